Source: an optimization exercise on an open RTL-to-GDS flow (aim: small area). Production flows keep margins and buffers that such runs may drop. At most, simulation tests tie the RTL to the original design; equivalence was not proved. Runs are listed by start time; runs that overlapped did not see each other's results, and the first one shown may already differ from the original design. The series may have gaps, and a smaller design here may also do less where the tests do not look. Function not checked in runs 3 and 4: the RTL went through the layout flow alone. No activity file was given, so power comes from the tool's default toggle rates.

[run.sh]
#!/bin/bash
# synth_recipe.tcl (not shown) runs the flow's synth.tcl, then flattens the netlist and writes it again
# the make line also repeats each setting of config.mk as NAME=value (left out here)
make -C /OpenROAD-flow-scripts/flow DESIGN_CONFIG=/design/flow/config.mk WORK_HOME=/design/flow/orfs CLKGATE_MAP_FILE= SYNTH_SCRIPT=/design/flow/synth_recipe.tcl finish
[config.mk]
export PLATFORM = sky130hd
export DESIGN_NAME = testpattern
export DESIGN_NICKNAME = testpattern
export VERILOG_FILES = /design/flow/design.v
export SDC_FILE = /design/flow/constraint.sdc
export NUM_CORES = 8
export LEC_CHECK = 0
export CAP_MARGIN = 20
export CORE_MARGIN = 2
export CORE_UTILIZATION = 40
export SLEW_MARGIN = 20
[constraint.sdc]
create_clock -name core_clock -period 6.7 [get_ports {I_pxl_clk}]
set_input_delay 1.3400 -clock core_clock [delete_from_list [all_inputs] [get_ports {I_pxl_clk}]]
set_output_delay 1.3400 -clock core_clock [all_outputs]
set_load 0.01 [all_outputs]
[design.v]
module testpattern
(
	input              I_pxl_clk   , 
    input              I_rst_n     , 
    input      [2:0]   I_mode      , 
    input      [7:0]   I_single_r  ,
    input      [7:0]   I_single_g  ,
    input      [7:0]   I_single_b  ,
    input      [11:0]  I_h_total   , 
    input      [11:0]  I_h_sync    , 
    input      [11:0]  I_h_bporch  , 
    input      [11:0]  I_h_res     , 
    input      [11:0]  I_v_total   , 
    input      [11:0]  I_v_sync    , 
    input      [11:0]  I_v_bporch  , 
    input      [11:0]  I_v_res     , 
    input              I_hs_pol    , 
    input              I_vs_pol    , 
    output             O_de        ,   
    output reg         O_hs        , 
    output reg         O_vs        , 
    output     [7:0]   O_data_r    ,    
    output     [7:0]   O_data_g    ,
    output     [7:0]   O_data_b    
); 
localparam N = 5;  
localparam	WHITE	= {8'd255 , 8'd255 , 8'd255 }; 
localparam	YELLOW	= {8'd0   , 8'd255 , 8'd255 };
localparam	CYAN	= {8'd255 , 8'd255 , 8'd0   };
localparam	GREEN	= {8'd0   , 8'd255 , 8'd0   };
localparam	MAGENTA	= {8'd255 , 8'd0   , 8'd255 };
localparam	RED		= {8'd0   , 8'd0   , 8'd255 };
localparam	BLUE	= {8'd255 , 8'd0   , 8'd0   };
localparam	BLACK	= {8'd0   , 8'd0   , 8'd0   };
reg  [11:0]   V_cnt     ;
reg  [11:0]   H_cnt     ;
wire          Pout_de_w    ;                          
wire          Pout_hs_w    ;
wire          Pout_vs_w    ;
reg  [N-1:0]  Pout_de_dn   ;                          
reg  [N-1:0]  Pout_hs_dn   ;
reg  [N-1:0]  Pout_vs_dn   ;
wire 		  De_pos;
wire 		  De_neg;
wire 		  Vs_pos;
reg  [11:0]   De_vcnt     ;
reg  [11:0]   De_hcnt     ;
reg  [11:0]   De_hcnt_d1  ;
reg  [11:0]   De_hcnt_d2  ;
reg  [11:0]   Color_trig_num; 
reg           Color_trig    ;
reg  [3:0]    Color_cnt     ;
reg  [23:0]   Color_bar     ;
reg           Net_h_trig;
reg           Net_v_trig;
wire [1:0]    Net_pos   ;
reg  [23:0]   Net_grid  ;
reg  [23:0]   Gray;
reg  [23:0]   Gray_d1;
wire [23:0]   Single_color;
wire [23:0]   Data_sel;
reg  [23:0]   Data_tmp ;
always@(posedge I_pxl_clk or negedge I_rst_n)
begin
	if(!I_rst_n)
		V_cnt <= 12'd0;
	else     
		begin
			if((V_cnt >= (I_v_total-1'b1)) && (H_cnt >= (I_h_total-1'b1)))
				V_cnt <= 12'd0;
			else if(H_cnt >= (I_h_total-1'b1))
				V_cnt <=  V_cnt + 1'b1;
			else
				V_cnt <= V_cnt;
		end
end
always @(posedge I_pxl_clk or negedge I_rst_n)
begin
	if(!I_rst_n)
		H_cnt <=  12'd0; 
	else if(H_cnt >= (I_h_total-1'b1))
		H_cnt <=  12'd0 ; 
	else 
		H_cnt <=  H_cnt + 1'b1 ;           
end
assign  Pout_de_w = ((H_cnt>=(I_h_sync+I_h_bporch))&(H_cnt<=(I_h_sync+I_h_bporch+I_h_res-1'b1)))&
                    ((V_cnt>=(I_v_sync+I_v_bporch))&(V_cnt<=(I_v_sync+I_v_bporch+I_v_res-1'b1))) ;
assign  Pout_hs_w =  ~((H_cnt>=12'd0) & (H_cnt<=(I_h_sync-1'b1))) ;
assign  Pout_vs_w =  ~((V_cnt>=12'd0) & (V_cnt<=(I_v_sync-1'b1))) ;  
always@(posedge I_pxl_clk or negedge I_rst_n)
begin
	if(!I_rst_n)
		begin
			Pout_de_dn  <= {N{1'b0}};                          
			Pout_hs_dn  <= {N{1'b1}};
			Pout_vs_dn  <= {N{1'b1}}; 
		end
	else 
		begin
			Pout_de_dn  <= {Pout_de_dn[N-2:0],Pout_de_w};                          
			Pout_hs_dn  <= {Pout_hs_dn[N-2:0],Pout_hs_w};
			Pout_vs_dn  <= {Pout_vs_dn[N-2:0],Pout_vs_w}; 
		end
end
assign O_de = Pout_de_dn[4]; 
always@(posedge I_pxl_clk or negedge I_rst_n)
begin
	if(!I_rst_n)
		begin                        
			O_hs  <= 1'b1;
			O_vs  <= 1'b1; 
		end
	else 
		begin                         
			O_hs  <= I_hs_pol ? ~Pout_hs_dn[3] : Pout_hs_dn[3] ;
			O_vs  <= I_vs_pol ? ~Pout_vs_dn[3] : Pout_vs_dn[3] ;
		end
end
assign De_pos	= !Pout_de_dn[1] & Pout_de_dn[0];  
assign De_neg	= Pout_de_dn[1] && !Pout_de_dn[0]; 
assign Vs_pos	= !Pout_vs_dn[1] && Pout_vs_dn[0]; 
always @(posedge I_pxl_clk or negedge I_rst_n)
begin
	if(!I_rst_n)
		De_hcnt <= 12'd0;
	else if (De_pos == 1'b1)
		De_hcnt <= 12'd0;
	else if (Pout_de_dn[1] == 1'b1)
		De_hcnt <= De_hcnt + 1'b1;
	else
		De_hcnt <= De_hcnt;
end
always @(posedge I_pxl_clk or negedge I_rst_n)
begin
	if(!I_rst_n) 
		De_vcnt <= 12'd0;
	else if (Vs_pos == 1'b1)
		De_vcnt <= 12'd0;
	else if (De_neg == 1'b1)
		De_vcnt <= De_vcnt + 1'b1;
	else
		De_vcnt <= De_vcnt;
end
always @(posedge I_pxl_clk or negedge I_rst_n)
begin
	if(!I_rst_n)
		Color_trig_num <= 12'd0;
	else if (Pout_de_dn[1] == 1'b0)
		Color_trig_num <= I_h_res[11:3];  
	else if ((Color_trig == 1'b1) && (Pout_de_dn[1] == 1'b1))
		Color_trig_num <= Color_trig_num + I_h_res[11:3];
	else
		Color_trig_num <= Color_trig_num;
end
always @(posedge I_pxl_clk or negedge I_rst_n)
begin
	if(!I_rst_n)
		Color_trig <= 1'b0;
	else if (De_hcnt == (Color_trig_num-1'b1)) 
		Color_trig <= 1'b1;
	else
		Color_trig <= 1'b0;
end
always @(posedge I_pxl_clk or negedge I_rst_n)
begin
	if(!I_rst_n)
		Color_cnt <= 3'd0;
	else if (Pout_de_dn[1] == 1'b0)
		Color_cnt <= 3'd0;
	else if ((Color_trig == 1'b1) && (Pout_de_dn[1] == 1'b1))
		Color_cnt <= Color_cnt + 1'b1;
	else
		Color_cnt <= Color_cnt;
end
always @(posedge I_pxl_clk or negedge I_rst_n)
begin
	if(!I_rst_n)
		Color_bar <= 24'd0;
	else if(Pout_de_dn[2] == 1'b1)
		case(Color_cnt)
			3'd0	:	Color_bar	<=	WHITE  ;
			3'd1	:	Color_bar	<=	YELLOW ;
			3'd2	:	Color_bar	<=	CYAN   ;
			3'd3	:	Color_bar	<=	GREEN  ;
			3'd4	:	Color_bar	<=	MAGENTA;
			3'd5	:	Color_bar	<=	RED    ;
			3'd6	:	Color_bar	<=	BLUE   ;
			3'd7	:	Color_bar	<=	BLACK  ;
			default	:	Color_bar	<=	BLACK  ;
		endcase
	else
		Color_bar	<=	BLACK  ;
end
always @(posedge I_pxl_clk or negedge I_rst_n)
begin
	if(!I_rst_n)
		Net_h_trig <= 1'b0;
	else if (((De_hcnt[4:0] == 5'd0) || (De_hcnt == (I_h_res-1'b1))) && (Pout_de_dn[1] == 1'b1))
		Net_h_trig <= 1'b1;
	else
		Net_h_trig <= 1'b0;
end
always @(posedge I_pxl_clk or negedge I_rst_n)
begin
	if(!I_rst_n)
		Net_v_trig <= 1'b0;
	else if (((De_vcnt[4:0] == 5'd0) || (De_vcnt == (I_v_res-1'b1))) && (Pout_de_dn[1] == 1'b1))
		Net_v_trig <= 1'b1;
	else
		Net_v_trig <= 1'b0;
end
assign Net_pos = {Net_v_trig,Net_h_trig};
always @(posedge I_pxl_clk or negedge I_rst_n)
begin
	if(!I_rst_n)
		Net_grid <= 24'd0;
	else if(Pout_de_dn[2] == 1'b1)
		case(Net_pos)
			2'b00	:	Net_grid	<=	BLACK  ;
			2'b01	:	Net_grid	<=	RED    ;
			2'b10	:	Net_grid	<=	RED    ;
			2'b11	:	Net_grid	<=	RED    ;
			default	:	Net_grid	<=	BLACK  ;
		endcase
	else
		Net_grid	<=	BLACK  ;
end
always @(posedge I_pxl_clk or negedge I_rst_n)
begin
	if(!I_rst_n)
		Gray <= 24'd0;
	else
		Gray <= {De_hcnt[7:0],De_hcnt[7:0],De_hcnt[7:0]};
end
always @(posedge I_pxl_clk or negedge I_rst_n)
begin
	if(!I_rst_n)
		Gray_d1 <= 24'd0;
	else
		Gray_d1 <= Gray;
end
assign Single_color = {I_single_b,I_single_g,I_single_r};
assign Data_sel = (I_mode[2:0] == 3'b000) ? Color_bar		: 
                  (I_mode[2:0] == 3'b001) ? Net_grid 		: 
                  (I_mode[2:0] == 3'b010) ? Gray_d1    		: 
				  (I_mode[2:0] == 3'b011) ? Single_color	: BLUE;
always @(posedge I_pxl_clk or negedge I_rst_n)
begin
	if(!I_rst_n) 
		Data_tmp <= 24'd0;
	else
		Data_tmp <= Data_sel;
end
assign O_data_r = Data_tmp[ 7: 0];
assign O_data_g = Data_tmp[15: 8];
assign O_data_b = Data_tmp[23:16];
endmodule       
==> results of run 1 <==
-- worst paths after layout --
kind,start,end,cells past startpoint
max,I_v_sync[0],Pout_de_dn[0]$_DFF_PN0_,23
max reg2reg,V_cnt[0]$_DFFE_PN0P_,V_cnt[3]$_DFFE_PN0P_,11
min,Gray[20]$_DFF_PN0_,Gray_d1[20]$_DFF_PN0_,0
min reg2reg,Gray[20]$_DFF_PN0_,Gray_d1[20]$_DFF_PN0_,0
min in group asynchronous,I_rst_n,Color_trig_num[2]$_DFFE_PN0P_,1
max in group asynchronous,I_rst_n,Data_tmp[5]$_DFF_PN0_,2
-- cell families (layout without fill, tap and decap cells) --
kind of cell / after synthesis / in the layout / synth area share [%]
muxes: 23 / 23 / 2.057
and+or+nand+nor: 411 / 411 / 18.46
xor gates and xnor gates: 160 / 160 / 12.32
adders and majority gates: 175 / 175 / 19.43
DFF: 126 / 126 / 27.83
buffers and inverters: 132 / 281 / 4.422
AOI/OAI and AO/OA: 292 / 292 / 15.48
-- metal layers --
layer | global-route usage, % | part of all wire, % | vias up | wire (um)
met5 | 0 | 0 | - | 0
met4 | 4.701 | 1.1 | 0 | 317
met3 | 2.682 | 4.0 | 20 | 1115
met2 | 30.81 | 45 | 220 | 12530
met1 | 25.46 | 50 | 4440 | 13760
li1 | - | - | 4933 | -
-- sequential cells by signal (all words and copies together), names as in the netlist, 5 cells and up --
register	count
De_vcnt	12
V_cnt	12
Gray_d1	8
Pout_de_dn	5
De_hcnt	12
Data_tmp	24
Color_trig_num	12
H_cnt	12
Gray	8
-- layout by cell type, fill, tap and decap left out, types with 4 or more instances in the layout --
master	count
nor4_1	12
nand3_1	29
or3_1	12
dfstp_2	10
ha_1	163
inv_1	92
dfrtp_1	116
o31ai_1	5
a21o_1	31
nor2_1	112
o21a_1	5
xnor2_1	89
and3_1	22
nand2_1	68
clkbuf_16	17
a211oi_1	6
or4_1	7
and2_1	13
nand2b_1	22
a21oi_1	104
nor3_1	33
clkdlybuf4s50_1	152
mux2i_1	20
fa_1	5
a31oi_1	12
maj3_1	7
a22o_1	11
o21ai_0	80
nor2b_1	31
nand4_1	24
inv_6	5
o211ai_1	6
or2_2	10
xor2_1	71
buf_4	4
a2111oi_0	7
-- cell type report --
cell class,count,area share [%]
Clock buffer,18,3.171
Clock inverter,14,1.138
Inverter,92,2.494
Multi-Input combinational cell,1061,55.64
Sequential cell,126,22.86
Tap cell,378,3.415
Timing Repair Buffer,157,11.28
-- where the power goes --
group	internal, W	switching (W)	total (W)
sequential	0.000803	0.0000845	0.000888
combinational	0.000556	0.000612	0.00117
clock	0.000564	0.000368	0.000932
-- critical path, delay by kind of cell --
family | cells | cell delay (ns)
compound gates | 9 | 1.53
xor+xnor | 2 | 0.36
fa+ha+maj | 5 | 1.53
buf+inv | 2 | 0.53
simple gates | 5 | 1.17
-- through the flow --
stage                     setup WS (ns)  cells  utilization, %  hold WS (ns)
after CTS                        0.5795   1846           49.71        0.3473
final                            0.5470   1846           49.71        0.3446
after floorplan                   1.146   1319               -        0.3312
after global routing            0.04466   1846           49.71        0.3565
after detailed placement         0.1396   1814           47.57        0.3347
after global placement           0.3145   1814           47.57        0.3320
==> out/metrics.cfg, run 1 <==
[synth]
synth_edf_count = 0
yosys-top-cells-count = 163 x ha_1, 116 x dfrtp_1, 112 x nor2_1
syn_area_um2 = 11370
syn_inst = 1319
yosysMostFrequentCell = ha_1
yosysTopAreaCell = dfrtp_1
synth_cell_types = 60
ys_ff_latch = 126
syn_nets = 1614
yosysSeqAreaShare_pct = 27.83
yosys.area.top_type_share_pct = 25.52
syn_avg_cell_area_um2 = 8.623
ys_top_cells_by_area = dfrtp_1 26%, ha_1 18%, xnor2_1 6.9%
yosysWarnings = 1
async_flop_share_pct = 100.0
synth_flop_cell = dfrtp_1

[power_and_ir_drop]
max-vdd-ir-drop_mv = 0.1677
power.leakage_nw = 6.382
powerDensity_nw_per_um2 = 215.7
power_w = 0.002988

[min_path]
hold_class = reg -> reg

[clock_network]
postCtsSetupBuffers = 0
cts-buffers-inserted = 17
insertion_delay_ns = 0.42
hold_buffers = 0
cts-htree-levels = 4
cts_tree = yes
clockBufferDepth = 2
clk_pin_slew_worst_paths_ns = 0.06
clock-root-buffer = clkbuf_16
clock-sinks = 126
cts_resized = 0

[run]
maxCapViolations = 0

[setup_path]
worstPathCellList = clkdlybuf4s50_1 > ha_1 > fa_1 > a21oi_1 > o211ai_1 > or4_1 > a31o_2 > a21oi_1 > xor2_1 > ha_1 > inv_1 > ha_1 > and2_1 > o21ai_0 > o31ai_1 > nor2_1 > xor2_1 > ha_1 > nand4_1 > or2_2 > o21ai_0 > o21ai_0 > a311oi_1
r2r_setup_slack_ns = 3.49
path_common_cell = ha_1
crit_arrival_ns = 6.47
crit_path_end_kind = register
critPathMaxStageDelay_ns = 0.47
slowest_stage = clkdlybuf4s50_1
worstPathRequired_ns = 7.02
worstSetupStartpointType = input pin
critPathMaxFanout = 4
worstSetupPathType = in -> reg

[sta]
slew_headroom_pct = 35.18
setup_viol = 0
slew_violations = 0
min_period_over_period_pct = 91.84
final-hold-violation-count = 0
fin_worst_skew_ns = 0.01003
fmax_ghz = 0.1625
tightest_slew_ns = 0.9678
min_period_ns = 6.153
rsz0062_at_grt = false
setup_tns_ns = 0

[global_route]
grt_pass1_wl_um = 45870
grt_usage_pct = 18.59
grt_pass1_vias = 9154
overflow = 0
antenna_found_initial = 0
grt_max_degree = 73

[floorplan]
die_w_um = 172.6
die_h_um = 172.6
ios = 154
num_rows = 61
initial_core_util_pct = 40.83
dieArea_um2 = 29800
core-area_um2 = 27860

[place]
globalplace.congestion = 0.8270
dpl_cell_area_um2 = 13250
hpwl_um = 21570
portBuffers = 153

[layout]
multi_input_area_um2 = 7705
fillCellCount = 2645
final_layout_size_suffix_gt1_share_pct = 4.564
n_antenna_cell = 0
syn_to_final_growth_pct = 21.76
design_area_um2 = 13850
final_nets = 1750
seq_area_um2 = 3166

[routing]
first_pass_iters = 5
viasPerCell = 5.207
ant_nets = 0
drc = 0
avgRoutedWirePerCell_um = 15.02
drt-total-wl_um = 27720
drt_iter0_drc = 543
vias = 9613

[outcome]
status = complete, no violations

==> inputs of run 2 (changes only) <==
==> design.v (replaced) <==
module testpattern
(
    input              I_pxl_clk   ,
    input              I_rst_n     ,
    input      [2:0]   I_mode      ,
    input      [7:0]   I_single_r  ,
    input      [7:0]   I_single_g  ,
    input      [7:0]   I_single_b  ,
    input      [11:0]  I_h_total   ,
    input      [11:0]  I_h_sync    ,
    input      [11:0]  I_h_bporch  ,
    input      [11:0]  I_h_res     ,
    input      [11:0]  I_v_total   ,
    input      [11:0]  I_v_sync    ,
    input      [11:0]  I_v_bporch  ,
    input      [11:0]  I_v_res     ,
    input              I_hs_pol    ,
    input              I_vs_pol    ,
    output reg         O_de        ,
    output reg         O_hs        ,
    output reg         O_vs        ,
    output     [7:0]   O_data_r    ,
    output     [7:0]   O_data_g    ,
    output     [7:0]   O_data_b
);
localparam SYNC = 2'd0, BP = 2'd1, ACT = 2'd2, FP = 2'd3;
reg  [11:0] L, S;
reg  [1:0]  hph;
wire        lend  = (L == 12'd1);
wire [11:0] S_inc = S + 1'b1;
wire [11:0] hlen  = hph[1] ? I_h_res : (hph[0] ? I_h_bporch : I_h_sync);
wire        send  = (S_inc == hlen);
wire        hbp0  = (I_h_bporch == 12'd0);
always @(posedge I_pxl_clk) begin
    if (!I_rst_n) begin
        L   <= 12'd4;        
        S   <= 12'd0;
        hph <= FP;
    end else if (lend) begin
        L   <= I_h_total;
        S   <= 12'd0;
        hph <= SYNC;
    end else begin
        L   <= L - 1'b1;
        S   <= send ? 12'd0 : S_inc;
        if (send)
            case (hph)
                SYNC:    hph <= hbp0 ? ACT : BP;
                BP:      hph <= ACT;
                default: hph <= FP;
            endcase
    end
end
reg  [11:0] VL, VS;
reg  [1:0]  vph;
wire        fend   = (VL == 12'd1);
wire [11:0] VS_inc = VS + 1'b1;
wire [11:0] vlen   = vph[1] ? I_v_res : (vph[0] ? I_v_bporch : I_v_sync);
wire        vsend  = (VS_inc == vlen);
wire        vbp0   = (I_v_bporch == 12'd0);
always @(posedge I_pxl_clk) begin
    if (!I_rst_n) begin
        VL  <= 12'd1;
        VS  <= 12'd0;
        vph <= FP;
    end else if (lend) begin
        if (fend) begin
            VL  <= I_v_total;
            VS  <= 12'd0;
            vph <= SYNC;
        end else begin
            VL  <= VL - 1'b1;
            VS  <= vsend ? 12'd0 : VS_inc;
            if (vsend)
                case (vph)
                    SYNC:    vph <= vbp0 ? ACT : BP;
                    BP:      vph <= ACT;
                    default: vph <= FP;
                endcase
        end
    end
end
wire de  = (hph == ACT) & (vph == ACT);
wire hsn = (hph != SYNC);
wire vsn = (vph != SYNC);
reg        seen;             
reg  [8:0] u;                
reg  [3:0] bar;              
reg        k;                
reg        sk;               
wire [8:0] W    = I_h_res[11:3];
wire       W1   = (W == 9'd1);
wire [8:0] u_inc = u + 1'b1;
wire       eqW  = (u_inc == W);
wire       c_in = eqW & ~sk & ~(W1 & ~k & (bar != 4'd0));
wire       c0   = O_de ? (W1 ? k : eqW) : (~seen & W1);
always @(posedge I_pxl_clk) begin
    if (!I_rst_n) begin
        seen <= 1'b0;
        u    <= 9'd0;
        bar  <= 4'd0;
        k    <= 1'b0;
        sk   <= 1'b0;
    end else if (de) begin
        seen <= 1'b1;
        u    <= eqW ? 9'd0 : u_inc;
        bar  <= bar + c_in;
        sk   <= sk & ~eqW;
    end else begin
        u    <= 9'd0;
        bar  <= {3'd0, c0};
        k    <= c0;
        sk   <= c0 & ~W1;
    end
end
wire        blk     = ~de | bar[3];
wire [23:0] color   = blk ? 24'd0 : {{8{~bar[0]}}, {8{~bar[2]}}, {8{~bar[1]}}};
wire        grid    = de & ((S[4:0] == 5'd0) | send | (VS[4:0] == 5'd0) | ((vph == ACT) & vsend));
wire [7:0]  gray    = de ? S[7:0] : (seen ? I_h_res[7:0] : 8'd0);
wire [23:0] data_sel = (I_mode == 3'd0) ? color :
                       (I_mode == 3'd1) ? {16'd0, {8{grid}}} :
                       (I_mode == 3'd2) ? {gray, gray, gray} :
                       (I_mode == 3'd3) ? {I_single_b, I_single_g, I_single_r} :
                                          {8'hff, 16'd0};
reg [23:0] data;
always @(posedge I_pxl_clk or negedge I_rst_n) begin
    if (!I_rst_n) begin
        O_de <= 1'b0;
        O_hs <= 1'b1;
        O_vs <= 1'b1;
        data <= 24'd0;
    end else begin
        O_de <= de;
        O_hs <= I_hs_pol ? ~hsn : hsn;
        O_vs <= I_vs_pol ? ~vsn : vsn;
        data <= data_sel;
    end
end
assign O_data_r = data[ 7: 0];
assign O_data_g = data[15: 8];
assign O_data_b = data[23:16];
endmodule
==> run 2 against run 1 <==
  * Clock-buffer cell count decreased by 6
  * Sequential cell count decreased by 31
  * Synthesized cell count decreased by 42%
  * Area after synthesis fell by 46%
  * Critical path type is now reg -> reg
  * Largest power group unchanged
==> out/metrics.cfg, run 2 <==
[floorplan]
initial_core_util_pct = 40.52  ; was 40.83%
ios = 154  ; unchanged
num_rows = 45  ; was 61
core-area_um2 = 15090  ; was 27,860 um2
dieArea_um2 = 16290  ; was 29,800 um2
die_h_um = 127.6  ; was 172.6 um
die_w_um = 127.6  ; was 172.6 um

[clock_network]
clk_pin_slew_worst_paths_ns = 0.07  ; was 0.06 ns
cts-htree-levels = 3  ; was 4
clock-sinks = 95  ; was 126
hold_buffers = 0  ; unchanged
cts_resized = 0  ; unchanged
postCtsSetupBuffers = 0  ; unchanged
insertion_delay_ns = 0.35  ; was 0.42 ns
cts_tree = yes  ; unchanged
cts-buffers-inserted = 9  ; was 17
clock-root-buffer = clkbuf_16  ; unchanged
clockBufferDepth = 2  ; unchanged

[power_and_ir_drop]
max-vdd-ir-drop_mv = 0.2085  ; was 0.1677 mV
comb_power_share_pct = 38.2  ; was 39.1%
p_switching_w = 0.0007395  ; was 0.001065 W
p_int_w = 0.001255  ; was 0.001923 W
seq_power_share_pct = 35.3  ; was 29.7%
p_clk_share_pct = 26.5  ; was 31.2%
powerDensity_nw_per_um2 = 250.1  ; was 215.7 nW/um2
sw_frac_of_total_pct = 37.08  ; was 35.63%
power.leakage_nw = 3.150  ; was 6.382 nW

[layout]
layout_common_cells = 152 x clkdlybuf4s50_1, 76 x nor2_1, 74 x nand2_1  ; was 163 x ha_1, 152 x clkdlybuf4s50_1, 116 x dfrtp_1
mostFrequentLayoutCell = clkdlybuf4s50_1  ; was ha_1
n_antenna_cell = 0  ; unchanged
largest-register = data  ; was Data_tmp
largest_register_ffs = 24  ; unchanged
final_nets = 1016  ; was 1,750
final_layout_size_suffix_gt1_share_pct = 4.643  ; was 4.564%
design_area_um2 = 7975  ; was 13,850 um2
syn_to_final_growth_pct = 30.43  ; was 21.76%

[synth]
synth_flop_cell = dfxtp_1  ; was dfrtp_1
yosys.area.top_type_share_pct = 22.26  ; was 25.52%
yosysSeqAreaShare_pct = 33.35  ; was 27.83%
synth_cell_types = 71  ; was 60
async_flop_share_pct = 28.42  ; was 100.0%
yosysWarnings = 1  ; unchanged
synth_edf_count = 0  ; unchanged
syn_area_um2 = 6115  ; was 11,370 um2
syn_nets = 898  ; was 1,614
syn_inst = 760  ; was 1,319
syn_avg_cell_area_um2 = 8.046  ; was 8.623 um2
yosys-top-cells-count = 76 x nor2_1, 74 x nand2_1, 68 x a21oi_1, 68 x dfxtp_1, 50 x o21ai_0  ; was 163 x ha_1, 116 x dfrtp_1, 112 x nor2_1
yosysTopAreaCell = dfxtp_1  ; was dfrtp_1
yosysMostFrequentCell = nor2_1  ; was ha_1
ys_ff_latch = 95  ; was 126
ys_top_cells_by_area = dfxtp_1 22%, dfrtp_1 10%, a21oi_1 5.6%  ; was dfrtp_1 26%, ha_1 18%, xnor2_1 6.9%

[global_route]
grt_max_degree = 59  ; was 73
antenna_found_initial = 0  ; unchanged
grt_pass1_wl_um = 29610  ; was 45,870 um
grt_pass1_vias = 5914  ; was 9,154
overflow = 0  ; unchanged
grt_usage_pct = 22.33  ; was 18.59%

[place]
hpwl_um = 13450  ; was 21,570 um
dpl_cell_area_um2 = 7675  ; was 13,250 um2
globalplace.congestion = 0.8189  ; was 0.8270
portBuffers = 153  ; unchanged

[sta]
rsz0062_at_grt = false  ; unchanged
fmax_ghz = 0.2749  ; was 0.1625 GHz
tightest_slew_ns = 0.9837  ; was 0.9678 ns
setup_tns_ns = 0  ; unchanged
slew_headroom_pct = 34.02  ; was 35.18%
slew_violations = 0  ; unchanged
setup_viol = 0  ; unchanged
final-hold-violation-count = 0  ; unchanged
fin_worst_skew_ns = 0.007238  ; was 0.01003 ns
min_period_over_period_pct = 54.29  ; was 91.84%
min_period_ns = 3.638  ; was 6.153 ns

[setup_path]
slowest_stage = dfxtp_1  ; was clkdlybuf4s50_1
worstSetupPathType = reg -> reg  ; was in -> reg
path_common_cell = a21oi_1  ; was ha_1
crit_path_end_kind = register  ; unchanged
worstSetupStartpointType = register  ; was input pin
worstPathRequired_ns = 6.97  ; was 7.02 ns
worstPathCellList = nand4bb_1 > inv_1 > nand2_1 > a21oi_1 > a21oi_1 > nor2_1 > a21oi_1 > a31oi_1  ; was clkdlybuf4s50_1 > ha_1 > fa_1 > a21oi_1 > o211ai_1 > or4_1 > a31o_2 > a21oi_1 > xor2_1 > ha_1 > inv_1 > ha_1 > and2_1 > o21ai_0 > o31ai_1 > nor2_1 > xor2_1 > ha_1 > nand4_1 > or2_2 > o21ai_0 > o21ai_0 > a311oi_1
crit_arrival_ns = 3.91  ; was 6.47 ns
cp_num_buf_inv = 1  ; was 2
critPathMaxStageDelay_ns = 0.94  ; was 0.47 ns
path_delay_family = simple AND/OR/NAND/NOR gates  ; was adder cells
critPathMaxFanout = 27  ; was 4

[routing]
drc = 0  ; unchanged
drt_iter0_drc = 337  ; was 543
drt-total-wl_um = 18230  ; was 27,720 um
first_pass_iters = 5  ; unchanged
vias = 6032  ; was 9,613
viasPerCell = 5.632  ; was 5.207
avgRoutedWirePerCell_um = 17.02  ; was 15.02 um
ant_nets = 0  ; unchanged

[outcome]
status = complete, no violations  ; unchanged

[min_path]
hold_class = reg -> reg  ; unchanged

[run]
maxCapViolations = 0  ; unchanged

[run 2: cell types whose count changed after synthesis, moves of 36 or more]
cell	previous run	this run
nor2_1	112	76
xnor2_1	89	34
inv_1	92	24
ha_1	163	11
xor2_1	71	18
dfrtp_1	116	25
a21oi_1	104	68
dfxtp_1	0	68
[run 2: final timing paths]
kind | start | slack [ns] | end | cells past startpoint
setup reg to reg | vph[1]$_SDFFE_PN1P_ | 3.06 | data[1]$_DFF_PN0_ | 8
hold reg to reg | VL[1]$_SDFFE_PN0P_ | 0.48 | VL[1]$_SDFFE_PN0P_ | 2
setup / recovery | vph[1]$_SDFFE_PN1P_ | 3.06 | data[1]$_DFF_PN0_ | 8
min in group asynchronous | I_rst_n | 1.11 | data[17]$_DFF_PN0_ | 2
hold / removal | VL[1]$_SDFFE_PN0P_ | 0.48 | VL[1]$_SDFFE_PN0P_ | 2
max in group asynchronous | I_rst_n | 5.15 | data[0]$_DFF_PN0_ | 2
[run 2: cells by family (layout without fill, tap and decap cells)]
| group | after synthesis | count (layout) | synth area share [%] |
|---|---|---|---|
| compound gates | 210 | 210 | 21.87 |
| xor+xnor | 56 | 56 | 8.963 |
| fa+ha+maj | 11 | 11 | 2.251 |
| buf+inv | 72 | 195 | 5.095 |
| flops | 95 | 95 | 33.35 |
| mux | 28 | 28 | 4.747 |
| simple gates | 288 | 288 | 23.72 |
[run 2: worst min-delay path, cell delays in order (launching register included)]
cell	delay, ns
dfxtp_1	0.32
nand2_1	0.06
a21oi_1	0.05
[run 2: cell type report]
| class | instances | area, um2 |
|---|---|---|
| Tap cell | 188 | 235.2 |
| Clock buffer | 12 | 246.5 |
| Clock inverter | 4 | 53.80 |
| Timing Repair Buffer | 155 | 1541 |
| Inverter | 24 | 90.09 |
| Fill cell | 1453 | 7114 |
| Multi-Input combinational cell | 593 | 3769 |
| Sequential cell | 95 | 2039 |
[run 2: routing by layer]
layer	share of wire (%)	routed length (um)	track usage [%]	vias up
met5	0	0	0	-
met3	4.2	764	3.141	23
met1	44	7942	27.37	2874
met2	51	9233	40.92	151
li1	-	-	-	2984
met4	1.6	289	5.947	0
[run 2: metrics by stage]
| stage | util (%) | power [W] | setup slack [ns] | hold slack, ns | cells |
|---|---|---|---|---|---|
| after floorplan | - | 0.001257 | 3.501 | 0.4298 | 760 |
| after global placement | 50.86 | 0.001462 | 2.753 | 0.4478 | 1055 |
| after detailed placement | 50.86 | 0.001475 | 2.723 | 0.4661 | 1055 |
| after CTS | 52.85 | 0.002008 | 3.095 | 0.4775 | 1071 |
| after global routing | 52.85 | 0.002117 | 2.749 | 0.5122 | 1071 |
| final | 52.85 | 0.001995 | 3.062 | 0.4793 | 1071 |
[run 2: power groups by stage]
stage	clock network (W)	logic, W	registers, W
4_1_cts	0.000541	0.000762	0.000705
5_1_grt	0.000564	0.000837	0.000717
3_5_place_dp	0	0.000759	0.000716
6_report	0.000529	0.000761	0.000704
3_3_place_gp	0	0.000749	0.000713
2_1_floorplan	0	0.000581	0.000676
==> inputs of run 3 (changes only) <==
--- a/design.v
+++ b/design.v
@@ -54,9 +54,7 @@
 reg  [11:0] VL, VS;
 reg  [1:0]  vph;
 wire        fend   = (VL == 12'd1);
-wire [11:0] VS_inc = VS + 1'b1;
-wire [11:0] vlen   = vph[1] ? I_v_res : (vph[0] ? I_v_bporch : I_v_sync);
-wire        vsend  = (VS_inc == vlen);
+wire        vsend  = (VS == 12'd1);
 wire        vbp0   = (I_v_bporch == 12'd0);
 always @(posedge I_pxl_clk) begin
     if (!I_rst_n) begin
@@ -66,15 +64,15 @@
     end else if (lend) begin
         if (fend) begin
             VL  <= I_v_total;
-            VS  <= 12'd0;
+            VS  <= I_v_sync;
             vph <= SYNC;
         end else begin
             VL  <= VL - 1'b1;
-            VS  <= vsend ? 12'd0 : VS_inc;
+            VS  <= VS - 1'b1;
             if (vsend)
                 case (vph)
-                    SYNC:    vph <= vbp0 ? ACT : BP;
-                    BP:      vph <= ACT;
+                    SYNC:    begin vph <= vbp0 ? ACT : BP; VS <= vbp0 ? I_v_res : I_v_bporch; end
+                    BP:      begin vph <= ACT; VS <= I_v_res; end
                     default: vph <= FP;
                 endcase
         end
@@ -83,31 +81,26 @@
 wire de  = (hph == ACT) & (vph == ACT);
 wire hsn = (hph != SYNC);
 wire vsn = (vph != SYNC);
-reg        seen;             
-reg  [8:0] u;                
-reg  [3:0] bar;              
-reg        k;                
-reg        sk;               
+reg        seen;
+reg  [8:0] d;
+reg  [3:0] bar;
+reg        k;
+reg        sk;
 wire [8:0] W    = I_h_res[11:3];
 wire       W1   = (W == 9'd1);
-wire [8:0] u_inc = u + 1'b1;
-wire       eqW  = (u_inc == W);
+wire       eqW  = (d == 9'd1);
 wire       c_in = eqW & ~sk & ~(W1 & ~k & (bar != 4'd0));
 wire       c0   = O_de ? (W1 ? k : eqW) : (~seen & W1);
 always @(posedge I_pxl_clk) begin
     if (!I_rst_n) begin
-        seen <= 1'b0;
-        u    <= 9'd0;
-        bar  <= 4'd0;
-        k    <= 1'b0;
-        sk   <= 1'b0;
+        seen <= 1'b0; d <= 9'd0; bar <= 4'd0; k <= 1'b0; sk <= 1'b0;
     end else if (de) begin
         seen <= 1'b1;
-        u    <= eqW ? 9'd0 : u_inc;
+        d    <= eqW ? W : d - 1'b1;
         bar  <= bar + c_in;
         sk   <= sk & ~eqW;
     end else begin
-        u    <= 9'd0;
+        d    <= W;
         bar  <= {3'd0, c0};
         k    <= c0;
         sk   <= c0 & ~W1;
@@ -115,7 +108,7 @@
 end
 wire        blk     = ~de | bar[3];
 wire [23:0] color   = blk ? 24'd0 : {{8{~bar[0]}}, {8{~bar[2]}}, {8{~bar[1]}}};
-wire        grid    = de & ((S[4:0] == 5'd0) | send | (VS[4:0] == 5'd0) | ((vph == ACT) & vsend));
+wire        grid    = de & ((S[4:0] == 5'd0) | send | (VS[4:0] == I_v_res[4:0]) | ((vph == ACT) & vsend));
 wire [7:0]  gray    = de ? S[7:0] : (seen ? I_h_res[7:0] : 8'd0);
 wire [23:0] data_sel = (I_mode == 3'd0) ? color :
                        (I_mode == 3'd1) ? {16'd0, {8{grid}}} :
==> flow/run.sh (new file) <==
#!/bin/bash
# Own layout flow: the standard ORFS flow, with two changes:
#  - ABC maps the logic with an area-oriented script (flow/area.script)
#    instead of the delay-oriented one; everything else in synthesis
#    (synth_recipe.tcl, registers, flattening, renaming) is unchanged.
#  - the input/output port buffers are sky130_fd_sc_hd__buf_1.
#  - clock tree synthesis uses clkbuf_8 cells and no dummy loads.
set -euo pipefail
HERE=$(pwd)
cat > "$HERE/own_synth.tcl" <<EOT
proc abc {args} {
  set i [lsearch \$args -script]
  if {\$i >= 0} { lset args [expr {\$i + 1}] $HERE/flow/area.script }
  yosys abc {*}\$args
}
source $HERE/synth_recipe.tcl
EOT
bash standard.sh SYNTH_SCRIPT="$HERE/own_synth.tcl" \
  BUFFER_PORTS_ARGS="-buffer_cell sky130_fd_sc_hd__buf_1" \
  CTS_ARGS="-sink_clustering_enable -repair_clock_nets -buf_list sky130_fd_sc_hd__clkbuf_8 -dont_use_dummy_load" finish > "$HERE/standard.log" 2>&1
==> flow/area.script (new file) <==
&get -n
&st
&dch
&nf -a
&put
topo
dnsize
==> standard.sh (new file) <==
#!/bin/bash
# synth_recipe.tcl (not shown) runs the flow's synth.tcl, then flattens the netlist and writes it again
# the make line also repeats each setting of config.mk as NAME=value (left out here)
make -C /OpenROAD-flow-scripts/flow DESIGN_CONFIG=/design/flow/config.mk WORK_HOME=/design/flow/orfs CLKGATE_MAP_FILE= SYNTH_SCRIPT=/design/flow/synth_recipe.tcl "${@:-finish}"
removed: run.sh
==> run 3 against run 2 <==
  * Combinational power is 11% lower
  * Critical path type unchanged
  * Still clean on timing, DRC and antenna
  * Highest routed layer unchanged
  * Final cell count is 13% lower
  * First-iteration DRC count is 2.1% higher
==> out/metrics.cfg, run 3 <==
[outcome]
status = complete, no violations  ; unchanged

[floorplan]
num_rows = 41  ; was 45
dieArea_um2 = 13750  ; was 16,290 um2
core-area_um2 = 12570  ; was 15,090 um2
ios = 154  ; unchanged
die_w_um = 117.2  ; was 127.6 um
initial_core_util_pct = 40.82  ; was 40.52%
die_h_um = 117.2  ; was 127.6 um

[global_route]
met3_usage_pct = 3.605  ; was 3.141%
antenna_found_initial = 1  ; was 0
grt_pass1_vias = 5027  ; was 5,914
grt_max_degree = 50  ; was 59
grt_use_met1_pct = 30.02  ; was 27.37%
gr-max-usage-layer = met2  ; unchanged
met2_usage_pct = 38.39  ; was 40.92%
overflow = 0  ; unchanged
grt_usage_pct = 23.25  ; was 22.33%
grt_pass1_wl_um = 24800  ; was 29,610 um

[setup_path]
worstPathRequired_ns = 7.02  ; was 6.97 ns
path_delay_family = simple AND/OR/NAND/NOR gates  ; unchanged
path_common_cell = a21oi_1  ; unchanged
crit_arrival_ns = 3.41  ; was 3.91 ns
r2r_cells = 8  ; unchanged
worstSetupStartpointType = register  ; unchanged
critPathLaunch = hph[1]$_SDFFE_PN1P_  ; was vph[1]$_SDFFE_PN1P_
crit_path_end_kind = register  ; unchanged
crit_end = data[1]$_DFF_PN0_  ; unchanged
reg2reg_to = data[1]$_DFF_PN0_  ; unchanged
cp_num_buf_inv = 0  ; was 1
worstPathCellList = nor2_1 > a22o_1 > a21oi_1 > xor2_1 > nor3_1 > nand4_1 > a21oi_1 > a2111o_1  ; was nand4bb_1 > inv_1 > nand2_1 > a21oi_1 > a21oi_1 > nor2_1 > a21oi_1 > a31oi_1
slowest_stage = nor2_1  ; was dfxtp_1
r2r_setup_slack_ns = 3.62  ; was 3.06 ns
critPathMaxFanout = 17  ; was 27
r2r-start = hph[1]$_SDFFE_PN1P_  ; was vph[1]$_SDFFE_PN1P_
worstSetupPathType = reg -> reg  ; unchanged
crit_cells = 8  ; unchanged
critPathMaxStageDelay_ns = 0.82  ; was 0.94 ns

[layout]
fillCellCount = 1306  ; was 1,453
seq_area_um2 = 2039  ; unchanged
final_nets = 902  ; was 1,016
largest_register_ffs = 24  ; unchanged
post-route-util_pct = 48.35  ; was 52.85%
final_layout_size_suffix_gt1_share_pct = 2.234  ; was 4.643%
mostFrequentLayoutCell = buf_1  ; was clkdlybuf4s50_1
syn_to_final_growth_pct = 18.46  ; was 30.43%
multi_input_area_um2 = 3049  ; was 3769 um2
layout_common_cells = 152 x buf_1, 68 x dfxtp_1, 60 x nand2_1  ; was 152 x clkdlybuf4s50_1, 76 x nor2_1, 74 x nand2_1
design_area_um2 = 6077  ; was 7975 um2
largest-register = data  ; unchanged

[clock_network]
clockBufferDepth = 2  ; unchanged
cts-buffers-inserted = 9  ; unchanged
insertion_delay_ns = 0.39  ; was 0.35 ns
clock-root-buffer = clkbuf_8  ; was clkbuf_16
clk_pin_slew_worst_paths_ns = 0.09  ; was 0.07 ns
hold_buffers = 0  ; unchanged
cts_tree = yes  ; unchanged
cts_resized = 0  ; unchanged
cts-htree-levels = 3  ; unchanged
clock-sinks = 95  ; unchanged
postCtsSetupBuffers = 0  ; unchanged

[synth]
yosys.area.top_type_share_pct = 26.54  ; was 22.26%
synth_top_family_by_area = compound AO/OA/AOI/OAI gates  ; was simple AND/OR/NAND/NOR gates
ys_top_cells_by_area = dfxtp_1 27%, dfrtp_1 12%, a21oi_1 5.6%  ; was dfxtp_1 22%, dfrtp_1 10%, a21oi_1 5.6%
yosys.area_share.simple_pct = 21.10  ; was 23.72%
yosysTopAreaCell = dfxtp_1  ; unchanged
syn_nets = 735  ; was 898
synth_flop_cell = dfxtp_1  ; unchanged
yosysWarnings = 1  ; unchanged
syn_avg_cell_area_um2 = 8.607  ; was 8.046 um2
async_flop_share_pct = 28.42  ; unchanged
synthAdderAreaFrac_pct = 2.927  ; was 2.251%
synth_compound_gate_area_share_pct = 25.88  ; was 21.87%
yosysMostFrequentCell = dfxtp_1  ; was nor2_1
ys_ff_latch = 95  ; unchanged
syn_area_um2 = 5130  ; was 6115 um2
synth_cell_types = 46  ; was 71
yosys-top-cells-count = 68 x dfxtp_1, 60 x nand2_1, 57 x a21oi_1  ; was 76 x nor2_1, 74 x nand2_1, 68 x a21oi_1, 68 x dfxtp_1, 50 x o21ai_0
synthXorXnorAreaFrac_pct = 9.390  ; was 8.963%
synth_edf_count = 0  ; unchanged
syn_inst = 596  ; was 760
synth_mux_area_share_pct = 0  ; was 4.747%
yosysSeqAreaShare_pct = 39.76  ; was 33.35%

[sta]
rsz0062_at_grt = false  ; unchanged
fin_worst_skew_ns = 0.02754  ; was 0.007238 ns
min_period_ns = 3.082  ; was 3.638 ns
setup_viol = 0  ; unchanged
slew_violations = 0  ; unchanged
setup_tns_ns = 0  ; unchanged
final-hold-violation-count = 0  ; unchanged
setup_ws_ns = 3.618  ; was 3.062 ns
tightest_slew_ns = 0.9692  ; was 0.9837 ns
slew_headroom_pct = 35.15  ; was 34.02%
fmax_ghz = 0.3245  ; was 0.2749 GHz
min_period_over_period_pct = 46.00  ; was 54.29%

[routing]
drc = 0  ; unchanged
avgRoutedWirePerCell_um = 16.86  ; was 17.02 um
first_pass_iters = 6  ; was 5
vias = 5313  ; was 6,032
viasPerCell = 5.688  ; was 5.632
drt_iter0_drc = 344  ; was 337
ant_nets = 0  ; unchanged
drt-total-wl_um = 15750  ; was 18,230 um

[place]
pre_cts_ws_ns = 3.417  ; was 2.723 ns
hpwl_um = 12010  ; was 13,450 um
portBuffers = 153  ; unchanged
dpl_cell_area_um2 = 5948  ; was 7675 um2
globalplace.congestion = 0.9167  ; was 0.8189

[min_path]
hold_class = reg -> reg  ; unchanged

[power_and_ir_drop]
power_w = 0.001711  ; was 0.001995 W
power.leakage_nw = 2.199  ; was 3.150 nW
max-vdd-ir-drop_mv = 0.09883  ; was 0.2085 mV
powerDensity_nw_per_um2 = 281.6  ; was 250.1 nW/um2

[run]
maxCapViolations = 0  ; unchanged

-- run 3: cell count changes after synthesis, sizes merged, moves of 13 or more --
cell    before  now
a22oi        0   15
buf         23    0
clkbuf      25    0
clkinv       0   13
inv         24    0
mux2i       23    0
nand2       75   60
nand3       35   20
nor2        76   48
o22ai       13    0
-- run 3: worst min-delay path, stage by stage (launching register included) --
cell     delay (ns)
dfxtp_1        0.32
nand3_1        0.07
nand2_1        0.05
-- run 3: stage by stage --
step	hold slack (ns)	instances
finish	0.4716	934
global route	0.4985	933
CTS	0.4723	933
detailed placement	0.4594	924
global placement	0.4472	924
floorplan	0.4309	596
-- run 3: cell families (layout without fill, tap and decap cells) --
family          count (synthesis)  after routing
flops                          95             95
xor+xnor                       55             55
buf+inv                        13            178
other cells                     0              1
simple gates                  218            218
compound gates                203            203
fa+ha+maj                      12             12
-- run 3: area by class of cell --
| cell class | instances | area share (%) |
|---|---|---|
| Antenna cell | 1 | 0.04118 |
| Multi-Input combinational cell | 488 | 50.17 |
| Clock buffer | 9 | 2.038 |
| Timing Repair Buffer | 156 | 9.841 |
| Inverter | 13 | 0.8030 |
| Tap cell | 172 | 3.541 |
| Sequential cell | 95 | 33.56 |
-- run 3: report_power, final --
part	switching [W]	internal (W)	total [W]
logic	0.000416	0.000263	0.000679
registers	0.0000819	0.000640	0.000722
clock network	0.000189	0.000121	0.000310
-- run 3: worst min path at each step --
stage / slack [ns] / start / cells past startpoint / endpoint
after floorplan: 0.43 / seen$_SDFFE_PN0P_ / 2 / seen$_SDFFE_PN0P_
final: 0.47 / k$_SDFFE_PN0N_ / 2 / k$_SDFFE_PN0N_
after detailed placement: 0.46 / k$_SDFFE_PN0N_ / 2 / k$_SDFFE_PN0N_
after global placement: 0.45 / k$_SDFFE_PN0N_ / 2 / k$_SDFFE_PN0N_
after CTS: 0.47 / k$_SDFFE_PN0N_ / 2 / k$_SDFFE_PN0N_
after global routing: 0.50 / sk$_SDFF_PN0_ / 2 / sk$_SDFF_PN0_
-- run 3: per-layer routing --
layer	wire length, um	part of all wire (%)
met2	7381	47
met5	0	0
met3	865	5.5
met1	6965	44
met4	538	3.4
==> inputs of run 4 (changes only) <==
--- a/flow/run.sh
+++ b/flow/run.sh
@@ -17,4 +17,4 @@
 EOT
 bash standard.sh SYNTH_SCRIPT="$HERE/own_synth.tcl" \
   BUFFER_PORTS_ARGS="-buffer_cell sky130_fd_sc_hd__buf_1" \
-  CTS_ARGS="-sink_clustering_enable -repair_clock_nets -buf_list sky130_fd_sc_hd__clkbuf_8 -dont_use_dummy_load" finish > "$HERE/standard.log" 2>&1
+  CTS_ARGS="-sink_clustering_enable -repair_clock_nets -buf_list sky130_fd_sc_hd__clkbuf_8 -sink_clustering_size 30 -dont_use_dummy_load" finish > "$HERE/standard.log" 2>&1
==> run 4 against run 3 <==
  * Maximum frequency stayed put
  * Clock-buffer cell count is the same
  * Worst setup slack did not move
  * Global-route usage did not move
  * Largest cell class unchanged
  * Clock skew is the same
==> out/metrics.cfg, run 4 <==
[outcome]
status = complete, no violations  ; unchanged

[global_route]
gr-max-usage-layer = met2  ; unchanged
antenna_found_initial = 1  ; unchanged
met2_usage_pct = 38.39  ; unchanged
grt_pass1_wl_um = 24800  ; unchanged
grt_use_met1_pct = 30.02  ; unchanged
overflow = 0  ; unchanged
grt_pass1_vias = 5027  ; unchanged
grt_max_degree = 50  ; unchanged
met3_usage_pct = 3.605  ; unchanged
grt_usage_pct = 23.25  ; unchanged

[floorplan]
ios = 154  ; unchanged
die_w_um = 117.2  ; unchanged
initial_core_util_pct = 40.82  ; unchanged
die_h_um = 117.2  ; unchanged
dieArea_um2 = 13750  ; unchanged
num_rows = 41  ; unchanged
core-area_um2 = 12570  ; unchanged

[clock_network]
cts-htree-levels = 3  ; unchanged
hold_buffers = 0  ; unchanged
cts_resized = 0  ; unchanged
cts_tree = yes  ; unchanged
postCtsSetupBuffers = 0  ; unchanged
clk_pin_slew_worst_paths_ns = 0.09  ; about the same
clockBufferDepth = 2  ; unchanged
clock-root-buffer = clkbuf_8  ; unchanged
insertion_delay_ns = 0.39  ; about the same
clock-sinks = 95  ; unchanged
cts-buffers-inserted = 9  ; unchanged

[synth]
yosys-top-cells-count = 68 x dfxtp_1, 60 x nand2_1, 57 x a21oi_1  ; unchanged
synth_flop_cell = dfxtp_1  ; unchanged
yosys.area.top_type_share_pct = 26.54  ; unchanged
synth_edf_count = 0  ; unchanged
syn_avg_cell_area_um2 = 8.607  ; unchanged
syn_inst = 596  ; unchanged
syn_nets = 735  ; unchanged
yosysSeqAreaShare_pct = 39.76  ; unchanged
synth_cell_types = 46  ; unchanged
async_flop_share_pct = 28.42  ; unchanged
yosysTopAreaCell = dfxtp_1  ; unchanged
ys_ff_latch = 95  ; unchanged
yosysWarnings = 1  ; unchanged
yosysMostFrequentCell = dfxtp_1  ; unchanged
ys_top_cells_by_area = dfxtp_1 27%, dfrtp_1 12%, a21oi_1 5.6%  ; unchanged
syn_area_um2 = 5130  ; unchanged

[power_and_ir_drop]
power.leakage_nw = 2.199  ; unchanged
powerDensity_nw_per_um2 = 281.6  ; unchanged
max-vdd-ir-drop_mv = 0.09883  ; unchanged

[setup_path]
critPathMaxFanout = 17  ; unchanged
worstSetupStartpointType = register  ; unchanged
crit_arrival_ns = 3.41  ; about the same
crit_path_end_kind = register  ; unchanged
worstSetupPathType = reg -> reg  ; unchanged
worstPathRequired_ns = 7.02  ; about the same
r2r_setup_slack_ns = 3.62  ; about the same

[sta]
fin_worst_skew_ns = 0.02754  ; unchanged
min_period_over_period_pct = 46.00  ; unchanged
tightest_slew_ns = 0.9692  ; unchanged
whs_ns = 0.4716  ; unchanged
slew_violations = 0  ; unchanged
setup_viol = 0  ; unchanged
rsz0062_at_grt = false  ; unchanged
min_period_ns = 3.082  ; unchanged
setup_tns_ns = 0  ; unchanged
fmax_ghz = 0.3245  ; unchanged
setup_ws_ns = 3.618  ; unchanged
slew_headroom_pct = 35.15  ; unchanged
final-hold-violation-count = 0  ; unchanged

[routing]
drc = 0  ; unchanged
first_pass_iters = 6  ; unchanged
drt_iter0_drc = 344  ; unchanged
ant_nets = 0  ; unchanged
vias = 5313  ; unchanged
avgRoutedWirePerCell_um = 16.86  ; unchanged
viasPerCell = 5.688  ; unchanged
drt-total-wl_um = 15750  ; unchanged

[layout]
final_nets = 902  ; unchanged
largest_register_ffs = 24  ; unchanged
syn_to_final_growth_pct = 18.46  ; unchanged
layout_common_cells = 152 x buf_1, 68 x dfxtp_1, 60 x nand2_1  ; unchanged
mostFrequentLayoutCell = buf_1  ; unchanged
final_layout_size_suffix_gt1_share_pct = 2.234  ; unchanged
largest-register = data  ; unchanged

[run]
maxCapViolations = 0  ; unchanged

[place]
hpwl_um = 12010  ; unchanged
globalplace.congestion = 0.9167  ; unchanged
portBuffers = 153  ; unchanged
pre_cts_ws_ns = 3.417  ; unchanged

[min_path]
hold_class = reg -> reg  ; unchanged

-- run 4: path summary, 6_finish.rpt --
check | cells after the start | end | startpoint
setup / recovery | 8 | data[1]$_DFF_PN0_ | hph[1]$_SDFFE_PN1P_
hold / removal | 2 | k$_SDFFE_PN0N_ | k$_SDFFE_PN0N_
setup reg to reg | 8 | data[1]$_DFF_PN0_ | hph[1]$_SDFFE_PN1P_
hold reg to reg | 2 | k$_SDFFE_PN0N_ | k$_SDFFE_PN0N_
max in group asynchronous | 2 | O_vs$_DFF_PN1_ | I_rst_n
min in group asynchronous | 1 | data[4]$_DFF_PN0_ | I_rst_n
-- run 4: cell families after synthesis --
kind of cell / synth area share [%]
xor gates and xnor gates: 9.390
AOI/OAI and AO/OA: 25.88
DFF: 39.76
and+or+nand+nor: 21.10
adders and majority gates: 2.927
buffers and inverters: 0.9513
-- run 4: cell type report --
type / count / area, um2
Fill cell: 1306 / 6491
Multi-Input combinational cell: 488 / 3049
Sequential cell: 95 / 2039
Timing Repair Buffer: 156 / 598.1
Tap cell: 172 / 215.2
Clock buffer: 9 / 123.9
Inverter: 13 / 48.80
Antenna cell: 1 / 2.502
-- run 4: critical path, cell delays in order (launching register included) --
cell      delay [ns]
dfxtp_1         0.50
nor2_1          0.82
a22o_1          0.29
a21oi_1         0.07
xor2_1          0.22
nor3_1          0.22
nand4_1         0.18
a21oi_1         0.56
a2111o_1        0.18
-- run 4: metrics by stage --
| step | instances | power [W] | util [%] | instance area, um2 |
|---|---|---|---|---|
| after CTS | 933 | 0.001710 | 48.31 | 6072 |
| after detailed placement | 924 | 0.001402 | 47.33 | 5948 |
| final | 934 | 0.001711 | 48.35 | 6077 |
| after global placement | 924 | 0.001389 | 47.33 | 5948 |
| after floorplan | 596 | 0.001199 | - | 5130 |
| after global routing | 933 | 0.001832 | 48.33 | 6075 |
-- run 4: metal layers --
metal,vias to the layer above,part of all wire [%]
met5,-,0
met4,0,3.4
met3,39,5.5
met2,172,47
met1,2526,44
li1,2576,-
-- run 4: power breakdown --
group | total (W) | switching [W] | internal [W]
clock | 0.000310 | 0.000189 | 0.000121
combinational | 0.000679 | 0.000416 | 0.000263
sequential | 0.000722 | 0.0000819 | 0.000640
total | 0.00171 | 0.000687 | 0.00102
==> inputs of run 5 (changes only) <==
--- a/design.v
+++ b/design.v
@@ -56,26 +56,26 @@
 wire        fend   = (VL == 12'd1);
 wire        vsend  = (VS == 12'd1);
 wire        vbp0   = (I_v_bporch == 12'd0);
+wire        vnew   = lend & fend;
+wire        vseg   = lend & vsend;
 always @(posedge I_pxl_clk) begin
     if (!I_rst_n) begin
         VL  <= 12'd1;
         VS  <= 12'd0;
         vph <= FP;
-    end else if (lend) begin
-        if (fend) begin
-            VL  <= I_v_total;
+    end else begin
+        VL <= vnew ? I_v_total : VL - lend;
+        if (vnew) begin
             VS  <= I_v_sync;
             vph <= SYNC;
-        end else begin
-            VL  <= VL - 1'b1;
-            VS  <= VS - 1'b1;
-            if (vsend)
-                case (vph)
-                    SYNC:    begin vph <= vbp0 ? ACT : BP; VS <= vbp0 ? I_v_res : I_v_bporch; end
-                    BP:      begin vph <= ACT; VS <= I_v_res; end
-                    default: vph <= FP;
-                endcase
-        end
+        end else if (vseg) begin
+            case (vph)
+                SYNC:    begin vph <= vbp0 ? ACT : BP; VS <= vbp0 ? I_v_res : I_v_bporch; end
+                BP:      begin vph <= ACT; VS <= I_v_res; end
+                default: begin vph <= FP; VS <= 12'd0; end
+            endcase
+        end else
+            VS <= VS - lend;
     end
 end
 wire de  = (hph == ACT) & (vph == ACT);
--- a/flow/run.sh
+++ b/flow/run.sh
@@ -17,4 +17,4 @@
 EOT
 bash standard.sh SYNTH_SCRIPT="$HERE/own_synth.tcl" \
   BUFFER_PORTS_ARGS="-buffer_cell sky130_fd_sc_hd__buf_1" \
-  CTS_ARGS="-sink_clustering_enable -repair_clock_nets -buf_list sky130_fd_sc_hd__clkbuf_8 -sink_clustering_size 30 -dont_use_dummy_load" finish > "$HERE/standard.log" 2>&1
+  CTS_ARGS="-sink_clustering_enable -repair_clock_nets -buf_list sky130_fd_sc_hd__clkbuf_8 -dont_use_dummy_load" finish > "$HERE/standard.log" 2>&1
==> flow/area.script (replaced) <==
&get -n
&st
&syn2
&dch -f
&nf -a
&put
topo
dnsize
==> run 5 against run 4 <==
  * Still clean on timing, DRC and antenna
  * Final cell count is 0.21% lower
  * Non-clock buffer count is 1 lower
  * Sequential power is 6.8% higher
  * Critical path depth is 1 higher
  * Clock power is 2% lower
  * Synthesized cell count is 0.67% higher
  * Worst setup slack worse by 0.42 ns
  * Die area is 2.1% lower
  * First-iteration DRC count is 21% lower
  * Via count is 6.7% lower
==> out/metrics.cfg, run 5 <==
[setup_path]
worstPathRequired_ns = 6.98  ; was 7.02 ns
worstPathCellList = buf_1 > mux2_1 > mux2i_1 > nand3_1 > a2111oi_0 > nand4_1 > nor4_1 > o2111ai_1 > o221ai_1  ; was nor2_1 > a22o_1 > a21oi_1 > xor2_1 > nor3_1 > nand4_1 > a21oi_1 > a2111o_1
crit_path_end_kind = register  ; unchanged
crit_arrival_ns = 3.79  ; was 3.41 ns
r2r_cells = 8  ; unchanged
critPathMaxFanout = 8  ; was 17
critPathLaunch = I_h_bporch[8]  ; was hph[1]$_SDFFE_PN1P_
r2r-start = hph[0]$_SDFFE_PN1P_  ; was hph[1]$_SDFFE_PN1P_
reg2reg_to = data[3]$_DFF_PN0_  ; was data[1]$_DFF_PN0_
worstSetupPathType = in -> reg  ; was reg -> reg
critPathMaxStageDelay_ns = 0.53  ; was 0.82 ns
r2r_setup_slack_ns = 3.28  ; was 3.62 ns
slowest_stage = nor4_1  ; was nor2_1
worstSetupStartpointType = input pin  ; was register

[synth]
yosysWarnings = 1  ; unchanged
synth_cell_types = 42  ; was 46
syn_nets = 739  ; was 735
yosysTopAreaCell = dfxtp_1  ; unchanged
synth_edf_count = 0  ; unchanged
yosys-top-cells-count = 91 x nor2_1, 72 x o21ai_0, 68 x dfxtp_1  ; was 68 x dfxtp_1, 60 x nand2_1, 57 x a21oi_1
synth_flop_cell = dfxtp_1  ; unchanged
yosysMostFrequentCell = nor2_1  ; was dfxtp_1
syn_avg_cell_area_um2 = 8.362  ; was 8.607 um2
syn_inst = 600  ; was 596
async_flop_share_pct = 28.42  ; unchanged
syn_area_um2 = 5017  ; was 5130 um2
ys_ff_latch = 95  ; unchanged
yosys.area.top_type_share_pct = 27.13  ; was 26.54%
yosysSeqAreaShare_pct = 40.65  ; was 39.76%
ys_top_cells_by_area = dfxtp_1 27%, dfrtp_1 12%, o21ai_0 7.2%  ; was dfxtp_1 27%, dfrtp_1 12%, a21oi_1 5.6%

[floorplan]
num_rows = 40  ; was 41
die_w_um = 116.0  ; was 117.2 um
core-area_um2 = 12110  ; was 12,570 um2
dieArea_um2 = 13450  ; was 13,750 um2
ios = 154  ; unchanged
initial_core_util_pct = 41.43  ; was 40.82%
die_h_um = 116.0  ; was 117.2 um

[routing]
viasPerCell = 5.318  ; was 5.688
avgRoutedWirePerCell_um = 14.75  ; was 16.86 um
drt-total-wl_um = 13750  ; was 15,750 um
vias = 4956  ; was 5,313
first_pass_iters = 5  ; was 6
drt_iter0_drc = 271  ; was 344
drc = 0  ; unchanged
ant_nets = 0  ; unchanged

[layout]
design_area_um2 = 5943  ; was 6077 um2
fillCellCount = 1267  ; was 1,306
final_nets = 905  ; was 902
layout_common_cells = 152 x buf_1, 91 x nor2_1, 72 x o21ai_0  ; was 152 x buf_1, 68 x dfxtp_1, 60 x nand2_1
n_antenna_cell = 0  ; was 1
seq_area_um2 = 2039  ; unchanged
largest_register_ffs = 24  ; unchanged
largest-register = data  ; unchanged
final_layout_size_suffix_gt1_share_pct = 1.963  ; was 2.234%
syn_to_final_growth_pct = 18.45  ; was 18.46%
multi_input_area_um2 = 2915  ; was 3049 um2
mostFrequentLayoutCell = buf_1  ; unchanged

[power_and_ir_drop]
max-vdd-ir-drop_mv = 0.1017  ; was 0.09883 mV
powerDensity_nw_per_um2 = 267.3  ; was 281.6 nW/um2
power.leakage_nw = 2.313  ; was 2.199 nW

[sta]
final-hold-violation-count = 0  ; unchanged
setup_viol = 0  ; unchanged
slew_headroom_pct = 30.61  ; was 35.15%
tightest_slew_ns = 1.033  ; was 0.9692 ns
fmax_ghz = 0.2852  ; was 0.3245 GHz
rsz0062_at_grt = false  ; unchanged
setup_tns_ns = 0  ; unchanged
slew_violations = 0  ; unchanged
min_period_ns = 3.507  ; was 3.082 ns
fin_worst_skew_ns = 0.02116  ; was 0.02754 ns
setup_ws_ns = 3.193  ; was 3.618 ns
min_period_over_period_pct = 52.34  ; was 46.00%

[global_route]
grt_max_degree = 83  ; was 50
grt_usage_pct = 20.71  ; was 23.25%
antenna_found_initial = 0  ; was 1
overflow = 0  ; unchanged
grt_pass1_vias = 4697  ; was 5,027
grt_pass1_wl_um = 22030  ; was 24,800 um

[clock_network]
cts_tree = yes  ; unchanged
cts-htree-levels = 3  ; unchanged
cts-buffers-inserted = 9  ; unchanged
hold_buffers = 0  ; unchanged
clk_pin_slew_worst_paths_ns = 0.09  ; about the same
clockBufferDepth = 2  ; unchanged
clock-sinks = 95  ; unchanged
insertion_delay_ns = 0.37  ; was 0.39 ns
postCtsSetupBuffers = 0  ; unchanged
cts_resized = 0  ; unchanged
clock-root-buffer = clkbuf_8  ; unchanged

[min_path]
hold_class = reg -> reg  ; unchanged
hold_depth = 2  ; unchanged
worst_hold_path.endpoint = sk$_SDFF_PN0_  ; was k$_SDFFE_PN0N_
hold_start = sk$_SDFF_PN0_  ; was k$_SDFFE_PN0N_

[place]
portBuffers = 153  ; unchanged
pre_cts_ws_ns = 2.884  ; was 3.417 ns
hpwl_um = 10380  ; was 12,010 um
dpl_cell_area_um2 = 5818  ; was 5948 um2
globalplace.congestion = 0.8548  ; was 0.9167

[outcome]
status = complete, no violations  ; unchanged

[run]
maxCapViolations = 0  ; unchanged

## run 5: cells by family (layout without fill, tap and decap cells)
group                      after synthesis  count (layout)  share of synthesized area (%)
adders and majority gates               12              12                          2.992
DFF                                     95              95                          40.65
AOI/OAI and AO/OA                      174             174                          20.32
muxes                                   16              16                          3.217
and+or+nand+nor                        229             229                          21.32
buffers and inverters                   17             181                          1.272
xor gates and xnor gates                57              57                          10.22
## run 5: final cells by class
cell class / instances / share of cell area (%)
multi-input combinational: 488 / 49.05
sequential: 95 / 34.32
timing repair buffer: 155 / 9.937
tap: 168 / 3.537
clock buffer: 9 / 2.084
inverter: 17 / 1.074
## run 5: worst max-delay path by stage
stage,to,slack (ns),depth (start not counted)
finish,data[3]$_DFF_PN0_,3.19,9
global route,data[3]$_DFF_PN0_,3.06,9
CTS,data[6]$_DFF_PN0_,3.27,9
detailed placement,data[6]$_DFF_PN0_,2.88,9
global placement,data[0]$_DFF_PN0_,2.95,9
floorplan,S[8]$_SDFF_PP0_,3.49,8
## run 5: metrics by stage
stage	util, %	power, W	hold WS [ns]	cells
2_1_floorplan	-	0.001142	0.4446	600
3_3_place_gp	48.04	0.001286	0.4677	923
3_5_place_dp	48.04	0.001296	0.4753	923
4_1_cts	49.06	0.001602	0.4852	932
5_1_grt	49.07	0.001710	0.5382	932
6_report	49.07	0.001589	0.4772	932
## run 5: routing by layer
| layer | track usage (%) | wire length (um) |
|---|---|---|
| met1 | 27.08 | 6348 |
| met5 | 0 | 0 |
| met2 | 34.70 | 6517 |
| met4 | 7.540 | 251 |
| met3 | 3.295 | 633 |
## run 5: power by group
group | total, W | switching (W) | internal (W)
Combinational | 0.000515 | 0.000284 | 0.000231
Clock | 0.000303 | 0.000182 | 0.000121
Sequential | 0.000771 | 0.000108 | 0.000664
Total | 0.00159 | 0.000573 | 0.00102
## run 5: critical path: cells and delay by family
kind	cells	cell delay, ns
mux	2	0.51
simple gates	3	0.78
buf+inv	1	0.08
compound gates	3	1.07
==> inputs of run 6 (changes only) <==
==> design.v (replaced) <==
module testpattern
(
    input              I_pxl_clk   ,
    input              I_rst_n     ,
    input      [2:0]   I_mode      ,
    input      [7:0]   I_single_r  ,
    input      [7:0]   I_single_g  ,
    input      [7:0]   I_single_b  ,
    input      [11:0]  I_h_total   ,
    input      [11:0]  I_h_sync    ,
    input      [11:0]  I_h_bporch  ,
    input      [11:0]  I_h_res     ,
    input      [11:0]  I_v_total   ,
    input      [11:0]  I_v_sync    ,
    input      [11:0]  I_v_bporch  ,
    input      [11:0]  I_v_res     ,
    input              I_hs_pol    ,
    input              I_vs_pol    ,
    output reg         O_de        ,
    output reg         O_hs        ,
    output reg         O_vs        ,
    output     [7:0]   O_data_r    ,
    output     [7:0]   O_data_g    ,
    output     [7:0]   O_data_b
);
localparam SYNC = 2'd0, BP = 2'd1, ACT = 2'd2, FP = 2'd3;
reg  [11:0] L, S;
reg  [1:0]  hph;
wire        lend  = (L == 12'd1);
wire [11:0] S_inc = S + 1'b1;
wire [11:0] hlen  = hph[1] ? I_h_res : (hph[0] ? I_h_bporch : I_h_sync);
wire        send  = (S_inc == hlen);
wire        hbp0  = (I_h_bporch == 12'd0);
always @(posedge I_pxl_clk)
    if (!I_rst_n)  L <= 12'd4;
    else if (lend) L <= I_h_total;
    else           L <= L - 1'b1;
always @(posedge I_pxl_clk)
    S <= (lend | send) ? 12'd0 : S_inc;
always @(posedge I_pxl_clk)
    if (!I_rst_n)  hph <= FP;
    else if (lend) hph <= SYNC;
    else if (send)
        case (hph)
            SYNC:    hph <= hbp0 ? ACT : BP;
            BP:      hph <= ACT;
            default: hph <= FP;
        endcase
reg  [11:0] VL, VS;
reg  [1:0]  vph;
wire        fend  = (VL == 12'd1);
wire        vsend = (VS == 12'd1);
wire        vbp0  = (I_v_bporch == 12'd0);
wire        vnew  = lend & fend;
wire        vseg  = lend & vsend;
always @(posedge I_pxl_clk)
    if (!I_rst_n) VL <= 12'd1;
    else          VL <= vnew ? I_v_total : VL - lend;
always @(posedge I_pxl_clk)
    if (vnew)
        VS <= I_v_sync;
    else if (vseg & (vph == SYNC) & ~vbp0)
        VS <= I_v_bporch;
    else if (vseg & (vph != ACT))
        VS <= I_v_res;
    else
        VS <= VS - lend;
always @(posedge I_pxl_clk)
    if (!I_rst_n)  vph <= FP;
    else if (vnew) vph <= SYNC;
    else if (vseg)
        case (vph)
            SYNC:    vph <= vbp0 ? ACT : BP;
            BP:      vph <= ACT;
            default: vph <= FP;
        endcase
wire de  = (hph == ACT) & (vph == ACT);
wire hsn = (hph != SYNC);
wire vsn = (vph != SYNC);
reg        seen;             
reg  [8:0] d;
reg  [3:0] bar;
reg        k;
reg        sk;
wire [8:0] W    = I_h_res[11:3];
wire       W1   = (W == 9'd1);
wire       eqW  = (d == 9'd1);
wire       c_in = eqW & ~sk & ~(W1 & ~k & (bar != 4'd0));
wire       c0   = O_de ? (W1 ? k : eqW) : (~seen & W1);
always @(posedge I_pxl_clk)
    if (!I_rst_n) seen <= 1'b0;
    else if (de)  seen <= 1'b1;
always @(posedge I_pxl_clk) begin
    d   <= (de & ~eqW) ? d - 1'b1 : W;
    bar <= de ? bar + c_in : {3'd0, c0};
    k   <= de ? k : c0;
    sk  <= de ? (sk & ~eqW) : (c0 & ~W1);
end
wire        blk      = ~de | bar[3];
wire [23:0] color    = blk ? 24'd0 : {{8{~bar[0]}}, {8{~bar[2]}}, {8{~bar[1]}}};
wire        grid     = de & ((S[4:0] == 5'd0) | send | (VS[4:0] == I_v_res[4:0]) | vsend);
wire [7:0]  gray     = de ? S[7:0] : (seen ? I_h_res[7:0] : 8'd0);
wire [23:0] data_sel = (I_mode == 3'd0) ? color :
                       (I_mode == 3'd1) ? {16'd0, {8{grid}}} :
                       (I_mode == 3'd2) ? {gray, gray, gray} :
                       (I_mode == 3'd3) ? {I_single_b, I_single_g, I_single_r} :
                                          {8'hff, 16'd0};
reg [23:0] data;
always @(posedge I_pxl_clk or negedge I_rst_n)
    if (!I_rst_n) begin
        O_de <= 1'b0;
        O_hs <= 1'b1;
        O_vs <= 1'b1;
        data <= 24'd0;
    end else begin
        O_de <= de;
        O_hs <= I_hs_pol ? ~hsn : hsn;
        O_vs <= I_vs_pol ? ~vsn : vsn;
        data <= data_sel;
    end
assign O_data_r = data[ 7: 0];
assign O_data_g = data[15: 8];
assign O_data_b = data[23:16];
endmodule
==> flow/run.sh (replaced) <==
#!/bin/bash
# Own layout flow: the standard ORFS flow (standard.sh), with these changes:
#  - ABC maps the logic with an area-oriented script (flow/area.script)
#    instead of the delay-oriented one, and adders' carry chains are mapped
#    as ripple chains (flow/ripple_lcu.v) instead of Kogge-Stone trees.
#    Everything else in synthesis (synth_recipe.tcl: registers, flattening,
#    renaming) is unchanged.
#  - the input/output port buffers are sky130_fd_sc_hd__buf_1.
#  - clock tree synthesis uses CTS_ARGS below (no dummy loads).
set -euo pipefail
HERE=$(pwd)
CTS_ARGS_OWN="${CTS_ARGS_OWN:--sink_clustering_enable -repair_clock_nets -buf_list sky130_fd_sc_hd__clkbuf_8 -dont_use_dummy_load}"
cat > "$HERE/own_synth.tcl" <<EOT
proc abc {args} {
  set i [lsearch \$args -script]
  if {\$i >= 0} { lset args [expr {\$i + 1}] $HERE/flow/area.script }
  yosys abc {*}\$args
}
source $HERE/synth_recipe.tcl
EOT
bash standard.sh SYNTH_SCRIPT="$HERE/own_synth.tcl" \
  SYNTH_OPERATIONS_ARGS="-extra-map $HERE/flow/ripple_lcu.v" \
  BUFFER_PORTS_ARGS="-buffer_cell sky130_fd_sc_hd__buf_1" \
  CTS_ARGS="$CTS_ARGS_OWN" finish > "$HERE/standard.log" 2>&1
==> flow/ripple_lcu.v (new file) <==
(* techmap_celltype = "$lcu" *)
module _80_lcu_ripple (P, G, CI, CO);
	parameter WIDTH = 2;
	(* force_downto *)
	input [WIDTH-1:0] P, G;
	input CI;
	(* force_downto *)
	output [WIDTH-1:0] CO;
	genvar i;
	generate for (i = 0; i < WIDTH; i = i + 1) begin: g
		if (i == 0) begin: f
			assign CO[0] = G[0] | (P[0] & CI);
		end else begin: r
			assign CO[i] = G[i] | (P[i] & CO[i-1]);
		end
	end endgenerate
endmodule
==> run 6 against run 5 <==
  * Hold slack gained 0.0038 ns
  * Critical path depth grew 7
  * Routed wire length shrank 3.7%
  * Clock power is essentially flat
  * Sequential cell count is the same
  * Sequential power grew 2%
  * Critical endpoint is now data[2]$_DFF_PN0_
  * Largest power group unchanged
==> out/metrics.cfg, run 6 <==
[synth]
yosys.area.top_type_share_pct = 27.13  ; about the same
synth_flop_cell = dfxtp_1  ; unchanged
yosysTopAreaCell = dfxtp_1  ; unchanged
syn_inst = 532  ; was 600
yosys-top-cells-count = 67 x dfxtp_1, 56 x a21oi_1, 55 x ha_1  ; was 91 x nor2_1, 72 x o21ai_0, 68 x dfxtp_1
syn_area_um2 = 4943  ; was 5017 um2
yosysWarnings = 1  ; unchanged
ys_top_cells_by_area = dfxtp_1 27%, ha_1 14%, dfrtp_1 13%  ; was dfxtp_1 27%, dfrtp_1 12%, o21ai_0 7.2%
async_flop_share_pct = 28.42  ; unchanged
ys_ff_latch = 95  ; unchanged
syn_avg_cell_area_um2 = 9.292  ; was 8.362 um2
synth_edf_count = 1  ; was 0
syn_nets = 714  ; was 739
yosysSeqAreaShare_pct = 41.46  ; was 40.65%
synth_cell_types = 41  ; was 42
yosysMostFrequentCell = dfxtp_1  ; was nor2_1

[floorplan]
ios = 154  ; unchanged
die_h_um = 115.2  ; was 116.0 um
core-area_um2 = 12060  ; was 12,110 um2
die_w_um = 115.2  ; was 116.0 um
dieArea_um2 = 13260  ; was 13,450 um2
num_rows = 40  ; unchanged
initial_core_util_pct = 40.99  ; was 41.43%

[routing]
avgRoutedWirePerCell_um = 15.30  ; was 14.75 um
viasPerCell = 5.266  ; was 5.318
first_pass_iters = 5  ; unchanged
drt-total-wl_um = 13240  ; was 13,750 um
vias = 4555  ; was 4,956
drc = 0  ; unchanged
drt_iter0_drc = 267  ; was 271
ant_nets = 0  ; unchanged

[sta]
min_period_ns = 4.088  ; was 3.507 ns
slew_headroom_pct = 31.74  ; was 30.61%
setup_viol = 0  ; unchanged
final-hold-violation-count = 0  ; unchanged
min_period_over_period_pct = 61.02  ; was 52.34%
fmax_ghz = 0.2446  ; was 0.2852 GHz
slew_violations = 0  ; unchanged
tightest_slew_ns = 1.015  ; was 1.033 ns
fin_worst_skew_ns = 0.01808  ; was 0.02116 ns
rsz0062_at_grt = false  ; unchanged
setup_tns_ns = 0  ; unchanged

[global_route]
grt_usage_pct = 20.20  ; was 20.71%
grt_pass1_vias = 4436  ; was 4,697
overflow = 0  ; unchanged
grt_pass1_wl_um = 21050  ; was 22,030 um
antenna_found_initial = 0  ; unchanged
grt_max_degree = 53  ; was 83

[layout]
largest_register_ffs = 24  ; unchanged
syn_to_final_growth_pct = 18.91  ; was 18.45%
design_area_um2 = 5878  ; was 5943 um2
mostFrequentLayoutCell = buf_1  ; unchanged
n_antenna_cell = 0  ; unchanged
largest-register = data  ; unchanged
final_layout_size_suffix_gt1_share_pct = 2.296  ; was 1.963%
final_nets = 881  ; was 905
layout_common_cells = 152 x buf_1, 67 x dfxtp_1, 56 x a21oi_1  ; was 152 x buf_1, 91 x nor2_1, 72 x o21ai_0

[setup_path]
worstPathCellList = ha_1 > ha_1 > ha_1 > ha_1 > ha_1 > ha_1 > ha_1 > ha_1 > ha_1 > ha_1 > xnor2_1 > xnor2_1 > nand4_1 > nor3_1 > o2111ai_1 > nand3_1  ; was buf_1 > mux2_1 > mux2i_1 > nand3_1 > a2111oi_0 > nand4_1 > nor4_1 > o2111ai_1 > o221ai_1
slowest_stage = nor3_1  ; was nor4_1
crit_path_end_kind = register  ; unchanged
critPathMaxStageDelay_ns = 0.61  ; was 0.53 ns
worstPathRequired_ns = 7.00  ; was 6.98 ns
cp_num_buf_inv = 0  ; was 1
crit_arrival_ns = 4.39  ; was 3.79 ns
critPathMaxFanout = 8  ; unchanged
r2r-start = S[0]$_SDFF_PP0_  ; was hph[0]$_SDFFE_PN1P_
path_common_cell = ha_1
critPathLaunch = S[0]$_SDFF_PP0_  ; was I_h_bporch[8]
worstSetupStartpointType = register  ; was input pin
path_delay_family = adder cells  ; was compound AO/OA/AOI/OAI gates
worstSetupPathType = reg -> reg  ; was in -> reg

[place]
globalplace.congestion = 0.8566  ; was 0.8548
dpl_cell_area_um2 = 5752  ; was 5818 um2
portBuffers = 153  ; unchanged
hpwl_um = 10540  ; was 10,380 um

[run]
maxCapViolations = 0  ; unchanged

[clock_network]
clockBufferDepth = 2  ; unchanged
cts-htree-levels = 3  ; unchanged
cts_resized = 0  ; unchanged
postCtsSetupBuffers = 0  ; unchanged
clock-sinks = 95  ; unchanged
cts_tree = yes  ; unchanged
clk_pin_slew_worst_paths_ns = 0.09  ; about the same
clock-root-buffer = clkbuf_8  ; unchanged
hold_buffers = 0  ; unchanged
insertion_delay_ns = 0.37  ; about the same
cts-buffers-inserted = 9  ; unchanged

[min_path]
hold_start = sk$_DFF_P_  ; was sk$_SDFF_PN0_
hold_class = reg -> reg  ; unchanged

[power_and_ir_drop]
max-vdd-ir-drop_mv = 0.1205  ; was 0.1017 mV
power.leakage_nw = 2.481  ; was 2.313 nW
powerDensity_nw_per_um2 = 273.7  ; was 267.3 nW/um2

[outcome]
status = complete, no violations  ; unchanged

## run 6: cell type report
class / instances / area (um2)
Clock buffer: 9 / 123.9
Multi-Input combinational cell: 383 / 2694
Timing Repair Buffer: 156 / 598.1
Sequential cell: 95 / 2049
Tap cell: 168 / 210.2
Fill cell: 1198 / 6183
Inverter: 54 / 202.7
## run 6: worst reg2reg max path, delay by kind of cell (launching register included)
| family | cells | cell delay, ns |
|---|---|---|
| flops | 1 | 0.36 |
| fa+ha+maj | 10 | 1.82 |
| xor+xnor | 2 | 0.43 |
| simple gates | 3 | 0.93 |
| compound gates | 1 | 0.45 |
## run 6: logic make-up after synthesis
group	count (synthesis)	share of synthesized area [%]
muxes	10	2.278
DFF	95	41.46
buffers and inverters	54	4.100
adders and majority gates	55	13.92
AOI/OAI and AO/OA	147	18.30
xor gates and xnor gates	25	4.429
and+or+nand+nor	146	15.52
## run 6: routing by layer
metal | share of wire, % | up-vias | wire [um] | track usage, %
met5 | 0 | - | 0 | 0
met4 | 1.2 | 0 | 160 | 6.024
met3 | 6.9 | 13 | 920 | 4.112
met2 | 48 | 172 | 6405 | 34.94
met1 | 43 | 2110 | 5752 | 25.47
li1 | - | 2260 | - | -
## run 6: per-stage QoR
stage / util (%) / cells / hold slack [ns] / setup WS, ns / total power, W
after floorplan: - / 532 / 0.4176 / 3.232 / 0.001157
after global placement: 47.69 / 856 / 0.4470 / 2.785 / 0.001306
after detailed placement: 47.69 / 856 / 0.4589 / 2.671 / 0.001325
after CTS: 48.71 / 865 / 0.4747 / 2.618 / 0.001628
after global routing: 48.73 / 865 / 0.5131 / 2.353 / 0.001734
final: 48.73 / 865 / 0.4810 / 2.612 / 0.001609
## run 6: final timing paths
| kind | endpoint | slack (ns) | depth (start not counted) |
|---|---|---|---|
| max | data[2]$_DFF_PN0_ | 2.61 | 16 |
| min | sk$_DFF_P_ | 0.48 | 2 |
| max reg2reg | data[2]$_DFF_PN0_ | 2.61 | 16 |
| min reg2reg | sk$_DFF_P_ | 0.48 | 2 |
| max in group asynchronous | O_de$_DFF_PN0_ | 5.25 | 2 |
| min in group asynchronous | data[10]$_DFF_PN0_ | 1.05 | 2 |
## run 6: power breakdown
group / internal [W] / switching (W) / total (W)
registers: 0.000691 / 0.0000925 / 0.000783
clock network: 0.000121 / 0.000181 / 0.000301
logic: 0.000251 / 0.000274 / 0.000524
==> inputs of run 7 (changes only) <==
--- a/flow/run.sh
+++ b/flow/run.sh
@@ -9,7 +9,7 @@
 #  - clock tree synthesis uses CTS_ARGS below (no dummy loads).
 set -euo pipefail
 HERE=$(pwd)
-CTS_ARGS_OWN="${CTS_ARGS_OWN:--sink_clustering_enable -repair_clock_nets -buf_list sky130_fd_sc_hd__clkbuf_8 -dont_use_dummy_load}"
+CTS_ARGS_OWN="${CTS_ARGS_OWN:--sink_clustering_enable -repair_clock_nets -buf_list sky130_fd_sc_hd__clkbuf_16 -dont_use_dummy_load -sink_clustering_size 50 -sink_clustering_max_diameter 300}"
 cat > "$HERE/own_synth.tcl" <<EOT
 proc abc {args} {
   set i [lsearch \$args -script]
==> run 7 against run 6 <==
  * Clock-buffer cell count stayed put
  * Sequential share of layout area is 0.59 points lower
  * Cell area increased by 1.7%
  * Critical path type unchanged
  * Largest cell class unchanged
  * Highest routed layer unchanged
==> out/metrics.cfg, run 7 <==
[setup_path]
worstSetupPathType = reg -> reg  ; unchanged
crit_arrival_ns = 4.36  ; was 4.39 ns
worstSetupStartpointType = register  ; unchanged
path_common_cell = ha_1  ; unchanged
critPathMaxFanout = 8  ; unchanged
slowest_stage = nor3_1  ; unchanged
worstPathRequired_ns = 6.97  ; was 7.00 ns
worstPathCellList = ha_1 > ha_1 > ha_1 > ha_1 > ha_1 > ha_1 > ha_1 > ha_1 > ha_1 > ha_1 > xnor2_1 > xnor2_1 > nand4_1 > nor3_1 > o2111ai_1 > nand3_1  ; unchanged
critPathMaxStageDelay_ns = 0.62  ; was 0.61 ns
crit_path_end_kind = register  ; unchanged

[layout]
design_area_um2 = 5979  ; was 5878 um2
mostFrequentLayoutCell = buf_1  ; unchanged
final_layout_size_suffix_gt1_share_pct = 2.296  ; unchanged
n_antenna_cell = 0  ; unchanged
post-route-util_pct = 49.57  ; was 48.73%
largest_register_ffs = 24  ; unchanged
syn_to_final_growth_pct = 20.96  ; was 18.91%
layout_common_cells = 152 x buf_1, 67 x dfxtp_1, 56 x a21oi_1  ; unchanged
largest-register = data  ; unchanged
fillCellCount = 1190  ; was 1,198
final_nets = 881  ; unchanged

[synth]
yosys-top-cells-count = 67 x dfxtp_1, 56 x a21oi_1, 55 x ha_1  ; unchanged
synth_top_family_by_area = compound AO/OA/AOI/OAI gates  ; unchanged
syn_avg_cell_area_um2 = 9.292  ; unchanged
synth_mux_area_share_pct = 2.278  ; unchanged
synth_edf_count = 1  ; unchanged
ys_top_cells_by_area = dfxtp_1 27%, ha_1 14%, dfrtp_1 13%  ; unchanged
ys_ff_latch = 95  ; unchanged
synth_flop_cell = dfxtp_1  ; unchanged
syn_inst = 532  ; unchanged
yosys.area.top_type_share_pct = 27.13  ; unchanged
yosysTopAreaCell = dfxtp_1  ; unchanged
synthAdderAreaFrac_pct = 13.92  ; unchanged
synthXorXnorAreaFrac_pct = 4.429  ; unchanged
yosys.area_share.simple_pct = 15.52  ; unchanged
yosysWarnings = 1  ; unchanged
syn_area_um2 = 4943  ; unchanged
synth_cell_types = 41  ; unchanged
async_flop_share_pct = 28.42  ; unchanged
synth_compound_gate_area_share_pct = 18.30  ; unchanged
yosysSeqAreaShare_pct = 41.46  ; unchanged
syn_nets = 714  ; unchanged
yosysMostFrequentCell = dfxtp_1  ; unchanged

[floorplan]
initial_core_util_pct = 40.99  ; unchanged
die_w_um = 115.2  ; unchanged
dieArea_um2 = 13260  ; unchanged
core-area_um2 = 12060  ; unchanged
die_h_um = 115.2  ; unchanged
ios = 154  ; unchanged
num_rows = 40  ; unchanged

[sta]
fmax_ghz = 0.2440  ; was 0.2446 GHz
slew_violations = 0  ; unchanged
min_period_over_period_pct = 61.17  ; was 61.02%
tightest_slew_ns = 1.011  ; was 1.015 ns
fin_worst_skew_ns = 0.01298  ; was 0.01808 ns
slew_headroom_pct = 32.05  ; was 31.74%
final-hold-violation-count = 0  ; unchanged
min_period_ns = 4.099  ; was 4.088 ns
rsz0062_at_grt = false  ; unchanged
whs_ns = 0.4825  ; was 0.4810 ns
setup_tns_ns = 0  ; unchanged
setup_viol = 0  ; unchanged

[global_route]
grt_pass1_wl_um = 21050  ; about the same
overflow = 0  ; unchanged
grt_usage_pct = 20.21  ; was 20.20%
antenna_found_initial = 0  ; unchanged
grt_pass1_vias = 4433  ; was 4,436
grt_max_degree = 53  ; unchanged

[routing]
ant_nets = 0  ; unchanged
vias = 4548  ; was 4,555
drt-total-wl_um = 13270  ; was 13,240 um
first_pass_iters = 5  ; unchanged
drc = 0  ; unchanged
drt_iter0_drc = 285  ; was 267
avgRoutedWirePerCell_um = 15.34  ; was 15.30 um
viasPerCell = 5.258  ; was 5.266

[outcome]
status = complete, no violations  ; unchanged

[clock_network]
postCtsSetupBuffers = 0  ; unchanged
clk_pin_slew_worst_paths_ns = 0.06  ; was 0.09 ns
clockBufferDepth = 2  ; unchanged
cts-htree-levels = 3  ; unchanged
cts_resized = 0  ; unchanged
cts-buffers-inserted = 9  ; unchanged
clock-root-buffer = clkbuf_16  ; was clkbuf_8
clock-sinks = 95  ; unchanged
insertion_delay_ns = 0.34  ; was 0.37 ns
hold_buffers = 0  ; unchanged
cts_tree = yes  ; unchanged

[run]
maxCapViolations = 0  ; unchanged

[power_and_ir_drop]
power.leakage_nw = 2.527  ; was 2.481 nW
powerDensity_nw_per_um2 = 290.9  ; was 273.7 nW/um2
max-vdd-ir-drop_mv = 0.1245  ; was 0.1205 mV

[place]
globalplace.congestion = 0.8566  ; unchanged
portBuffers = 153  ; unchanged
hpwl_um = 10540  ; unchanged
dpl_cell_area_um2 = 5752  ; unchanged

[min_path]
hold_class = reg -> reg  ; unchanged

-- run 7: worst max-delay path: cells and delay by family (launching register included) --
family / cells / cell delay (ns)
adder cells (fa/ha/maj): 10 / 1.82
AND/OR/NAND/NOR: 3 / 0.95
XOR/XNOR: 2 / 0.43
AO/OA/AOI/OAI: 1 / 0.44
flip-flops: 1 / 0.35
-- run 7: layer usage --
metal  up-vias  routed length [um]  track usage (%)
li1       2259                   -                -
met1      2121                5735            25.49
met2       155                6441            34.94
met3        13                 935            4.112
met4         0                 158            6.024
met5         -                   0                0
-- run 7: cell type report --
class                      count  area [um2]  area share, %
multi-input combinational    383        2694          45.05
sequential                    95        2049          34.28
timing repair buffer         156       598.1          10.00
clock buffer                   9       225.2          3.766
tap                          168       210.2          3.515
inverter                      54       202.7          3.390
-- run 7: final timing paths --
check                                start            endpoint  slack [ns]  cells past startpoint
setup / recovery           S[0]$_SDFF_PP0_   data[2]$_DFF_PN0_        2.60                     16
hold / removal                  sk$_DFF_P_          sk$_DFF_P_        0.48                      2
setup reg to reg           S[0]$_SDFF_PP0_   data[2]$_DFF_PN0_        2.60                     16
hold reg to reg                 sk$_DFF_P_          sk$_DFF_P_        0.48                      2
max in group asynchronous          I_rst_n      O_de$_DFF_PN0_        5.22                      2
min in group asynchronous          I_rst_n  data[10]$_DFF_PN0_        1.09                      2
-- run 7: logic make-up after synthesis --
logic type               after synthesis
AO/OA/AOI/OAI                        147
XOR/XNOR                              25
adder cells (fa/ha/maj)               55
buffers and inverters                 54
flip-flops                            95
multiplexers                          10
AND/OR/NAND/NOR                      146
-- run 7: power breakdown --
part / internal [W] / switching (W) / leakage [nW] / total [W]
Clock: 0.000237 / 0.000193 / 0.111 / 0.000429
Combinational: 0.000251 / 0.000274 / 1.51 / 0.000525
Sequential: 0.000692 / 0.0000927 / 0.910 / 0.000785
Total: 0.00118 / 0.000560 / 2.53 / 0.00174
-- run 7: stage by stage --
stage | total power, W | setup WS (ns) | cells
after floorplan | 0.001157 | 3.232 | 532
after global placement | 0.001306 | 2.785 | 856
after detailed placement | 0.001325 | 2.671 | 856
after CTS | 0.001761 | 2.624 | 865
after global routing | 0.001867 | 2.368 | 865
final | 0.001739 | 2.601 | 865
==> inputs of run 8 (changes only) <==
--- a/flow/run.sh
+++ b/flow/run.sh
@@ -9,7 +9,7 @@
 #  - clock tree synthesis uses CTS_ARGS below (no dummy loads).
 set -euo pipefail
 HERE=$(pwd)
-CTS_ARGS_OWN="${CTS_ARGS_OWN:--sink_clustering_enable -repair_clock_nets -buf_list sky130_fd_sc_hd__clkbuf_16 -dont_use_dummy_load -sink_clustering_size 50 -sink_clustering_max_diameter 300}"
+CTS_ARGS_OWN="${CTS_ARGS_OWN:--sink_clustering_enable -repair_clock_nets -buf_list sky130_fd_sc_hd__clkbuf_8 -dont_use_dummy_load -sink_clustering_size 40 -sink_clustering_max_diameter 300 -sink_buffer_max_cap_derate 1.0}"
 cat > "$HERE/own_synth.tcl" <<EOT
 proc abc {args} {
   set i [lsearch \$args -script]
==> run 8 against run 7 <==
  * Power decreased by 7.5%
  * Routed wire length decreased by 0.24%
  * Synthesized cell count is the same
  * Clock-buffer cell count unchanged
  * Sequential power is essentially flat
  * Utilization decreased by 0.84 points
  * Non-clock buffer count unchanged
  * Combinational power about the same
==> out/metrics.cfg, run 8 <==
[setup_path]
worstSetupPathType = reg -> reg  ; unchanged
slowest_stage = nor3_1  ; unchanged
r2r-start = S[0]$_SDFF_PP0_  ; unchanged
critPathMaxStageDelay_ns = 0.61  ; was 0.62 ns
reg2reg_to = data[2]$_DFF_PN0_  ; unchanged
crit_arrival_ns = 4.39  ; was 4.36 ns
path_common_cell = ha_1  ; unchanged
critPathMaxFanout = 8  ; unchanged
r2r_cells = 16  ; unchanged
worstPathCellList = ha_1 > ha_1 > ha_1 > ha_1 > ha_1 > ha_1 > ha_1 > ha_1 > ha_1 > ha_1 > xnor2_1 > xnor2_1 > nand4_1 > nor3_1 > o2111ai_1 > nand3_1  ; unchanged
worstPathRequired_ns = 7.00  ; was 6.97 ns
r2r_setup_slack_ns = 2.61  ; was 2.60 ns
crit_path_end_kind = register  ; unchanged
worstSetupStartpointType = register  ; unchanged

[sta]
min_period_ns = 4.088  ; was 4.099 ns
min_period_over_period_pct = 61.02  ; was 61.17%
tightest_slew_ns = 1.015  ; was 1.011 ns
fmax_ghz = 0.2446  ; was 0.2440 GHz
final-hold-violation-count = 0  ; unchanged
setup_ws_ns = 2.612  ; was 2.601 ns
slew_headroom_pct = 31.74  ; was 32.05%
fin_worst_skew_ns = 0.01808  ; was 0.01298 ns
slew_violations = 0  ; unchanged
setup_tns_ns = 0  ; unchanged
setup_viol = 0  ; unchanged
rsz0062_at_grt = false  ; unchanged

[floorplan]
num_rows = 40  ; unchanged
core-area_um2 = 12060  ; unchanged
die_h_um = 115.2  ; unchanged
initial_core_util_pct = 40.99  ; unchanged
die_w_um = 115.2  ; unchanged
ios = 154  ; unchanged
dieArea_um2 = 13260  ; unchanged

[global_route]
met2_usage_pct = 34.94  ; unchanged
grt_max_degree = 53  ; unchanged
grt_usage_pct = 20.20  ; was 20.21%
grt_use_met1_pct = 25.47  ; was 25.49%
gr-max-usage-layer = met2  ; unchanged
grt_pass1_wl_um = 21050  ; about the same
grt_pass1_vias = 4436  ; was 4,433
antenna_found_initial = 0  ; unchanged
overflow = 0  ; unchanged
met3_usage_pct = 4.112  ; unchanged

[synth]
syn_nets = 714  ; unchanged
yosys-top-cells-count = 67 x dfxtp_1, 56 x a21oi_1, 55 x ha_1  ; unchanged
synth_top_family_by_area = compound AO/OA/AOI/OAI gates  ; unchanged
yosysTopAreaCell = dfxtp_1  ; unchanged
yosysWarnings = 1  ; unchanged
synthAdderAreaFrac_pct = 13.92  ; unchanged
synthXorXnorAreaFrac_pct = 4.429  ; unchanged
synth_compound_gate_area_share_pct = 18.30  ; unchanged
yosysMostFrequentCell = dfxtp_1  ; unchanged
syn_area_um2 = 4943  ; unchanged
ys_ff_latch = 95  ; unchanged
synth_cell_types = 41  ; unchanged
synth_flop_cell = dfxtp_1  ; unchanged
yosys.area.top_type_share_pct = 27.13  ; unchanged
ys_top_cells_by_area = dfxtp_1 27%, ha_1 14%, dfrtp_1 13%  ; unchanged
synth_mux_area_share_pct = 2.278  ; unchanged
yosys.area_share.simple_pct = 15.52  ; unchanged
syn_avg_cell_area_um2 = 9.292  ; unchanged
yosysSeqAreaShare_pct = 41.46  ; unchanged
synth_edf_count = 1  ; unchanged
async_flop_share_pct = 28.42  ; unchanged
syn_inst = 532  ; unchanged

[clock_network]
postCtsSetupBuffers = 0  ; unchanged
cts_tree = yes  ; unchanged
clk_pin_slew_worst_paths_ns = 0.09  ; was 0.06 ns
clockBufferDepth = 2  ; unchanged
cts-buffers-inserted = 9  ; unchanged
clock-sinks = 95  ; unchanged
clock-root-buffer = clkbuf_8  ; was clkbuf_16
insertion_delay_ns = 0.37  ; was 0.34 ns
hold_buffers = 0  ; unchanged
cts_resized = 0  ; unchanged
cts-htree-levels = 3  ; unchanged

[layout]
largest_register_ffs = 24  ; unchanged
design_area_um2 = 5878  ; was 5979 um2
syn_to_final_growth_pct = 18.91  ; was 20.96%
final_nets = 881  ; unchanged
mostFrequentLayoutCell = buf_1  ; unchanged
final_layout_size_suffix_gt1_share_pct = 2.296  ; unchanged
n_antenna_cell = 0  ; unchanged
post-route-util_pct = 48.73  ; was 49.57%
largest-register = data  ; unchanged
layout_common_cells = 152 x buf_1, 67 x dfxtp_1, 56 x a21oi_1  ; unchanged

[min_path]
hold_class = reg -> reg  ; unchanged
hold_start = sk$_DFF_P_  ; unchanged
worst_hold_path.endpoint = sk$_DFF_P_  ; unchanged
hold_depth = 2  ; unchanged

[routing]
drt_iter0_drc = 267  ; was 285
vias = 4555  ; was 4,548
drc = 0  ; unchanged
avgRoutedWirePerCell_um = 15.30  ; was 15.34 um
first_pass_iters = 5  ; unchanged
viasPerCell = 5.266  ; was 5.258
ant_nets = 0  ; unchanged
drt-total-wl_um = 13240  ; was 13,270 um

[power_and_ir_drop]
powerDensity_nw_per_um2 = 273.7  ; was 290.9 nW/um2
max-vdd-ir-drop_mv = 0.1205  ; was 0.1245 mV
power_w = 0.001609  ; was 0.001739 W
power.leakage_nw = 2.481  ; was 2.527 nW

[place]
hpwl_um = 10540  ; unchanged
globalplace.congestion = 0.8566  ; unchanged
portBuffers = 153  ; unchanged
dpl_cell_area_um2 = 5752  ; unchanged
pre_cts_ws_ns = 2.671  ; unchanged

[outcome]
status = complete, no violations  ; unchanged

[run]
maxCapViolations = 0  ; unchanged

-- run 8: cell count changes in the layout (fill, tap and decap cells not counted) --
cell | previous run | this run
clkbuf_8 | 0 | 9
clkbuf_16 | 9 | 0
-- run 8: how the worst max path moves through the flow --
stage	from	end	slack, ns	cells past startpoint
2_1_floorplan	S[0]$_SDFF_PP0_	data[7]$_DFF_PN0_	3.23	16
3_3_place_gp	S[0]$_SDFF_PP0_	data[7]$_DFF_PN0_	2.78	16
3_5_place_dp	S[0]$_SDFF_PP0_	data[2]$_DFF_PN0_	2.67	16
4_1_cts	S[0]$_SDFF_PP0_	data[2]$_DFF_PN0_	2.62	16
5_1_grt	S[0]$_SDFF_PP0_	S[1]$_SDFF_PP0_	2.35	16
6_report	S[0]$_SDFF_PP0_	data[2]$_DFF_PN0_	2.61	16
-- run 8: power breakdown --
group	internal, W	leakage, nW	total (W)	switching (W)
registers	0.000691	0.910	0.000783	0.0000925
logic	0.000251	1.51	0.000524	0.000274
clock network	0.000121	0.0647	0.000301	0.000181
-- run 8: logic make-up (layout without fill, tap and decap cells) --
kind of cell / after synthesis / after routing
AOI/OAI and AO/OA: 147 / 147
DFF: 95 / 95
and+or+nand+nor: 146 / 146
xor gates and xnor gates: 25 / 25
muxes: 10 / 10
adders and majority gates: 55 / 55
buffers and inverters: 54 / 219
-- run 8: per-layer routing --
layer  up-vias  wire [um]
met2       172       6405
met5         -          0
met3        13        920
li1       2260          -
met1      2110       5752
met4         0        160
-- run 8: cell type report --
type,count,area (um2)
clock buffer,9,123.9
fill,1198,6183
inverter,54,202.7
multi-input combinational,383,2694
sequential,95,2049
tap,168,210.2
timing repair buffer,156,598.1
-- run 8: stage by stage --
stage	hold WS (ns)	cells
CTS	0.4747	865
detailed placement	0.4589	856
global placement	0.4470	856
floorplan	0.4176	532
global route	0.5131	865
finish	0.4810	865
-- run 8: worst max-delay path, delay by kind of cell (launching register included) --
kind | cells | cell delay (ns)
AND/OR/NAND/NOR | 3 | 0.93
XOR/XNOR | 2 | 0.43
adder cells (fa/ha/maj) | 10 | 1.82
AO/OA/AOI/OAI | 1 | 0.45
flip-flops | 1 | 0.36
==> inputs of run 9 (changes only) <==
==> flow/run.sh (replaced) <==
#!/bin/bash
# Own layout flow: the standard ORFS flow (standard.sh), with these changes:
#  - ABC maps the logic with an area-oriented script (flow/area.script)
#    instead of the delay-oriented one, and adders' carry chains are mapped
#    as ripple chains (flow/ripple_lcu.v) instead of Kogge-Stone trees, and
#    adders are left to ABC (ADDER_MAP_FILE empty: no half/full-adder cells).
#    Everything else in synthesis (synth_recipe.tcl: registers, flattening,
#    renaming) is unchanged.
#  - the input/output port buffers are sky130_fd_sc_hd__buf_1.
#  - clock tree synthesis uses CTS_ARGS below (no dummy loads).
set -euo pipefail
HERE=$(pwd)
CTS_ARGS_OWN="${CTS_ARGS_OWN:--sink_clustering_enable -repair_clock_nets -buf_list sky130_fd_sc_hd__clkbuf_8 -dont_use_dummy_load}"
cat > "$HERE/own_synth.tcl" <<EOT
proc abc {args} {
  set i [lsearch \$args -script]
  if {\$i >= 0} { lset args [expr {\$i + 1}] $HERE/flow/area.script }
  yosys abc {*}\$args
}
source $HERE/synth_recipe.tcl
EOT
bash standard.sh SYNTH_SCRIPT="$HERE/own_synth.tcl" \
  SYNTH_OPERATIONS_ARGS="-extra-map $HERE/flow/ripple_lcu.v" ADDER_MAP_FILE= \
  BUFFER_PORTS_ARGS="-buffer_cell sky130_fd_sc_hd__buf_1" \
  CTS_ARGS="$CTS_ARGS_OWN" finish > "$HERE/standard.log" 2>&1
==> run 9 against run 8 <==
  * Still clean on timing, DRC and antenna
  * Combinational power fell by about 10%
  * Synthesized cell count rose by 5.6%
  * Sequential share of layout area rose by 1.1 points
  * Hold slack got worse by 0.024 ns
  * Die area fell by 3.3%
==> out/metrics.cfg, run 9 <==
[clock_network]
clk_pin_slew_worst_paths_ns = 0.06  ; was 0.09 ns
clock-sinks = 95  ; unchanged
cts-htree-levels = 3  ; unchanged
cts_tree = yes  ; unchanged
clockBufferDepth = 2  ; unchanged
postCtsSetupBuffers = 0  ; unchanged
hold_buffers = 0  ; unchanged
insertion_delay_ns = 0.36  ; was 0.37 ns
clock-root-buffer = clkbuf_8  ; unchanged
cts-buffers-inserted = 9  ; unchanged
cts_resized = 0  ; unchanged

[sta]
tightest_slew_ns = 0.8918  ; was 1.015 ns
min_period_over_period_pct = 59.18  ; was 61.02%
setup_tns_ns = 0  ; unchanged
whs_ns = 0.4567  ; was 0.4810 ns
fin_worst_skew_ns = 0.03211  ; was 0.01808 ns
min_period_ns = 3.965  ; was 4.088 ns
slew_headroom_pct = 40.00  ; was 31.74%
final-hold-violation-count = 0  ; unchanged
slew_violations = 0  ; unchanged
setup_ws_ns = 2.735  ; was 2.612 ns
setup_viol = 0  ; unchanged
fmax_ghz = 0.2522  ; was 0.2446 GHz
rsz0062_at_grt = false  ; unchanged

[layout]
syn_to_final_growth_pct = 19.12  ; was 18.91%
largest_register_ffs = 24  ; unchanged
largest-register = data  ; unchanged
n_antenna_cell = 0  ; unchanged
final_layout_size_suffix_gt1_share_pct = 2.476  ; was 2.296%
final_nets = 856  ; was 881
design_area_um2 = 5690  ; was 5878 um2
mostFrequentLayoutCell = buf_1  ; unchanged
layout_common_cells = 152 x buf_1, 85 x a21oi_1, 71 x nor2_1  ; was 152 x buf_1, 67 x dfxtp_1, 56 x a21oi_1

[routing]
viasPerCell = 5.501  ; was 5.266
met1_length_um = 6433  ; was 5752 um
first_pass_iters = 4  ; was 5
vias = 4786  ; was 4,555
avgRoutedWirePerCell_um = 15.46  ; was 15.30 um
drt_iter0_drc = 355  ; was 267
ant_nets = 0  ; unchanged
drc = 0  ; unchanged
dr_wl_met2_um = 6146  ; was 6405 um
drt-total-wl_um = 13450  ; was 13,240 um
met3_length_um = 685  ; was 920 um
maxUsedRoutingLayer = met4  ; unchanged

[synth]
syn_avg_cell_area_um2 = 8.500  ; was 9.292 um2
syn_area_um2 = 4777  ; was 4943 um2
synth_edf_count = 1  ; unchanged
syn_inst = 562  ; was 532
ys_top_cells_by_area = dfxtp_1 28%, dfrtp_1 13%, a21oi_1 8.9%  ; was dfxtp_1 27%, ha_1 14%, dfrtp_1 13%
yosysWarnings = 1  ; unchanged
synth_flop_cell = dfxtp_1  ; unchanged
synth_cell_types = 45  ; was 41
yosysSeqAreaShare_pct = 42.90  ; was 41.46%
ys_ff_latch = 95  ; unchanged
syn_nets = 689  ; was 714
yosysMostFrequentCell = a21oi_1  ; was dfxtp_1
yosys-top-cells-count = 85 x a21oi_1, 72 x nor2_1, 67 x dfxtp_1  ; was 67 x dfxtp_1, 56 x a21oi_1, 55 x ha_1
yosysTopAreaCell = dfxtp_1  ; unchanged
async_flop_share_pct = 28.42  ; unchanged
yosys.area.top_type_share_pct = 28.08  ; was 27.13%

[floorplan]
dieArea_um2 = 12830  ; was 13,260 um2
die_w_um = 113.3  ; was 115.2 um
initial_core_util_pct = 41.48  ; was 40.99%
num_rows = 39  ; was 40
ios = 154  ; unchanged
die_h_um = 113.3  ; was 115.2 um
core-area_um2 = 11520  ; was 12,060 um2

[setup_path]
critPathMaxFanout = 16  ; was 8
crit_arrival_ns = 4.20  ; was 4.39 ns
worstSetupPathType = reg -> reg  ; unchanged
worstPathRequired_ns = 6.93  ; was 7.00 ns
worstSetupStartpointType = register  ; unchanged
crit_path_end_kind = register  ; unchanged
r2r-start = hph[1]$_SDFFE_PN1P_  ; was S[0]$_SDFF_PP0_
critPathLaunch = hph[1]$_SDFFE_PN1P_  ; was S[0]$_SDFF_PP0_

[global_route]
grt_pass1_vias = 4540  ; was 4,436
grt_pass1_wl_um = 21780  ; was 21,050 um
grt_max_degree = 57  ; was 53
antenna_found_initial = 0  ; unchanged
grt_usage_pct = 20.80  ; was 20.20%
overflow = 0  ; unchanged

[power_and_ir_drop]
power_w = 0.001574  ; was 0.001609 W
max-vdd-ir-drop_mv = 0.1104  ; was 0.1205 mV
powerDensity_nw_per_um2 = 276.6  ; was 273.7 nW/um2
power.leakage_nw = 2.162  ; was 2.481 nW

[place]
pre_cts_ws_ns = 2.651  ; was 2.671 ns
portBuffers = 153  ; unchanged
globalplace.congestion = 0.8843  ; was 0.8566
hpwl_um = 10210  ; was 10,540 um
dpl_cell_area_um2 = 5564  ; was 5752 um2

[min_path]
hold_class = reg -> reg  ; unchanged
hold_start = sk$_DFF_P_  ; unchanged

[run]
maxCapViolations = 0  ; unchanged

[outcome]
status = complete, no violations  ; unchanged

run 9: cell types whose count changed after synthesis, sizes merged, moves of 10 or more:
cell    delta
clkinv    -47
mux2      -10
xnor2     +10
ha        -55
o22ai     -11
a21oi     +29
nor3      +21
a21o      -16
xor2      +14
a22oi     -10
and2      -10
nor2      +40
o21ai     +16
run 9: report_power, final:
| part | internal, W | leakage, nW | switching [W] |
|---|---|---|---|
| sequential | 0.000680 | 0.911 | 0.000124 |
| combinational | 0.000218 | 1.19 | 0.000253 |
| clock | 0.000121 | 0.0647 | 0.000179 |
| total | 0.00102 | 2.16 | 0.000555 |
run 9: through the flow:
step	instances	util, %
finish	870	49.41
global route	870	49.41
CTS	870	49.39
detailed placement	861	48.32
global placement	861	48.23
floorplan	562	-
run 9: kinds of logic after synthesis:
group,after synthesis,share of synthesized area (%)
buf+inv,7,0.5501
compound gates,173,21.63
mux,1,0.2095
flops,95,42.90
simple gates,237,25.72
xor+xnor,49,8.984
run 9: area by class of cell:
class | count | area, um2
repair buffers | 156 | 598.1
inverters | 7 | 26.28
well taps | 143 | 178.9
clock buffers | 9 | 123.9
multi-input cells | 460 | 2714
flip-flops and latches | 95 | 2049
fillers | 1169 | 5826
run 9: worst paths after layout:
path	endpoint	depth (start not counted)	slack, ns
max in group asynchronous	data[22]$_DFF_PN0_	2	5.23
max reg2reg	S[10]$_SDFF_PP0_	8	2.74
max	S[10]$_SDFF_PP0_	8	2.74
min in group asynchronous	data[6]$_DFF_PN0_	2	1.07
min	sk$_DFF_P_	2	0.46
min reg2reg	sk$_DFF_P_	2	0.46
run 9: critical path, stage by stage, from the launching register on:
cell,delay [ns]
dfxtp_1,0.68
or2_0,0.74
o221ai_1,0.26
xor2_1,0.21
nor4b_1,0.31
nand4_1,0.15
nor4_1,0.66
or2_0,0.60
and3b_1,0.25
run 9: routing by layer:
| metal | GRT usage (%) | up-vias |
|---|---|---|
| met5 | 0 | - |
| li1 | - | 2421 |
| met1 | 29.30 | 2219 |
| met3 | 3.321 | 17 |
| met2 | 32.93 | 129 |
| met4 | 6.341 | 0 |
==> inputs of run 10 (changes only) <==
==> flow/area.script (replaced) <==
&get -n
&st
&deepsyn -T 60
&dch -f
&nf -a
&put
topo
dnsize
==> run 10 against run 9 <==
  * Critical path type is now in -> reg
  * First-iteration DRC count up 6.5%
  * Worst setup slack better by 0.40 ns
  * Register-to-register slack improved by 0.45 ns
  * Sequential share of layout area up 0.34 points
  * Clock-buffer cell count did not move
  * Power decreased by 5.8%
  * Critical endpoint is now S[2]$_SDFF_PP0_
  * Hold slack better by 0.030 ns
  * Sequential cell count unchanged
  * Highest routed layer unchanged
  * Combinational power fell by 19%
  * Largest power group unchanged
  * Cell area shrank 0.95%
  * Still clean
==> out/metrics.cfg, run 10 <==
[setup_path]
crit_arrival_ns = 3.79  ; was 4.20 ns
worstSetupStartpointType = input pin  ; was register
r2r_cells = 9  ; was 8
r2r_setup_slack_ns = 3.19  ; was 2.74 ns
crit_path_end_kind = register  ; unchanged
worstPathRequired_ns = 6.93  ; about the same
r2r-start = hph[1]$_SDFFE_PN1P_  ; unchanged
reg2reg_to = data[2]$_DFF_PN0_  ; was S[10]$_SDFF_PP0_
worstSetupPathType = in -> reg  ; was reg -> reg
critPathMaxFanout = 10  ; was 16

[clock_network]
clock-root-buffer = clkbuf_8  ; unchanged
cts-buffers-inserted = 9  ; unchanged
cts-htree-levels = 3  ; unchanged
postCtsSetupBuffers = 0  ; unchanged
clk_pin_slew_worst_paths_ns = 0.08  ; was 0.06 ns
cts_resized = 0  ; unchanged
clockBufferDepth = 2  ; unchanged
cts_tree = yes  ; unchanged
hold_buffers = 0  ; unchanged
insertion_delay_ns = 0.39  ; was 0.36 ns
clock-sinks = 95  ; unchanged

[sta]
rsz0062_at_grt = false  ; unchanged
fin_worst_skew_ns = 0.03518  ; was 0.03211 ns
setup_tns_ns = 0  ; unchanged
final-hold-violation-count = 0  ; unchanged
fmax_ghz = 0.2807  ; was 0.2522 GHz
slew_headroom_pct = 30.36  ; was 40.00%
min_period_ns = 3.562  ; was 3.965 ns
setup_ws_ns = 3.138  ; was 2.735 ns
slew_violations = 0  ; unchanged
setup_viol = 0  ; unchanged
min_period_over_period_pct = 53.17  ; was 59.18%
tightest_slew_ns = 1.036  ; was 0.8918 ns
whs_ns = 0.4869  ; was 0.4567 ns

[layout]
mostFrequentLayoutCell = buf_1  ; unchanged
fin_cells = 854  ; was 870
largest_register_ffs = 24  ; unchanged
layout_common_cells = 152 x buf_1, 67 x dfxtp_1, 63 x nor2_1  ; was 152 x buf_1, 85 x a21oi_1, 71 x nor2_1
final_layout_size_suffix_gt1_share_pct = 2.391  ; was 2.476%
largest-register = data  ; unchanged
syn_to_final_growth_pct = 19.40  ; was 19.12%
n_antenna_cell = 0  ; unchanged
final_nets = 840  ; was 856

[power_and_ir_drop]
powerDensity_nw_per_um2 = 263.0  ; was 276.6 nW/um2
power_w = 0.001483  ; was 0.001574 W
max-vdd-ir-drop_mv = 0.1105  ; was 0.1104 mV
power.leakage_nw = 2.163  ; was 2.162 nW

[routing]
vias = 4863  ; was 4,786
avgRoutedWirePerCell_um = 16.02  ; was 15.46 um
ant_nets = 0  ; unchanged
drc = 0  ; unchanged
first_pass_iters = 6  ; was 4
viasPerCell = 5.694  ; was 5.501
drt-total-wl_um = 13690  ; was 13,450 um
drt_iter0_drc = 378  ; was 355

[synth]
yosysWarnings = 1  ; unchanged
synth_cell_types = 51  ; was 45
yosysTopAreaCell = dfxtp_1  ; unchanged
synth_flop_cell = dfxtp_1  ; unchanged
yosys-top-cells-count = 67 x dfxtp_1, 63 x nor2_1, 55 x a21oi_1  ; was 85 x a21oi_1, 72 x nor2_1, 67 x dfxtp_1
async_flop_share_pct = 28.42  ; unchanged
syn_avg_cell_area_um2 = 8.662  ; was 8.500 um2
syn_nets = 672  ; was 689
yosysMostFrequentCell = dfxtp_1  ; was a21oi_1
yosys.area.top_type_share_pct = 28.41  ; was 28.08%
synth_edf_count = 1  ; unchanged
syn_inst = 545  ; was 562
ys_top_cells_by_area = dfxtp_1 28%, dfrtp_1 13%, a21oi_1 5.8%  ; was dfxtp_1 28%, dfrtp_1 13%, a21oi_1 8.9%
yosysSeqAreaShare_pct = 43.41  ; was 42.90%
syn_area_um2 = 4721  ; was 4777 um2
ys_ff_latch = 95  ; unchanged

[floorplan]
die_h_um = 112.6  ; was 113.3 um
dieArea_um2 = 12690  ; was 12,830 um2
initial_core_util_pct = 41.17  ; was 41.48%
num_rows = 39  ; unchanged
die_w_um = 112.6  ; was 113.3 um
core-area_um2 = 11470  ; was 11,520 um2
ios = 154  ; unchanged

[min_path]
hold_start = seen$_SDFFE_PN0P_  ; was sk$_DFF_P_
hold_depth = 2  ; unchanged
worst_hold_path.endpoint = seen$_SDFFE_PN0P_  ; was sk$_DFF_P_
hold_class = reg -> reg  ; unchanged

[global_route]
grt_usage_pct = 21.55  ; was 20.80%
overflow = 0  ; unchanged
grt_pass1_wl_um = 22180  ; was 21,780 um
grt_pass1_vias = 4636  ; was 4,540
antenna_found_initial = 0  ; unchanged
grt_max_degree = 34  ; was 57

[place]
place_inst = 845  ; was 861
hpwl_um = 10420  ; was 10,210 um
globalplace.congestion = 0.8727  ; was 0.8843
portBuffers = 153  ; unchanged
pre_cts_ws_ns = 2.788  ; was 2.651 ns

[outcome]
status = complete, no violations  ; unchanged

[run]
maxCapViolations = 0  ; unchanged

==> run 10: cell count changes after synthesis, moves of 8 or more <==
cell      change
a21oi_1      -30
nand2_1      +20
a21o_1       +17
xor2_1       -15
nand2b_1     -13
o21ai_0      -13
nor3_1       -11
a22o_1       +10
o221ai_1     -10
a222oi_1      +9
nor2_1        -9
a2111o_1      -8
nand3b_1      +8
==> run 10: layout make-up <==
class | instances | area (um2)
fill | 1162 | 5831
inverter | 11 | 41.29
tap | 143 | 178.9
multi-input combinational | 439 | 2638
timing repair buffer | 157 | 605.6
sequential | 95 | 2049
clock buffer | 9 | 123.9
==> run 10: worst max-delay path, stage by stage <==
cell and delay [ns]:
buf_1 0.08, and3b_1 0.17, or4_1 0.53, and3b_1 0.21, nor4_1 0.27, o2111ai_1 0.15
a2111oi_1 0.29, buf_4 0.22, or2_0 0.44, nor3b_1 0.11
==> run 10: through the flow <==
step	utilization (%)	area, um2
4_1_cts	49.15	5637
3_3_place_gp	48.07	5513
6_report	49.15	5637
5_1_grt	49.15	5637
2_1_floorplan	-	4721
3_5_place_dp	48.07	5513
==> run 10: logic make-up (layout without fill, tap and decap cells) <==
logic type / count (synthesis) / after routing / synth area share (%)
compound gates: 163 / 163 / 22.55
xor+xnor: 27 / 27 / 5.009
buf+inv: 11 / 177 / 0.8746
flops: 95 / 95 / 43.41
mux: 2 / 2 / 0.4241
simple gates: 247 / 247 / 27.72
==> run 10: how the worst max path moves through the flow <==
stage | from | end | slack, ns | cells past startpoint
floorplan | I_h_bporch[7] | S[2]$_SDFF_PP0_ | 2.68 | 8
global placement | I_h_bporch[7] | S[2]$_SDFF_PP0_ | 2.82 | 10
finish | I_h_bporch[7] | S[2]$_SDFF_PP0_ | 3.14 | 10
CTS | I_h_bporch[7] | S[2]$_SDFF_PP0_ | 3.17 | 10
global route | hph[1]$_SDFFE_PN1P_ | S[2]$_SDFF_PP0_ | 2.79 | 9
detailed placement | I_h_bporch[7] | S[2]$_SDFF_PP0_ | 2.79 | 10
==> run 10: power breakdown <==
group	internal, W	leakage, nW	switching, W
clock network	0.000121	0.0647	0.000184
registers	0.000672	0.911	0.000124
logic	0.000189	1.19	0.000193
==> run 10: layer usage <==
metal | GRT usage (%) | vias up | wire length [um]
met5 | 0 | - | 0
met4 | 7.480 | 0 | 218
met3 | 3.996 | 14 | 883
met2 | 36.01 | 171 | 6373
met1 | 28.05 | 2274 | 6210
li1 | - | 2404 | -
==> inputs of run 11 (changes only) <==
==> flow/run.sh (replaced) <==
#!/bin/bash
# Own layout flow: the standard ORFS flow (standard.sh), with these changes:
#  - synthesis is synth_recipe.tcl unchanged (registers, flattening, renaming),
#    except for the logic mapping: yosys's abc pass is wrapped by
#    flow/abc_best.tcl, which maps the logic with an area-oriented ABC script
#    once per seed of ABC's &deepsyn and keeps the smallest mapping. Adders'
#    carry chains are ripple chains (flow/ripple_lcu.v) and are left to ABC
#    (ADDER_MAP_FILE empty: no half/full-adder cells).
#  - the input/output port buffers are sky130_fd_sc_hd__buf_1.
#  - clock tree synthesis uses clkbuf_8 cells and no dummy loads.
# Each tool's output is in standard.log and in ORFS's logs under orfs/logs.
set -euo pipefail
HERE=$(pwd)
mkdir -p "$HERE/abc_runs"
cat > "$HERE/own_synth.tcl" <<EOT
set ::own_dir $HERE/abc_runs
set ::own_abc_seeds {0 1 2 3 4 5 6 7 8 9 10 11 12 13 14 15}
source $HERE/flow/abc_best.tcl
source $HERE/synth_recipe.tcl
EOT
bash standard.sh SYNTH_SCRIPT="$HERE/own_synth.tcl" \
  SYNTH_OPERATIONS_ARGS="-extra-map $HERE/flow/ripple_lcu.v" ADDER_MAP_FILE= \
  BUFFER_PORTS_ARGS="-buffer_cell sky130_fd_sc_hd__buf_1" \
  CTS_ARGS="-sink_clustering_enable -repair_clock_nets -buf_list sky130_fd_sc_hd__clkbuf_8 -dont_use_dummy_load" \
  finish > "$HERE/standard.log" 2>&1
==> flow/abc_best.tcl (new file) <==
# Wraps yosys's abc pass: maps the logic once per seed of ABC's &deepsyn
# and keeps the mapping with the least cell area. Registers are mapped
# before this pass and are not touched by it.
proc abc {args} {
  set i [lsearch $args -script]
  set lib [lindex $args [expr {[lsearch $args -liberty] + 1}]]
  yosys design -save own_pre_abc
  set best_area -1
  foreach seed $::own_abc_seeds {
    yosys design -load own_pre_abc
    set f [open $::own_dir/abc_seed_$seed.script w]
    puts $f "&get -n\n&st\n&deepsyn -J 50 -S $seed\n&dch -f\n&nf -a -R 1000\n&put\ntopo\ndnsize"
    close $f
    set a $args
    if {$i >= 0} { lset a [expr {$i + 1}] $::own_dir/abc_seed_$seed.script }
    yosys abc {*}$a
    yosys tee -q -o $::own_dir/abc_seed_$seed.stat stat -liberty $lib
    set f [open $::own_dir/abc_seed_$seed.stat r]
    set txt [read $f]
    close $f
    regexp {Chip area for module [^:]*: ([0-9.]+)} $txt -> area
    puts "own abc: seed $seed area $area"
    if {$best_area < 0 || $area < $best_area} {
      set best_area $area
      yosys design -save own_best_abc
    }
  }
  yosys design -load own_best_abc
  puts "own abc: best area $best_area"
}
removed: flow/area.script
==> run 11 against run 10 <==
  * Cell area down 5.5%
  * Global-route usage is 0.16 points lower
  * Sequential power is 7.0% lower
  * Power shrank 6.8%
  * Synthesized cell count decreased by 7.7%
  * Clock power fell by 3%
  * Clock skew decreased by 0.0051 ns
  * Register-to-register slack lost 0.39 ns
  * Via count is 7.8% lower
  * Critical path depth is the same
  * Maximum frequency down 8.7%
==> out/metrics.cfg, run 11 <==
[synth]
synth_cell_types = 46  ; was 51
ys_ff_latch = 95  ; unchanged
yosysTopAreaCell = dfxtp_1  ; unchanged
synth_flop_cell = dfxtp_1  ; unchanged
syn_avg_cell_area_um2 = 8.818  ; was 8.662 um2
syn_nets = 630  ; was 672
syn_area_um2 = 4436  ; was 4721 um2
ys_top_cells_by_area = dfxtp_1 30%, dfrtp_1 14%, nor2_1 5.5%  ; was dfxtp_1 28%, dfrtp_1 13%, a21oi_1 5.8%
yosys.area.top_type_share_pct = 30.24  ; was 28.41%
async_flop_share_pct = 28.42  ; unchanged
yosys-top-cells-count = 67 x dfxtp_1, 65 x nor2_1, 51 x nand2_1  ; was 67 x dfxtp_1, 63 x nor2_1, 55 x a21oi_1
yosysWarnings = 1  ; unchanged
yosysSeqAreaShare_pct = 46.21  ; was 43.41%
syn_inst = 503  ; was 545
synth_edf_count = 1  ; unchanged
yosysMostFrequentCell = dfxtp_1  ; unchanged

[global_route]
grt_pass1_wl_um = 19790  ; was 22,180 um
grt_usage_pct = 21.39  ; was 21.55%
antenna_found_initial = 0  ; unchanged
overflow = 0  ; unchanged
grt_pass1_vias = 4245  ; was 4,636
grt_max_degree = 34  ; unchanged

[layout]
n_antenna_cell = 0  ; unchanged
largest-register = data  ; unchanged
layout_common_cells = 152 x buf_1, 67 x dfxtp_1, 64 x nor2_1  ; was 152 x buf_1, 67 x dfxtp_1, 63 x nor2_1
syn_to_final_growth_pct = 20.11  ; was 19.40%
design_area_um2 = 5328  ; was 5637 um2
final_layout_size_suffix_gt1_share_pct = 2.249  ; was 2.391%
post-route-util_pct = 49.15  ; about the same
fillCellCount = 1150  ; was 1,162
final_nets = 796  ; was 840
largest_register_ffs = 24  ; unchanged
mostFrequentLayoutCell = buf_1  ; unchanged
fin_cells = 807  ; was 854

[min_path]
hold_start = sk$_DFF_P_  ; was seen$_SDFFE_PN0P_
hold_depth = 2  ; unchanged
worst_hold_path.endpoint = sk$_DFF_P_  ; was seen$_SDFFE_PN0P_
hold_class = reg -> reg  ; unchanged

[clock_network]
postCtsSetupBuffers = 0  ; unchanged
cts-buffers-inserted = 9  ; unchanged
cts_resized = 0  ; unchanged
hold_buffers = 0  ; unchanged
clk_pin_slew_worst_paths_ns = 0.09  ; was 0.08 ns
clock-sinks = 95  ; unchanged
cts-htree-levels = 3  ; unchanged
clock-root-buffer = clkbuf_8  ; unchanged
clockBufferDepth = 2  ; unchanged
cts_tree = yes  ; unchanged
insertion_delay_ns = 0.36  ; was 0.39 ns

[sta]
fmax_ghz = 0.2562  ; was 0.2807 GHz
tightest_slew_ns = 0.9763  ; was 1.036 ns
setup_viol = 0  ; unchanged
slew_headroom_pct = 34.68  ; was 30.36%
min_period_over_period_pct = 58.26  ; was 53.17%
whs_ns = 0.4800  ; was 0.4869 ns
slew_violations = 0  ; unchanged
fin_worst_skew_ns = 0.03007  ; was 0.03518 ns
final-hold-violation-count = 0  ; unchanged
setup_tns_ns = 0  ; unchanged
rsz0062_at_grt = false  ; unchanged
min_period_ns = 3.904  ; was 3.562 ns

[outcome]
status = complete, no violations  ; unchanged

[place]
place_inst = 798  ; was 845
globalplace.congestion = 0.8278  ; was 0.8727
portBuffers = 153  ; unchanged
hpwl_um = 9860  ; was 10,420 um
dpl_cell_area_um2 = 5201  ; was 5513 um2

[power_and_ir_drop]
p_int_w = 0.0009386  ; was 0.0009817 W
p_clk_share_pct = 21.5  ; was 20.5%
p_switching_w = 0.0004433  ; was 0.0005009 W
powerDensity_nw_per_um2 = 259.4  ; was 263.0 nW/um2
max-vdd-ir-drop_mv = 0.1202  ; was 0.1105 mV
seq_power_share_pct = 53.6  ; was 53.7%
sw_frac_of_total_pct = 32.08  ; was 33.79%
power.leakage_nw = 2.052  ; was 2.163 nW
comb_power_share_pct = 24.9  ; was 25.8%

[routing]
avgRoutedWirePerCell_um = 15.60  ; was 16.02 um
first_pass_iters = 5  ; was 6
drc = 0  ; unchanged
drt-total-wl_um = 12590  ; was 13,690 um
drt_iter0_drc = 292  ; was 378
vias = 4484  ; was 4,863
ant_nets = 0  ; unchanged
viasPerCell = 5.556  ; was 5.694

[setup_path]
slowest_stage = nor2_1  ; was or4_1
critPathMaxStageDelay_ns = 0.83  ; was 0.53 ns
crit_arrival_ns = 4.19  ; was 3.79 ns
worstPathRequired_ns = 6.99  ; was 6.93 ns
worstSetupStartpointType = register  ; was input pin
crit_path_end_kind = register  ; unchanged
crit_cells = 10  ; unchanged
cp_num_buf_inv = 0  ; was 2
reg2reg_to = data[6]$_DFF_PN0_  ; was data[2]$_DFF_PN0_
worstSetupPathType = reg -> reg  ; was in -> reg
path_common_cell = nor4_1  ; was and3b_1
r2r_setup_slack_ns = 2.80  ; was 3.19 ns
worstPathCellList = nor2_1 > a222oi_1 > xor2_1 > nor4_1 > nand3_1 > nor4_1 > nand4_1 > nor4b_1 > o22ai_1 > a211o_1  ; was buf_1 > and3b_1 > or4_1 > and3b_1 > nor4_1 > o2111ai_1 > a2111oi_1 > buf_4 > or2_0 > nor3b_1
r2r_cells = 10  ; was 9
r2r-start = hph[1]$_SDFFE_PN1P_  ; unchanged
critPathMaxFanout = 17  ; was 10
critPathLaunch = hph[1]$_SDFFE_PN1P_  ; was I_h_bporch[7]
path_delay_family = simple AND/OR/NAND/NOR gates  ; unchanged

[floorplan]
die_w_um = 109.3  ; was 112.6 um
initial_core_util_pct = 40.92  ; was 41.17%
dieArea_um2 = 11950  ; was 12,690 um2
num_rows = 38  ; was 39
ios = 154  ; unchanged
core-area_um2 = 10840  ; was 11,470 um2
die_h_um = 109.3  ; was 112.6 um

[run]
maxCapViolations = 0  ; unchanged

## run 11: cell count changes after synthesis, sizes merged, moves of 5 or more
cell	change
nand2	+8
a21oi	-10
a31oi	+9
nor3b	-6
nand3b	-11
a21o	-16
or4	-10
a211o	+14
nand3	-6
nor3	-10
o22ai	+5
## run 11: final cells by class
type | instances | area, um2 | area share, %
Clock buffer | 9 | 123.9 | 2.325
Inverter | 11 | 41.29 | 0.7750
Multi-Input combinational cell | 397 | 2347 | 44.06
Sequential cell | 95 | 2049 | 38.47
Tap cell | 140 | 175.2 | 3.288
Timing Repair Buffer | 155 | 590.6 | 11.09
## run 11: power by group through the flow
stage          Sequential (W)  Clock, W  Combinational [W]
2_1_floorplan        0.000735         0           0.000246
3_3_place_gp         0.000750         0           0.000339
3_5_place_dp         0.000752         0           0.000343
4_1_cts              0.000739  0.000307           0.000345
5_1_grt              0.000754  0.000330           0.000387
6_report             0.000740  0.000297           0.000345
## run 11: per-layer routing
metal  share of wire, %  global-route usage [%]  wire length, um  vias to the layer above
li1                   -                       -                -                     2229
met1                 44                   26.39             5516                     2080
met2                 48                   37.58             6012                      155
met3                6.5                   3.082              817                       20
met4                2.0                   8.499              246                        0
met5                  0                       0                0                        -
## run 11: tightest hold or removal path: cells and delay by family (launching register included)
| family | cells | cell delay (ns) |
|---|---|---|
| compound gates | 1 | 0.07 |
| flops | 1 | 0.32 |
| simple gates | 1 | 0.05 |
## run 11: cell families (layout without fill, tap and decap cells)
family                    Yosys count  count (layout)  synth area share [%]
xor gates and xnor gates           33              33                 6.516
AOI/OAI and AO/OA                 158             158                 23.75
muxes                               1               1                0.2257
DFF                                95              95                 46.21
and+or+nand+nor                   205             205                 22.37
buffers and inverters              11             175                0.9309
## run 11: worst max-delay path by stage
stage	to	slack (ns)
2_1_floorplan	data[0]$_DFF_PN0_	3.39
3_3_place_gp	data[7]$_DFF_PN0_	2.64
3_5_place_dp	data[2]$_DFF_PN0_	2.47
4_1_cts	data[6]$_DFF_PN0_	2.78
5_1_grt	data[6]$_DFF_PN0_	2.54
6_report	data[6]$_DFF_PN0_	2.80
## run 11: stage by stage
stage	worst slack, ns	total power, W
after detailed placement	2.469	0.001095
after global placement	2.636	0.001088
after CTS	2.781	0.001392
final	2.796	0.001382
after global routing	2.541	0.001471
after floorplan	3.386	0.0009809
==> inputs of run 12 (changes only) <==
--- a/flow/run.sh
+++ b/flow/run.sh
@@ -14,7 +14,7 @@
 mkdir -p "$HERE/abc_runs"
 cat > "$HERE/own_synth.tcl" <<EOT
 set ::own_dir $HERE/abc_runs
-set ::own_abc_seeds {0 1 2 3 4 5 6 7 8 9 10 11 12 13 14 15}
+set ::own_abc_seeds {0 1 2 3 4 5 6 7 8 9 10 11 12 13 14 15 16 17 18 19 20 21 22 23 24 25 26 27 28 29 30 31 32 33 34 35 36 37 38 39}
 source $HERE/flow/abc_best.tcl
 source $HERE/synth_recipe.tcl
 EOT
==> run 12 against run 11 <==
  * Critical path type unchanged
  * Still clean
  * Via count is 1.0% higher
  * Highest routed layer unchanged
  * Clock power up 2%
  * Sequential cell count unchanged
  * Routed wire length grew 4.8%
==> out/metrics.cfg, run 12 <==
[sta]
min_period_over_period_pct = 58.39  ; was 58.26%
slew_violations = 0  ; unchanged
fin_worst_skew_ns = 0.02800  ; was 0.03007 ns
fmax_ghz = 0.2556  ; was 0.2562 GHz
rsz0062_at_grt = false  ; unchanged
tightest_slew_ns = 1.045  ; was 0.9763 ns
setup_ws_ns = 2.788  ; was 2.796 ns
setup_tns_ns = 0  ; unchanged
setup_viol = 0  ; unchanged
slew_headroom_pct = 30.07  ; was 34.68%
min_period_ns = 3.912  ; was 3.904 ns
final-hold-violation-count = 0  ; unchanged

[power_and_ir_drop]
power_w = 0.001447  ; was 0.001382 W
max-vdd-ir-drop_mv = 0.1126  ; was 0.1202 mV
powerDensity_nw_per_um2 = 272.4  ; was 259.4 nW/um2
power.leakage_nw = 1.966  ; was 2.052 nW

[global_route]
antenna_found_initial = 0  ; unchanged
grt_pass1_vias = 4340  ; was 4,245
grt_pass1_wl_um = 20770  ; was 19,790 um
grt_usage_pct = 22.24  ; was 21.39%
overflow = 0  ; unchanged
grt_max_degree = 34  ; unchanged

[clock_network]
cts_resized = 0  ; unchanged
clk_pin_slew_worst_paths_ns = 0.10  ; was 0.09 ns
clockBufferDepth = 2  ; unchanged
clock-root-buffer = clkbuf_8  ; unchanged
postCtsSetupBuffers = 0  ; unchanged
cts-htree-levels = 3  ; unchanged
hold_buffers = 0  ; unchanged
clock-sinks = 95  ; unchanged
cts_tree = yes  ; unchanged
cts-buffers-inserted = 9  ; unchanged
insertion_delay_ns = 0.36  ; about the same

[setup_path]
worstSetupStartpointType = register  ; unchanged
worstSetupPathType = reg -> reg  ; unchanged
r2r_setup_slack_ns = 2.79  ; was 2.80 ns
worstPathRequired_ns = 6.90  ; was 6.99 ns
crit_arrival_ns = 4.11  ; was 4.19 ns
r2r_cells = 10  ; unchanged
critPathLaunch = hph[1]$_SDFFE_PN1P_  ; unchanged
r2r-start = hph[1]$_SDFFE_PN1P_  ; unchanged
critPathMaxFanout = 17  ; unchanged
reg2reg_to = S[10]$_SDFF_PP0_  ; was data[6]$_DFF_PN0_
crit_path_end_kind = register  ; unchanged

[routing]
viasPerCell = 5.537  ; was 5.556
first_pass_iters = 5  ; unchanged
drt-total-wl_um = 13200  ; was 12,590 um
avgRoutedWirePerCell_um = 16.13  ; was 15.60 um
ant_nets = 0  ; unchanged
drt_iter0_drc = 339  ; was 292
vias = 4529  ; was 4,484
drc = 0  ; unchanged

[synth]
syn_avg_cell_area_um2 = 8.598  ; was 8.818 um2
synth_top_family_by_area = simple AND/OR/NAND/NOR gates  ; was compound AO/OA/AOI/OAI gates
synth_cell_types = 45  ; was 46
yosys-top-cells-count = 67 x dfxtp_1, 64 x nor2_1, 56 x nand2_1  ; was 67 x dfxtp_1, 65 x nor2_1, 51 x nand2_1
syn_inst = 515  ; was 503
synthAdderAreaFrac_pct = 0  ; unchanged
async_flop_share_pct = 28.42  ; unchanged
yosys.area_share.simple_pct = 26.14  ; was 22.37%
synth_flop_cell = dfxtp_1  ; unchanged
yosys.area.top_type_share_pct = 30.29  ; was 30.24%
ys_top_cells_by_area = dfxtp_1 30%, dfrtp_1 14%, nor2_1 5.4%  ; was dfxtp_1 30%, dfrtp_1 14%, nor2_1 5.5%
yosysSeqAreaShare_pct = 46.28  ; was 46.21%
yosysTopAreaCell = dfxtp_1  ; unchanged
synth_edf_count = 1  ; unchanged
syn_nets = 642  ; was 630
yosysMostFrequentCell = dfxtp_1  ; unchanged
yosysWarnings = 1  ; unchanged
synthXorXnorAreaFrac_pct = 7.121  ; was 6.516%
syn_area_um2 = 4428  ; was 4436 um2
ys_ff_latch = 95  ; unchanged
synth_compound_gate_area_share_pct = 19.55  ; was 23.75%
synth_mux_area_share_pct = 0.2261  ; was 0.2257%

[layout]
layout_common_cells = 152 x buf_1, 67 x dfxtp_1, 63 x nor2_1  ; was 152 x buf_1, 67 x dfxtp_1, 64 x nor2_1
final_layout_size_suffix_gt1_share_pct = 2.065  ; was 2.249%
fillCellCount = 1120  ; was 1,150
multi_input_area_um2 = 2351  ; was 2347 um2
largest-register = data  ; unchanged
n_antenna_cell = 0  ; unchanged
final_nets = 807  ; was 796
mostFrequentLayoutCell = buf_1  ; unchanged
syn_to_final_growth_pct = 19.98  ; was 20.11%
seq_area_um2 = 2049  ; unchanged
largest_register_ffs = 24  ; unchanged

[floorplan]
die_h_um = 109.2  ; was 109.3 um
dieArea_um2 = 11930  ; was 11,950 um2
ios = 154  ; unchanged
initial_core_util_pct = 40.85  ; was 40.92%
die_w_um = 109.2  ; was 109.3 um
core-area_um2 = 10840  ; unchanged
num_rows = 38  ; unchanged

[place]
globalplace.congestion = 0.8321  ; was 0.8278
portBuffers = 153  ; unchanged
hpwl_um = 10020  ; was 9860 um
pre_cts_ws_ns = 2.555  ; was 2.469 ns

[min_path]
hold_class = reg -> reg  ; unchanged
hold_start = VL[2]$_SDFF_PN0_  ; was sk$_DFF_P_
hold_depth = 2  ; unchanged
worst_hold_path.endpoint = VL[2]$_SDFF_PN0_  ; was sk$_DFF_P_

[outcome]
status = complete, no violations  ; unchanged

[run]
maxCapViolations = 0  ; unchanged

==> run 12: changes by cell type after synthesis, sizes merged, moves of 4 or more <==
cell	before	now
a211o	16	1
a22o	12	3
a22oi	2	10
a31oi	19	12
nand2	51	56
nand3	11	40
or2	3	8
xor2	15	19
==> run 12: critical path: stages (launching register included) <==
cell and delay (ns):
dfxtp_1 0.49, nor2_1 0.82, a222oi_1 0.24, xor2_1 0.23, a21oi_1 0.15, o211ai_1 0.12
nor4_1 0.19, nand4_1 0.12, nor4_1 0.74, or2_0 0.58, nor2_1 0.08
==> run 12: where the power goes <==
group | internal (W) | switching [W]
Clock | 0.000121 | 0.000181
Combinational | 0.000176 | 0.000196
Sequential | 0.000672 | 0.000101
==> run 12: per-stage QoR <==
stage                     cell area [um2]  std cells  utilization (%)  hold WS, ns
after detailed placement             5186        809            47.84       0.4810
after global placement               5186        809            47.84       0.4721
after floorplan                      4428        515                -       0.4503
final                                5313        818            49.01       0.4989
after global routing                 5313        818            49.01       0.5218
after CTS                            5310        818            48.98       0.5008
==> run 12: cell type report <==
cell class / count / area share, %
Tap cell: 140 / 3.297
Timing Repair Buffer: 154 / 10.98
Sequential cell: 95 / 38.58
Inverter: 8 / 0.5652
Clock buffer: 9 / 2.332
Multi-Input combinational cell: 412 / 44.25
==> run 12: how the worst max path moves through the flow <==
stage                                   end  slack, ns  depth (start not counted)
after floorplan           data[0]$_DFF_PN0_       3.36                         11
after global placement      S[2]$_SDFF_PP0_       2.76                         10
after detailed placement    S[8]$_SDFF_PP0_       2.55                         10
after CTS                   S[7]$_SDFF_PP0_       2.84                         10
after global routing        S[7]$_SDFF_PP0_       2.29                         10
final                      S[10]$_SDFF_PP0_       2.79                         10
==> run 12: layer usage <==
layer | vias up | routed length [um] | GRT usage (%)
met3 | 21 | 1081 | 5.140
met5 | - | 0 | 0
met4 | 0 | 222 | 7.233
li1 | 2236 | - | -
met1 | 2098 | 6025 | 30.14
met2 | 174 | 5867 | 35.05
==> run 12: logic make-up after synthesis <==
family,after synthesis
AND/OR/NAND/NOR,239
AO/OA/AOI/OAI,136
flip-flops,95
XOR/XNOR,36
buffers and inverters,8
multiplexers,1
==> inputs of run 13 (changes only) <==
--- a/flow/run.sh
+++ b/flow/run.sh
@@ -14,7 +14,7 @@
 mkdir -p "$HERE/abc_runs"
 cat > "$HERE/own_synth.tcl" <<EOT
 set ::own_dir $HERE/abc_runs
-set ::own_abc_seeds {0 1 2 3 4 5 6 7 8 9 10 11 12 13 14 15 16 17 18 19 20 21 22 23 24 25 26 27 28 29 30 31 32 33 34 35 36 37 38 39}
+set ::own_abc_seeds {0 1 2 3 4 5 6 7 8 9 10 11 12 13 14 15 16 17 18 19 20 21 22 23 24 25 26 27 28 29 30 31 32 33 34 35 36 37 38 39 40 41 42 43 44 45 46 47 48 49 50 51 52 53 54 55 56 57 58 59 60 61 62 63 64 65 66 67 68 69 70 71 72 73 74 75 76 77 78 79 80 81 82 83 84 85 86 87 88 89 90 91 92 93 94 95 96 97 98 99}
 source $HERE/flow/abc_best.tcl
 source $HERE/synth_recipe.tcl
 EOT
==> run 13 against run 12 <==
  * Still clean
  * Clock power is essentially flat
  * Clock skew grew 0.016 ns
  * Via count shrank 1.8%
  * Cell area is essentially flat
  * First-iteration DRC count shrank 3.8%
  * Critical endpoint is now VL[11]$_SDFF_PN0_
  * Largest power group unchanged
==> out/metrics.cfg, run 13 <==
[layout]
fillCellCount = 1077  ; was 1,120
final_layout_size_suffix_gt1_share_pct = 2.242  ; was 2.065%
fin_cells = 809  ; was 818
mostFrequentLayoutCell = buf_1  ; unchanged
n_antenna_cell = 0  ; unchanged
largest_register_ffs = 24  ; unchanged
syn_to_final_growth_pct = 20.20  ; was 19.98%
largest-register = data  ; unchanged
layout_common_cells = 152 x buf_1, 67 x dfxtp_1, 59 x a21oi_1  ; was 152 x buf_1, 67 x dfxtp_1, 63 x nor2_1
final_nets = 798  ; was 807
design_area_um2 = 5308  ; was 5313 um2

[routing]
viasPerCell = 5.497  ; was 5.537
first_pass_iters = 5  ; unchanged
vias = 4447  ; was 4,529
avgRoutedWirePerCell_um = 15.79  ; was 16.13 um
drt-total-wl_um = 12770  ; was 13,200 um
drc = 0  ; unchanged
drt_iter0_drc = 326  ; was 339
ant_nets = 0  ; unchanged

[floorplan]
ios = 154  ; unchanged
dieArea_um2 = 11900  ; was 11,930 um2
num_rows = 38  ; unchanged
die_h_um = 109.1  ; was 109.2 um
initial_core_util_pct = 40.91  ; was 40.85%
die_w_um = 109.1  ; was 109.2 um
core-area_um2 = 10790  ; was 10,840 um2

[sta]
setup_viol = 0  ; unchanged
setup_ws_ns = 2.506  ; was 2.788 ns
slew_violations = 0  ; unchanged
fin_worst_skew_ns = 0.04406  ; was 0.02800 ns
min_period_ns = 4.194  ; was 3.912 ns
fmax_ghz = 0.2384  ; was 0.2556 GHz
tightest_slew_ns = 0.9742  ; was 1.045 ns
final-hold-violation-count = 0  ; unchanged
rsz0062_at_grt = false  ; unchanged
setup_tns_ns = 0  ; unchanged
whs_ns = 0.4933  ; was 0.4989 ns
min_period_over_period_pct = 62.60  ; was 58.39%
slew_headroom_pct = 34.37  ; was 30.07%

[power_and_ir_drop]
max-vdd-ir-drop_mv = 0.1191  ; was 0.1126 mV
power.leakage_nw = 1.969  ; was 1.966 nW
powerDensity_nw_per_um2 = 262.1  ; was 272.4 nW/um2

[clock_network]
cts-buffers-inserted = 9  ; unchanged
cts-htree-levels = 3  ; unchanged
clockBufferDepth = 2  ; unchanged
clk_pin_slew_worst_paths_ns = 0.11  ; was 0.10 ns
insertion_delay_ns = 0.37  ; was 0.36 ns
cts_resized = 0  ; unchanged
hold_buffers = 0  ; unchanged
clock-root-buffer = clkbuf_8  ; unchanged
postCtsSetupBuffers = 0  ; unchanged
clock-sinks = 95  ; unchanged
cts_tree = yes  ; unchanged

[setup_path]
critPathMaxFanout = 10  ; was 17
worstSetupPathType = reg -> reg  ; unchanged
crit_path_end_kind = register  ; unchanged
worstSetupStartpointType = register  ; unchanged
crit_arrival_ns = 4.44  ; was 4.11 ns
worstPathRequired_ns = 6.95  ; was 6.90 ns

[synth]
syn_avg_cell_area_um2 = 8.744  ; was 8.598 um2
syn_inst = 505  ; was 515
yosysTopAreaCell = dfxtp_1  ; unchanged
yosys-top-cells-count = 67 x dfxtp_1, 59 x a21oi_1, 59 x nor2_1  ; was 67 x dfxtp_1, 64 x nor2_1, 56 x nand2_1
yosysMostFrequentCell = dfxtp_1  ; unchanged
synth_flop_cell = dfxtp_1  ; unchanged
yosys.area.top_type_share_pct = 30.38  ; was 30.29%
synth_cell_types = 46  ; was 45
synth_edf_count = 1  ; unchanged
async_flop_share_pct = 28.42  ; unchanged
ys_top_cells_by_area = dfxtp_1 30%, dfrtp_1 14%, a21oi_1 6.7%  ; was dfxtp_1 30%, dfrtp_1 14%, nor2_1 5.4%
syn_nets = 632  ; was 642
syn_area_um2 = 4415  ; was 4428 um2
yosysWarnings = 1  ; unchanged
ys_ff_latch = 95  ; unchanged
yosysSeqAreaShare_pct = 46.42  ; was 46.28%

[place]
pre_cts_ws_ns = 2.544  ; was 2.555 ns
place_inst = 800  ; was 809
dpl_cell_area_um2 = 5181  ; was 5186 um2
globalplace.congestion = 0.8596  ; was 0.8321
hpwl_um = 9905  ; was 10,020 um
portBuffers = 153  ; unchanged

[global_route]
grt_usage_pct = 21.38  ; was 22.24%
grt_max_degree = 37  ; was 34
antenna_found_initial = 0  ; unchanged
overflow = 0  ; unchanged
grt_pass1_wl_um = 19910  ; was 20,770 um
grt_pass1_vias = 4119  ; was 4,340

[min_path]
hold_class = reg -> reg  ; unchanged

[outcome]
status = complete, no violations  ; unchanged

[run]
maxCapViolations = 0  ; unchanged

==> run 13: kinds of logic after synthesis <==
kind of cell	after synthesis	share of synthesized area, %
buffers and inverters	11	0.9351
AO/OA/AOI/OAI	169	24.40
multiplexers	1	0.2267
XOR/XNOR	36	7.141
flip-flops	95	46.42
AND/OR/NAND/NOR	193	20.88
==> run 13: worst max-delay path, cell delays in order (launching register included) <==
cell     delay, ns
dfxtp_1       0.35
nor4_1        0.35
nand2_1       0.10
nor4_1        0.39
nand2_1       0.32
or3_1         0.45
or3_1         0.37
or2_0         0.28
or3_1         0.40
or3_1         0.38
or2_0         0.27
nor2_1        0.17
xnor2_1       0.14
a21oi_1       0.08
==> run 13: stage by stage <==
| step | total power (W) | util, % |
|---|---|---|
| 2_1_floorplan | 0.0009841 | - |
| 3_3_place_gp | 0.001092 | 48.01 |
| 3_5_place_dp | 0.001101 | 48.01 |
| 4_1_cts | 0.001397 | 49.15 |
| 5_1_grt | 0.001482 | 49.18 |
| 6_report | 0.001391 | 49.18 |
==> run 13: cell type report <==
cell class / instances / area (um2) / area share [%]
flip-flops and latches: 95 / 2049 / 38.61
multi-input cells: 399 / 2327 / 43.85
repair buffers: 155 / 590.6 / 11.13
inverters: 11 / 41.29 / 0.7779
well taps: 140 / 175.2 / 3.300
clock buffers: 9 / 123.9 / 2.334
==> run 13: power by group <==
group	switching, W	total, W	internal, W
clock network	0.000178	0.000299	0.000121
registers	0.0000928	0.000755	0.000662
logic	0.000178	0.000337	0.000160
total	0.000448	0.00139	0.000943
==> run 13: final timing paths <==
kind | slack (ns) | startpoint | to | cells past startpoint
max in group asynchronous | 5.35 | I_rst_n | O_vs$_DFF_PN1_ | 2
min reg2reg | 0.49 | d[7]$_DFF_P_ | d[7]$_DFF_P_ | 2
max reg2reg | 2.51 | L[6]$_SDFF_PN0_ | VL[11]$_SDFF_PN0_ | 13
max | 2.51 | L[6]$_SDFF_PN0_ | VL[11]$_SDFF_PN0_ | 13
min in group asynchronous | 0.99 | I_rst_n | data[23]$_DFF_PN0_ | 2
min | 0.49 | d[7]$_DFF_P_ | d[7]$_DFF_P_ | 2
==> run 13: metal layers <==
metal | vias up | track usage [%] | wire, um
met5 | - | 0 | 0
met4 | 0 | 7.509 | 227
met3 | 21 | 3.586 | 848
met2 | 166 | 36.02 | 5842
met1 | 2051 | 27.58 | 5856
li1 | 2209 | - | -

==> static timing again, ports no longer ideal <==
In the flow no input, the clock included, has a driving cell. The finished layouts below were timed again as built, in two steps.
Step 1: set_driving_cell puts a clkbuf_16 on I_pxl_clk and a buf_2 on each other input, an assumption about the parent block.
Step 2 also shifts input and output timing later by t, the mid clock arrival at the registers, as if the neighbouring blocks saw the same clock.
a / b / c = ideal / step 1 / step 2; a / b = the first two.
run | shift t [ns] | setup slack, ns | hold slack, ns | worst slew at a driven data input, ns | pins driven straight from the clock port
run 1 | 0.464 | 0.547 / 0.571 / 0.108 | 0.345 / 0.345 / 0.345 | 0.06 | 1
run 2 | 0.383 | 3.062 / 3.062 / 2.701 | 0.479 / 0.479 / 0.479 | 0.08 | 1
run 3 | 0.409 | 3.618 / 3.618 / 3.420 | 0.472 / 0.472 / 0.472 | 0.06 | 1
run 4 | 0.409 | 3.618 / 3.618 / 3.420 | 0.472 / 0.472 / 0.472 | 0.06 | 1
run 5 | 0.397 | 3.193 / 3.208 / 2.811 | 0.477 / 0.477 / 0.477 | 0.05 | 1
run 6 | 0.395 | 2.612 / 2.612 / 2.612 | 0.481 / 0.481 / 0.481 | 0.07 | 1
run 7 | 0.373 | 2.601 / 2.601 / 2.601 | 0.482 / 0.482 / 0.482 | 0.07 | 1
run 8 | 0.395 | 2.612 / 2.612 / 2.612 | 0.481 / 0.481 / 0.481 | 0.07 | 1
run 9 | 0.383 | 2.735 / 2.735 / 2.621 | 0.457 / 0.457 / 0.457 | 0.05 | 1
run 10 | 0.412 | 3.138 / 3.152 / 2.739 | 0.487 / 0.487 / 0.487 | 0.05 | 1
run 11 | 0.377 | 2.796 / 2.796 / 2.474 | 0.480 / 0.480 / 0.480 | 0.06 | 1
run 12 | 0.377 | 2.788 / 2.788 / 2.508 | 0.499 / 0.499 / 0.499 | 0.06 | 1
run 13 | 0.379 | 2.506 / 2.506 / 2.506 | 0.493 / 0.493 / 0.493 | 0.05 | 1
After both steps every run listed still meets setup and hold. The setup slack of run 1, which loses most, moves by +0.024 ns with the drivers and by -0.439 ns with both steps.
